This is an optimization exercise on Yosys and OpenROAD, whose aim is small area, not a production implementation. The RTL was checked by simulation tests, not by an equivalence proof against the original design. The runs stand in the order in which they began. Some may have run side by side, so a run need not build on the results above it, and the first need not be the original design. Some runs may be left out. An edit can pass the tests and still lose a function that they never use. No driver is modelled on the clock port, so clocking that relies on it looks cheaper here than on a real chip. No activity file was given, so power comes from the tool's default toggle rates.

===== flow/config.mk =====
export PLATFORM = sky130hd
export DESIGN_NAME = uart_box
export DESIGN_NICKNAME = uart_box
export VERILOG_FILES = /design/flow/design.v
export SDC_FILE = /design/flow/constraint.sdc
export NUM_CORES = 4
export LEC_CHECK = 0
export CAP_MARGIN = 20
export CORE_MARGIN = 2
export CORE_UTILIZATION = 50
export SLEW_MARGIN = 20

===== flow/constraint.sdc =====
create_clock -name core_clock -period 10.0 [get_ports {CLK}]
set_input_delay 2.0000 -clock core_clock [delete_from_list [all_inputs] [get_ports {CLK}]]
set_output_delay 2.0000 -clock core_clock [all_outputs]
set_load 0.01 [all_outputs]

===== flow/design.v =====
module serial_tx_box 
(                             
input  wire	      	CLK,		
input  wire       	RST,		
input  wire       	I_STB,       
input  wire [7:0] 	I_DATA,	
output wire       	I_ACK,
output wire       	O_TxD,		
input  wire [15:0] 	CFG_CLK_DIV
);                            
wire       f0_stb;
wire       f0_ack;
reg  [7:0] f0_data [31:0];
reg  [5:0] f0_sel;
wire       f0_full;
wire       f0_rdy;
wire       f1_stb;	
wire       f1_clr;	
reg  [7:0] f1_data;
reg        f1_rdy;
wire       f1_ack;
reg  [15:0] sc_cntl;
reg  [2:0] sc_cnth;
wire       sc_tic;
wire       sc_lde;
integer    tx_state;
reg        tx_bit;
wire       tx_ack;
reg  [8:0] tx_reg;
assign                             f0_stb = f0_ack; 
always@(posedge CLK)
 if(f0_stb)
	begin
		f0_data[5'h00] <= I_DATA;
		f0_data[5'h01] <= f0_data[5'h00];
		f0_data[5'h02] <= f0_data[5'h01];
		f0_data[5'h03] <= f0_data[5'h02];
		f0_data[5'h04] <= f0_data[5'h03];
		f0_data[5'h05] <= f0_data[5'h04];
		f0_data[5'h06] <= f0_data[5'h05];
		f0_data[5'h07] <= f0_data[5'h06];
		f0_data[5'h08] <= f0_data[5'h07];
		f0_data[5'h09] <= f0_data[5'h08];
		f0_data[5'h0A] <= f0_data[5'h09];
		f0_data[5'h0B] <= f0_data[5'h0A];
		f0_data[5'h0C] <= f0_data[5'h0B];
		f0_data[5'h0D] <= f0_data[5'h0C];
		f0_data[5'h0E] <= f0_data[5'h0D];
		f0_data[5'h0F] <= f0_data[5'h0E];
		f0_data[5'h10] <= f0_data[5'h0F];
		f0_data[5'h11] <= f0_data[5'h10];
		f0_data[5'h12] <= f0_data[5'h11];
		f0_data[5'h13] <= f0_data[5'h12];
		f0_data[5'h14] <= f0_data[5'h13];
		f0_data[5'h15] <= f0_data[5'h14];
		f0_data[5'h16] <= f0_data[5'h15];
		f0_data[5'h17] <= f0_data[5'h16];
		f0_data[5'h18] <= f0_data[5'h17];
		f0_data[5'h19] <= f0_data[5'h18];
		f0_data[5'h1A] <= f0_data[5'h19];
		f0_data[5'h1B] <= f0_data[5'h1A];
		f0_data[5'h1C] <= f0_data[5'h1B];
		f0_data[5'h1D] <= f0_data[5'h1C];
		f0_data[5'h1E] <= f0_data[5'h1D];
		f0_data[5'h1F] <= f0_data[5'h1E];
	end
always@(posedge CLK or posedge RST) 
 if(RST)                         f0_sel       <=         - 1;
 else if(~f0_ack &&  f1_stb)     f0_sel       <=  f0_sel - 1;
 else if( f0_ack && ~f1_stb)     f0_sel       <=  f0_sel + 1;
assign                           f0_rdy        = ~f0_sel[5];
assign                           f0_full       =  f0_sel==6'b0_11111;
assign                           f0_ack        = ~f0_full && I_STB;
assign                           I_ACK         =  f0_ack;
assign                           f1_stb        = (f1_ack || ~f1_rdy) && f0_rdy;
assign                           f1_clr        =  f1_ack;
always@(posedge CLK or posedge RST)			   
 if(RST)                         f1_data      <= 0;
 else if(f1_stb)                 f1_data      <= f0_data[f0_sel[4:0]];
always@(posedge CLK or posedge RST)			   
 if(RST)                         f1_rdy       <= 0;
 else if(f1_stb)                 f1_rdy       <= f0_rdy;
 else if(f1_clr)                 f1_rdy       <= 0;
assign                           f1_ack        = tx_ack & f1_rdy;
assign                           sc_tic   = (sc_cntl==CFG_CLK_DIV);
always@(posedge CLK or posedge RST)
 if(RST)                         sc_cntl <= 1; 
 else if(tx_state==0)            sc_cntl <= 1;
 else if(tx_state==13)           sc_cntl <= 1;
 else                            sc_cntl <= (sc_tic) ? 1 : sc_cntl + 1;
always@(posedge CLK or posedge RST)
 if(RST)                         sc_cnth <= 0; 
 else if(tx_state==0)            sc_cnth <= 0;
 else if(tx_state==13)           sc_cnth <= 0;
 else if(sc_tic)                 sc_cnth <= sc_cnth+1;
assign                           sc_lde  = sc_tic && (sc_cnth==3'h0);
always@(posedge CLK or posedge RST)
 if(RST)                         tx_state <= 0;
 else case(tx_state)
  0:   	 if( f1_rdy)            tx_state <= 1; 
  1:      if( sc_lde)            tx_state <= 2;   
  2:      if( sc_lde)            tx_state <= 3;   
  3:      if( sc_lde)            tx_state <= 4;   
  4:      if( sc_lde)            tx_state <= 5;   
  5:      if( sc_lde)            tx_state <= 6;   
  6:      if( sc_lde)            tx_state <= 7;   
  7:      if( sc_lde)            tx_state <= 8;   
  8:      if( sc_lde)            tx_state <= 9;   
  9:      if( sc_lde)            tx_state <= 10;  
 10:      if( sc_lde)            tx_state <= 11;  
 11:      if( sc_lde)            tx_state <= 12; 
 12:      if( sc_lde)            tx_state <= 13;  
 13:      if( f1_rdy)            tx_state <= 1;
     else                        tx_state <= 0;
 endcase
assign                           tx_ack    = (tx_state==1) && sc_lde && f1_rdy;
always@(posedge CLK or posedge RST)
 if(RST)                         tx_reg   <= 9'h1FF;
 else if(tx_state==1  && sc_lde) tx_reg   <= {f1_data,1'b0};
 else if(tx_state==2  && sc_lde) tx_reg   <= {1'b1,tx_reg[8:1]};
 else if(tx_state==3  && sc_lde) tx_reg   <= {1'b1,tx_reg[8:1]};
 else if(tx_state==4  && sc_lde) tx_reg   <= {1'b1,tx_reg[8:1]};
 else if(tx_state==5  && sc_lde) tx_reg   <= {1'b1,tx_reg[8:1]};
 else if(tx_state==6  && sc_lde) tx_reg   <= {1'b1,tx_reg[8:1]};
 else if(tx_state==7  && sc_lde) tx_reg   <= {1'b1,tx_reg[8:1]};
 else if(tx_state==8  && sc_lde) tx_reg   <= {1'b1,tx_reg[8:1]};
 else if(tx_state==9  && sc_lde) tx_reg   <= {1'b1,tx_reg[8:1]};
 else if(tx_state==10 && sc_lde) tx_reg   <= 9'h1FF;
always@(posedge CLK or posedge RST)
 if(RST)                         tx_bit  <= 1'b1; 
 else                            tx_bit  <= tx_reg[0];
assign                           O_TxD    = tx_bit;
endmodule
module serial_rx_box 
(                             
input  wire	      	CLK,		
input  wire       	RST,		
input  wire       	I_RxD,		
output wire       	O_STB,       
output wire [7:0] 	O_DATA,	
input  wire       	O_ACK,
input  wire [15:0] CFG_CLK_DIV
);                            
reg  [15:0] sc_cntl;
reg  [2:0] sc_cnth;
wire       sc_tic;
wire       sc_lde;
wire       f0_stb;
reg  [7:0] f0_data [31:0];
reg  [5:0] f0_sel;
wire       f0_rdy;
wire       f0_full;
wire       f0_wr;
wire       f1_stb;	
wire       f1_clr;	
reg  [7:0] f1_data;
reg        f1_rdy;
wire       f1_ack;
integer    rx_state;
reg  [3:0] rx_filter;
wire       rx_bit;
reg  [7:0] rx_reg;
assign                         sc_tic   = (sc_cntl==CFG_CLK_DIV);
always@(posedge CLK or posedge RST)
 if(RST)                       sc_cntl <= 1; 
 else if(rx_state==0)          sc_cntl <= 1;
 else                          sc_cntl <= (sc_tic) ? 1 : sc_cntl + 1;
always@(posedge CLK or posedge RST)
 if(RST)                       sc_cnth <= 0; 
 else if(rx_state==0)          sc_cnth <= 0;
 else if(sc_tic)               sc_cnth <= sc_cnth+1;
assign                         sc_lde  = sc_tic && (sc_cnth==3'h4);
always@(posedge CLK or posedge RST)
 if(RST)                     rx_filter <= 4'hF;
 else                        rx_filter <= {rx_filter[2:0],I_RxD};
assign                       rx_bit     = rx_filter[3];
always@(posedge CLK or posedge RST)
 if(RST)                     rx_state <= 0;
 else case(rx_state)
  0:   	 if(!rx_bit)        rx_state <= 1; 
  1:      if( sc_lde)        rx_state <= 2;   
  2:      if( sc_lde)        rx_state <= 3;   
  3:      if( sc_lde)        rx_state <= 4;   
  4:      if( sc_lde)        rx_state <= 5;   
  5:      if( sc_lde)        rx_state <= 6;   
  6:      if( sc_lde)        rx_state <= 7;   
  7:      if( sc_lde)        rx_state <= 8;   
  8:      if( sc_lde)        rx_state <= 9;   
  9:      if( sc_lde)        rx_state <= 10;  
 10:      if( sc_lde)        rx_state <= 11;  
 11:                         rx_state <= 0;
 endcase
always@(posedge CLK or posedge RST)
 if(RST)                        rx_reg   <= 0;
 else if(rx_state==2 && sc_lde) rx_reg   <= {rx_bit,rx_reg[7:1]};
 else if(rx_state==3 && sc_lde) rx_reg   <= {rx_bit,rx_reg[7:1]};
 else if(rx_state==4 && sc_lde) rx_reg   <= {rx_bit,rx_reg[7:1]};
 else if(rx_state==5 && sc_lde) rx_reg   <= {rx_bit,rx_reg[7:1]};
 else if(rx_state==6 && sc_lde) rx_reg   <= {rx_bit,rx_reg[7:1]};
 else if(rx_state==7 && sc_lde) rx_reg   <= {rx_bit,rx_reg[7:1]};
 else if(rx_state==8 && sc_lde) rx_reg   <= {rx_bit,rx_reg[7:1]};
 else if(rx_state==9 && sc_lde) rx_reg   <= {rx_bit,rx_reg[7:1]};
assign                          f0_stb    = (rx_state==11);
assign                              f0_full       =  f0_sel==6'b0_11111;
assign                              f0_wr         =  f0_stb && (~f0_full || f1_stb);
always@(posedge CLK)
 if(f0_wr)
	begin
		f0_data[5'h00] <= rx_reg;
		f0_data[5'h01] <= f0_data[5'h00];
		f0_data[5'h02] <= f0_data[5'h01];
		f0_data[5'h03] <= f0_data[5'h02];
		f0_data[5'h04] <= f0_data[5'h03];
		f0_data[5'h05] <= f0_data[5'h04];
		f0_data[5'h06] <= f0_data[5'h05];
		f0_data[5'h07] <= f0_data[5'h06];
		f0_data[5'h08] <= f0_data[5'h07];
		f0_data[5'h09] <= f0_data[5'h08];
		f0_data[5'h0A] <= f0_data[5'h09];
		f0_data[5'h0B] <= f0_data[5'h0A];
		f0_data[5'h0C] <= f0_data[5'h0B];
		f0_data[5'h0D] <= f0_data[5'h0C];
		f0_data[5'h0E] <= f0_data[5'h0D];
		f0_data[5'h0F] <= f0_data[5'h0E];
		f0_data[5'h10] <= f0_data[5'h0F];
		f0_data[5'h11] <= f0_data[5'h10];
		f0_data[5'h12] <= f0_data[5'h11];
		f0_data[5'h13] <= f0_data[5'h12];
		f0_data[5'h14] <= f0_data[5'h13];
		f0_data[5'h15] <= f0_data[5'h14];
		f0_data[5'h16] <= f0_data[5'h15];
		f0_data[5'h17] <= f0_data[5'h16];
		f0_data[5'h18] <= f0_data[5'h17];
		f0_data[5'h19] <= f0_data[5'h18];
		f0_data[5'h1A] <= f0_data[5'h19];
		f0_data[5'h1B] <= f0_data[5'h1A];
		f0_data[5'h1C] <= f0_data[5'h1B];
		f0_data[5'h1D] <= f0_data[5'h1C];
		f0_data[5'h1E] <= f0_data[5'h1D];
		f0_data[5'h1F] <= f0_data[5'h1E];
	end
always@(posedge CLK or posedge RST) 
 if(RST)                            f0_sel       <=         - 1;
 else if(~f0_wr  &&  f1_stb)        f0_sel       <=  f0_sel - 1;
 else if( f0_wr  && ~f1_stb)        f0_sel       <=  f0_sel + 1;
assign                              f0_rdy        = ~f0_sel[5];
assign                              f1_stb        = (f1_ack || ~f1_rdy) && f0_rdy;
assign                              f1_clr        =  f1_ack;
always@(posedge CLK or posedge RST)			   
 if(RST)                            f1_data      <= 0;
 else if(f1_stb)                    f1_data      <= f0_data[f0_sel[4:0]];
 else if(f1_clr)                    f1_data      <= 0;
always@(posedge CLK or posedge RST)			   
 if(RST)                            f1_rdy       <= 0;
 else if(f1_stb)                    f1_rdy       <= f0_rdy;
 else if(f1_clr)                    f1_rdy       <= 0;
assign                              O_DATA        = f1_data;
assign                              O_STB         = f1_rdy;
assign                              f1_ack        = O_ACK & f1_rdy;
endmodule
module uart_box
(
input  wire        CLK,
input  wire        RST,
input  wire        I_STB,
input  wire [7:0]  I_DATA,
output wire        I_ACK,
output wire        O_TxD,
input  wire        I_RxD,
output wire        O_STB,
output wire [7:0]  O_DATA,
input  wire        O_ACK,
input  wire [15:0] CFG_CLK_DIV
);
serial_tx_box tx
(
.CLK        (CLK),
.RST        (RST),
.I_STB      (I_STB),
.I_DATA     (I_DATA),
.I_ACK      (I_ACK),
.O_TxD      (O_TxD),
.CFG_CLK_DIV(CFG_CLK_DIV)
);
serial_rx_box rx
(
.CLK        (CLK),
.RST        (RST),
.I_RxD      (I_RxD),
.O_STB      (O_STB),
.O_DATA     (O_DATA),
.O_ACK      (O_ACK),
.CFG_CLK_DIV(CFG_CLK_DIV)
);
endmodule

===== flow/run.sh =====
#!/bin/bash
# synth_recipe.tcl (not shown) runs the flow's synth.tcl, then flattens the netlist and writes it again
# the make line also repeats each setting of config.mk as NAME=value (left out here)
make -C /OpenROAD-flow-scripts/flow DESIGN_CONFIG=/design/flow/config.mk WORK_HOME=/design/flow/orfs CLKGATE_MAP_FILE= SYNTH_SCRIPT=/design/flow/synth_recipe.tcl finish

==> summary.txt, run 1 <==
Final layout
  – Antenna diodes: 0
  – Final #Nets: 1857
  – Fillers: between 4000 and 5000
  – Top Registers: rx.f0_data: 256 flops, tx.f0_data: 256 flops
  – Share of cells above drive strength 1: a little under an eighth
  – Layout area overhead: 13.5%

Power
  – Worst VDD drop: 0.136 mV
  – Psw: 0.00250 W
  – Combinational power share: a little over a quarter
  – Pleak: approximately 9 nW
  – Sw frac: 33.0%
  – Seq pwr share: between 30% and 40%
  – Clock group share of total power: 34.0%
  – Int Pwr: about 0.0051 W
  – Pwr/cell area: 264 mW/mm^2

Synthesis
  – YS warnings: 4
  – Yosys reg bits: 610
  – Post-synthesis mux area share: between 2 and 2.5%
  – Top FF cell, synth: edfxtp_1
  – Area share of xor/xnor cells in the synthesized design: between 2 and 3%
  – Async SR Flop Fraction: between 10% and 20%
  – Synth Area in Adders: 1.10%
  – Post-synth EDFFs: between 500 and 600
  – Simple-gate share of the synthesized area: between 10% and 20%
  – Avg Synthesized Cell Area: 14.3 sq um
  – Cell count after synthesis: approximately 1800
  – Syn Std Cell Area: roughly 0.025 sq mm
  – Synth unique cells: 80
  – Main combinational cell family by area after synthesis: simple AND/OR/NAND/NOR gates
  – Sequential-to-total area share from yosys stat: slightly above 70%
  – Post-synthesis compound-gate area fraction: a little under a tenth

Clock network
  – TritonCTS clock tree: built
  – H-Tree Level Count: 3
  – Post-CTS resize count: 0
  – Sink Count: about 600
  – Root Driver: clkbuf_16
  – Clk pin slew, worst setup/hold paths: 0.06 ns
  – Worst skew pair latency: 0.61 ns
  – Post-CTS setup buffer count: 0
  – # hold bufs at CTS: 0
  – Clock buffer depth: 3
  – TritonCTS Buffers: 66

Critical path
  – Worst Setup Start Kind: input pin
  – CP Launch Point: I_STB
  – CP required: 8.00 ns
  – Slowest-stage cell, CP: clkdlybuf4s50_1
  – Worst EP arrival: slightly above 4 ns
  – Critical Path Most Common Cell: clkdlybuf4s50_1
  – CP Class: input pin to primary output
  – CP bufs+invs: 3
  – Crit path max-delay family: buffers and inverters
  – Crit-path max FO: a little over 90
  – CP Capture Type: primary output
  – R2R Setup Slk: around 5.7 ns
  – CP max stage delay: ~0.67 ns
  – R2r startpoint: tx.f0_sel[3]
  – CP Cell Sequence: clkdlybuf4s50_1 > o21ai_0 > inv_8 > clkdlybuf4s50_1

Routing
  – Wl on met1: 27.7 mm
  – Initial DRC Count: 1984
  – Post-DR vias/cell: about 6.4
  – Avg WL per Cell: about 26 um
  – DRC errors left: 0
  – DRT Pass-1 Iters: 6
  – WL met2: between 20 and 30 mm
  – Drt total wl: ~66 mm
  – DRT antenna net count: 0
  – Met3 WL: approximately 6.0 mm
  – Via count: 16100
  – Top Metal Used: met4

Timing
  – TNS Setup: 0 ns
  – Worst-margin pin slew: 1.16 ns
  – Fin crit share: between 60% and 70%
  – Hold Vio Cnt, Final: 0
  – Pins over their slew limit: 0
  – Fmax: roughly 160 MHz
  – Min Clock Period, post-route: between 6 and 7 ns
  – Slew headroom: between 20% and 30%
  – RSZ-0062 raised after global routing: false
  – Worst hold margin: between 0.3 and 0.4 ns
  – Setup Skew: 0.0283 ns
  – Final setup vio count: 0

GRT
  – Initial antenna violation count: 0
  – Total GRT Usage: between 20% and 30%
  – Grt total ovfl: 0
  – Largest net degree at the start of global routing: 220
  – First-pass GRT wire length: slightly below 100 mm
  – Vias in the first global route: approximately 16000

Run status
  – Status: finished clean

Floorplan
  – Die ar.: ~0.052 sq mm
  – Die X: ~230 um
  – Starting density of the core: approximately half
  – Core area: around 0.050 sq mm
  – Die height: around 230 um
  – Number of I/O pins: 40
  – Num rows: 82

Worst hold path
  – Class of the worst hold path: flip-flop to flip-flop
  – Hold path start: rx.rx_filter[1]

Flow run
  – Max cap viols: 0

Placed design
  – RD Place Congestion: roughly 0.84
  – I/O Buffers: 39
  – HPWL after DPL: a little over 40 mm
## cell usage after synthesis (7+ instances only)
master	count	area, sq um
dfrtp_1	70	1750
buf_2	36	180
o21ai_0	47	235
nand2_1	75	282
nor2b_1	25	156
nor2_1	91	342
a31oi_1	22	138
and3_1	36	225
buf_1	10	37.5
nand4_1	41	257
xnor2_1	33	289
nor3_1	36	180
o22ai_1	7	43.8
nand3_1	135	676
clkbuf_1	54	203
nor3b_1	10	75.1
inv_1	28	105
a32o_1	24	240
dfstp_2	28	736
nand2b_1	10	62.6
mux2i_1	29	290
ha_1	19	238
mux2_2	28	315
a22oi_1	37	278
xor2_1	43	377
a32oi_1	37	324
and3b_1	8	70.1
and2_1	14	87.6
edfxtp_1	512	15400
a21oi_1	38	190
a22o_1	24	210
nor4_1	18	113
o31ai_1	7	52.6
a221oi_1	9	78.8
## path summary, 6_finish.rpt
check | to | depth (start not counted)
worst min-delay path | rx.rx_filter[2] | 0
worst min register to register | rx.rx_filter[2] | 0
min in group asynchronous | rx.f1_rdy | 2
max in group asynchronous | rx.sc_cntl[15] | 3
worst max-delay path | I_ACK | 4
worst max register to register | tx.f0_data[6][0] | 6
## routing by layer
layer,track usage [%],vias to the layer above
li1,-,7028
met1,36.2,8066
met2,36.4,848
met3,5.69,157
met4,9.52,0
met5,0,-
## cells in the final DEF, fill, tap and decap left out, drive strengths merged, types with 29 or more instances in the layout
master and n:
a32oi 37, buf 37, and3 36, xor2 43
o21ai 50, edfxtp 512, nand2 75, a21oi 39
dfrtp 70, nand4 41, mux2 29, clkdlybuf4s50 39
nor3 37, mux2i 29, xnor2 33, a22oi 37
nand3 135, nor2 91, clkbuf 81, inv 32
## power by group through the flow
stage               Sequential, W  Combinational [W]  Clock (W)
floorplan                 0.00302            0.00124          0
global placement          0.00307            0.00194          0
detailed placement        0.00307            0.00194          0
CTS                       0.00302            0.00195    0.00262
global route              0.00304            0.00210    0.00271
finish                    0.00303            0.00199    0.00258
## kinds of logic (layout without fill, tap and decap cells)
family | count (synthesis) | in the layout
adders and majority gates | 21 | 21
and+or+nand+nor | 544 | 544
xor gates and xnor gates | 76 | 76
buffers and inverters | 134 | 224
AOI/OAI and AO/OA | 324 | 324
muxes | 58 | 58
DFF | 610 | 610
## layout make-up
class	instances	area, sq um	share of cell area [%]
clock buffer	81	1760	6.12
clock inverter	37	510	1.78
inverter	30	123	0.427
multi-input combinational	1023	6930	24.1
sequential	610	17900	62.2
tap	672	841	2.93
timing repair buffer	76	702	2.44
## worst register-to-register path: stages, from the launching register on
cell and delay [ns]:
dfstp_2 0.65, and3_1 0.40, nand2_1 0.09, o21ai_0 0.25, inv_8 0.56, buf_4 0.97
buf_4 0.94
## stage by stage
stage               instance area [sq um]  total power, W  std cells  utilization, %  setup WS (ns)
CTS                                 28700         0.00759       2528            57.3           3.87
global placement                    26400         0.00502       2409            52.8           3.90
global route                        28700         0.00785       2529            57.4           3.81
floorplan                           25300         0.00426       1767               -          0.895
detailed placement                  26400         0.00501       2410            52.8           3.87
finish                              28700         0.00759       2529            57.4           3.85
==> inputs of run 2 (changes only) <==
==> flow/design.v (replaced) <==
module serial_tx_box
(
input  wire        CLK,
input  wire        RST,
input  wire        I_STB,
input  wire [7:0]  I_DATA,
output wire        I_ACK,
output wire        O_TxD,
input  wire [15:0] CFG_CLK_DIV
);
reg  [7:0]  f0_data [31:0];      
reg  [5:0]  f0_sel;
reg  [7:0]  f1_data;             
reg         f1_rdy;
reg  [7:0]  tx_data;             
reg  [15:0] sc_cntl;
reg  [2:0]  sc_cnth;
reg  [3:0]  tx_state;
reg         tx_bit;
reg         ph;
integer     i;
wire        f0_rdy  = ~f0_sel[5];
wire        f0_full = (f0_sel == 6'b0_11111);
wire        f0_ack  = ~f0_full && I_STB;
wire        sc_tic  = (sc_cntl == CFG_CLK_DIV);
wire        sc_lde  = sc_tic && (sc_cnth == 3'h0);
wire        tx_ack  = (tx_state == 4'd1) && sc_lde;
wire        f1_stb  = (tx_ack || ~f1_rdy) && f0_rdy;
wire        sc_clr  = (tx_state == 4'd0) || (tx_state == 4'd13);
wire        tx_shl  = sc_lde && (tx_state != 4'd1) && (tx_state != 4'd2);
assign      I_ACK   = f0_ack;
assign      O_TxD   = tx_bit;
always @(posedge CLK or posedge RST)
 if (RST)                        ph <= 1'b0;
 else                            ph <= ~ph;
wire [7:0]  f0_nxt [31:0];
wire [7:0]  f0_in   = I_DATA ^ {8{ph}};
wire        f0_ack_n = ~f0_ack;
ph_keep8 k0 (.q(f0_data[0]), .x(f0_in), .en(f0_ack), .en_n(f0_ack_n), .d(f0_nxt[0]));
genvar g;
generate for (g = 1; g < 32; g = g + 1) begin : fk
  ph_keep8 k (.q(f0_data[g]), .x(f0_data[g-1]), .en(f0_ack), .en_n(f0_ack_n), .d(f0_nxt[g]));
end endgenerate
always @(posedge CLK)
 for (i = 0; i < 32; i = i + 1) f0_data[i] <= f0_nxt[i];
always @(posedge CLK or posedge RST)
 if (RST)                        f0_sel <= 6'h3F;
 else if (~f0_ack &&  f1_stb)    f0_sel <= f0_sel - 6'd1;
 else if ( f0_ack && ~f1_stb)    f0_sel <= f0_sel + 6'd1;
wire [31:0] f0_pick_n;
wire [7:0]  f0_out_n;
dec32_n  dc (.a(f0_sel[4:0]), .y_n(f0_pick_n));
mux32x8_n mx (.d({f0_data[31], f0_data[30], f0_data[29], f0_data[28], f0_data[27], f0_data[26],
                  f0_data[25], f0_data[24], f0_data[23], f0_data[22], f0_data[21], f0_data[20],
                  f0_data[19], f0_data[18], f0_data[17], f0_data[16], f0_data[15], f0_data[14],
                  f0_data[13], f0_data[12], f0_data[11], f0_data[10], f0_data[9],  f0_data[8],
                  f0_data[7],  f0_data[6],  f0_data[5],  f0_data[4],  f0_data[3],  f0_data[2],
                  f0_data[1],  f0_data[0]}),
              .s_n(f0_pick_n), .y_n(f0_out_n));
wire [7:0]  f1_nxt;
wire        f1_stb_n = ~f1_stb;
ph_keep8 k1 (.q(f1_data), .x(f0_out_n), .en(f1_stb), .en_n(f1_stb_n), .d(f1_nxt));
always @(posedge CLK)            f1_data <= f1_nxt;
always @(posedge CLK or posedge RST)
 if (RST)                        f1_rdy <= 1'b0;
 else if (f1_stb)                f1_rdy <= 1'b1;
 else if (tx_ack)                f1_rdy <= 1'b0;
always @(posedge CLK)
 if (sc_clr)                     sc_cntl <= 16'd1;
 else                            sc_cntl <= sc_tic ? 16'd1 : sc_cntl + 16'd1;
always @(posedge CLK)
 if (sc_clr)                     sc_cnth <= 3'd0;
 else if (sc_tic)                sc_cnth <= sc_cnth + 3'd1;
always @(posedge CLK or posedge RST)
 if (RST)                        tx_state <= 4'd0;
 else case (tx_state)
  4'd0:     if (f1_rdy)          tx_state <= 4'd1;
  4'd13:    tx_state <= f1_rdy ? 4'd1 : 4'd0;
  default:  if (sc_lde)          tx_state <= tx_state + 4'd1;
 endcase
wire [7:0]  tx_nxtd;
wire        tx_hold = ~(tx_ack | tx_shl);
ph_keep3x8 ks (.q(tx_data), .h(tx_hold), .x(f1_data), .l(tx_ack), .s({tx_data[0], tx_data[7:1]}),
               .sh(tx_shl), .d(tx_nxtd));
always @(posedge CLK)            tx_data <= tx_nxtd;
wire        tx_nxt  = (tx_state == 4'd2) ? 1'b0 :
                      (tx_state >= 4'd3 && tx_state <= 4'd10) ? ~(tx_data[0] ^ ph) : 1'b1;
always @(posedge CLK or posedge RST)
 if (RST)                        tx_bit <= 1'b1;
 else                            tx_bit <= tx_nxt;
endmodule
module serial_rx_box
(
input  wire        CLK,
input  wire        RST,
input  wire        I_RxD,
output wire        O_STB,
output wire [7:0]  O_DATA,
input  wire        O_ACK,
input  wire [15:0] CFG_CLK_DIV
);
reg  [7:0]  f0_data [31:0];      
reg  [5:0]  f0_sel;
reg  [7:0]  f1_data;             
reg         f1_rdy;
reg  [15:0] sc_cntl;
reg  [2:0]  sc_cnth;
reg  [3:0]  rx_state;
reg  [3:0]  rx_filter;
reg  [7:0]  rx_reg;              
reg         ph;
integer     i;
wire        rx_bit  = rx_filter[3];
wire        rx_idle = (rx_state == 4'd0);
wire        sc_tic  = (sc_cntl == CFG_CLK_DIV);
wire        sc_lde  = sc_tic && (sc_cnth == 3'h4);
wire        f0_stb  = (rx_state == 4'd11);
wire        f0_rdy  = ~f0_sel[5];
wire        f0_full = (f0_sel == 6'b0_11111);
wire        f1_ack  = O_ACK && f1_rdy;
wire        f1_stb  = (f1_ack || ~f1_rdy) && f0_rdy;
wire        f0_wr   = f0_stb && (~f0_full || f1_stb);
assign      O_STB   = f1_rdy;
assign      O_DATA  = ~(f1_data ^ {8{ph}});
always @(posedge CLK or posedge RST)
 if (RST)                        ph <= 1'b0;
 else                            ph <= ~ph;
always @(posedge CLK)
 if (rx_idle)                    sc_cntl <= 16'd1;
 else                            sc_cntl <= sc_tic ? 16'd1 : sc_cntl + 16'd1;
always @(posedge CLK)
 if (rx_idle)                    sc_cnth <= 3'd0;
 else if (sc_tic)                sc_cnth <= sc_cnth + 3'd1;
always @(posedge CLK or posedge RST)
 if (RST)                        rx_filter <= 4'hF;
 else                            rx_filter <= {rx_filter[2:0], I_RxD};
always @(posedge CLK or posedge RST)
 if (RST)                        rx_state <= 4'd0;
 else case (rx_state)
  4'd0:     if (!rx_bit)         rx_state <= 4'd1;
  4'd11:                         rx_state <= 4'd0;
  default:  if (sc_lde)          rx_state <= rx_state + 4'd1;
 endcase
wire        rx_sh   = sc_lde && (rx_state != 4'd10);
wire        rx_sh_n = ~rx_sh;
wire [7:0]  rx_nxt;
ph_keep8 kr (.q(rx_reg), .x({rx_bit ^ ph, rx_reg[7:1]}), .en(rx_sh), .en_n(rx_sh_n), .d(rx_nxt));
always @(posedge CLK)            rx_reg <= rx_nxt;
wire [7:0]  f0_nxt [31:0];
wire        f0_wr_n = ~f0_wr;
ph_keep8 k0 (.q(f0_data[0]), .x(rx_reg), .en(f0_wr), .en_n(f0_wr_n), .d(f0_nxt[0]));
genvar g;
generate for (g = 1; g < 32; g = g + 1) begin : fk
  ph_keep8 k (.q(f0_data[g]), .x(f0_data[g-1]), .en(f0_wr), .en_n(f0_wr_n), .d(f0_nxt[g]));
end endgenerate
always @(posedge CLK)
 for (i = 0; i < 32; i = i + 1) f0_data[i] <= f0_nxt[i];
always @(posedge CLK or posedge RST)
 if (RST)                        f0_sel <= 6'h3F;
 else if (~f0_wr &&  f1_stb)     f0_sel <= f0_sel - 6'd1;
 else if ( f0_wr && ~f1_stb)     f0_sel <= f0_sel + 6'd1;
wire [31:0] f0_pick_n;
wire [7:0]  f0_out_n;
dec32_n  dc (.a(f0_sel[4:0]), .y_n(f0_pick_n));
mux32x8_n mx (.d({f0_data[31], f0_data[30], f0_data[29], f0_data[28], f0_data[27], f0_data[26],
                  f0_data[25], f0_data[24], f0_data[23], f0_data[22], f0_data[21], f0_data[20],
                  f0_data[19], f0_data[18], f0_data[17], f0_data[16], f0_data[15], f0_data[14],
                  f0_data[13], f0_data[12], f0_data[11], f0_data[10], f0_data[9],  f0_data[8],
                  f0_data[7],  f0_data[6],  f0_data[5],  f0_data[4],  f0_data[3],  f0_data[2],
                  f0_data[1],  f0_data[0]}),
              .s_n(f0_pick_n), .y_n(f0_out_n));
wire [7:0]  f1_nxt;
wire        f1_stb_n = ~f1_stb;
ph_keep8 k1 (.q(f1_data), .x(f0_out_n), .en(f1_stb), .en_n(f1_stb_n), .d(f1_nxt));
always @(posedge CLK)            f1_data <= f1_nxt;
always @(posedge CLK or posedge RST)
 if (RST)                        f1_rdy <= 1'b0;
 else if (f1_stb)                f1_rdy <= 1'b1;
 else if (f1_ack)                f1_rdy <= 1'b0;
endmodule
module ph_keep8
(
input  wire [7:0]  q,
input  wire [7:0]  x,
input  wire        en,
input  wire        en_n,
output wire [7:0]  d
);
genvar g;
generate for (g = 0; g < 8; g = g + 1) begin : b
  oai22 c (.a1(q[g]), .a2(en), .b1(x[g]), .b2(en_n), .y(d[g]));
end endgenerate
endmodule
module oai22
(
input  wire a1, a2, b1, b2,
output wire y
);
assign y = ~((a1 | a2) & (b1 | b2));
endmodule
module nor2
(
input  wire a, b,
output wire y
);
assign y = ~(a | b);
endmodule
module nand4
(
input  wire a, b, c, d,
output wire y
);
assign y = ~(a & b & c & d);
endmodule
module ph_keep3x8
(
input  wire [7:0]  q,
input  wire        h,
input  wire [7:0]  x,
input  wire        l,
input  wire [7:0]  s,
input  wire        sh,
output wire [7:0]  d
);
genvar g;
generate for (g = 0; g < 8; g = g + 1) begin : b
  aoi222 c (.a1(q[g]), .a2(h), .b1(x[g]), .b2(l), .c1(s[g]), .c2(sh), .y(d[g]));
end endgenerate
endmodule
module aoi222
(
input  wire a1, a2, b1, b2, c1, c2,
output wire y
);
assign y = ~((a1 & a2) | (b1 & b2) | (c1 & c2));
endmodule
module dec32_n
(
input  wire [4:0]  a,
output wire [31:0] y_n
);
genvar g;
generate for (g = 0; g < 32; g = g + 1) begin : d
  assign y_n[g] = ~(a == g);
end endgenerate
endmodule
module mux32x8_n
(
input  wire [255:0] d,
input  wire [31:0]  s_n,
output wire [7:0]   y_n
);
genvar g, k;
generate for (g = 0; g < 8; g = g + 1) begin : b
  wire [15:0] p_n;
  wire [7:0]  q;
  wire [1:0]  r_n;
  for (k = 0; k < 16; k = k + 1) begin : p
    oai22 c (.a1(d[(2*k)*8+g]), .a2(s_n[2*k]), .b1(d[(2*k+1)*8+g]), .b2(s_n[2*k+1]), .y(p_n[k]));
  end
  for (k = 0; k < 8; k = k + 1) begin : r
    nor2 c (.a(p_n[2*k]), .b(p_n[2*k+1]), .y(q[k]));
  end
  nand4 c0 (.a(q[0]), .b(q[1]), .c(q[2]), .d(q[3]), .y(r_n[0]));
  nand4 c1 (.a(q[4]), .b(q[5]), .c(q[6]), .d(q[7]), .y(r_n[1]));
  assign y_n[g] = r_n[0] | r_n[1];
end endgenerate
endmodule
module uart_box
(
input  wire        CLK,
input  wire        RST,
input  wire        I_STB,
input  wire [7:0]  I_DATA,
output wire        I_ACK,
output wire        O_TxD,
input  wire        I_RxD,
output wire        O_STB,
output wire [7:0]  O_DATA,
input  wire        O_ACK,
input  wire [15:0] CFG_CLK_DIV
);
serial_tx_box tx
(
.CLK        (CLK),
.RST        (RST),
.I_STB      (I_STB),
.I_DATA     (I_DATA),
.I_ACK      (I_ACK),
.O_TxD      (O_TxD),
.CFG_CLK_DIV(CFG_CLK_DIV)
);
serial_rx_box rx
(
.CLK        (CLK),
.RST        (RST),
.I_RxD      (I_RxD),
.O_STB      (O_STB),
.O_DATA     (O_DATA),
.O_ACK      (O_ACK),
.CFG_CLK_DIV(CFG_CLK_DIV)
);
endmodule
--- a/flow/config.mk
+++ b/flow/config.mk
@@ -11 +11,2 @@
 export SLEW_MARGIN = 20
+export SYNTH_HIERARCHICAL = 1
==> summary.txt, run 2 <==
Run status
  – Status: finished clean

Synthesis
  – Count leader, synth: o22ai_1
  – Top FF cell, synth: dfxtp_1
  – Sequential-to-total area share from yosys stat: 58.6%
  – Synth unique cells: 56
  – Post-synth top area share: 55.1%
  – Syn Std Cell Area: between 0.02 and 0.025 sq mm
  – Async SR Flop Fraction: between 4 and 5%
  – Simple-gate share of the synthesized area: under 10%
  – Synth Area in Adders: ~1.5%
  – Yosys reg bits: between 600 and 700
  – Synth cell count leaders: o22ai_1 (792), dfxtp_1 (582), nor2_1 (178)
  – Main area contributors after synthesis: dfxtp_1 (55%), o22ai_1 (23%), nor2_1 (3.2%), dfstp_2 (2.1%), xor2_1 (2.0%)
  – Post-synthesis compound-gate area fraction: 25.2%
  – Post-synth EDFFs: 0
  – Avg Synthesized Cell Area: between 10 and 15 sq um
  – YS warnings: 12
  – Area share of xor/xnor cells in the synthesized design: under 10%
  – Yosys top cell by area: dfxtp_1
  – Cell count after synthesis: between 2000 and 2500
  – Post-synthesis mux area share: 0.550%
  – Main combinational cell family by area after synthesis: compound AO/OA/AOI/OAI gates

Final layout
  – Most frequent cells in the layout: o22ai_1 (792), dfxtp_1 (582), nor2_1 (178)
  – Commonest non-fill, non-tap cell in the layout: o22ai_1
  – Antenna diodes: 0
  – Fillers: 3639
  – Top Registers: rx.f0_data: 256 flops, tx.f0_data: 256 flops
  – Post-route cell area: 0.0242 sq mm
  – Final #Nets: 2193
  – Share of cells above drive strength 1: ~7%
  – Layout area overhead: 14.4%

Placed design
  – I/O Buffers: 39
  – Worst slack at placement: ~3.7 ns
  – RD Place Congestion: roughly 0.84
  – Placed Area: between 0.02 and 0.025 sq mm
  – HPWL after DPL: 32.9 mm

Routing
  – DRC errors left: 0
  – Drt total wl: ~50 mm
  – Post-DR vias/cell: slightly above 6
  – Initial DRC Count: between 1000 and 1500
  – Avg WL per Cell: ~18 um
  – DRT antenna net count: 0
  – Via count: approximately 17000
  – DRT Pass-1 Iters: 5

Floorplan
  – Die ar.: around 0.044 sq mm
  – Die X: approximately 210 um
  – Number of I/O pins: 40
  – Die height: between 200 and 250 um
  – Core area: approximately 0.042 sq mm
  – Num rows: between 70 and 80
  – Starting density of the core: 50.6%

Timing
  – RSZ-0062 raised after global routing: false
  – Setup WS post-layout: approximately 3.7 ns
  – Fin crit share: between 60% and 70%
  – Min Clock Period, post-route: 6.29 ns
  – Fmax: 159 MHz
  – Pins over their slew limit: 0
  – Slew headroom: between 20 and 30%
  – Worst-margin pin slew: about 1.1 ns
  – Hold Vio Cnt, Final: 0
  – TNS Setup: 0 ns
  – Final setup vio count: 0
  – Setup Skew: 0.0282 ns

Clock network
  – TritonCTS Buffers: 61
  – Post-CTS resize count: 0
  – Root Driver: clkbuf_16
  – Worst skew pair latency: 0.62 ns
  – Clk pin slew, worst setup/hold paths: approximately 0.060 ns
  – # hold bufs at CTS: 0
  – Clock buffer depth: 3
  – H-Tree Level Count: 2
  – TritonCTS clock tree: built
  – Sink Count: roughly 610
  – Post-CTS setup buffer count: 0

GRT
  – Largest net degree at the start of global routing: 171
  – Initial antenna violation count: 0
  – Total GRT Usage: between 20% and 30%
  – Grt total ovfl: 0
  – First-pass GRT wire length: ~82 mm
  – Vias in the first global route: 16000

Critical path
  – CP Cell Sequence: clkdlybuf4s50_1 > o21ai_4 > buf_4 > inv_6 > clkdlybuf4s50_1
  – Critical Path Most Common Cell: clkdlybuf4s50_1
  – Crit-path max FO: between 80 and 90
  – CP Capture Type: primary output
  – Slowest-stage cell, CP: buf_4
  – Worst EP arrival: ~4.3 ns
  – Crit path max-delay family: buffers and inverters
  – CP Class: input pin to primary output
  – CP max stage delay: approximately 0.7 ns
  – CP bufs+invs: 4
  – CP required: approximately 8 ns
  – Worst Setup Start Kind: input pin

Worst hold path
  – Class of the worst hold path: flip-flop to flip-flop

Power
  – Pwr/cell area: 267 mW/mm^2
  – Worst VDD drop: between 0.15 and 0.2 mV
  – Pleak: around 9.3 nW

Flow run
  – Max cap viols: 0
[run 2: cell count changes in the layout (fill, tap and decap cells not counted), sizes merged, moves of 28 or more]
| cell | change |
|---|---|
| o22ai | +785 |
| nor2 | +87 |
| buf | -28 |
| a22oi | -36 |
| a32oi | -37 |
| edfxtp | -512 |
| o21ai | -38 |
| dfxtp | +582 |
| nand3 | -115 |
| dfrtp | -58 |
[run 2: per-module statistics from Yosys (local to each module, per instance), excerpt]
module	cell area, sq um	flip-flops and latches
aoi222	10.0	0
dec32_n	236	0
mux32x8_n	50.0	0
nand4	6.26	0
nor2	3.75	0
oai22	6.26	0
serial_rx_box	7460	307
serial_tx_box	7420	304
[run 2: worst paths after layout]
check / startpoint / to / slack (ns) / cells past startpoint
max in group asynchronous: RST / rx.f1_rdy / 7.70 / 2
min in group asynchronous: RST / tx.tx_state[2] / 1.87 / 2
worst max-delay path: I_STB / I_ACK / 3.71 / 5
worst min-delay path: rx.rx_filter[2] / rx.rx_filter[3] / 0.35 / 0
worst max register to register: tx.f0_sel[3] / tx.f0_data[11][0] / 6.09 / 6
worst min register to register: rx.rx_filter[2] / rx.rx_filter[3] / 0.35 / 0
[run 2: power breakdown]
| group | switching (W) | internal (W) | leakage (nW) |
|---|---|---|---|
| registers | 0.000263 | 0.00272 | 5.43 |
| clock network | 0.000940 | 0.00129 | 0.999 |
| logic | 0.000736 | 0.000529 | 2.83 |
[run 2: final cells by class]
type	count	area, sq um	share of cell area (%)
Sequential cell	611	12400	51.2
Timing Repair Buffer	48	458	1.89
Clock inverter	37	309	1.28
Clock buffer	75	1670	6.90
Tap cell	539	674	2.79
Inverter	24	103	0.424
Multi-Input combinational cell	1394	8590	35.5
[run 2: layer usage]
| layer | GRT usage (%) | wire length, um |
|---|---|---|
| met5 | 0 | 0 |
| met1 | 30.6 | 23400 |
| met2 | 36.3 | 23300 |
| met3 | 2.84 | 1740 |
| met4 | 8.34 | 1440 |
[run 2: through the flow]
stage	total power [W]	hold slack, ns	util [%]	instances
after CTS	0.00653	0.356	57.8	2728
after global placement	0.00425	0.348	53.1	2616
after detailed placement	0.00428	0.348	53.1	2616
after floorplan	0.00381	0.345	-	2049
final	0.00647	0.355	57.8	2728
after global routing	0.00677	0.360	57.8	2728
[run 2: logic make-up (layout without fill, tap and decap cells)]
group,Yosys count,in the layout
simple gates,424,424
flops,611,611
fa+ha+maj,24,24
xor+xnor,88,88
buf+inv,44,184
compound gates,847,847
mux,11,11
==> inputs of run 3 (changes only) <==
--- a/flow/design.v
+++ b/flow/design.v
@@ -4,2 +4,3 @@
 input  wire        RST,
+input  wire        PH,              
 input  wire        I_STB,
@@ -11,3 +12,3 @@
 reg  [7:0]  f0_data [31:0];      
-reg  [5:0]  f0_sel;
+reg  [5:0]  f0_cnt;              
 reg  [7:0]  f1_data;             
@@ -15,3 +16,2 @@
 reg  [7:0]  tx_data;             
-reg  [15:0] sc_cntl;
 reg  [2:0]  sc_cnth;
@@ -19,8 +19,7 @@
 reg         tx_bit;
-reg         ph;
 integer     i;
-wire        f0_rdy  = ~f0_sel[5];
-wire        f0_full = (f0_sel == 6'b0_11111);
+wire        f0_rdy  = f0_cnt[5];
+wire        f0_full = (f0_cnt == 6'b10_0000);
 wire        f0_ack  = ~f0_full && I_STB;
-wire        sc_tic  = (sc_cntl == CFG_CLK_DIV);
+wire        sc_tic;
 wire        sc_lde  = sc_tic && (sc_cnth == 3'h0);
@@ -32,7 +31,4 @@
 assign      O_TxD   = tx_bit;
-always @(posedge CLK or posedge RST)
- if (RST)                        ph <= 1'b0;
- else                            ph <= ~ph;
 wire [7:0]  f0_nxt [31:0];
-wire [7:0]  f0_in   = I_DATA ^ {8{ph}};
+wire [7:0]  f0_in    = I_DATA ^ {8{PH}};
 wire        f0_ack_n = ~f0_ack;
@@ -46,8 +42,8 @@
 always @(posedge CLK or posedge RST)
- if (RST)                        f0_sel <= 6'h3F;
- else if (~f0_ack &&  f1_stb)    f0_sel <= f0_sel - 6'd1;
- else if ( f0_ack && ~f1_stb)    f0_sel <= f0_sel + 6'd1;
+ if (RST)                        f0_cnt <= 6'h00;
+ else if (~f0_ack &&  f1_stb)    f0_cnt <= f0_cnt + 6'd1;
+ else if ( f0_ack && ~f1_stb)    f0_cnt <= f0_cnt - 6'd1;
 wire [31:0] f0_pick_n;
 wire [7:0]  f0_out_n;
-dec32_n  dc (.a(f0_sel[4:0]), .y_n(f0_pick_n));
+dec32_n  dc (.a_n(f0_cnt[4:0]), .y_n(f0_pick_n));
 mux32x8_n mx (.d({f0_data[31], f0_data[30], f0_data[29], f0_data[28], f0_data[27], f0_data[26],
@@ -67,5 +63,3 @@
  else if (tx_ack)                f1_rdy <= 1'b0;
-always @(posedge CLK)
- if (sc_clr)                     sc_cntl <= 16'd1;
- else                            sc_cntl <= sc_tic ? 16'd1 : sc_cntl + 16'd1;
+scaler16 sc (.CLK(CLK), .ld(sc_clr), .div(CFG_CLK_DIV), .tic(sc_tic));
 always @(posedge CLK)
@@ -86,3 +80,3 @@
 wire        tx_nxt  = (tx_state == 4'd2) ? 1'b0 :
-                      (tx_state >= 4'd3 && tx_state <= 4'd10) ? ~(tx_data[0] ^ ph) : 1'b1;
+                      (tx_state >= 4'd3 && tx_state <= 4'd10) ? ~(tx_data[0] ^ PH) : 1'b1;
 always @(posedge CLK or posedge RST)
@@ -95,2 +89,3 @@
 input  wire        RST,
+input  wire        PH,              
 input  wire        I_RxD,
@@ -102,19 +97,17 @@
 reg  [7:0]  f0_data [31:0];      
-reg  [5:0]  f0_sel;
+reg  [5:0]  f0_cnt;              
 reg  [7:0]  f1_data;             
 reg         f1_rdy;
-reg  [15:0] sc_cntl;
 reg  [2:0]  sc_cnth;
 reg  [3:0]  rx_state;
-reg  [3:0]  rx_filter;
+reg  [3:0]  rx_filter_n;         
 reg  [7:0]  rx_reg;              
-reg         ph;
 integer     i;
-wire        rx_bit  = rx_filter[3];
+wire        rx_bit  = ~rx_filter_n[3];
 wire        rx_idle = (rx_state == 4'd0);
-wire        sc_tic  = (sc_cntl == CFG_CLK_DIV);
+wire        sc_tic;
 wire        sc_lde  = sc_tic && (sc_cnth == 3'h4);
 wire        f0_stb  = (rx_state == 4'd11);
-wire        f0_rdy  = ~f0_sel[5];
-wire        f0_full = (f0_sel == 6'b0_11111);
+wire        f0_rdy  = f0_cnt[5];
+wire        f0_full = (f0_cnt == 6'b10_0000);
 wire        f1_ack  = O_ACK && f1_rdy;
@@ -123,9 +116,4 @@
 assign      O_STB   = f1_rdy;
-assign      O_DATA  = ~(f1_data ^ {8{ph}});
-always @(posedge CLK or posedge RST)
- if (RST)                        ph <= 1'b0;
- else                            ph <= ~ph;
-always @(posedge CLK)
- if (rx_idle)                    sc_cntl <= 16'd1;
- else                            sc_cntl <= sc_tic ? 16'd1 : sc_cntl + 16'd1;
+assign      O_DATA  = ~(f1_data ^ {8{PH}});
+scaler16 sc (.CLK(CLK), .ld(rx_idle), .div(CFG_CLK_DIV), .tic(sc_tic));
 always @(posedge CLK)
@@ -134,4 +122,4 @@
 always @(posedge CLK or posedge RST)
- if (RST)                        rx_filter <= 4'hF;
- else                            rx_filter <= {rx_filter[2:0], I_RxD};
+ if (RST)                        rx_filter_n <= 4'h0;
+ else                            rx_filter_n <= {rx_filter_n[2:0], ~I_RxD};
 always @(posedge CLK or posedge RST)
@@ -146,3 +134,3 @@
 wire [7:0]  rx_nxt;
-ph_keep8 kr (.q(rx_reg), .x({rx_bit ^ ph, rx_reg[7:1]}), .en(rx_sh), .en_n(rx_sh_n), .d(rx_nxt));
+ph_keep8 kr (.q(rx_reg), .x({rx_bit ^ PH, rx_reg[7:1]}), .en(rx_sh), .en_n(rx_sh_n), .d(rx_nxt));
 always @(posedge CLK)            rx_reg <= rx_nxt;
@@ -158,8 +146,8 @@
 always @(posedge CLK or posedge RST)
- if (RST)                        f0_sel <= 6'h3F;
- else if (~f0_wr &&  f1_stb)     f0_sel <= f0_sel - 6'd1;
- else if ( f0_wr && ~f1_stb)     f0_sel <= f0_sel + 6'd1;
+ if (RST)                        f0_cnt <= 6'h00;
+ else if (~f0_wr &&  f1_stb)     f0_cnt <= f0_cnt + 6'd1;
+ else if ( f0_wr && ~f1_stb)     f0_cnt <= f0_cnt - 6'd1;
 wire [31:0] f0_pick_n;
 wire [7:0]  f0_out_n;
-dec32_n  dc (.a(f0_sel[4:0]), .y_n(f0_pick_n));
+dec32_n  dc (.a_n(f0_cnt[4:0]), .y_n(f0_pick_n));
 mux32x8_n mx (.d({f0_data[31], f0_data[30], f0_data[29], f0_data[28], f0_data[27], f0_data[26],
@@ -180,2 +168,43 @@
 endmodule
+module uart_box
+(
+input  wire        CLK,
+input  wire        RST,
+input  wire        I_STB,
+input  wire [7:0]  I_DATA,
+output wire        I_ACK,
+output wire        O_TxD,
+input  wire        I_RxD,
+output wire        O_STB,
+output wire [7:0]  O_DATA,
+input  wire        O_ACK,
+input  wire [15:0] CFG_CLK_DIV
+);
+reg ph;
+always @(posedge CLK or posedge RST)
+ if (RST)  ph <= 1'b0;
+ else      ph <= ~ph;
+serial_tx_box tx
+(
+.CLK        (CLK),
+.RST        (RST),
+.PH         (ph),
+.I_STB      (I_STB),
+.I_DATA     (I_DATA),
+.I_ACK      (I_ACK),
+.O_TxD      (O_TxD),
+.CFG_CLK_DIV(CFG_CLK_DIV)
+);
+serial_rx_box rx
+(
+.CLK        (CLK),
+.RST        (RST),
+.PH         (ph),
+.I_RxD      (I_RxD),
+.O_STB      (O_STB),
+.O_DATA     (O_DATA),
+.O_ACK      (O_ACK),
+.CFG_CLK_DIV(CFG_CLK_DIV)
+);
+endmodule
 module ph_keep8
@@ -193,23 +222,2 @@
 endmodule
-module oai22
-(
-input  wire a1, a2, b1, b2,
-output wire y
-);
-assign y = ~((a1 | a2) & (b1 | b2));
-endmodule
-module nor2
-(
-input  wire a, b,
-output wire y
-);
-assign y = ~(a | b);
-endmodule
-module nand4
-(
-input  wire a, b, c, d,
-output wire y
-);
-assign y = ~(a & b & c & d);
-endmodule
 module ph_keep3x8
@@ -229,18 +237,49 @@
 endmodule
-module aoi222
-(
-input  wire a1, a2, b1, b2, c1, c2,
-output wire y
-);
-assign y = ~((a1 & a2) | (b1 & b2) | (c1 & c2));
-endmodule
 module dec32_n
 (
-input  wire [4:0]  a,
+input  wire [4:0]  a_n,
 output wire [31:0] y_n
 );
+wire [4:0] a;
+wire [7:0] hi;
+wire [3:0] lo;
 genvar g;
+generate for (g = 0; g < 5; g = g + 1) begin : i
+  inv1 c (.a(a_n[g]), .y(a[g]));
+end endgenerate
+generate for (g = 0; g < 8; g = g + 1) begin : h
+  and3 c (.a(g & 1 ? a[2] : a_n[2]), .b(g & 2 ? a[3] : a_n[3]), .c(g & 4 ? a[4] : a_n[4]), .y(hi[g]));
+end endgenerate
+generate for (g = 0; g < 4; g = g + 1) begin : l
+  nor2 c (.a(g & 1 ? a_n[0] : a[0]), .b(g & 2 ? a_n[1] : a[1]), .y(lo[g]));
+end endgenerate
 generate for (g = 0; g < 32; g = g + 1) begin : d
-  assign y_n[g] = ~(a == g);
+  nand2 c (.a(hi[g / 4]), .b(lo[g % 4]), .y(y_n[g]));
+end endgenerate
+endmodule
+module scaler16
+(
+input  wire        CLK,
+input  wire        ld,
+input  wire [15:0] div,
+output wire        tic
+);
+reg  [15:0] q;
+wire [15:0] d;
+wire [16:0] t;
+wire [15:0] s_n;
+wire        load;
+assign t[0] = 1'b1;
+genvar g;
+generate for (g = 0; g < 16; g = g + 1) begin : b
+  xnor2 x (.a(q[g]), .b(t[g]), .y(s_n[g]));
+  mux2i m (.a0(s_n[g]), .a1(div[g]), .s(load), .y(d[g]));
+  if (g < 15) begin : c
+    and2 a (.a(q[g]), .b(t[g]), .y(t[g+1]));
+  end
 end endgenerate
+assign t[16] = 1'b0;
+assign tic  = (q == 16'hFFFE);
+assign load = ld | tic;
+always @(posedge CLK) q <= d;
 endmodule
@@ -268,36 +307,71 @@
 endmodule
-module uart_box
+module oai22
 (
-input  wire        CLK,
-input  wire        RST,
-input  wire        I_STB,
-input  wire [7:0]  I_DATA,
-output wire        I_ACK,
-output wire        O_TxD,
-input  wire        I_RxD,
-output wire        O_STB,
-output wire [7:0]  O_DATA,
-input  wire        O_ACK,
-input  wire [15:0] CFG_CLK_DIV
+input  wire a1, a2, b1, b2,
+output wire y
 );
-serial_tx_box tx
+assign y = ~((a1 | a2) & (b1 | b2));
+endmodule
+module aoi222
 (
-.CLK        (CLK),
-.RST        (RST),
-.I_STB      (I_STB),
-.I_DATA     (I_DATA),
-.I_ACK      (I_ACK),
-.O_TxD      (O_TxD),
-.CFG_CLK_DIV(CFG_CLK_DIV)
+input  wire a1, a2, b1, b2, c1, c2,
+output wire y
 );
-serial_rx_box rx
+assign y = ~((a1 & a2) | (b1 & b2) | (c1 & c2));
+endmodule
+module nor2
 (
-.CLK        (CLK),
-.RST        (RST),
-.I_RxD      (I_RxD),
-.O_STB      (O_STB),
-.O_DATA     (O_DATA),
-.O_ACK      (O_ACK),
-.CFG_CLK_DIV(CFG_CLK_DIV)
+input  wire a, b,
+output wire y
+);
+assign y = ~(a | b);
+endmodule
+module nand4
+(
+input  wire a, b, c, d,
+output wire y
+);
+assign y = ~(a & b & c & d);
+endmodule
+module inv1
+(
+input  wire a,
+output wire y
+);
+assign y = ~a;
+endmodule
+module nand2
+(
+input  wire a, b,
+output wire y
+);
+assign y = ~(a & b);
+endmodule
+module and2
+(
+input  wire a, b,
+output wire y
+);
+assign y = a & b;
+endmodule
+module and3
+(
+input  wire a, b, c,
+output wire y
+);
+assign y = a & b & c;
+endmodule
+module xnor2
+(
+input  wire a, b,
+output wire y
+);
+assign y = ~(a ^ b);
+endmodule
+module mux2i
+(
+input  wire a0, a1, s,
+output wire y
 );
+assign y = ~(s ? a1 : a0);
 endmodule
--- a/flow/config.mk
+++ b/flow/config.mk
@@ -10,2 +10,4 @@
 export CORE_UTILIZATION = 50
+export CTS_BUF_LIST = sky130_fd_sc_hd__clkbuf_4 sky130_fd_sc_hd__clkbuf_8
+export CTS_CLUSTER_SIZE = 30
 export SLEW_MARGIN = 20
==> summary.txt, run 3 <==
Run status
  – Status: finished clean

Floorplan
  – Die X: between 200 and 250 um
  – Num rows: 74
  – Starting density of the core: just over 50%
  – Core area: about 0.04 sq mm
  – Number of I/O pins: 40
  – Die ar.: 0.0435 sq mm
  – Die height: roughly 210 um

Timing
  – Fin crit share: 63.9%
  – Fmax: approximately 160 MHz
  – Hold Vio Cnt, Final: 0
  – Min Clock Period, post-route: 6.39 ns
  – Final setup vio count: 0
  – Worst-margin pin slew: about 1.2 ns
  – Slew headroom: 21.6%
  – TNS Setup: 0 ns
  – Setup WS post-layout: 3.61 ns
  – RSZ-0062 raised after global routing: false
  – Setup Skew: ~0.018 ns
  – Pins over their slew limit: 0

Critical path
  – Worst Setup Start Kind: input pin
  – Crit-path max FO: between 100 and 150
  – CP Class: input pin to primary output
  – CP Capture Type: primary output
  – Worst EP arrival: about 4.4 ns
  – CP required: about 8.0 ns

Synthesis
  – YS warnings: 14
  – Post-synth top area share: roughly 56%
  – Synth cell count leaders: o22ai_1 (794), dfxtp_1 (582), nor2_1 (154)
  – Synth unique cells: 50
  – Syn Std Cell Area: between 0.02 and 0.025 sq mm
  – Yosys reg bits: approximately 600
  – Post-synth EDFFs: 0
  – Count leader, synth: o22ai_1
  – Avg Synthesized Cell Area: between 10 and 15 sq um
  – Main area contributors after synthesis: dfxtp_1 (56%), o22ai_1 (24%), dfrtp_1 (3.2%), nor2_1 (2.8%), xnor2_1 (2.1%)
  – Sequential-to-total area share from yosys stat: 59.1%
  – Cell count after synthesis: 1987
  – Top FF cell, synth: dfxtp_1
  – Async SR Flop Fraction: under 10%
  – Yosys top cell by area: dfxtp_1

Final layout
  – Top Registers: rx.f0_data: 256 flops, tx.f0_data: 256 flops
  – Post-route cell area: between 0.02 and 0.025 sq mm
  – Commonest non-fill, non-tap cell in the layout: o22ai_1
  – Layout area overhead: 16.1%
  – Core Util, Final: roughly three fifths
  – Final #Nets: between 2000 and 2500
  – Fillers: 3502
  – Share of cells above drive strength 1: 9.60%
  – Register area: 0.0124 sq mm
  – Area of the multi-input gates: between 0.008 and 0.009 sq mm
  – Most frequent cells in the layout: o22ai_1 (794), dfxtp_1 (582), nor2_1 (154)

Routing
  – Drt total wl: 47.7 mm
  – DRT Pass-1 Iters: 6
  – Post-DR vias/cell: between 6 and 7
  – Via count: approximately 17000
  – Initial DRC Count: between 1000 and 1500
  – Avg WL per Cell: approximately 17 um
  – DRC errors left: 0
  – DRT antenna net count: 0

Clock network
  – Worst skew pair latency: around 0.66 ns
  – TritonCTS clock tree: built
  – H-Tree Level Count: 3
  – Clock buffer depth: 3
  – # hold bufs at CTS: 0
  – TritonCTS Buffers: 99
  – Post-CTS setup buffer count: 0
  – Sink Count: 610
  – Post-CTS resize count: 0
  – Clk pin slew, worst setup/hold paths: about 0.060 ns
  – Root Driver: clkbuf_8

Placed design
  – RD Place Congestion: just under 0.8
  – I/O Buffers: 39
  – Placed Area: 0.0221 sq mm
  – Worst slack at placement: approximately 3.6 ns
  – HPWL after DPL: a little over 30 mm

Power
  – Pwr/cell area: ~280 mW/mm^2
  – Pleak: about 9.3 nW
  – Worst VDD drop: 0.151 mV

GRT
  – Total GRT Usage: 21.4%
  – Grt total ovfl: 0
  – Vias in the first global route: 15200
  – First-pass GRT wire length: 77.3 mm
  – Initial antenna violation count: 3
  – Largest net degree at the start of global routing: 258

Flow run
  – Max cap viols: 0

Worst hold path
  – Class of the worst hold path: flip-flop to flip-flop
[run 3: cell types whose count changed in the layout (fill, tap and decap cells not counted), moves of 14 or more]
cell | previous run | this run
clkbuf_4 | 0 | 28
nand3_1 | 20 | 3
dfstp_2 | 17 | 1
nand2_1 | 96 | 79
xor2_1 | 48 | 16
nor2_1 | 178 | 154
clkbuf_16 | 61 | 0
mux2i_1 | 6 | 37
and2_1 | 5 | 30
clkinv_2 | 25 | 11
dfrtp_1 | 12 | 27
clkbuf_8 | 9 | 133
[run 3: final cells by class]
cell class | instances | share of cell area (%)
antenna | 1 | 0.0103
clock buffer | 161 | 8.41
clock inverter | 17 | 0.613
inverter | 32 | 0.577
multi-input combinational | 1340 | 34.8
sequential | 610 | 50.9
tap | 532 | 2.74
timing repair buffer | 48 | 1.94
[run 3: cells by family after synthesis]
group                      Yosys count  synth area share (%)
AOI/OAI and AO/OA                  835                  25.2
xor gates and xnor gates            65                  2.72
adders and majority gates           22                  1.39
buffers and inverters               39                 0.796
DFF                                610                  59.1
muxes                               44                  2.20
other                                2                0.0359
and+or+nand+nor                    370                  8.50
[run 3: where the power goes]
part | switching (W) | total, W | internal [W]
clock network | 0.000951 | 0.00229 | 0.00134
logic | 0.000574 | 0.00107 | 0.000495
registers | 0.000392 | 0.00334 | 0.00295
[run 3: path summary, 6_finish.rpt]
| path | startpoint | to | slack [ns] | depth (start not counted) |
|---|---|---|---|---|
| max in group asynchronous | RST | rx.f0_cnt[5] | 7.82 | 2 |
| worst max register to register | tx.sc.q[0] | tx.f0_cnt[5] | 5.73 | 15 |
| worst max-delay path | I_STB | I_ACK | 3.61 | 4 |
| worst min-delay path | rx.rx_filter_n[2] | rx.rx_filter_n[3] | 0.35 | 0 |
| worst min register to register | rx.rx_filter_n[2] | rx.rx_filter_n[3] | 0.35 | 0 |
| min in group asynchronous | RST | ph | 1.55 | 2 |
[run 3: per-stage QoR]
step	std cells	total power (W)	hold slack (ns)
after global placement	2562	0.00437	0.334
after floorplan	1989	0.00409	0.331
after detailed placement	2562	0.00444	0.335
after CTS	2740	0.00675	0.349
final	2741	0.00670	0.347
after global routing	2740	0.00704	0.372
[run 3: worst max-delay path: stages]
cell             delay (ns)
clkdlybuf4s50_1        0.56
nand2_8                0.46
inv_6                  0.65
clkdlybuf4s50_1        0.65
[run 3: layer usage]
metal	vias up	part of all wire, %	GRT usage (%)
met1	7814	49	30.8
met4	2	2.0	6.72
met3	85	5.0	4.56
met2	360	44	31.9
li1	8285	-	-
met5	-	0.027	0
[run 3: Yosys stat by module, one instance, submodules excluded, a selection]
module         cells inside  copies in the design  flops+latches
serial_tx_box           389                     1            287
serial_rx_box           379                     1            290
scaler16                 24                     2             16
mux32x8_n                 8                     2              0
uart_box                  3                     1              1
mux2i                     1                    32              0
aoi222                    1                     8              0
xnor2                     1                    32              0
and2                      1                    30              0
and3                      1                    16              0
nand4                     1                    32              0
oai22                     1                   792              0
nor2                      1                   136              0
nand2                     1                    64              0
==> inputs of run 4 (changes only) <==
--- a/flow/config.mk
+++ b/flow/config.mk
@@ -10,4 +10,2 @@
 export CORE_UTILIZATION = 50
-export CTS_BUF_LIST = sky130_fd_sc_hd__clkbuf_4 sky130_fd_sc_hd__clkbuf_8
-export CTS_CLUSTER_SIZE = 30
 export SLEW_MARGIN = 20
==> summary.txt, run 4 <==
Power
  – Final total power: around 0.0067 W
  – Pwr/cell area: 277 mW/mm^2
  – Pleak: 9.18 nW
  – Worst VDD drop: 0.138 mV

Synthesis
  – Simple-gate share of the synthesized area: 8.50%
  – Post-synth top area share: 55.7%
  – Top FF cell, synth: dfxtp_1
  – Avg Synthesized Cell Area: between 10 and 15 sq um
  – Main combinational cell family by area after synthesis: compound AO/OA/AOI/OAI gates
  – Area share of xor/xnor cells in the synthesized design: ~2.7%
  – Post-synth EDFFs: 0
  – Cell count after synthesis: approximately 2000
  – Syn Std Cell Area: 0.0209 sq mm
  – YS warnings: 14
  – Main area contributors after synthesis: dfxtp_1 (56%), o22ai_1 (24%), dfrtp_1 (3.2%), nor2_1 (2.8%), xnor2_1 (2.1%)
  – Synth cell count leaders: o22ai_1 (794), dfxtp_1 (582), nor2_1 (154)
  – Sequential-to-total area share from yosys stat: about three fifths
  – Yosys top cell by area: dfxtp_1
  – Synth unique cells: 50
  – Count leader, synth: o22ai_1
  – Synth Area in Adders: roughly 1.4%
  – Post-synthesis mux area share: about 2.2%
  – Yosys reg bits: between 600 and 700
  – Post-synthesis compound-gate area fraction: roughly 25%
  – Async SR Flop Fraction: between 4 and 5%

GRT
  – Vias in the first global route: 14900
  – Grt total ovfl: 0
  – Total GRT Usage: 21.1%
  – First-pass GRT wire length: 76.9 mm
  – Initial antenna violation count: 4
  – Largest net degree at the start of global routing: between 200 and 300

Clock network
  – Post-CTS resize count: 0
  – Clock buffer depth: 3
  – Root Driver: clkbuf_16
  – # hold bufs at CTS: 0
  – Clk pin slew, worst setup/hold paths: roughly 0.060 ns
  – Worst skew pair latency: a little over 0.6 ns
  – TritonCTS clock tree: built
  – Post-CTS setup buffer count: 0
  – Sink Count: 610
  – TritonCTS Buffers: around 60
  – H-Tree Level Count: 2

Timing
  – Slew headroom: just under 20%
  – Final setup vio count: 0
  – RSZ-0062 raised after global routing: false
  – Pins over their slew limit: 0
  – Worst-margin pin slew: 1.21 ns
  – Fmax: about 160 MHz
  – Fin crit share: between 60% and 70%
  – Setup Skew: 0.0211 ns
  – Min Clock Period, post-route: 6.39 ns
  – Hold Vio Cnt, Final: 0
  – Setup WS post-layout: between 3 and 4 ns

Placed design
  – Worst slack at placement: ~3.6 ns
  – HPWL after DPL: 30.4 mm
  – Placed Cells: approximately 2600
  – RD Place Congestion: around 0.8
  – I/O Buffers: 39

Final layout
  – Commonest non-fill, non-tap cell in the layout: o22ai_1
  – Most frequent cells in the layout: o22ai_1 (794), dfxtp_1 (582), nor2_1 (154)
  – Final #Nets: 2144
  – Non-Filler Instances: between 2000 and 3000
  – Share of cells above drive strength 1: under 10%
  – Layout area overhead: 15.3%
  – Top Registers: rx.f0_data: 256 flops, tx.f0_data: 256 flops

Routing
  – DRC errors left: 0
  – Initial DRC Count: ~1400
  – DRT Pass-1 Iters: 6
  – Via count: approximately 16000
  – Avg WL per Cell: ~18 um
  – Drt total wl: 47.3 mm
  – DRT antenna net count: 0
  – Post-DR vias/cell: 6.14

Critical path
  – Slowest-stage cell, CP: inv_6
  – CP bufs+invs: 3
  – Crit path max-delay family: buffers and inverters
  – Worst Setup Start Kind: input pin
  – CP max stage delay: around 0.65 ns
  – Crit-path max FO: between 100 and 150
  – CP Class: input pin to primary output
  – CP Cell Sequence: clkdlybuf4s50_1 > nand2_8 > inv_6 > clkdlybuf4s50_1
  – Critical Path Most Common Cell: clkdlybuf4s50_1
  – CP required: 8.00 ns
  – CP Capture Type: primary output
  – Worst EP arrival: 4.39 ns

Worst hold path
  – Class of the worst hold path: flip-flop to flip-flop

Floorplan
  – Die X: roughly 210 um
  – Starting density of the core: around half
  – Number of I/O pins: 40
  – Core area: about 0.04 sq mm
  – Die ar.: between 0.04 and 0.05 sq mm
  – Num rows: 74
  – Die height: between 200 and 250 um

Flow run
  – Max cap viols: 0

Run status
  – Status: finished clean
## run 4: layout make-up
cell class              instances  area (sq um)
repair buffers                 48           470
inverters                      32           140
clock inverters                18           240
well taps                     532           666
multi-input cells            1340          8450
clock buffers                  91          1780
flip-flops and latches        610         12400
diodes                          1          2.50
fillers                      3504         16900
## run 4: worst register-to-register path, stage by stage, from the launching register on
cell and delay, ns:
dfxtp_1 0.33, nand4b_1 0.31, nor4_1 0.79, and3b_1 0.41
and3_2 0.33, nand2b_4 0.16, nand2_1 0.19, inv_1 0.28
ha_1 0.22, inv_1 0.12, ha_1 0.30, a21oi_1 0.16
nor2b_1 0.08, a31oi_1 0.21, mux2i_1 0.24, xnor2_1 0.13
## run 4: cells by family (layout without fill, tap and decap cells)
group / after synthesis / in the layout
fa+ha+maj: 22 / 22
simple gates: 370 / 370
xor+xnor: 65 / 65
buf+inv: 39 / 189
compound gates: 835 / 835
flops: 610 / 610
mux: 44 / 44
other cells: 2 / 5
## run 4: per-layer routing
layer	vias to the layer above	global-route usage (%)	routed length, um
li1	8180	-	-
met1	7794	30.9	23400
met2	371	31.9	20600
met3	66	4.32	2480
met4	2	5.36	837
met5	-	0	13
## run 4: modules after synthesis, one instance, submodules excluded, a selection
| module | cells inside | copies in the design |
|---|---|---|
| aoi222 | 1 | 8 |
| serial_rx_box | 379 | 1 |
| nor2 | 1 | 136 |
| oai22 | 1 | 792 |
| mux32x8_n | 8 | 2 |
| nand2 | 1 | 64 |
| and2 | 1 | 30 |
| inv1 | 1 | 10 |
## run 4: through the flow
stage               TNS [ns]  instance area, sq um  hold WS, ns  util, %
floorplan            -246.59                 20900        0.331        -
global placement           0                 22100        0.334     53.8
detailed placement         0                 22100        0.335     53.8
CTS                        0                 24100        0.363     58.7
global route               0                 24100        0.370     58.8
finish                     0                 24100        0.359     58.8
## run 4: worst paths after layout
path	depth (start not counted)	to	slack (ns)	from
worst max register to register	15	tx.f0_cnt[5]	5.67	tx.sc.q[0]
worst max-delay path	4	I_ACK	3.61	I_STB
min in group asynchronous	2	ph	1.61	RST
max in group asynchronous	2	rx.f0_cnt[4]	7.73	RST
worst min-delay path	0	rx.rx_filter_n[1]	0.36	rx.rx_filter_n[0]
worst min register to register	0	rx.rx_filter_n[1]	0.36	rx.rx_filter_n[0]
## run 4: where the power goes
group	leakage (nW)	total [W]	switching, W	internal (W)
clock network	1.00	0.00228	0.000910	0.00137
logic	2.73	0.00107	0.000573	0.000495
registers	5.45	0.00334	0.000391	0.00295
total	9.18	0.00669	0.00187	0.00481
==> inputs of run 5 (changes only) <==
--- a/flow/config.mk
+++ b/flow/config.mk
@@ -9,3 +9,6 @@
 export CORE_MARGIN = 2
-export CORE_UTILIZATION = 50
+export CORE_UTILIZATION = 70
+export CTS_BUF_LIST = sky130_fd_sc_hd__clkbuf_8
+export CTS_CLUSTER_DIAMETER = 120
+export CTS_CLUSTER_SIZE = 16
 export SLEW_MARGIN = 20
==> summary.txt, run 5 <==
Critical path
  – CP Class: input pin to primary output
  – CP required: around 8.0 ns
  – Worst Setup Start Kind: input pin
  – Crit-path max FO: between 100 and 150
  – CP Capture Type: primary output
  – Worst EP arrival: about 4.7 ns

Synthesis
  – Yosys reg bits: between 600 and 700
  – Synth cell count leaders: o22ai_1 (794), dfxtp_1 (582), nor2_1 (154)
  – Yosys top cell by area: dfxtp_1
  – Count leader, synth: o22ai_1
  – Top FF cell, synth: dfxtp_1
  – Post-synth EDFFs: 0
  – Avg Synthesized Cell Area: roughly 11 sq um
  – Post-synth top area share: a little under three fifths
  – Async SR Flop Fraction: 4.59%
  – YS warnings: 14
  – Main area contributors after synthesis: dfxtp_1 (56%), o22ai_1 (24%), dfrtp_1 (3.2%), nor2_1 (2.8%), xnor2_1 (2.1%)
  – Synth unique cells: 50
  – Syn Std Cell Area: about 0.021 sq mm
  – Sequential-to-total area share from yosys stat: between 50% and 60%
  – Cell count after synthesis: approximately 2000

Clock network
  – TritonCTS Buffers: 44
  – # hold bufs at CTS: 0
  – H-Tree Level Count: 2
  – Clk pin slew, worst setup/hold paths: approximately 0.1 ns
  – TritonCTS clock tree: built
  – Post-CTS setup buffer count: 0
  – Worst skew pair latency: 0.60 ns
  – Clock buffer depth: 3
  – Sink Count: between 600 and 700
  – Post-CTS resize count: 0
  – Root Driver: clkbuf_8

GRT
  – First-pass GRT wire length: 75.5 mm
  – Largest net degree at the start of global routing: 258
  – Grt total ovfl: 0
  – Total GRT Usage: between 20% and 30%
  – Initial antenna violation count: 0
  – Vias in the first global route: 15500

Power
  – Pleak: roughly 8.5 nW
  – Pwr/cell area: around 250 mW/mm^2
  – Worst VDD drop: between 0.15 and 0.2 mV

Timing
  – Pins over their slew limit: 0
  – RSZ-0062 raised after global routing: false
  – TNS Setup: 0 ns
  – Worst hold margin: around 0.36 ns
  – Setup Skew: between 0.02 and 0.025 ns
  – Hold Vio Cnt, Final: 0
  – Worst-margin pin slew: ~1.0 ns
  – Min Clock Period, post-route: just under 7 ns
  – Fmax: roughly 150 MHz
  – Fin crit share: between 60% and 70%
  – Slew headroom: between 30% and 40%
  – Final setup vio count: 0

Routing
  – DRT antenna net count: 0
  – Avg WL per Cell: between 15 and 20 um
  – DRT Pass-1 Iters: 8
  – DRC errors left: 0
  – Post-DR vias/cell: a little under 7
  – Via count: 16700
  – Initial DRC Count: around 1500
  – Drt total wl: 46.5 mm

Floorplan
  – Starting density of the core: between 70 and 80%
  – Die height: roughly 180 um
  – Num rows: 63
  – Die X: 177 um
  – Die ar.: 0.0313 sq mm
  – Core area: about 0.03 sq mm
  – Number of I/O pins: 40

Final layout
  – Layout area overhead: 8.11%
  – Commonest non-fill, non-tap cell in the layout: o22ai_1
  – Antenna diodes: 0
  – Most frequent cells in the layout: o22ai_1 (794), dfxtp_1 (582), nor2_1 (154)
  – Final #Nets: ~2100
  – Share of cells above drive strength 1: about 3.9%
  – Top Registers: rx.f0_data: 256 flops, tx.f0_data: 256 flops

Worst hold path
  – Class of the worst hold path: flip-flop to flip-flop

Placed design
  – I/O Buffers: 39
  – RD Place Congestion: ~0.86
  – HPWL after DPL: ~30 mm

Flow run
  – Max cap viols: 0

Run status
  – Status: finished clean
## run 5: changes by cell type in the layout (fill, tap and decap cells not counted), moves of 2 or more
| cell | change |
|---|---|
| buf_6 | +2 |
| buf_4 | -4 |
| clkbuf_16 | -61 |
| inv_1 | +7 |
| clkinv_2 | -12 |
| clkbuf_1 | -16 |
| clkinvlp_4 | +2 |
| clkbuf_8 | +31 |
| bufinv_16 | -6 |
## run 5: final timing paths
| check | end | cells after the start | slack (ns) | start |
|---|---|---|---|---|
| setup / recovery | I_ACK | 4 | 3.26 | I_STB |
| min in group asynchronous | ph | 2 | 1.81 | RST |
| setup reg to reg | tx.f0_cnt[5] | 15 | 5.68 | tx.sc.q[10] |
| max in group asynchronous | rx.rx_filter_n[1] | 2 | 7.51 | RST |
| hold / removal | rx.rx_filter_n[3] | 0 | 0.36 | rx.rx_filter_n[2] |
| hold reg to reg | rx.rx_filter_n[3] | 0 | 0.36 | rx.rx_filter_n[2] |
## run 5: Yosys stat by module, one instance, submodules excluded, a selection
module,times used,flip-flops and latches,cells inside
and3,16,0,1
inv1,10,0,1
oai22,792,0,1
nand4,32,0,1
serial_tx_box,1,287,389
serial_rx_box,1,290,379
uart_box,1,1,3
nor2,136,0,1
mux32x8_n,2,0,8
nand2,64,0,1
xnor2,32,0,1
scaler16,2,16,24
mux2i,32,0,1
and2,30,0,1
## run 5: cell type report
class | instances | area, sq um
clock inverter | 10 | 57.6
tap | 390 | 488
sequential | 610 | 12400
inverter | 32 | 138
fill | 2095 | 6890
multi-input combinational | 1340 | 8450
clock buffer | 45 | 619
timing repair buffer | 47 | 490
## run 5: power by group
part | switching, W | total, W | internal [W]
Clock | 0.000733 | 0.00115 | 0.000414
Combinational | 0.000554 | 0.00105 | 0.000494
Sequential | 0.000410 | 0.00335 | 0.00294
## run 5: logic make-up (layout without fill, tap and decap cells)
group | after synthesis | count (layout) | synth area share, %
other | 2 | 4 | 0.0359
buffers and inverters | 39 | 134 | 0.796
AND/OR/NAND/NOR | 370 | 370 | 8.50
multiplexers | 44 | 44 | 2.20
AO/OA/AOI/OAI | 835 | 835 | 25.2
adder cells (fa/ha/maj) | 22 | 22 | 1.39
XOR/XNOR | 65 | 65 | 2.72
flip-flops | 610 | 610 | 59.1
## run 5: per-stage QoR
step | util [%] | power (W) | area, sq um | std cells | setup WS, ns
6_report | 76.6 | 0.00555 | 22600 | 2474 | 3.26
5_1_grt | 76.6 | 0.00582 | 22600 | 2474 | 3.11
4_1_cts | 76.5 | 0.00555 | 22600 | 2473 | 3.32
3_5_place_dp | 74.2 | 0.00442 | 21900 | 2418 | 3.33
3_3_place_gp | 74.2 | 0.00435 | 21900 | 2418 | 3.37
2_1_floorplan | - | 0.00409 | 20900 | 1989 | -0.963
## run 5: critical path, stage by stage
cell	delay, ns
clkdlybuf4s50_1	0.56
nand2_8	0.43
inv_6	0.93
clkdlybuf4s50_1	0.69
## run 5: metal layers
| layer | up-vias | routed length (um) | global-route usage (%) |
|---|---|---|---|
| li1 | 8103 | - | - |
| met1 | 8095 | 21000 | 39.8 |
| met2 | 408 | 21800 | 46.9 |
| met3 | 115 | 1850 | 3.03 |
| met4 | 0 | 1880 | 13.2 |
| met5 | - | 0 | 0 |
==> inputs of run 6 (changes only) <==
--- a/flow/config.mk
+++ b/flow/config.mk
@@ -9,3 +9,3 @@
 export CORE_MARGIN = 2
-export CORE_UTILIZATION = 70
+export CORE_UTILIZATION = 50
 export CTS_BUF_LIST = sky130_fd_sc_hd__clkbuf_8
==> summary.txt, run 6 <==
Placed design
  – HPWL after DPL: between 30 and 40 mm
  – I/O Buffers: 39
  – RD Place Congestion: 0.796
  – Placed Area: 0.0221 sq mm

GRT
  – Total GRT Usage: 20.8%
  – Initial antenna violation count: 3
  – Largest net degree at the start of global routing: roughly 260
  – Grt total ovfl: 0
  – Vias in the first global route: between 10000 and 15000
  – First-pass GRT wire length: approximately 76 mm

Power
  – Pwr/cell area: 244 mW/mm^2
  – Seq pwr share: approximately three fifths
  – Psw: between 0.0015 and 0.002 W
  – Pleak: 8.54 nW
  – Int Pwr: approximately 0.0038 W
  – Combinational power share: around a fifth
  – Clock group share of total power: 20.9%
  – Sw frac: between 30% and 40%
  – Worst VDD drop: 0.165 mV

Synthesis
  – Post-synth EDFFs: 0
  – Top FF cell, synth: dfxtp_1
  – Post-synthesis mux area share: under 10%
  – Post-synth top area share: approximately 56%
  – Main combinational cell family by area after synthesis: compound AO/OA/AOI/OAI gates
  – Post-synthesis compound-gate area fraction: 25.2%
  – Syn Std Cell Area: ~0.021 sq mm
  – Avg Synthesized Cell Area: around 11 sq um
  – YS warnings: 14
  – Yosys reg bits: 610
  – Count leader, synth: o22ai_1
  – Main area contributors after synthesis: dfxtp_1 (56%), o22ai_1 (24%), dfrtp_1 (3.2%), nor2_1 (2.8%), xnor2_1 (2.1%)
  – Async SR Flop Fraction: between 4 and 5%
  – Simple-gate share of the synthesized area: 8.50%
  – Cell count after synthesis: just under 2000
  – Sequential-to-total area share from yosys stat: 59.1%
  – Synth cell count leaders: o22ai_1 (794), dfxtp_1 (582), nor2_1 (154)
  – Synth unique cells: 50
  – Synth Area in Adders: ~1.4%
  – Yosys top cell by area: dfxtp_1
  – Area share of xor/xnor cells in the synthesized design: around 2.7%

Clock network
  – Post-CTS resize count: 0
  – H-Tree Level Count: 2
  – # hold bufs at CTS: 0
  – Worst skew pair latency: roughly 0.64 ns
  – Sink Count: approximately 600
  – Post-CTS setup buffer count: 0
  – Clock buffer depth: 3
  – TritonCTS clock tree: built
  – TritonCTS Buffers: between 40 and 50
  – Root Driver: clkbuf_8
  – Clk pin slew, worst setup/hold paths: around 0.11 ns

Critical path
  – Worst EP arrival: about 4.4 ns
  – R2R Setup Slk: about 5.8 ns
  – Crit-path max FO: between 100 and 150
  – CP Capture Type: primary output
  – CP Class: input pin to primary output
  – Worst Setup Start Kind: input pin
  – R2r startpoint: tx.sc.q[9]
  – RR Endpoint: tx.f0_cnt[5]
  – CP required: ~8.0 ns
  – Reg2Reg Depth: 15

Worst hold path
  – Class of the worst hold path: flip-flop to flip-flop
  – Hold path start: rx.rx_filter_n[2]
  – Hold depth: 0
  – Hold Path End: rx.rx_filter_n[3]

Floorplan
  – Die height: between 200 and 250 um
  – Core area: about 0.041 sq mm
  – Num rows: 74
  – Number of I/O pins: 40
  – Die X: 208 um
  – Starting density of the core: roughly 50%
  – Die ar.: about 0.043 sq mm

Final layout
  – Most frequent cells in the layout: o22ai_1 (794), dfxtp_1 (582), nor2_1 (154)
  – Core Util, Final: a little under three fifths
  – Area of the multi-input gates: roughly 0.0084 sq mm
  – Final #Nets: 2127
  – Register area: between 0.01 and 0.015 sq mm
  – Layout area overhead: 8.81%
  – Top Registers: rx.f0_data: 256 flops, tx.f0_data: 256 flops
  – Post-route cell area: about 0.023 sq mm
  – Share of cells above drive strength 1: 3.84%
  – Fillers: about 3600
  – Commonest non-fill, non-tap cell in the layout: o22ai_1

Routing
  – DRT Pass-1 Iters: 7
  – Initial DRC Count: between 1000 and 1500
  – Post-DR vias/cell: between 6 and 7
  – DRC errors left: 0
  – Drt total wl: about 47 mm
  – Avg WL per Cell: between 15 and 20 um
  – DRT antenna net count: 0
  – Via count: roughly 16000

Timing
  – Final setup vio count: 0
  – Worst-margin pin slew: about 1.1 ns
  – Fmax: approximately 160 MHz
  – RSZ-0062 raised after global routing: false
  – TNS Setup: 0 ns
  – Fin crit share: about 64%
  – Setup Skew: slightly above 0.05 ns
  – Hold Vio Cnt, Final: 0
  – Worst hold margin: about 0.35 ns
  – Pins over their slew limit: 0
  – Min Clock Period, post-route: between 6 and 7 ns
  – Slew headroom: a little under a quarter

Flow run
  – Max cap viols: 0

Run status
  – Status: finished clean
-- run 6: cell counts after synthesis --
Identical to the previous run, type by type.
-- run 6: cell type report --
class | instances | area share [%]
Inverter | 32 | 0.616
Antenna cell | 1 | 0.0110
Clock buffer | 45 | 2.72
Clock inverter | 8 | 0.187
Tap cell | 532 | 2.93
Multi-Input combinational cell | 1340 | 37.2
Timing Repair Buffer | 48 | 2.07
Sequential cell | 610 | 54.3
-- run 6: through the flow --
| step | total power, W | cells | setup slack [ns] |
|---|---|---|---|
| after floorplan | 0.00409 | 1989 | -0.963 |
| after global placement | 0.00437 | 2562 | 3.65 |
| after detailed placement | 0.00444 | 2562 | 3.65 |
| after CTS | 0.00560 | 2615 | 3.64 |
| after global routing | 0.00588 | 2615 | 3.47 |
| final | 0.00556 | 2616 | 3.62 |
-- run 6: layer usage --
metal	track usage (%)	vias up	wire (um)	part of all wire [%]
met5	0	-	13	0.028
met2	31.4	280	20400	43
met4	5.83	2	845	1.8
li1	-	8096	-	-
met3	3.38	64	1910	4.1
met1	30.8	7629	23700	51
-- run 6: worst max-delay path by stage --
stage,startpoint,to,slack (ns),depth (start not counted)
6_report,I_STB,I_ACK,3.62,4
4_1_cts,I_STB,I_ACK,3.64,4
3_5_place_dp,I_STB,I_ACK,3.65,4
2_1_floorplan,O_ACK,rx.f0_data[0][0],-0.96,6
3_3_place_gp,I_STB,I_ACK,3.65,4
5_1_grt,I_STB,I_ACK,3.47,4
-- run 6: cell families (layout without fill, tap and decap cells) --
logic type / Yosys count / count (layout)
other: 2 / 5
adder cells (fa/ha/maj): 22 / 22
flip-flops: 610 / 610
AND/OR/NAND/NOR: 370 / 370
AO/OA/AOI/OAI: 835 / 835
buffers and inverters: 39 / 133
multiplexers: 44 / 44
XOR/XNOR: 65 / 65
-- run 6: modules after synthesis (local to each module, per instance), excerpt --
module / flip-flops and latches / area, sq um
and2: 0 / 6.26
nand4: 0 / 6.26
serial_rx_box: 290 / 6550
oai22: 0 / 6.26
scaler16: 16 / 378
inv1: 0 / 3.75
-- run 6: worst max-delay path, cell delays in order --
cell             delay, ns
clkdlybuf4s50_1       0.56
nand2_8               0.47
inv_6                 0.65
clkdlybuf4s50_1       0.65
-- run 6: power by group through the flow --
stage / logic, W / registers, W / clock network (W)
final: 0.00106 / 0.00333 / 0.00116
after global routing: 0.00117 / 0.00341 / 0.00130
after CTS: 0.00106 / 0.00333 / 0.00121
after detailed placement: 0.00106 / 0.00338 / 0
after global placement: 0.00102 / 0.00336 / 0
after floorplan: 0.000794 / 0.00329 / 0
==> inputs of run 7 (changes only) <==
--- a/flow/design.v
+++ b/flow/design.v
@@ -16,4 +16,4 @@
 reg  [7:0]  tx_data;             
-reg  [2:0]  sc_cnth;
-reg  [3:0]  tx_state;
+reg         tx_busy;             
+reg  [6:0]  tx_cnt;              
 reg         tx_bit;
@@ -24,7 +24,9 @@
 wire        sc_tic;
-wire        sc_lde  = sc_tic && (sc_cnth == 3'h0);
-wire        tx_ack  = (tx_state == 4'd1) && sc_lde;
+wire [3:0]  tx_bitn = tx_cnt[6:3];
+wire        sc_lde  = sc_tic && (tx_cnt[2:0] == 3'h7);
+wire        tx_last = (tx_bitn == 4'd12);                   
+wire        tx_ack  = tx_busy && (tx_bitn == 4'd0) && sc_lde;
 wire        f1_stb  = (tx_ack || ~f1_rdy) && f0_rdy;
-wire        sc_clr  = (tx_state == 4'd0) || (tx_state == 4'd13);
-wire        tx_shl  = sc_lde && (tx_state != 4'd1) && (tx_state != 4'd2);
+wire        sc_clr  = ~tx_busy || tx_last;
+wire        tx_shl  = sc_lde && (tx_bitn >= 4'd2);
 assign      I_ACK   = f0_ack;
@@ -45,6 +47,6 @@
  else if ( f0_ack && ~f1_stb)    f0_cnt <= f0_cnt - 6'd1;
-wire [31:0] f0_pick_n;
-wire [7:0]  f0_out_n;
-dec32_n  dc (.a_n(f0_cnt[4:0]), .y_n(f0_pick_n));
-mux32x8_n mx (.d({f0_data[31], f0_data[30], f0_data[29], f0_data[28], f0_data[27], f0_data[26],
+wire [31:0] f0_pick;
+wire [7:0]  f0_out;
+dec32    dc (.a_n(f0_cnt[4:0]), .y(f0_pick));
+mux32x8  mx (.d({f0_data[31], f0_data[30], f0_data[29], f0_data[28], f0_data[27], f0_data[26],
                   f0_data[25], f0_data[24], f0_data[23], f0_data[22], f0_data[21], f0_data[20],
@@ -54,6 +56,6 @@
                   f0_data[1],  f0_data[0]}),
-              .s_n(f0_pick_n), .y_n(f0_out_n));
+              .s(f0_pick), .y(f0_out));
 wire [7:0]  f1_nxt;
 wire        f1_stb_n = ~f1_stb;
-ph_keep8 k1 (.q(f1_data), .x(f0_out_n), .en(f1_stb), .en_n(f1_stb_n), .d(f1_nxt));
+ph_keep8 k1 (.q(f1_data), .x(f0_out), .en(f1_stb), .en_n(f1_stb_n), .d(f1_nxt));
 always @(posedge CLK)            f1_data <= f1_nxt;
@@ -64,12 +66,9 @@
 scaler16 sc (.CLK(CLK), .ld(sc_clr), .div(CFG_CLK_DIV), .tic(sc_tic));
-always @(posedge CLK)
- if (sc_clr)                     sc_cnth <= 3'd0;
- else if (sc_tic)                sc_cnth <= sc_cnth + 3'd1;
 always @(posedge CLK or posedge RST)
- if (RST)                        tx_state <= 4'd0;
- else case (tx_state)
-  4'd0:     if (f1_rdy)          tx_state <= 4'd1;
-  4'd13:    tx_state <= f1_rdy ? 4'd1 : 4'd0;
-  default:  if (sc_lde)          tx_state <= tx_state + 4'd1;
- endcase
+ if (RST)                        tx_busy <= 1'b0;
+ else if (~tx_busy)              tx_busy <= f1_rdy;
+ else if (tx_last)               tx_busy <= f1_rdy;
+always @(posedge CLK)
+ if (sc_clr)                     tx_cnt <= 7'h07;
+ else if (sc_tic)                tx_cnt <= tx_cnt + 7'd1;
 wire [7:0]  tx_nxtd;
@@ -79,4 +78,5 @@
 always @(posedge CLK)            tx_data <= tx_nxtd;
-wire        tx_nxt  = (tx_state == 4'd2) ? 1'b0 :
-                      (tx_state >= 4'd3 && tx_state <= 4'd10) ? ~(tx_data[0] ^ PH) : 1'b1;
+wire        tx_nxt  = ~tx_busy ? 1'b1 :
+                      (tx_bitn == 4'd1) ? 1'b0 :
+                      (tx_bitn >= 4'd2 && tx_bitn <= 4'd9) ? (tx_data[0] ^ PH) : 1'b1;
 always @(posedge CLK or posedge RST)
@@ -100,4 +100,4 @@
 reg         f1_rdy;
-reg  [2:0]  sc_cnth;
-reg  [3:0]  rx_state;
+reg         rx_busy;             
+reg  [6:0]  rx_cnt;              
 reg  [3:0]  rx_filter_n;         
@@ -106,6 +106,7 @@
 wire        rx_bit  = ~rx_filter_n[3];
-wire        rx_idle = (rx_state == 4'd0);
+wire        rx_idle = ~rx_busy;
+wire [3:0]  rx_bitn = rx_cnt[6:3];
 wire        sc_tic;
-wire        sc_lde  = sc_tic && (sc_cnth == 3'h4);
-wire        f0_stb  = (rx_state == 4'd11);
+wire        sc_lde  = sc_tic && (rx_cnt[2:0] == 3'h7);
+wire        f0_stb  = rx_busy && (rx_bitn == 4'd10);
 wire        f0_rdy  = f0_cnt[5];
@@ -116,7 +117,4 @@
 assign      O_STB   = f1_rdy;
-assign      O_DATA  = ~(f1_data ^ {8{PH}});
+assign      O_DATA  = f1_data ^ {8{PH}};
 scaler16 sc (.CLK(CLK), .ld(rx_idle), .div(CFG_CLK_DIV), .tic(sc_tic));
-always @(posedge CLK)
- if (rx_idle)                    sc_cnth <= 3'd0;
- else if (sc_tic)                sc_cnth <= sc_cnth + 3'd1;
 always @(posedge CLK or posedge RST)
@@ -125,9 +123,9 @@
 always @(posedge CLK or posedge RST)
- if (RST)                        rx_state <= 4'd0;
- else case (rx_state)
-  4'd0:     if (!rx_bit)         rx_state <= 4'd1;
-  4'd11:                         rx_state <= 4'd0;
-  default:  if (sc_lde)          rx_state <= rx_state + 4'd1;
- endcase
-wire        rx_sh   = sc_lde && (rx_state != 4'd10);
+ if (RST)                        rx_busy <= 1'b0;
+ else if (rx_idle)               rx_busy <= ~rx_bit;
+ else if (f0_stb)                rx_busy <= 1'b0;
+always @(posedge CLK)
+ if (rx_idle)                    rx_cnt <= 7'h03;
+ else if (sc_tic)                rx_cnt <= rx_cnt + 7'd1;
+wire        rx_sh   = sc_lde && (rx_bitn != 4'd9);
 wire        rx_sh_n = ~rx_sh;
@@ -149,6 +147,6 @@
  else if ( f0_wr && ~f1_stb)     f0_cnt <= f0_cnt - 6'd1;
-wire [31:0] f0_pick_n;
-wire [7:0]  f0_out_n;
-dec32_n  dc (.a_n(f0_cnt[4:0]), .y_n(f0_pick_n));
-mux32x8_n mx (.d({f0_data[31], f0_data[30], f0_data[29], f0_data[28], f0_data[27], f0_data[26],
+wire [31:0] f0_pick;
+wire [7:0]  f0_out;
+dec32    dc (.a_n(f0_cnt[4:0]), .y(f0_pick));
+mux32x8  mx (.d({f0_data[31], f0_data[30], f0_data[29], f0_data[28], f0_data[27], f0_data[26],
                   f0_data[25], f0_data[24], f0_data[23], f0_data[22], f0_data[21], f0_data[20],
@@ -158,6 +156,6 @@
                   f0_data[1],  f0_data[0]}),
-              .s_n(f0_pick_n), .y_n(f0_out_n));
+              .s(f0_pick), .y(f0_out));
 wire [7:0]  f1_nxt;
 wire        f1_stb_n = ~f1_stb;
-ph_keep8 k1 (.q(f1_data), .x(f0_out_n), .en(f1_stb), .en_n(f1_stb_n), .d(f1_nxt));
+ph_keep8 k1 (.q(f1_data), .x(f0_out), .en(f1_stb), .en_n(f1_stb_n), .d(f1_nxt));
 always @(posedge CLK)            f1_data <= f1_nxt;
@@ -237,10 +235,10 @@
 endmodule
-module dec32_n
+module dec32
 (
 input  wire [4:0]  a_n,
-output wire [31:0] y_n
+output wire [31:0] y
 );
 wire [4:0] a;
-wire [7:0] hi;
-wire [3:0] lo;
+wire [7:0] hi_n;
+wire [3:0] lo_n;
 genvar g;
@@ -250,9 +248,9 @@
 generate for (g = 0; g < 8; g = g + 1) begin : h
-  and3 c (.a(g & 1 ? a[2] : a_n[2]), .b(g & 2 ? a[3] : a_n[3]), .c(g & 4 ? a[4] : a_n[4]), .y(hi[g]));
+  nand3 c (.a(g & 1 ? a[2] : a_n[2]), .b(g & 2 ? a[3] : a_n[3]), .c(g & 4 ? a[4] : a_n[4]), .y(hi_n[g]));
 end endgenerate
 generate for (g = 0; g < 4; g = g + 1) begin : l
-  nor2 c (.a(g & 1 ? a_n[0] : a[0]), .b(g & 2 ? a_n[1] : a[1]), .y(lo[g]));
+  nand2 c (.a(g & 1 ? a[0] : a_n[0]), .b(g & 2 ? a[1] : a_n[1]), .y(lo_n[g]));
 end endgenerate
 generate for (g = 0; g < 32; g = g + 1) begin : d
-  nand2 c (.a(hi[g / 4]), .b(lo[g % 4]), .y(y_n[g]));
+  nor2 c (.a(hi_n[g / 4]), .b(lo_n[g % 4]), .y(y[g]));
 end endgenerate
@@ -268,10 +266,10 @@
 wire [15:0] d;
-wire [16:0] t;
-wire [15:0] s_n;
-wire        load;
-assign t[0] = 1'b1;
+wire [15:0] t;                   
+wire [15:0] s_n;                 
+wire        load, load_n;
+assign t[1]   = q[0];
+assign s_n[0] = q[0];
 genvar g;
-generate for (g = 0; g < 16; g = g + 1) begin : b
+generate for (g = 1; g < 16; g = g + 1) begin : b
   xnor2 x (.a(q[g]), .b(t[g]), .y(s_n[g]));
-  mux2i m (.a0(s_n[g]), .a1(div[g]), .s(load), .y(d[g]));
   if (g < 15) begin : c
@@ -280,12 +278,15 @@
 end endgenerate
-assign t[16] = 1'b0;
-assign tic  = (q == 16'hFFFE);
-assign load = ld | tic;
+generate for (g = 0; g < 16; g = g + 1) begin : m
+  oai22 o (.a1(s_n[g]), .a2(load), .b1(div[g]), .b2(load_n), .y(d[g]));
+end endgenerate
+assign tic    = (q == 16'hFFFE);
+assign load   = ld | tic;
+assign load_n = ~load;
 always @(posedge CLK) q <= d;
 endmodule
-module mux32x8_n
+module mux32x8
 (
 input  wire [255:0] d,
-input  wire [31:0]  s_n,
-output wire [7:0]   y_n
+input  wire [31:0]  s,
+output wire [7:0]   y
 );
@@ -293,14 +294,14 @@
 generate for (g = 0; g < 8; g = g + 1) begin : b
-  wire [15:0] p_n;
-  wire [7:0]  q;
-  wire [1:0]  r_n;
-  for (k = 0; k < 16; k = k + 1) begin : p
-    oai22 c (.a1(d[(2*k)*8+g]), .a2(s_n[2*k]), .b1(d[(2*k+1)*8+g]), .b2(s_n[2*k+1]), .y(p_n[k]));
+  wire [11:0] p_n;
+  wire [2:0]  q;
+  for (k = 0; k < 10; k = k + 1) begin : p
+    aoi222 c (.a1(d[(3*k)*8+g]), .a2(s[3*k]), .b1(d[(3*k+1)*8+g]), .b2(s[3*k+1]),
+              .c1(d[(3*k+2)*8+g]), .c2(s[3*k+2]), .y(p_n[k]));
   end
-  for (k = 0; k < 8; k = k + 1) begin : r
-    nor2 c (.a(p_n[2*k]), .b(p_n[2*k+1]), .y(q[k]));
+  nand2 c30 (.a(d[30*8+g]), .b(s[30]), .y(p_n[10]));
+  nand2 c31 (.a(d[31*8+g]), .b(s[31]), .y(p_n[11]));
+  for (k = 0; k < 3; k = k + 1) begin : r
+    nand4 c (.a(p_n[4*k]), .b(p_n[4*k+1]), .c(p_n[4*k+2]), .d(p_n[4*k+3]), .y(q[k]));
   end
-  nand4 c0 (.a(q[0]), .b(q[1]), .c(q[2]), .d(q[3]), .y(r_n[0]));
-  nand4 c1 (.a(q[4]), .b(q[5]), .c(q[6]), .d(q[7]), .y(r_n[1]));
-  assign y_n[g] = r_n[0] | r_n[1];
+  or3 c (.a(q[0]), .b(q[1]), .c(q[2]), .y(y[g]));
 end endgenerate
@@ -377 +378,15 @@
 endmodule
+module nand3
+(
+input  wire a, b, c,
+output wire y
+);
+assign y = ~(a & b & c);
+endmodule
+module or3
+(
+input  wire a, b, c,
+output wire y
+);
+assign y = a | b | c;
+endmodule
==> summary.txt, run 7 <==
Final layout
  – Post-route cell area: around 0.022 sq mm
  – Commonest non-fill, non-tap cell in the layout: dfxtp_1
  – Top Registers: rx.f0_data: 256 flops, tx.f0_data: 256 flops
  – Core Util, Final: 54.8%
  – Most frequent cells in the layout: dfxtp_1 (590), o22ai_1 (568), a222oi_1 (168)
  – Fillers: 3550
  – Layout area overhead: 8.86%
  – Final #Nets: approximately 1900
  – Share of cells above drive strength 1: between 4 and 5%

Power
  – Seq pwr share: between 60% and 70%
  – Clock group share of total power: roughly a fifth
  – Pwr/cell area: 249 mW/mm^2
  – Combinational power share: 17.2%
  – Psw: around 0.0017 W
  – Int Pwr: 0.00381 W
  – Final total power: around 0.0055 W
  – Pleak: ~7.9 nW
  – Worst VDD drop: roughly 0.13 mV
  – Sw frac: a little under a third

Routing
  – Via count: between 15000 and 20000
  – DRC errors left: 0
  – DRT antenna net count: 0
  – Drt total wl: slightly above 50 mm
  – Post-DR vias/cell: approximately 6.7
  – Avg WL per Cell: roughly 21 um
  – DRT Pass-1 Iters: 9
  – Initial DRC Count: between 1500 and 2000

GRT
  – First-pass GRT wire length: 79.9 mm
  – Vias in the first global route: 14500
  – Grt total ovfl: 0
  – Total GRT Usage: 23.4%
  – Initial antenna violation count: 5
  – Largest net degree at the start of global routing: around 160

Synthesis
  – Top FF cell, synth: dfxtp_1
  – Synth cell count leaders: dfxtp_1 (590), o22ai_1 (568), a222oi_1 (168)
  – YS warnings: 14
  – Count leader, synth: dfxtp_1
  – Syn Std Cell Area: approximately 0.020 sq mm
  – Cell count after synthesis: roughly 1800
  – Synth unique cells: 60
  – Yosys reg bits: 612
  – Sequential-to-total area share from yosys stat: 60.6%
  – Post-synth top area share: between 50% and 60%
  – Avg Synthesized Cell Area: between 10 and 15 sq um
  – Yosys top cell by area: dfxtp_1
  – Async SR Flop Fraction: under 10%
  – Main area contributors after synthesis: dfxtp_1 (58%), o22ai_1 (17%), a222oi_1 (8.2%), dfrtp_1 (2.6%), nand4_1 (1.8%)
  – Post-synth EDFFs: 0

Critical path
  – Crit-path max FO: 161
  – Reg2Reg Depth: 13
  – CP required: ~8 ns
  – Worst EP arrival: ~4.6 ns
  – Worst Setup Start Kind: input pin
  – CP Capture Type: primary output
  – RR Endpoint: tx.f0_cnt[5]
  – CP Class: input pin to primary output
  – R2r startpoint: tx.sc.q[8]
  – R2R Setup Slk: ~6.2 ns

Clock network
  – Sink Count: 612
  – Post-CTS setup buffer count: 0
  – Worst skew pair latency: between 0.6 and 0.7 ns
  – Root Driver: clkbuf_8
  – # hold bufs at CTS: 0
  – Clk pin slew, worst setup/hold paths: 0.10 ns
  – TritonCTS clock tree: built
  – H-Tree Level Count: 2
  – Clock buffer depth: 3
  – TritonCTS Buffers: 44
  – Post-CTS resize count: 0

Floorplan
  – Number of I/O pins: 40
  – Num rows: 74
  – Starting density of the core: around half
  – Die height: a little over 200 um
  – Die ar.: ~0.042 sq mm
  – Core area: slightly above 0.04 sq mm
  – Die X: between 200 and 250 um

Worst hold path
  – Hold path start: rx.rx_filter_n[2]
  – Hold Path End: rx.rx_filter_n[3]
  – Class of the worst hold path: flip-flop to flip-flop
  – Hold depth: 0

Timing
  – Worst-margin pin slew: about 1.0 ns
  – Pins over their slew limit: 0
  – Hold Vio Cnt, Final: 0
  – Final setup vio count: 0
  – Fin crit share: approximately 66%
  – Min Clock Period, post-route: approximately 6.6 ns
  – Fmax: between 150 and 200 MHz
  – Setup WS post-layout: 3.41 ns
  – Setup Skew: 0.0240 ns
  – TNS Setup: 0 ns
  – RSZ-0062 raised after global routing: false
  – Slew headroom: about a third

Placed design
  – Worst slack at placement: 3.40 ns
  – I/O Buffers: 39
  – HPWL after DPL: around 33 mm
  – RD Place Congestion: 0.824
  – Placed Area: roughly 0.022 sq mm

Run status
  – Status: finished clean

Flow run
  – Max cap viols: 0
-- run 7: power by group through the flow --
stage	registers [W]	logic (W)	clock network [W]
5_1_grt	0.00348	0.00103	0.00129
2_1_floorplan	0.00333	0.000691	0
3_5_place_dp	0.00346	0.000937	0
6_report	0.00342	0.000947	0.00116
4_1_cts	0.00340	0.000941	0.00120
3_3_place_gp	0.00344	0.000903	0
-- run 7: layout make-up --
class	instances	area [sq um]	share of cell area, %
clock inverter	6	35.0	0.158
tap	532	666	3.00
sequential	612	12400	55.6
timing repair buffer	51	480	2.16
multi-input combinational	1150	7950	35.8
clock buffer	45	619	2.79
antenna	1	2.50	0.0113
inverter	24	100	0.451
-- run 7: kinds of logic (layout without fill, tap and decap cells) --
kind of cell    Yosys count  after routing  share of synthesized area [%]
other cells               0              1                              0
compound gates          778            778                           27.3
xor+xnor                 64             64                           2.75
fa+ha+maj                15             15                          0.993
simple gates            285            285                           7.26
mux                       8              8                          0.497
flops                   612            612                           60.6
buf+inv                  31            126                          0.644
-- run 7: metal layers --
layer  wire length, um  up-vias  part of all wire (%)  track usage [%]
met5                13        -                 0.025                0
met4               831        2                   1.6             5.41
met3              3050       60                   5.9             3.91
met2             22300      422                    43             34.6
met1             25100     8010                    49             35.7
li1                  -     7750                     -                -
-- run 7: critical path, stage by stage --
cell and delay, ns:
clkdlybuf4s50_1 0.56, nand2_8 0.49, inv_6 0.78, clkdlybuf4s50_1 0.66
-- run 7: stage by stage --
step	cells	hold slack, ns
floorplan	1793	0.331
global placement	2369	0.334
detailed placement	2369	0.338
CTS	2420	0.362
global route	2420	0.368
finish	2421	0.358
-- run 7: worst max-delay path by stage --
stage / start / to / cells past startpoint
6_report: I_STB / I_ACK / 4
4_1_cts: I_STB / I_ACK / 4
3_3_place_gp: I_STB / I_ACK / 4
2_1_floorplan: O_ACK / rx.f0_data[0][0] / 5
3_5_place_dp: I_STB / I_ACK / 4
5_1_grt: I_STB / I_ACK / 4
-- run 7: per-module statistics from Yosys (local to each module, per instance), a selection --
module	area (sq um)	copies in the design	flops+latches	cells
inv1	3.75	10	0	1
nand3	5.00	16	0	1
and2	6.26	28	0	1
nor2	3.75	64	0	1
serial_rx_box	6530	1	291	372
xnor2	8.76	30	0	1
scaler16	378	2	16	24
==> inputs of run 8 (changes only) <==
==> flow/flow/run.sh (new file) <==
#!/bin/bash
# Layout flow: the standard ORFS flow (standard.sh, unchanged synthesis) with settings changed
# through ORFS's own variables and step hooks:
#  - clock tree: clkbuf_8 buffers, clusters of at most 16 sinks, no dummy loads
#  - port buffers: sky130_fd_sc_hd__buf_1 on every input and output port
#  - after clock tree: power recovery downsizing (flow/recover.tcl)
# Each tool's full output stays in orfs/logs/ (ORFS's per-step logs) and in flow_make.log here.
set -euo pipefail
F="$(pwd)/flow"
export CTS_ARGS="-sink_clustering_enable -repair_clock_nets -dont_use_dummy_load -buf_list sky130_fd_sc_hd__clkbuf_8 -sink_clustering_size 16 -sink_clustering_max_diameter 120"
export BUFFER_PORTS_ARGS="-buffer_cell sky130_fd_sc_hd__buf_1"
export POST_CTS_TCL="$F/recover.tcl"
bash standard.sh > flow_make.log 2>&1
==> flow/flow/recover.tcl (new file) <==
# POST_CTS hook: downsize cells on paths with slack to spare, then legalize again.
repair_timing -recover_power 100
detailed_placement
check_placement -verbose
==> flow/standard.sh (new file) <==
#!/bin/bash
# synth_recipe.tcl (not shown) runs the flow's synth.tcl, then flattens the netlist and writes it again
# the make line also repeats each setting of config.mk as NAME=value (left out here)
make -C /OpenROAD-flow-scripts/flow DESIGN_CONFIG=/design/flow/config.mk WORK_HOME=/design/flow/orfs CLKGATE_MAP_FILE= SYNTH_SCRIPT=/design/flow/synth_recipe.tcl "${@:-finish}"
removed: flow/run.sh
==> summary.txt, run 8 <==
Final layout
  – Share of cells above drive strength 1: 3.82%
  – Top Registers: rx.f0_data: 256 flops, tx.f0_data: 256 flops
  – Core Util, Final: between 50% and 60%
  – Final #Nets: 1931
  – Commonest non-fill, non-tap cell in the layout: dfxtp_1
  – Antenna diodes: 0
  – Fillers: roughly 3600
  – Most frequent cells in the layout: dfxtp_1 (590), o22ai_1 (568), a222oi_1 (168)
  – Layout area overhead: 7.58%
  – Post-route cell area: between 0.02 and 0.025 sq mm

GRT
  – Most used routing layer: met1
  – Grt total ovfl: 0
  – Met1 usage: approximately 37%
  – Met3 global-route usage: around 3.5%
  – Initial antenna violation count: 1
  – Total GRT Usage: between 20% and 30%
  – Vias in the first global route: 14600
  – Met2 Resource Use GR: between 30% and 40%
  – Largest net degree at the start of global routing: 147
  – First-pass GRT wire length: about 80 mm

Synthesis
  – Synth unique cells: 60
  – Sequential-to-total area share from yosys stat: between 60% and 70%
  – Count leader, synth: dfxtp_1
  – Async SR Flop Fraction: ~3.6%
  – Main area contributors after synthesis: dfxtp_1 (58%), o22ai_1 (17%), a222oi_1 (8.2%), dfrtp_1 (2.6%), nand4_1 (1.8%)
  – Post-synth EDFFs: 0
  – Avg Synthesized Cell Area: 11.4 sq um
  – Top FF cell, synth: dfxtp_1
  – YS warnings: 14
  – Yosys reg bits: approximately 610
  – Synth cell count leaders: dfxtp_1 (590), o22ai_1 (568), a222oi_1 (168)
  – Yosys top cell by area: dfxtp_1
  – Cell count after synthesis: roughly 1800
  – Post-synth top area share: 57.9%
  – Syn Std Cell Area: just over 0.02 sq mm

Critical path
  – R2r startpoint: tx.f0_cnt[0]
  – Crit-path max FO: between 100 and 150
  – Reg2Reg Depth: 7
  – CP max stage delay: ~0.85 ns
  – R2R Setup Slk: about 5.6 ns
  – CP Class: input pin to primary output
  – CP Launch Point: I_STB
  – CP Cell Sequence: buf_1 > nand2_8 > clkinvlp_4 > buf_1
  – RR Endpoint: tx.f0_data[22][5]
  – Worst EP arrival: ~3.8 ns
  – Slowest-stage cell, CP: clkinvlp_4
  – CP required: approximately 8.0 ns
  – Critical Path Most Common Cell: buf_1
  – CP Capture Type: primary output
  – Worst setup endpoint: I_ACK
  – Worst Setup Start Kind: input pin

Worst hold path
  – Class of the worst hold path: flip-flop to flip-flop

Timing
  – TNS Setup: 0 ns
  – Fmax: 172 MHz
  – Worst-margin pin slew: 1.05 ns
  – RSZ-0062 raised after global routing: false
  – Fin crit share: roughly three fifths
  – Hold Vio Cnt, Final: 0
  – Pins over their slew limit: 0
  – Min Clock Period, post-route: 5.82 ns
  – Setup Skew: 0.0593 ns
  – Final setup vio count: 0
  – Slew headroom: a little under a third

Floorplan
  – Die ar.: roughly 0.042 sq mm
  – Num rows: between 70 and 80
  – Die X: between 200 and 250 um
  – Starting density of the core: between 50% and 60%
  – Number of I/O pins: 40
  – Core area: just over 0.04 sq mm
  – Die height: around 210 um

Placed design
  – HPWL after DPL: between 30 and 40 mm
  – I/O Buffers: 39
  – Placed Area: 0.0213 sq mm
  – RD Place Congestion: 0.789

Routing
  – DRT antenna net count: 0
  – Avg WL per Cell: approximately 21 um
  – Drt total wl: around 51 mm
  – Post-DR vias/cell: roughly 6.8
  – Initial DRC Count: between 2000 and 2500
  – DRT Pass-1 Iters: 10
  – DRC errors left: 0
  – Via count: 16300

Clock network
  – Sink Count: between 600 and 700
  – Worst skew pair latency: 0.65 ns
  – Clk pin slew, worst setup/hold paths: ~0.10 ns
  – TritonCTS clock tree: built

Power
  – Worst VDD drop: 0.122 mV
  – Pwr/cell area: ~250 mW/mm^2
  – Final total power: 0.00548 W
  – Pleak: slightly below 8 nW

Flow run
  – Max cap viols: 0

Run status
  – Status: finished clean
[run 8: cell types whose count changed in the layout (fill, tap and decap cells not counted), moves of 3 or more]
cell	previous run	this run
buf_16	0	3
mux2_1	0	3
mux2_4	4	1
and2_0	0	10
buf_4	12	5
clkbuf_1	0	4
clkbuf_4	0	3
buf_1	0	38
clkdlybuf4s50_1	39	0
inv_1	26	21
and2_1	29	19
[run 8: worst min path at each step]
stage	start	to	slack [ns]	cells after the start
detailed placement	rx.rx_filter_n[2]	rx.rx_filter_n[3]	0.34	0
finish	rx.rx_filter_n[2]	rx.rx_filter_n[3]	0.36	0
floorplan	rx.rx_filter_n[0]	rx.rx_filter_n[1]	0.33	0
global route	rx.rx_filter_n[2]	rx.rx_filter_n[3]	0.38	0
global placement	rx.rx_filter_n[2]	rx.rx_filter_n[3]	0.33	0
[run 8: cells by family (layout without fill, tap and decap cells)]
| group | Yosys count | in the layout | share of synthesized area, % |
|---|---|---|---|
| AOI/OAI and AO/OA | 778 | 778 | 27.3 |
| adders and majority gates | 15 | 15 | 0.993 |
| and+or+nand+nor | 285 | 285 | 7.26 |
| buffers and inverters | 31 | 123 | 0.644 |
| muxes | 8 | 8 | 0.497 |
| xor gates and xnor gates | 64 | 64 | 2.75 |
| DFF | 612 | 612 | 60.6 |
[run 8: area by class of cell]
| cell class | count | area [sq um] | share of cell area, % |
|---|---|---|---|
| clock buffers | 44 | 606 | 2.76 |
| inverters | 24 | 98.8 | 0.450 |
| flip-flops and latches | 612 | 12400 | 56.3 |
| multi-input cells | 1150 | 7900 | 36.0 |
| repair buffers | 55 | 325 | 1.48 |
| well taps | 532 | 666 | 3.03 |
[run 8: routing by layer]
layer,vias up,routed length [um]
li1,7750,-
met1,8066,25500
met2,451,21900
met3,50,3070
met4,0,604
met5,-,0
[run 8: Yosys stat by module, one instance, submodules excluded, a selection]
module	times used	cells inside
serial_rx_box	1	372
inv1	10	1
nand2	40	1
or3	16	1
uart_box	1	3
xnor2	30	1
scaler16	2	24
serial_tx_box	1	382
nor2	64	1
[run 8: stage by stage]
| stage | cells | setup slack, ns | hold slack, ns |
|---|---|---|---|
| after floorplan | 1793 | 0.555 | 0.331 |
| after global placement | 2369 | 4.76 | 0.334 |
| after detailed placement | 2369 | 4.68 | 0.336 |
| after global routing | 2417 | 4.06 | 0.378 |
| final | 2417 | 4.18 | 0.357 |
[run 8: report_power, final]
| group | leakage, nW | internal [W] | switching (W) |
|---|---|---|---|
| logic | 2.02 | 0.000418 | 0.000521 |
| registers | 5.40 | 0.00297 | 0.000445 |
| clock network | 0.316 | 0.000396 | 0.000734 |
| total | 7.74 | 0.00378 | 0.00170 |
[run 8: worst max-delay path: cells and delay by family]
kind,cells,cell delay [ns]
simple gates,1,0.43
buf+inv,3,1.29
==> inputs of run 9 (changes only) <==
==> flow/flow/run.sh (replaced) <==
#!/bin/bash
# Layout flow: the standard ORFS flow (standard.sh, unchanged synthesis) with two settings
# changed through ORFS's own variables:
#  - clock tree: clkbuf_8 buffers, clusters of at most 16 sinks, no dummy loads
#  - port buffers: sky130_fd_sc_hd__buf_1 on every input and output port
# Each tool's full output stays in orfs/logs/ (ORFS's per-step logs) and in flow_make.log here.
set -euo pipefail
export CTS_ARGS="-sink_clustering_enable -repair_clock_nets -dont_use_dummy_load -buf_list sky130_fd_sc_hd__clkbuf_8 -sink_clustering_size 16 -sink_clustering_max_diameter 120"
export BUFFER_PORTS_ARGS="-buffer_cell sky130_fd_sc_hd__buf_1"
bash standard.sh > flow_make.log 2>&1
removed: flow/flow/recover.tcl
==> summary.txt, run 9 <==
Timing
  – TNS Setup: 0 ns
  – Slew headroom: between 20% and 30%
  – Pins over their slew limit: 0
  – Min Clock Period, post-route: around 5.3 ns
  – Worst-margin pin slew: 1.06 ns
  – Final setup vio count: 0
  – Setup WS post-layout: 4.74 ns
  – Fin crit share: 52.6%
  – Setup Skew: around 0.059 ns
  – Fmax: 190 MHz
  – Hold Vio Cnt, Final: 0
  – RSZ-0062 raised after global routing: false
  – Worst hold margin: between 0.3 and 0.4 ns

Clock network
  – Sink Count: 612
  – Clk pin slew, worst setup/hold paths: ~0.10 ns
  – TritonCTS clock tree: built
  – Clock buffer depth: 3
  – # hold bufs at CTS: 0
  – H-Tree Level Count: 2
  – TritonCTS Buffers: 44
  – Worst skew pair latency: 0.65 ns
  – Root Driver: clkbuf_8
  – Post-CTS resize count: 0
  – Post-CTS setup buffer count: 0

Floorplan
  – Num rows: 74
  – Starting density of the core: about half
  – Die ar.: 0.0425 sq mm
  – Die X: 206 um
  – Core area: 0.0406 sq mm
  – Number of I/O pins: 40
  – Die height: 206 um

Synthesis
  – Yosys top cell by area: dfxtp_1
  – Sequential-to-total area share from yosys stat: between 60% and 70%
  – YS warnings: 14
  – Top FF cell, synth: dfxtp_1
  – Post-synthesis compound-gate area fraction: a little over a quarter
  – Yosys reg bits: around 610
  – Cell count after synthesis: about 1800
  – Avg Synthesized Cell Area: about 11 sq um
  – Simple-gate share of the synthesized area: ~7.3%
  – Post-synth EDFFs: 0
  – Post-synthesis mux area share: less than 1%
  – Area share of xor/xnor cells in the synthesized design: under 10%
  – Main area contributors after synthesis: dfxtp_1 (58%), o22ai_1 (17%), a222oi_1 (8.2%), dfrtp_1 (2.6%), nand4_1 (1.8%)
  – Post-synth top area share: 57.9%
  – Count leader, synth: dfxtp_1
  – Synth cell count leaders: dfxtp_1 (590), o22ai_1 (568), a222oi_1 (168)
  – Synth Area in Adders: less than 1%
  – Synth unique cells: 60
  – Async SR Flop Fraction: between 3 and 4%
  – Main combinational cell family by area after synthesis: compound AO/OA/AOI/OAI gates
  – Syn Std Cell Area: between 0.02 and 0.025 sq mm

Routing
  – DRT antenna net count: 0
  – Post-DR vias/cell: approximately 6.8
  – Via count: about 16000
  – DRC errors left: 0
  – Initial DRC Count: slightly above 2000
  – Avg WL per Cell: roughly 21 um
  – DRT Pass-1 Iters: 10
  – Drt total wl: 51.0 mm

Critical path
  – RR Endpoint: tx.f0_data[22][5]
  – Crit-path max FO: just over 100
  – Reg2Reg Depth: 7
  – R2r startpoint: tx.f0_cnt[0]
  – CP Launch Point: I_STB
  – CP Capture Type: primary output
  – R2R Setup Slk: roughly 5.9 ns
  – Worst setup endpoint: I_ACK
  – Worst EP arrival: 3.26 ns
  – CP required: roughly 8.0 ns
  – CP Class: input pin to primary output
  – Worst Setup Start Kind: input pin

Final layout
  – Antenna diodes: 0
  – Non-Filler Instances: roughly 2400
  – Register area: around 0.012 sq mm
  – Post-route cell area: between 0.02 and 0.025 sq mm
  – Layout area overhead: 7.42%
  – Area of the multi-input gates: ~0.0080 sq mm
  – Share of cells above drive strength 1: around 4.1%
  – Most frequent cells in the layout: dfxtp_1 (590), o22ai_1 (568), a222oi_1 (168)
  – Fillers: 3593
  – Commonest non-fill, non-tap cell in the layout: dfxtp_1
  – Final #Nets: 1927
  – Top Registers: rx.f0_data: 256 flops, tx.f0_data: 256 flops

GRT
  – First-pass GRT wire length: between 80 and 90 mm
  – Vias in the first global route: ~15000
  – Initial antenna violation count: 1
  – Total GRT Usage: approximately a quarter
  – Grt total ovfl: 0
  – Largest net degree at the start of global routing: ~150

Worst hold path
  – Class of the worst hold path: flip-flop to flip-flop

Placed design
  – RD Place Congestion: 0.789
  – Placed Area: about 0.021 sq mm
  – Worst slack at placement: between 4 and 5 ns
  – I/O Buffers: 39
  – HPWL after DPL: 32.6 mm
  – Placed Cells: 2369

Power
  – Pleak: just under 8 nW
  – Pwr/cell area: between 200 and 300 mW/mm^2
  – Worst VDD drop: 0.122 mV

Flow run
  – Max cap viols: 0

Run status
  – Status: finished clean
run 9: worst min-delay path by stage:
| stage | from | end | slack [ns] | cells after the start |
|---|---|---|---|---|
| after floorplan | rx.rx_filter_n[0] | rx.rx_filter_n[1] | 0.33 | 0 |
| after global placement | rx.rx_filter_n[2] | rx.rx_filter_n[3] | 0.33 | 0 |
| after global routing | rx.rx_filter_n[2] | rx.rx_filter_n[3] | 0.38 | 0 |
| final | rx.rx_filter_n[2] | rx.rx_filter_n[3] | 0.36 | 0 |
| after CTS | rx.rx_filter_n[2] | rx.rx_filter_n[3] | 0.36 | 0 |
| after detailed placement | rx.rx_filter_n[2] | rx.rx_filter_n[3] | 0.34 | 0 |
run 9: logic make-up after synthesis:
kind of cell / Yosys count
compound gates: 778
xor+xnor: 64
fa+ha+maj: 15
buf+inv: 31
flops: 612
mux: 8
simple gates: 285
run 9: metal layers:
metal	global-route usage (%)	routed length, um	vias up	part of all wire, %
li1	-	-	7758	-
met4	4.57	604	0	1.2
met2	34.0	21900	488	43
met1	36.8	25200	8062	49
met3	3.53	3280	48	6.4
met5	0	0	-	0
run 9: worst max-delay path, cell delays in order:
cell	delay [ns]
buf_1	0.19
nand2_8	0.34
inv_6	0.46
buf_1	0.19
run 9: power by group:
| part | total (W) | switching (W) | internal [W] |
|---|---|---|---|
| combinational | 0.000941 | 0.000522 | 0.000419 |
| sequential | 0.00341 | 0.000445 | 0.00297 |
| clock | 0.00113 | 0.000735 | 0.000396 |
run 9: final cells by class:
class,count,area share (%)
clock buffer,44,2.76
inverter,24,0.457
multi-input combinational,1150,36.3
timing repair buffer,51,1.08
tap,532,3.04
sequential,612,56.4
run 9: per-module statistics from Yosys (local to each module, per instance), a selection:
module    copies in the design  cells
uart_box                     1      3
xnor2                       30      1
and2                        28      1
or3                         16      1
nand2                       40      1
nor2                        64      1
run 9: per-stage QoR:
| step | power, W | utilization, % |
|---|---|---|
| 5_1_grt | 0.00577 | 54.1 |
| 3_5_place_dp | 0.00438 | 52.6 |
| 4_1_cts | 0.00551 | 54.1 |
| 3_3_place_gp | 0.00434 | 52.6 |
| 6_report | 0.00549 | 54.1 |
| 2_1_floorplan | 0.00402 | - |
==> inputs of run 10 (changes only) <==
==> flow/flow/run.sh (replaced) <==
#!/bin/bash
# Layout flow: the standard ORFS flow (standard.sh, unchanged synthesis) with two settings
# changed through ORFS's own variables:
#  - clock tree: clkbuf_8 buffers, clusters of at most 18 sinks, no dummy loads
#  - port buffers: sky130_fd_sc_hd__buf_1 on every input and output port
# Each tool's full output stays in orfs/logs/ (ORFS's per-step logs) and in flow_make.log here.
set -euo pipefail
export CTS_ARGS="-sink_clustering_enable -repair_clock_nets -dont_use_dummy_load -buf_list sky130_fd_sc_hd__clkbuf_8 -sink_clustering_size 18 -sink_clustering_max_diameter 120"
export BUFFER_PORTS_ARGS="-buffer_cell sky130_fd_sc_hd__buf_1"
bash standard.sh > flow_make.log 2>&1
==> summary.txt, run 10 <==
Critical path
  – Critical path depth: 4
  – Critical Path Most Common Cell: buf_1
  – CP required: 8.00 ns
  – Crit-path max FO: roughly 100
  – R2r startpoint: tx.f0_cnt[0]
  – CP Class: input pin to primary output
  – Slowest-stage cell, CP: inv_6
  – Reg2Reg Depth: 7
  – CP Launch Point: I_STB
  – CP bufs+invs: 3
  – Worst Setup Start Kind: input pin
  – CP Cell Sequence: buf_1 > nand2_8 > inv_6 > buf_1
  – CP Capture Type: primary output
  – CP max stage delay: 0.46 ns
  – Crit path max-delay family: buffers and inverters
  – Worst EP arrival: approximately 3.3 ns

Routing
  – Initial DRC Count: about 2200
  – DRT Pass-1 Iters: 13
  – DRT antenna net count: 0
  – Avg WL per Cell: roughly 21 um
  – Via count: 16300
  – Drt total wl: ~50 mm
  – DRC errors left: 0
  – Post-DR vias/cell: between 6 and 7

Worst hold path
  – Hold path start: rx.rx_filter_n[2]
  – Hold depth: 0
  – Class of the worst hold path: flip-flop to flip-flop

Placed design
  – I/O Buffers: 39
  – HPWL after DPL: about 33 mm
  – RD Place Congestion: ~0.8

Timing
  – Worst-margin pin slew: approximately 1.1 ns
  – Pins over their slew limit: 0
  – Slew headroom: about 29%
  – Fin crit share: 53.0%
  – TNS Setup: 0 ns
  – Hold Vio Cnt, Final: 0
  – RSZ-0062 raised after global routing: false
  – Fmax: approximately 190 MHz
  – Setup Skew: between 0.03 and 0.04 ns
  – Min Clock Period, post-route: 5.30 ns
  – Final setup vio count: 0

Clock network
  – TritonCTS Buffers: 39
  – # hold bufs at CTS: 0
  – Root Driver: clkbuf_8
  – Clk pin slew, worst setup/hold paths: between 0.1 and 0.15 ns
  – Post-CTS setup buffer count: 0
  – Clock buffer depth: 3
  – Worst skew pair latency: 0.63 ns
  – H-Tree Level Count: 2
  – Post-CTS resize count: 0
  – TritonCTS clock tree: built
  – Sink Count: roughly 600

Synthesis
  – Yosys top cell by area: dfxtp_1
  – Synth unique cells: 60
  – Cell count after synthesis: between 1500 and 2000
  – Count leader, synth: dfxtp_1
  – Post-synth top area share: 57.9%
  – Main area contributors after synthesis: dfxtp_1 (58%), o22ai_1 (17%), a222oi_1 (8.2%), dfrtp_1 (2.6%), nand4_1 (1.8%)
  – Async SR Flop Fraction: ~3.6%
  – Top FF cell, synth: dfxtp_1
  – Yosys reg bits: between 600 and 700
  – YS warnings: 14
  – Sequential-to-total area share from yosys stat: about three fifths
  – Post-synth EDFFs: 0
  – Avg Synthesized Cell Area: between 10 and 15 sq um
  – Syn Std Cell Area: around 0.02 sq mm
  – Synth cell count leaders: dfxtp_1 (590), o22ai_1 (568), a222oi_1 (168)

Run status
  – Status: finished clean

Floorplan
  – Core area: ~0.041 sq mm
  – Die ar.: 0.0425 sq mm
  – Die X: between 200 and 250 um
  – Die height: between 200 and 250 um
  – Number of I/O pins: 40
  – Num rows: 74
  – Starting density of the core: about half

GRT
  – Initial antenna violation count: 1
  – Grt total ovfl: 0
  – First-pass GRT wire length: about 80 mm
  – Vias in the first global route: approximately 15000
  – Total GRT Usage: about a quarter
  – Largest net degree at the start of global routing: between 100 and 150

Final layout
  – Core Util, Final: 53.9%
  – Most frequent cells in the layout: dfxtp_1 (590), o22ai_1 (568), a222oi_1 (168)
  – Top Registers: rx.f0_data: 256 flops, tx.f0_data: 256 flops
  – Commonest non-fill, non-tap cell in the layout: dfxtp_1
  – Antenna diodes: 0
  – Final #Nets: 1922
  – Layout area overhead: 7.08%
  – Fillers: approximately 3600
  – Share of cells above drive strength 1: roughly 4%

Flow run
  – Max cap viols: 0

Power
  – Pleak: 7.73 nW
  – Pwr/cell area: 249 mW/mm^2
  – Worst VDD drop: about 0.11 mV
run 10: metrics by stage:
stage	setup slack (ns)	area, sq um	total power [W]	hold slack [ns]	cells
after floorplan	0.555	20400	0.00402	0.331	1793
after global placement	4.76	21300	0.00434	0.334	2369
after detailed placement	4.68	21300	0.00438	0.336	2369
after CTS	4.73	21900	0.00546	0.363	2408
after global routing	4.63	21900	0.00572	0.379	2408
final	4.70	21900	0.00544	0.360	2408
run 10: metal layers:
metal	vias to the layer above	global-route usage [%]	share of wire [%]
met5	-	0	0
met4	0	4.80	1.4
met3	52	3.78	6.7
met2	477	33.9	43
met1	8060	36.5	49
li1	7757	-	-
run 10: kinds of logic after synthesis:
logic type | count (synthesis) | synth area share, %
AOI/OAI and AO/OA | 778 | 27.3
DFF | 612 | 60.6
and+or+nand+nor | 285 | 7.26
xor gates and xnor gates | 64 | 2.75
buffers and inverters | 31 | 0.644
adders and majority gates | 15 | 0.993
muxes | 8 | 0.497
run 10: power by group:
group          total [W]  leakage (nW)  internal [W]  switching (W)
Combinational   0.000940          2.05      0.000419       0.000521
Sequential       0.00341          5.40       0.00297       0.000447
Clock            0.00108         0.280      0.000354       0.000729
Total            0.00544          7.73       0.00374        0.00170
run 10: cell type report:
class | count | area, sq um | area share, %
repair buffers | 51 | 236 | 1.08
inverters | 24 | 100 | 0.458
multi-input cells | 1150 | 7950 | 36.4
clock buffers | 39 | 537 | 2.46
well taps | 532 | 666 | 3.05
flip-flops and latches | 612 | 12400 | 56.6
run 10: path summary, 6_finish.rpt:
check / to / slack [ns]
max: I_ACK / 4.70
min: rx.rx_filter_n[3] / 0.36
max reg2reg: tx.f0_data[22][5] / 5.88
min reg2reg: rx.rx_filter_n[3] / 0.36
max in group asynchronous: rx.f0_cnt[2] / 8.16
min in group asynchronous: ph / 1.28
run 10: per-module statistics from Yosys, one instance, submodules excluded, a selection:
module | cells inside | cell area [sq um] | times used
scaler16 | 24 | 378 | 2
nand2 | 1 | 3.75 | 40
inv1 | 1 | 3.75 | 10
xnor2 | 1 | 8.76 | 30
uart_box | 3 | 32.5 | 1
nand4 | 1 | 6.26 | 48
serial_tx_box | 382 | 6510 | 1
serial_rx_box | 372 | 6530 | 1
nand3 | 1 | 5.00 | 16
nor2 | 1 | 3.75 | 64
or3 | 1 | 6.26 | 16
aoi222 | 1 | 10.0 | 168
and2 | 1 | 6.26 | 28
==> inputs of run 11 (changes only) <==
--- a/flow/config.mk
+++ b/flow/config.mk
@@ -7,3 +7,3 @@
 export LEC_CHECK = 0
-export CAP_MARGIN = 20
+export CAP_MARGIN = 0
 export CORE_MARGIN = 2
@@ -13,3 +13,3 @@
 export CTS_CLUSTER_SIZE = 16
-export SLEW_MARGIN = 20
+export SLEW_MARGIN = 0
 export SYNTH_HIERARCHICAL = 1
==> summary.txt, run 11 <==
Run status
  – Status: finished clean

Routing
  – Post-DR vias/cell: slightly below 7
  – DRT Pass-1 Iters: 13
  – Avg WL per Cell: between 20 and 25 um
  – Drt total wl: a little over 50 mm
  – Initial DRC Count: 2194
  – Via count: around 16000
  – DRT antenna net count: 0
  – DRC errors left: 0

GRT
  – Largest net degree at the start of global routing: between 100 and 150
  – Total GRT Usage: a little under a quarter
  – Met1 usage: 36.5%
  – First-pass GRT wire length: roughly 80 mm
  – Met3 global-route usage: around 3.8%
  – Grt total ovfl: 0
  – Most used routing layer: met1
  – Vias in the first global route: between 10000 and 15000
  – Met2 Resource Use GR: ~34%
  – Initial antenna violation count: 1

Final layout
  – Commonest non-fill, non-tap cell in the layout: dfxtp_1
  – Most frequent cells in the layout: dfxtp_1 (590), o22ai_1 (568), a222oi_1 (168)
  – Layout area overhead: 7.08%
  – Antenna diodes: 0
  – Share of cells above drive strength 1: ~3.9%
  – Top Registers: rx.f0_data: 256 flops, tx.f0_data: 256 flops
  – Non-Filler Instances: 2408
  – Final #Nets: around 1900

Critical path
  – RR Endpoint: tx.f0_data[22][5]
  – CP Cell Sequence: buf_1 > nand2_8 > inv_6 > buf_1
  – Critical Path Most Common Cell: buf_1
  – CP max stage delay: 0.46 ns
  – R2r startpoint: tx.f0_cnt[0]
  – R2R Setup Slk: a little under 6 ns
  – Crit path max-delay family: buffers and inverters
  – CP Capture Type: primary output
  – CP bufs+invs: 3
  – Slowest-stage cell, CP: inv_6
  – Crit-path max FO: 102
  – CP required: 8.00 ns
  – Reg2Reg Depth: 7
  – CP Class: input pin to primary output
  – Worst Setup Start Kind: input pin
  – Worst EP arrival: between 3 and 4 ns

Timing
  – Pins over their slew limit: 0
  – Min Clock Period, post-route: around 5.3 ns
  – TNS Setup: 0 ns
  – Slew headroom: slightly below 30%
  – Hold Vio Cnt, Final: 0
  – Final setup vio count: 0
  – Worst-margin pin slew: ~1.1 ns
  – RSZ-0062 raised after global routing: false
  – Fmax: 189 MHz
  – Fin crit share: 53.0%
  – Setup Skew: approximately 0.037 ns

Synthesis
  – Sequential-to-total area share from yosys stat: approximately three fifths
  – Yosys top cell by area: dfxtp_1
  – Avg Synthesized Cell Area: around 11 sq um
  – Yosys reg bits: 612
  – Post-synth EDFFs: 0
  – Synth cell count leaders: dfxtp_1 (590), o22ai_1 (568), a222oi_1 (168)
  – Syn Std Cell Area: just over 0.02 sq mm
  – Main area contributors after synthesis: dfxtp_1 (58%), o22ai_1 (17%), a222oi_1 (8.2%), dfrtp_1 (2.6%), nand4_1 (1.8%)
  – Synth unique cells: 60
  – Count leader, synth: dfxtp_1
  – Post-synth top area share: slightly below 60%
  – YS warnings: 14
  – Async SR Flop Fraction: under 10%
  – Top FF cell, synth: dfxtp_1
  – Cell count after synthesis: 1793

Clock network
  – H-Tree Level Count: 2
  – TritonCTS Buffers: 39
  – TritonCTS clock tree: built
  – Root Driver: clkbuf_8
  – Post-CTS setup buffer count: 0
  – Clock buffer depth: 3
  – Post-CTS resize count: 0
  – Sink Count: between 600 and 700
  – # hold bufs at CTS: 0
  – Clk pin slew, worst setup/hold paths: around 0.11 ns
  – Worst skew pair latency: 0.63 ns

Power
  – Pwr/cell area: 249 mW/mm^2
  – Pleak: around 7.7 nW
  – Worst VDD drop: ~0.11 mV

Placed design
  – Placed Cells: between 2000 and 2500
  – I/O Buffers: 39
  – HPWL after DPL: about 33 mm
  – RD Place Congestion: about 0.79

Floorplan
  – Num rows: 74
  – Core area: around 0.04 sq mm
  – Die ar.: about 0.042 sq mm
  – Die X: 206 um
  – Die height: 206 um
  – Number of I/O pins: 40
  – Starting density of the core: approximately 50%

Worst hold path
  – Hold path start: rx.rx_filter_n[2]
  – Hold depth: 0
  – Hold Path End: rx.rx_filter_n[3]
  – Class of the worst hold path: flip-flop to flip-flop

Flow run
  – Max cap viols: 0
run 11: cell counts after synthesis:
Identical to the previous run, type by type.
run 11: final cells by class:
| cell class | instances | area, sq um |
|---|---|---|
| sequential | 612 | 12400 |
| inverter | 24 | 100 |
| timing repair buffer | 51 | 236 |
| clock buffer | 39 | 537 |
| tap | 532 | 666 |
| fill | 3587 | 18700 |
| multi-input combinational | 1150 | 7950 |
run 11: how the worst max path moves through the flow:
stage | startpoint | endpoint | slack [ns] | depth (start not counted)
after floorplan | O_ACK | rx.f0_data[0][0] | 0.55 | 5
after global placement | I_STB | I_ACK | 4.76 | 4
after detailed placement | I_STB | tx.f0_data[24][0] | 4.68 | 6
after CTS | I_STB | I_ACK | 4.73 | 4
after global routing | I_STB | I_ACK | 4.63 | 4
final | I_STB | I_ACK | 4.70 | 4
run 11: worst register-to-register path: cells and delay by family (launching register included):
kind            cells  cell delay (ns)
simple gates        3             0.71
compound gates      1             0.27
flops               1             0.55
buf+inv             3             2.43
run 11: per-module statistics from Yosys (local to each module, per instance), excerpt:
module / flops+latches / cell area (sq um)
scaler16: 16 / 378
serial_tx_box: 288 / 6510
nand2: 0 / 3.75
nor2: 0 / 3.75
nand4: 0 / 6.26
and2: 0 / 6.26
nand3: 0 / 5.00
or3: 0 / 6.26
run 11: cell families after synthesis:
logic type / synth area share (%)
buffers and inverters: 0.644
DFF: 60.6
AOI/OAI and AO/OA: 27.3
xor gates and xnor gates: 2.75
adders and majority gates: 0.993
muxes: 0.497
and+or+nand+nor: 7.26
run 11: report_power, final:
group | internal, W | switching, W | total (W)
combinational | 0.000419 | 0.000521 | 0.000940
clock | 0.000354 | 0.000729 | 0.00108
sequential | 0.00297 | 0.000447 | 0.00341
total | 0.00374 | 0.00170 | 0.00544
run 11: layer usage:
metal  wire (um)  up-vias  part of all wire, %
li1            -     7757                    -
met1       25100     8060                   49
met2       21800      477                   43
met3        3420       52                  6.7
met4         719        0                  1.4
met5           0        -                    0
run 11: metrics by stage:
step           total power (W)  util, %  setup WS [ns]  hold slack (ns)  instance area [sq um]
3_3_place_gp           0.00434     52.6           4.76            0.334                  21300
5_1_grt                0.00572     53.9           4.63            0.379                  21900
3_5_place_dp           0.00438     52.6           4.68            0.336                  21300
4_1_cts                0.00546     53.9           4.73            0.363                  21900
2_1_floorplan          0.00402        -          0.555            0.331                  20400
6_report               0.00544     53.9           4.70            0.360                  21900
==> inputs of run 12 (changes only) <==
--- a/flow/config.mk
+++ b/flow/config.mk
@@ -7,5 +7,5 @@
 export LEC_CHECK = 0
-export CAP_MARGIN = 0
+export CAP_MARGIN = 20
 export CORE_MARGIN = 2
-export CORE_UTILIZATION = 50
+export CORE_UTILIZATION = 70
 export CTS_BUF_LIST = sky130_fd_sc_hd__clkbuf_8
@@ -13,3 +13,3 @@
 export CTS_CLUSTER_SIZE = 16
-export SLEW_MARGIN = 0
+export SLEW_MARGIN = 20
 export SYNTH_HIERARCHICAL = 1
==> summary.txt, run 12 <==
Synthesis
  – Yosys top cell by area: dfxtp_1
  – Area share of xor/xnor cells in the synthesized design: 2.75%
  – Sequential-to-total area share from yosys stat: around three fifths
  – Top FF cell, synth: dfxtp_1
  – Avg Synthesized Cell Area: ~11 sq um
  – Post-synth top area share: 57.9%
  – Synth unique cells: 60
  – YS warnings: 14
  – Post-synth EDFFs: 0
  – Async SR Flop Fraction: roughly 3.6%
  – Count leader, synth: dfxtp_1
  – Synth cell count leaders: dfxtp_1 (590), o22ai_1 (568), a222oi_1 (168)
  – Cell count after synthesis: approximately 1800
  – Post-synthesis mux area share: less than 1%
  – Syn Std Cell Area: around 0.020 sq mm
  – Post-synthesis compound-gate area fraction: 27.3%
  – Main combinational cell family by area after synthesis: compound AO/OA/AOI/OAI gates
  – Main area contributors after synthesis: dfxtp_1 (58%), o22ai_1 (17%), a222oi_1 (8.2%), dfrtp_1 (2.6%), nand4_1 (1.8%)
  – Synth Area in Adders: less than 1%
  – Yosys reg bits: 612
  – Simple-gate share of the synthesized area: about 7.3%

Run status
  – Status: finished clean

Placed design
  – HPWL after DPL: ~32 mm
  – RD Place Congestion: about 0.83
  – Placed Area: between 0.02 and 0.025 sq mm
  – I/O Buffers: 39
  – Worst slack at placement: ~4.1 ns

Routing
  – Via count: 16600
  – DRT Pass-1 Iters: 11
  – DRT antenna net count: 0
  – Post-DR vias/cell: approximately 7.4
  – Drt total wl: roughly 49 mm
  – Initial DRC Count: around 2100
  – DRC errors left: 0
  – Avg WL per Cell: between 20 and 25 um

Floorplan
  – Core area: roughly 0.029 sq mm
  – Num rows: slightly above 60
  – Starting density of the core: between 70% and 80%
  – Die height: around 170 um
  – Die X: 175 um
  – Number of I/O pins: 40
  – Die ar.: 0.0305 sq mm

Timing
  – Setup WS post-layout: 4.12 ns
  – Slew headroom: 29.8%
  – Pins over their slew limit: 0
  – TNS Setup: 0 ns
  – Fin crit share: between 50% and 60%
  – RSZ-0062 raised after global routing: false
  – Worst-margin pin slew: 1.05 ns
  – Hold Vio Cnt, Final: 0
  – Final setup vio count: 0
  – Min Clock Period, post-route: slightly below 6 ns
  – Fmax: 170 MHz
  – Setup Skew: around 0.032 ns

Final layout
  – Commonest non-fill, non-tap cell in the layout: dfxtp_1
  – Most frequent cells in the layout: dfxtp_1 (590), o22ai_1 (568), a222oi_1 (168)
  – Layout area overhead: 6.17%
  – Antenna diodes: 0
  – Top Registers: rx.f0_data: 256 flops, tx.f0_data: 256 flops
  – Final #Nets: just under 2000
  – Post-route cell area: 0.0217 sq mm
  – Share of cells above drive strength 1: 3.84%

Critical path
  – CP required: 8.00 ns
  – R2r startpoint: tx.sc.q[10]
  – Worst Setup Start Kind: input pin
  – RR Endpoint: tx.f0_cnt[5]
  – CP Class: input pin to primary output
  – R2R Setup Slk: 6.01 ns
  – Worst EP arrival: about 3.9 ns
  – Crit-path max FO: between 100 and 150
  – CP Launch Point: I_STB
  – CP Capture Type: primary output
  – Worst setup endpoint: I_ACK
  – Reg2Reg Depth: 13

Power
  – Combinational power share: about 17%
  – Clock group share of total power: between 10% and 20%
  – Final total power: ~0.0054 W
  – Pleak: ~7.7 nW
  – Worst VDD drop: around 0.17 mV
  – Sw frac: around 31%
  – Psw: 0.00166 W
  – Seq pwr share: 63.2%
  – Int Pwr: between 0.003 and 0.004 W
  – Pwr/cell area: around 250 mW/mm^2

GRT
  – Largest net degree at the start of global routing: approximately 150
  – First-pass GRT wire length: between 70 and 80 mm
  – Total GRT Usage: ~30%
  – Initial antenna violation count: 0
  – Grt total ovfl: 0
  – Vias in the first global route: 15100

Clock network
  – Worst skew pair latency: 0.57 ns
  – H-Tree Level Count: 2
  – Post-CTS setup buffer count: 0
  – # hold bufs at CTS: 0
  – Clock buffer depth: 3
  – Clk pin slew, worst setup/hold paths: 0.10 ns
  – TritonCTS Buffers: 39
  – TritonCTS clock tree: built
  – Root Driver: clkbuf_8
  – Post-CTS resize count: 0
  – Sink Count: 612

Flow run
  – Max cap viols: 0

Worst hold path
  – Class of the worst hold path: flip-flop to flip-flop
## run 12: cell counts after synthesis
Identical to the previous run, type by type.
## run 12: worst max-delay path: stages
cell and delay (ns):
buf_1 0.21, nand2_8 0.47, inv_6 0.89, buf_1 0.22
## run 12: worst min-delay path by stage
stage,from,to,slack [ns],depth (start not counted)
after CTS,rx.rx_filter_n[2],rx.rx_filter_n[3],0.37,0
after detailed placement,rx.rx_filter_n[1],rx.rx_filter_n[2],0.34,0
after global placement,rx.rx_filter_n[2],rx.rx_filter_n[3],0.34,0
after floorplan,rx.rx_filter_n[0],rx.rx_filter_n[1],0.33,0
after global routing,rx.rx_filter_n[1],rx.rx_filter_n[2],0.38,0
final,rx.rx_filter_n[2],rx.rx_filter_n[3],0.36,0
## run 12: logic make-up (layout without fill, tap and decap cells)
| family | count (synthesis) | in the layout |
|---|---|---|
| compound gates | 778 | 778 |
| xor+xnor | 64 | 64 |
| fa+ha+maj | 15 | 15 |
| buf+inv | 31 | 113 |
| flops | 612 | 612 |
| mux | 8 | 8 |
| simple gates | 285 | 285 |
## run 12: layout make-up
cell class              count  area (sq um)
fillers                  2024          7030
inverters                  24           100
flip-flops and latches    612         12400
multi-input cells        1150          7950
well taps                 384           480
repair buffers             50           236
clock buffers              39           537
## run 12: per-stage QoR
step	hold WS, ns	util (%)	std cells
2_1_floorplan	0.331	-	1793
3_3_place_gp	0.340	73.6	2220
3_5_place_dp	0.338	73.6	2220
4_1_cts	0.367	75.5	2259
5_1_grt	0.377	75.5	2259
6_report	0.362	75.5	2259
## run 12: routing by layer
layer	track usage [%]	wire length [um]
met1	41.9	21000
met2	51.5	23900
met3	3.87	2800
met4	10.5	1500
met5	0	0
## run 12: modules after synthesis, one instance, submodules excluded, a selection
module | cell area (sq um) | cells
aoi222 | 10.0 | 1
and2 | 6.26 | 1
nor2 | 3.75 | 1
serial_tx_box | 6510 | 382
oai22 | 6.26 | 1
serial_rx_box | 6530 | 372
nand3 | 5.00 | 1
or3 | 6.26 | 1
scaler16 | 378 | 24
nand4 | 6.26 | 1
uart_box | 32.5 | 3
xnor2 | 8.76 | 1
inv1 | 3.75 | 1
nand2 | 3.75 | 1
## run 12: power groups by stage
stage / logic [W] / clock network (W) / registers [W]
CTS: 0.000917 / 0.00107 / 0.00340
global route: 0.00101 / 0.00116 / 0.00347
detailed placement: 0.000911 / 0 / 0.00345
finish: 0.000937 / 0.00105 / 0.00341
global placement: 0.000872 / 0 / 0.00342
floorplan: 0.000691 / 0 / 0.00333
==> inputs of run 13 (changes only) <==
--- a/flow/design.v
+++ b/flow/design.v
@@ -20,2 +20,3 @@
 integer     i;
+genvar      g;
 wire        f0_rdy  = f0_cnt[5];
@@ -37,3 +38,2 @@
 ph_keep8 k0 (.q(f0_data[0]), .x(f0_in), .en(f0_ack), .en_n(f0_ack_n), .d(f0_nxt[0]));
-genvar g;
 generate for (g = 1; g < 32; g = g + 1) begin : fk
@@ -43,6 +43,8 @@
  for (i = 0; i < 32; i = i + 1) f0_data[i] <= f0_nxt[i];
+wire [5:0]  f0_cnt_d;
+wire        f0_chg = f0_ack ^ f1_stb;
+updn6 uc (.q(f0_cnt), .t0(f0_chg), .dn(f0_ack), .d(f0_cnt_d));
 always @(posedge CLK or posedge RST)
  if (RST)                        f0_cnt <= 6'h00;
- else if (~f0_ack &&  f1_stb)    f0_cnt <= f0_cnt + 6'd1;
- else if ( f0_ack && ~f1_stb)    f0_cnt <= f0_cnt - 6'd1;
+ else                            f0_cnt <= f0_cnt_d;
 wire [31:0] f0_pick;
@@ -70,5 +72,18 @@
  else if (tx_last)               tx_busy <= f1_rdy;
-always @(posedge CLK)
- if (sc_clr)                     tx_cnt <= 7'h07;
- else if (sc_tic)                tx_cnt <= tx_cnt + 7'd1;
+wire [6:0]  tx_cnt_d, tx_cnt_sn;
+wire [6:0]  tx_cnt_t;
+wire        tx_cnt_clr_n = ~sc_clr;
+assign      tx_cnt_t[0] = sc_tic;
+generate for (g = 0; g < 7; g = g + 1) begin : tx_cnt_b
+  xnor2 x (.a(tx_cnt[g]), .b(tx_cnt_t[g]), .y(tx_cnt_sn[g]));
+  if (g < 6) begin : c
+    and2 a (.a(tx_cnt[g]), .b(tx_cnt_t[g]), .y(tx_cnt_t[g+1]));
+  end
+  if ((7'h07 >> g) & 1) begin : one
+    nand2 c (.a(tx_cnt_clr_n), .b(tx_cnt_sn[g]), .y(tx_cnt_d[g]));
+  end else begin : zero
+    nor2  c (.a(sc_clr), .b(tx_cnt_sn[g]), .y(tx_cnt_d[g]));
+  end
+end endgenerate
+always @(posedge CLK)            tx_cnt <= tx_cnt_d;
 wire [7:0]  tx_nxtd;
@@ -105,2 +120,3 @@
 integer     i;
+genvar      g;
 wire        rx_bit  = ~rx_filter_n[3];
@@ -126,5 +142,18 @@
  else if (f0_stb)                rx_busy <= 1'b0;
-always @(posedge CLK)
- if (rx_idle)                    rx_cnt <= 7'h03;
- else if (sc_tic)                rx_cnt <= rx_cnt + 7'd1;
+wire [6:0]  rx_cnt_d, rx_cnt_sn;
+wire [6:0]  rx_cnt_t;
+wire        rx_cnt_clr_n = ~rx_idle;
+assign      rx_cnt_t[0] = sc_tic;
+generate for (g = 0; g < 7; g = g + 1) begin : rx_cnt_b
+  xnor2 x (.a(rx_cnt[g]), .b(rx_cnt_t[g]), .y(rx_cnt_sn[g]));
+  if (g < 6) begin : c
+    and2 a (.a(rx_cnt[g]), .b(rx_cnt_t[g]), .y(rx_cnt_t[g+1]));
+  end
+  if ((7'h03 >> g) & 1) begin : one
+    nand2 c (.a(rx_cnt_clr_n), .b(rx_cnt_sn[g]), .y(rx_cnt_d[g]));
+  end else begin : zero
+    nor2  c (.a(rx_idle), .b(rx_cnt_sn[g]), .y(rx_cnt_d[g]));
+  end
+end endgenerate
+always @(posedge CLK)            rx_cnt <= rx_cnt_d;
 wire        rx_sh   = sc_lde && (rx_bitn != 4'd9);
@@ -137,3 +166,2 @@
 ph_keep8 k0 (.q(f0_data[0]), .x(rx_reg), .en(f0_wr), .en_n(f0_wr_n), .d(f0_nxt[0]));
-genvar g;
 generate for (g = 1; g < 32; g = g + 1) begin : fk
@@ -143,6 +171,8 @@
  for (i = 0; i < 32; i = i + 1) f0_data[i] <= f0_nxt[i];
+wire [5:0]  f0_cnt_d;
+wire        f0_chg = f0_wr ^ f1_stb;
+updn6 uc (.q(f0_cnt), .t0(f0_chg), .dn(f0_wr), .d(f0_cnt_d));
 always @(posedge CLK or posedge RST)
  if (RST)                        f0_cnt <= 6'h00;
- else if (~f0_wr &&  f1_stb)     f0_cnt <= f0_cnt + 6'd1;
- else if ( f0_wr && ~f1_stb)     f0_cnt <= f0_cnt - 6'd1;
+ else                            f0_cnt <= f0_cnt_d;
 wire [31:0] f0_pick;
@@ -392 +422,27 @@
 endmodule
+module updn6
+(
+input  wire [5:0] q,
+input  wire       t0,
+input  wire       dn,
+output wire [5:0] d
+);
+wire [5:0] t;
+wire [4:0] p;
+assign t[0] = t0;
+genvar g;
+generate for (g = 0; g < 6; g = g + 1) begin : b
+  xor2 s (.a(q[g]), .b(t[g]), .y(d[g]));
+  if (g < 5) begin : c
+    xor2 x (.a(q[g]), .b(dn), .y(p[g]));
+    and2 a (.a(t[g]), .b(p[g]), .y(t[g+1]));
+  end
+end endgenerate
+endmodule
+module xor2
+(
+input  wire a, b,
+output wire y
+);
+assign y = a ^ b;
+endmodule
==> summary.txt, run 13 <==
Power
  – Worst VDD drop: 0.140 mV
  – Psw: approximately 0.0016 W
  – Final total power: 0.00523 W
  – Clock group share of total power: about 20%
  – Pwr/cell area: 244 mW/mm^2
  – Int Pwr: 0.00358 W
  – Sw frac: 31.5%
  – Combinational power share: around a fifth
  – Seq pwr share: 61.0%
  – Pleak: about 7.7 nW

Synthesis
  – Syn Std Cell Area: between 0.02 and 0.025 sq mm
  – Main area contributors after synthesis: dfxtp_1 (59%), o22ai_1 (18%), a222oi_1 (8.4%), dfrtp_1 (2.6%), xnor2_1 (2.0%)
  – Area share of xor/xnor cells in the synthesized design: around 3.7%
  – Synth Area in Adders: 0%
  – Post-synthesis mux area share: 0%
  – Top FF cell, synth: dfxtp_1
  – Post-synth EDFFs: 0
  – Sequential-to-total area share from yosys stat: 61.5%
  – Count leader, synth: dfxtp_1
  – Yosys reg bits: 612
  – Post-synthesis compound-gate area fraction: between 20% and 30%
  – Synth cell count leaders: dfxtp_1 (590), o22ai_1 (568), a222oi_1 (168)
  – Post-synth top area share: between 50% and 60%
  – Simple-gate share of the synthesized area: under 10%
  – Synth unique cells: 44
  – Async SR Flop Fraction: between 3 and 4%
  – Main combinational cell family by area after synthesis: compound AO/OA/AOI/OAI gates
  – Avg Synthesized Cell Area: approximately 11 sq um
  – YS warnings: 14
  – Cell count after synthesis: ~1800
  – Yosys top cell by area: dfxtp_1

Clock network
  – Clk pin slew, worst setup/hold paths: 0.11 ns
  – H-Tree Level Count: 2
  – # hold bufs at CTS: 0
  – TritonCTS Buffers: 39
  – Post-CTS resize count: 0
  – TritonCTS clock tree: built
  – Post-CTS setup buffer count: 0
  – Worst skew pair latency: just under 0.6 ns
  – Sink Count: just over 600
  – Root Driver: clkbuf_8
  – Clock buffer depth: 3

GRT
  – First-pass GRT wire length: roughly 75 mm
  – Vias in the first global route: between 10000 and 15000
  – Grt total ovfl: 0
  – Largest net degree at the start of global routing: around 260
  – Initial antenna violation count: 1
  – Total GRT Usage: between 20% and 30%

Timing
  – Setup Skew: roughly 0.032 ns
  – Worst-margin pin slew: 1.33 ns
  – Pins over their slew limit: 0
  – Min Clock Period, post-route: 4.83 ns
  – Final setup vio count: 0
  – Setup WS post-layout: approximately 5.2 ns
  – Hold Vio Cnt, Final: 0
  – Fin crit share: approximately half
  – TNS Setup: 0 ns
  – RSZ-0062 raised after global routing: false
  – Slew headroom: between 10% and 20%
  – Fmax: between 200 and 250 MHz

Floorplan
  – Num rows: just over 60
  – Die height: roughly 170 um
  – Core area: around 0.028 sq mm
  – Die X: ~170 um
  – Number of I/O pins: 40
  – Die ar.: around 0.030 sq mm
  – Starting density of the core: 70.6%

Final layout
  – Top Registers: rx.f0_data: 256 flops, tx.f0_data: 256 flops
  – Antenna diodes: 0
  – Share of cells above drive strength 1: between 3 and 4%
  – Final #Nets: about 1900
  – Commonest non-fill, non-tap cell in the layout: dfxtp_1
  – Post-route cell area: between 0.02 and 0.025 sq mm
  – Non-Filler Instances: ~2200
  – Fillers: 2045
  – Most frequent cells in the layout: dfxtp_1 (590), o22ai_1 (568), a222oi_1 (168)
  – Layout area overhead: 6.62%

Critical path
  – RR Endpoint: tx.f0_cnt[5]
  – Worst setup endpoint: I_ACK
  – Worst EP arrival: 2.83 ns
  – Crit-path max FO: 80
  – R2r startpoint: tx.f0_cnt[0]
  – CP required: ~8.0 ns
  – Worst Setup Start Kind: input pin
  – CP Capture Type: primary output
  – CP Launch Point: I_STB
  – Reg2Reg Depth: 10
  – CP Class: input pin to primary output
  – R2R Setup Slk: 6.50 ns

Routing
  – Drt total wl: 47.2 mm
  – Initial DRC Count: roughly 2300
  – Post-DR vias/cell: between 7 and 8
  – Avg WL per Cell: 21.2 um
  – DRT antenna net count: 0
  – Via count: ~16000
  – DRC errors left: 0
  – DRT Pass-1 Iters: 12

Flow run
  – Max cap viols: 0

Placed design
  – Placed Cells: between 2000 and 2500
  – Worst slack at placement: slightly above 5 ns
  – HPWL after DPL: around 30 mm
  – Placed Area: approximately 0.021 sq mm
  – RD Place Congestion: 0.879
  – I/O Buffers: 39

Run status
  – Status: finished clean

Worst hold path
  – Class of the worst hold path: flip-flop to flip-flop
-- run 13: cell type report --
type	count	area (sq um)	area share (%)
sequential	612	12400	57.7
multi-input combinational	1120	7670	35.8
clock buffer	39	537	2.51
tap	384	480	2.24
timing repair buffer	49	267	1.24
inverter	26	106	0.496
-- run 13: cells by family after synthesis --
| group | count (synthesis) |
|---|---|
| and+or+nand+nor | 282 |
| AOI/OAI and AO/OA | 753 |
| DFF | 612 |
| xor gates and xnor gates | 85 |
| buffers and inverters | 28 |
-- run 13: worst max-delay path: stages --
cell and delay (ns):
buf_1 0.13, o31ai_4 0.13, inv_8 0.34, buf_1 0.20
-- run 13: worst min-delay path by stage --
stage | depth (start not counted) | end | slack [ns] | startpoint
2_1_floorplan | 0 | rx.rx_filter_n[1] | 0.33 | rx.rx_filter_n[0]
6_report | 0 | rx.rx_filter_n[1] | 0.36 | rx.rx_filter_n[0]
3_5_place_dp | 0 | rx.rx_filter_n[3] | 0.34 | rx.rx_filter_n[2]
4_1_cts | 0 | rx.rx_filter_n[1] | 0.36 | rx.rx_filter_n[0]
5_1_grt | 0 | rx.rx_filter_n[1] | 0.36 | rx.rx_filter_n[0]
3_3_place_gp | 0 | rx.rx_filter_n[2] | 0.33 | rx.rx_filter_n[1]
-- run 13: power by group through the flow --
stage	logic [W]	registers, W	clock network [W]
global placement	0.000934	0.00321	0
CTS	0.000972	0.00318	0.00107
floorplan	0.000698	0.00314	0
finish	0.000991	0.00319	0.00105
detailed placement	0.000967	0.00324	0
global route	0.00106	0.00324	0.00116
-- run 13: modules after synthesis (local to each module, per instance), excerpt --
module / cells inside / flops+latches / cell area [sq um] / copies in the design
or3: 1 / 0 / 6.26 / 16
serial_rx_box: 325 / 291 / 6110 / 1
inv1: 1 / 0 / 3.75 / 10
scaler16: 24 / 16 / 378 / 2
nand3: 1 / 0 / 5.00 / 16
nand4: 1 / 0 / 6.26 / 48
nand2: 1 / 0 / 3.75 / 45
-- run 13: per-layer routing --
metal | global-route usage, % | routed length (um) | vias up
li1 | - | - | 7582
met1 | 41.0 | 20200 | 7781
met2 | 48.0 | 22200 | 550
met3 | 3.36 | 2670 | 114
met5 | 0 | 0 | -
met4 | 13.3 | 2080 | 0
-- run 13: per-stage QoR --
stage,hold WS (ns),util (%)
after detailed placement,0.338,73.3
after global placement,0.333,73.3
final,0.356,75.3
after global routing,0.363,75.3
after floorplan,0.331,-
after CTS,0.356,75.2
==> inputs of run 14 (changes only) <==
--- a/flow/design.v
+++ b/flow/design.v
@@ -311,5 +311,13 @@
 end endgenerate
-assign tic    = (q == 16'hFFFE);
-assign load   = ld | tic;
-assign load_n = ~load;
+wire [3:0] z_n;
+wire [1:0] z;
+nand4  n0 (.a(q[15]), .b(q[14]), .c(q[13]), .d(q[12]), .y(z_n[3]));
+nand4  n1 (.a(q[11]), .b(q[10]), .c(q[9]),  .d(q[8]),  .y(z_n[2]));
+nand4  n2 (.a(q[7]),  .b(q[6]),  .c(q[5]),  .d(q[4]),  .y(z_n[1]));
+nand4b n3 (.a_n(q[0]), .b(q[1]), .c(q[2]),  .d(q[3]),  .y(z_n[0]));
+nor2   o0 (.a(z_n[3]), .b(z_n[2]), .y(z[1]));
+nor2   o1 (.a(z_n[1]), .b(z_n[0]), .y(z[0]));
+and2   a0 (.a(z[1]), .b(z[0]), .y(tic));
+nor2   l0 (.a(ld), .b(tic), .y(load_n));
+inv1   l1 (.a(load_n), .y(load));
 always @(posedge CLK) q <= d;
@@ -448 +456,8 @@
 endmodule
+module nand4b
+(
+input  wire a_n, b, c, d,
+output wire y
+);
+assign y = ~(~a_n & b & c & d);
+endmodule
==> summary.txt, run 14 <==
Synthesis
  – Main area contributors after synthesis: dfxtp_1 (59%), o22ai_1 (18%), a222oi_1 (8.4%), dfrtp_1 (2.6%), xnor2_1 (2.1%)
  – YS warnings: 14
  – Sequential-to-total area share from yosys stat: between 60% and 70%
  – Avg Synthesized Cell Area: approximately 11 sq um
  – Async SR Flop Fraction: 3.59%
  – Yosys top cell by area: dfxtp_1
  – Syn Std Cell Area: 0.0201 sq mm
  – Cell count after synthesis: 1762
  – Synth cell count leaders: dfxtp_1 (590), o22ai_1 (568), a222oi_1 (168)
  – Top FF cell, synth: dfxtp_1
  – Synth unique cells: 41
  – Post-synth top area share: approximately 59%
  – Count leader, synth: dfxtp_1
  – Post-synth EDFFs: 0
  – Yosys reg bits: around 610

Routing
  – DRC errors left: 0
  – DRT Pass-1 Iters: 10
  – Drt total wl: around 46 mm
  – Post-DR vias/cell: slightly above 7
  – Via count: 15900
  – DRT antenna net count: 0
  – Avg WL per Cell: around 20 um
  – Initial DRC Count: roughly 2100

Critical path
  – CP Cell Sequence: buf_1 > o31ai_4 > inv_8 > buf_1
  – CP required: approximately 8.0 ns
  – CP Class: input pin to primary output
  – Worst Setup Start Kind: input pin
  – Slowest-stage cell, CP: inv_8
  – Crit-path max FO: 160
  – Worst EP arrival: approximately 3.1 ns
  – CP Capture Type: primary output
  – Critical Path Most Common Cell: buf_1
  – CP max stage delay: 0.59 ns

Power
  – Pleak: 7.66 nW
  – Final total power: 0.00520 W
  – Pwr/cell area: around 240 mW/mm^2
  – Worst VDD drop: between 0.1 and 0.15 mV

Final layout
  – Core Util, Final: 76.3%
  – Antenna diodes: 0
  – Final #Nets: 1879
  – Layout area overhead: 6.49%
  – Commonest non-fill, non-tap cell in the layout: dfxtp_1
  – Post-route cell area: around 0.021 sq mm
  – Share of cells above drive strength 1: approximately 3.7%
  – Top Registers: rx.f0_data: 256 flops, tx.f0_data: 256 flops
  – Most frequent cells in the layout: dfxtp_1 (590), o22ai_1 (568), a222oi_1 (168)

Clock network
  – TritonCTS clock tree: built
  – # hold bufs at CTS: 0
  – Worst skew pair latency: between 0.5 and 0.6 ns
  – Clock buffer depth: 3
  – TritonCTS Buffers: 39
  – Post-CTS setup buffer count: 0
  – Root Driver: clkbuf_8
  – Clk pin slew, worst setup/hold paths: about 0.1 ns
  – Post-CTS resize count: 0
  – H-Tree Level Count: 2
  – Sink Count: roughly 600

GRT
  – Total GRT Usage: 29.2%
  – Grt total ovfl: 0
  – Largest net degree at the start of global routing: roughly 260
  – First-pass GRT wire length: around 73 mm
  – Initial antenna violation count: 0
  – Vias in the first global route: 14500

Worst hold path
  – Class of the worst hold path: flip-flop to flip-flop

Timing
  – Setup WS post-layout: 4.92 ns
  – Min Clock Period, post-route: slightly above 5 ns
  – Final setup vio count: 0
  – TNS Setup: 0 ns
  – Setup Skew: ~0.043 ns
  – Fmax: just under 200 MHz
  – RSZ-0062 raised after global routing: false
  – Slew headroom: ~24%
  – Pins over their slew limit: 0
  – Hold Vio Cnt, Final: 0
  – Fin crit share: 50.8%
  – Worst-margin pin slew: around 1.1 ns

Floorplan
  – Die X: ~170 um
  – Die height: 173 um
  – Number of I/O pins: 40
  – Num rows: approximately 60
  – Die ar.: 0.0301 sq mm
  – Core area: 0.0280 sq mm
  – Starting density of the core: a little under three quarters

Placed design
  – Worst slack at placement: approximately 4.6 ns
  – RD Place Congestion: ~0.85
  – Placed Area: 0.0208 sq mm
  – HPWL after DPL: ~29 mm
  – I/O Buffers: 39

Run status
  – Status: finished clean

Flow run
  – Max cap viols: 0
==> run 14: final cells by class <==
type | count | area (sq um)
clock buffer | 39 | 537
inverter | 26 | 106
timing repair buffer | 49 | 262
tap | 378 | 473
multi-input combinational | 1122 | 7640
sequential | 612 | 12400
fill | 1977 | 6630
==> run 14: where the power goes <==
part	internal, W	total (W)	leakage [nW]	switching (W)
clock	0.000354	0.00104	0.280	0.000686
combinational	0.000394	0.000974	1.97	0.000580
sequential	0.00283	0.00318	5.41	0.000350
total	0.00358	0.00520	7.66	0.00162
==> run 14: cells by family after synthesis <==
logic type | synth area share, %
compound gates | 26.7
flops | 61.6
simple gates | 7.47
xor+xnor | 3.71
buf+inv | 0.542
==> run 14: per-module statistics from Yosys (local to each module, per instance), a selection <==
module / times used / flops+latches
serial_tx_box: 1 / 288
scaler16: 2 / 16
uart_box: 1 / 1
aoi222: 168 / 0
xnor2: 44 / 0
nand4b: 2 / 0
xor2: 22 / 0
or3: 16 / 0
oai22: 568 / 0
nand2: 45 / 0
nor2: 79 / 0
==> run 14: worst paths after layout <==
path / start / end / slack, ns / cells past startpoint
min in group asynchronous: RST / ph / 1.27 / 2
setup reg to reg: rx.f0_cnt[3] / rx.f0_data[6][0] / 6.18 / 6
hold / removal: rx.rx_filter_n[2] / rx.rx_filter_n[3] / 0.36 / 0
max in group asynchronous: RST / rx.rx_filter_n[0] / 8.22 / 2
setup / recovery: I_STB / I_ACK / 4.92 / 4
hold reg to reg: rx.rx_filter_n[2] / rx.rx_filter_n[3] / 0.36 / 0
==> run 14: metal layers <==
layer	up-vias	track usage (%)	routed length (um)
met5	-	0	0
met4	0	10.1	1360
met3	87	3.00	2140
met2	504	48.0	22100
met1	7744	40.5	20100
li1	7554	-	-
==> run 14: through the flow <==
step           instances  hold slack [ns]
5_1_grt             2226            0.387
6_report            2226            0.362
3_5_place_dp        2186            0.340
4_1_cts             2225            0.366
2_1_floorplan       1762            0.331
3_3_place_gp        2186            0.341
==> run 14: worst max-delay path, delay by kind of cell <==
| kind | cells | cell delay (ns) |
|---|---|---|
| buffers and inverters | 3 | 0.91 |
| AO/OA/AOI/OAI | 1 | 0.12 |
==> inputs of run 15 (changes only) <==
==> flow/flow/run.sh (replaced) <==
#!/bin/bash
# Layout flow: the standard ORFS flow (standard.sh, unchanged synthesis) with two settings
# changed through ORFS's own variables:
#  - clock tree: clkbuf_4 buffers, clusters of at most 10 sinks, no dummy loads
#  - port buffers: sky130_fd_sc_hd__buf_1 on every input and output port
# Each tool's full output stays in orfs/logs/ (ORFS's per-step logs) and in flow_make.log here.
set -euo pipefail
export CTS_ARGS="-sink_clustering_enable -repair_clock_nets -dont_use_dummy_load -buf_list sky130_fd_sc_hd__clkbuf_4 -sink_clustering_size 10 -sink_clustering_max_diameter 60"
export BUFFER_PORTS_ARGS="-buffer_cell sky130_fd_sc_hd__buf_1"
bash standard.sh > flow_make.log 2>&1
==> summary.txt, run 15 <==
Final layout
  – Layout area overhead: 6.50%
  – Fillers: 2014
  – Commonest non-fill, non-tap cell in the layout: dfxtp_1
  – Final #Nets: roughly 1900
  – Share of cells above drive strength 1: under 10%
  – Non-Filler Instances: between 2000 and 2500
  – Top Registers: rx.f0_data: 256 flops, tx.f0_data: 256 flops
  – Most frequent cells in the layout: dfxtp_1 (590), o22ai_1 (568), a222oi_1 (168)

Clock network
  – TritonCTS clock tree: built
  – Root Driver: clkbuf_4
  – TritonCTS Buffers: between 70 and 80
  – Sink Count: about 610
  – # hold bufs at CTS: 0
  – Clock buffer depth: 3
  – Post-CTS resize count: 0
  – H-Tree Level Count: 3
  – Clk pin slew, worst setup/hold paths: about 0.1 ns
  – Post-CTS setup buffer count: 0
  – Worst skew pair latency: between 0.7 and 0.8 ns

Routing
  – Via count: 16200
  – WL met2: between 20 and 25 mm
  – Initial DRC Count: 2137
  – DRC errors left: 0
  – Wl on met1: about 20 mm
  – DRT antenna net count: 0
  – Avg WL per Cell: 20.4 um
  – Drt total wl: between 40 and 50 mm
  – Post-DR vias/cell: roughly 7.2
  – Top Metal Used: met4
  – DRT Pass-1 Iters: 13
  – Met3 WL: around 2.4 mm

Worst hold path
  – Class of the worst hold path: flip-flop to flip-flop

Synthesis
  – Yosys reg bits: 612
  – Sequential-to-total area share from yosys stat: around three fifths
  – Count leader, synth: dfxtp_1
  – Syn Std Cell Area: 0.0201 sq mm
  – Post-synth top area share: 58.8%
  – Avg Synthesized Cell Area: around 11 sq um
  – Top FF cell, synth: dfxtp_1
  – Async SR Flop Fraction: under 10%
  – YS warnings: 14
  – Main area contributors after synthesis: dfxtp_1 (59%), o22ai_1 (18%), a222oi_1 (8.4%), dfrtp_1 (2.6%), xnor2_1 (2.1%)
  – Synth unique cells: between 40 and 50
  – Cell count after synthesis: around 1800
  – Synth cell count leaders: dfxtp_1 (590), o22ai_1 (568), a222oi_1 (168)
  – Yosys top cell by area: dfxtp_1
  – Post-synth EDFFs: 0

Timing
  – Fin crit share: approximately 50%
  – Worst-margin pin slew: 1.16 ns
  – Hold Vio Cnt, Final: 0
  – Pins over their slew limit: 0
  – Setup Skew: roughly 0.074 ns
  – Final setup vio count: 0
  – RSZ-0062 raised after global routing: false
  – Min Clock Period, post-route: 5.10 ns
  – TNS Setup: 0 ns
  – Slew headroom: 22.6%
  – Fmax: slightly below 200 MHz

GRT
  – Initial antenna violation count: 1
  – Total GRT Usage: 29.6%
  – Grt total ovfl: 0
  – Vias in the first global route: 14800
  – Largest net degree at the start of global routing: 258
  – First-pass GRT wire length: roughly 74 mm

Floorplan
  – Num rows: 61
  – Number of I/O pins: 40
  – Starting density of the core: slightly above 70%
  – Core area: 0.0280 sq mm
  – Die height: about 170 um
  – Die ar.: between 0.03 and 0.04 sq mm
  – Die X: between 150 and 200 um

Power
  – Pwr/cell area: around 240 mW/mm^2
  – Worst VDD drop: ~0.15 mV
  – Pleak: 7.71 nW
  – Final total power: approximately 0.0052 W

Critical path
  – CP required: ~8.0 ns
  – Worst EP arrival: ~3.1 ns
  – CP Class: input pin to primary output
  – Worst Setup Start Kind: input pin
  – Crit-path max FO: 160
  – CP Capture Type: primary output

Placed design
  – HPWL after DPL: between 20 and 30 mm
  – I/O Buffers: 39
  – RD Place Congestion: about 0.85
  – Placed Cells: 2186

Flow run
  – Max cap viols: 0

Run status
  – Status: finished clean
[run 15: cell types whose count changed in the layout (fill, tap and decap cells not counted)]
cell | previous run | this run
clkbuf_8 | 39 | 0
diode_2 | 0 | 2
clkbuf_4 | 0 | 71
[run 15: logic make-up after synthesis]
logic type	after synthesis	share of synthesized area (%)
AOI/OAI and AO/OA	749	26.7
and+or+nand+nor	288	7.47
xor gates and xnor gates	85	3.71
buffers and inverters	28	0.542
DFF	612	61.6
[run 15: final timing paths]
kind | from | endpoint | slack (ns) | cells after the start
setup / recovery | I_STB | I_ACK | 4.90 | 4
hold / removal | rx.rx_filter_n[2] | rx.rx_filter_n[3] | 0.36 | 0
setup reg to reg | rx.f0_cnt[0] | rx.f0_data[5][0] | 6.21 | 6
hold reg to reg | rx.rx_filter_n[2] | rx.rx_filter_n[3] | 0.36 | 0
max in group asynchronous | RST | rx.f0_cnt[5] | 8.33 | 2
min in group asynchronous | RST | ph | 1.15 | 2
[run 15: area by class of cell]
cell class | instances | area [sq um] | share of cell area, %
Antenna cell | 2 | 5.00 | 0.0234
Timing Repair Buffer | 49 | 262 | 1.22
Sequential cell | 612 | 12400 | 57.8
Inverter | 26 | 106 | 0.497
Tap cell | 378 | 473 | 2.21
Clock buffer | 71 | 533 | 2.49
Multi-Input combinational cell | 1122 | 7640 | 35.7
[run 15: Yosys stat by module (local to each module, per instance), excerpt]
module,cells inside,copies in the design,area (sq um),flip-flops and latches
nand2,1,45,3.75,0
and2,1,52,6.26,0
inv1,1,12,3.75,0
uart_box,3,1,32.5,1
nand4b,1,2,8.76,0
scaler16,16,2,320,16
serial_rx_box,325,1,6110,291
nand3,1,16,5.00,0
serial_tx_box,324,1,6110,288
oai22,1,568,6.26,0
nand4,1,54,6.26,0
[run 15: worst max-delay path, cell delays in order]
cell and delay (ns):
buf_1 0.11, o31ai_4 0.12, inv_8 0.59, buf_1 0.21
[run 15: report_power, final]
| part | switching, W | total, W | internal (W) | leakage (nW) |
|---|---|---|---|---|
| clock network | 0.000713 | 0.00104 | 0.000329 | 0.327 |
| logic | 0.000583 | 0.000977 | 0.000394 | 1.97 |
| registers | 0.000351 | 0.00319 | 0.00283 | 5.41 |
| total | 0.00165 | 0.00520 | 0.00356 | 7.71 |
[run 15: metal layers]
layer,vias to the layer above,GRT usage (%)
met5,-,0
met4,0,11.5
met3,93,3.66
met2,582,48.5
met1,7835,40.3
li1,7649,-
[run 15: per-stage QoR]
step / util [%] / hold WS, ns / setup WS [ns] / cell area (sq um)
floorplan: - / 0.331 / -4.59 / 20100
global placement: 74.3 / 0.341 / 4.66 / 20800
detailed placement: 74.3 / 0.340 / 4.60 / 20800
CTS: 76.2 / 0.367 / 4.91 / 21300
global route: 76.3 / 0.382 / 4.81 / 21400
finish: 76.3 / 0.364 / 4.90 / 21400
==> inputs of run 16 (changes only) <==
==> flow/flow/run.sh (replaced) <==
#!/bin/bash
# Layout flow: the standard ORFS flow (standard.sh, unchanged synthesis) with two settings
# changed through ORFS's own variables:
#  - clock tree: clkbuf_8 buffers, clusters of at most 18 sinks, no dummy loads
#  - port buffers: sky130_fd_sc_hd__buf_1 on every input and output port
# Each tool's full output stays in orfs/logs/ (ORFS's per-step logs) and in flow_make.log here.
set -euo pipefail
export CTS_ARGS="-sink_clustering_enable -repair_clock_nets -dont_use_dummy_load -buf_list sky130_fd_sc_hd__clkbuf_8 -sink_clustering_size 18 -sink_clustering_max_diameter 120"
export BUFFER_PORTS_ARGS="-buffer_cell sky130_fd_sc_hd__buf_1"
bash standard.sh > flow_make.log 2>&1
--- a/flow/config.mk
+++ b/flow/config.mk
@@ -9,3 +9,3 @@
 export CORE_MARGIN = 2
-export CORE_UTILIZATION = 70
+export CORE_UTILIZATION = 80
 export CTS_BUF_LIST = sky130_fd_sc_hd__clkbuf_8
==> summary.txt, run 16 <==
Floorplan
  – Number of I/O pins: 40
  – Die X: around 160 um
  – Die ar.: ~0.026 sq mm
  – Die height: 162 um
  – Core area: approximately 0.024 sq mm
  – Starting density of the core: a little over 80%
  – Num rows: 57

Clock network
  – Clock buffer depth: 3
  – Worst skew pair latency: 0.57 ns
  – TritonCTS clock tree: built
  – Post-CTS resize count: 0
  – # hold bufs at CTS: 0
  – Post-CTS setup buffer count: 0
  – Root Driver: clkbuf_8
  – Clk pin slew, worst setup/hold paths: 0.10 ns
  – Sink Count: approximately 600
  – H-Tree Level Count: 2
  – TritonCTS Buffers: 39

GRT
  – Total GRT Usage: between 30% and 40%
  – First-pass GRT wire length: roughly 80 mm
  – Largest net degree at the start of global routing: about 260
  – Initial antenna violation count: 2
  – Grt total ovfl: 0
  – Vias in the first global route: 15400

Synthesis
  – Post-synth EDFFs: 0
  – Yosys reg bits: 612
  – Avg Synthesized Cell Area: 11.4 sq um
  – Sequential-to-total area share from yosys stat: a little over 60%
  – Syn Std Cell Area: approximately 0.02 sq mm
  – YS warnings: 14
  – Yosys top cell by area: dfxtp_1
  – Main area contributors after synthesis: dfxtp_1 (59%), o22ai_1 (18%), a222oi_1 (8.4%), dfrtp_1 (2.6%), xnor2_1 (2.1%)
  – Synth cell count leaders: dfxtp_1 (590), o22ai_1 (568), a222oi_1 (168)
  – Count leader, synth: dfxtp_1
  – Post-synth top area share: around 59%
  – Synth unique cells: 41
  – Async SR Flop Fraction: 3.59%
  – Cell count after synthesis: about 1800
  – Top FF cell, synth: dfxtp_1

Critical path
  – Worst EP arrival: 2.91 ns
  – Crit-path max FO: 66
  – CP Class: input pin to primary output
  – CP Capture Type: primary output
  – Critical path depth: 4
  – Reg2Reg Depth: 5
  – CP Cell Sequence: buf_1 > o31ai_4 > inv_6 > buf_1
  – Slowest-stage cell, CP: inv_6
  – Worst Setup Start Kind: input pin
  – CP required: 8.00 ns
  – CP bufs+invs: 3
  – Crit path max-delay family: buffers and inverters
  – Critical Path Most Common Cell: buf_1
  – CP max stage delay: around 0.40 ns

Timing
  – Worst-margin pin slew: 1.13 ns
  – Hold Vio Cnt, Final: 0
  – Final setup vio count: 0
  – Pins over their slew limit: 0
  – Slew headroom: 24.6%
  – Fmax: between 200 and 250 MHz
  – Setup Skew: a little over 0.02 ns
  – Min Clock Period, post-route: 4.91 ns
  – Fin crit share: just under 50%
  – RSZ-0062 raised after global routing: false

Routing
  – Initial DRC Count: 2561
  – DRT Pass-1 Iters: 15
  – DRC errors left: 0
  – DRT antenna net count: 0
  – Post-DR vias/cell: 7.67
  – Via count: about 17000
  – Avg WL per Cell: 22.8 um
  – Drt total wl: ~50 mm

Placed design
  – I/O Buffers: 39
  – RD Place Congestion: roughly 0.86
  – Placed Area: just over 0.02 sq mm
  – HPWL after DPL: 31.8 mm
  – Placed Cells: approximately 2100

Power
  – Pleak: 7.65 nW
  – Final total power: between 0.005 and 0.006 W
  – Worst VDD drop: ~0.18 mV
  – Pwr/cell area: between 200 and 250 mW/mm^2

Final layout
  – Non-Filler Instances: about 2200
  – Commonest non-fill, non-tap cell in the layout: dfxtp_1
  – Post-route cell area: ~0.021 sq mm
  – Layout area overhead: 6.05%
  – Top Registers: rx.f0_data: 256 flops, tx.f0_data: 256 flops
  – Core Util, Final: 87.0%
  – Final #Nets: between 1500 and 2000
  – Most frequent cells in the layout: dfxtp_1 (590), o22ai_1 (568), a222oi_1 (168)
  – Share of cells above drive strength 1: roughly 3.7%

Run status
  – Status: finished clean

Worst hold path
  – Class of the worst hold path: flip-flop to flip-flop
  – Hold depth: 0

Flow run
  – Max cap viols: 0
[run 16: cell counts after synthesis]
No cell type changed its count.
[run 16: path summary, 6_finish.rpt]
check / start / endpoint / slack [ns]
min in group asynchronous: RST / ph / 1.33
hold reg to reg: rx.rx_filter_n[2] / rx.rx_filter_n[3] / 0.36
hold / removal: rx.rx_filter_n[2] / rx.rx_filter_n[3] / 0.36
setup / recovery: I_STB / I_ACK / 5.09
max in group asynchronous: RST / rx.f0_cnt[1] / 8.19
setup reg to reg: rx.f0_cnt[3] / rx.f0_data[17][4] / 6.78
[run 16: layer usage]
| metal | part of all wire, % | vias to the layer above | wire length (um) | track usage (%) |
|---|---|---|---|---|
| li1 | - | 7551 | - | - |
| met1 | 39 | 8025 | 19400 | 46.8 |
| met5 | 0.022 | - | 11 | 0 |
| met2 | 48 | 924 | 24000 | 60.5 |
| met3 | 7.5 | 160 | 3690 | 4.51 |
| met4 | 5.0 | 2 | 2490 | 18.3 |
[run 16: cell families (layout without fill, tap and decap cells)]
logic type / count (synthesis) / after routing / synth area share, %
simple gates: 288 / 288 / 7.47
xor+xnor: 85 / 85 / 3.71
buf+inv: 28 / 113 / 0.542
compound gates: 749 / 749 / 26.7
flops: 612 / 612 / 61.6
other cells: 0 / 1 / 0
[run 16: per-module statistics from Yosys (local to each module, per instance), excerpt]
module / times used / flops+latches / cells
uart_box: 1 / 1 / 3
xnor2: 44 / 0 / 1
nand4: 54 / 0 / 1
scaler16: 2 / 16 / 16
inv1: 12 / 0 / 1
and2: 52 / 0 / 1
nor2: 79 / 0 / 1
serial_rx_box: 1 / 291 / 325
or3: 16 / 0 / 1
nand3: 16 / 0 / 1
[run 16: worst reg2reg max path, stage by stage (launching register included)]
cell and delay, ns:
dfrtp_1 0.50, or4_4 0.56, nor2_2 0.19, a31o_4 0.64, buf_4 0.86, o22ai_1 0.29
[run 16: stage by stage]
stage	TNS, ns	hold slack [ns]	setup slack (ns)
2_1_floorplan	-833.40	0.331	-4.59
3_5_place_dp	0	0.336	5.08
6_report	0	0.361	5.09
4_1_cts	0	0.359	5.07
5_1_grt	0	0.365	5.03
3_3_place_gp	0	0.333	5.15
[run 16: layout make-up]
type / instances / area [sq um]
antenna: 1 / 2.50
clock buffer: 39 / 537
timing repair buffer: 48 / 239
multi-input combinational: 1122 / 7640
sequential: 612 / 12400
tap: 324 / 405
fill: 1267 / 3170
inverter: 26 / 104
[run 16: power breakdown]
part / switching (W) / internal, W / leakage, nW
combinational: 0.000619 / 0.000395 / 1.96
sequential: 0.000365 / 0.00283 / 5.41
clock: 0.000690 / 0.000354 / 0.280

[port drivers added, routing unchanged]
The results above use ideal ports. As a check the final layouts listed here were re-extracted and re-timed, cells and wires unchanged.
Step 1 (the two cells are an assumption about what drives the block):
set clk [get_ports {CLK}]
set_driving_cell -lib_cell sky130_fd_sc_hd__clkbuf_16 $clk
set_driving_cell -lib_cell sky130_fd_sc_hd__buf_2 [delete_from_list [all_inputs] $clk]
Step 2 also shifts input and output timing later by t, the mid clock arrival at the registers, as if the neighbouring blocks saw the same clock.
a / b / c = no drivers / after step 1 / after step 2; a / b = the first two.
run | t (ns) | setup slack, ns | latest minus earliest clock arrival (ns) | worst data-port slew with drivers (ns)
run 1 | 0.654 | 3.846 / 3.815 / 3.815 | 0.032 / 0.032 | 0.05
run 2 | 0.654 | 3.714 / 3.681 / 3.681 | 0.028 / 0.028 | 0.06
run 3 | 0.712 | 3.609 / 3.586 / 3.586 | 0.022 / 0.021 | 0.06
run 4 | 0.655 | 3.606 / 3.583 / 3.583 | 0.023 / 0.023 | 0.06
run 5 | 0.643 | 3.258 / 3.233 / 3.233 | 0.034 / 0.034 | 0.05
run 6 | 0.671 | 3.617 / 3.594 / 3.594 | 0.051 / 0.051 | 0.06
run 7 | 0.674 | 3.410 / 3.386 / 3.386 | 0.033 / 0.033 | 0.06
run 8 | 0.666 | 4.176 / 4.148 / 4.148 | 0.059 / 0.060 | 0.06
run 9 | 0.666 | 4.737 / 4.705 / 4.618 | 0.059 / 0.060 | 0.06
run 10 | 0.664 | 4.695 / 4.665 / 4.568 | 0.039 / 0.040 | 0.06
run 11 | 0.664 | 4.695 / 4.665 / 4.568 | 0.039 / 0.040 | 0.06
run 12 | 0.605 | 4.120 / 4.093 / 4.093 | 0.040 / 0.040 | 0.04
run 13 | 0.619 | 5.171 / 5.145 / 5.145 | 0.034 / 0.034 | 0.03
run 14 | 0.616 | 4.925 / 4.888 / 4.888 | 0.048 / 0.048 | 0.05
run 15 | 0.746 | 4.903 / 4.865 / 4.865 | 0.079 / 0.079 | 0.05
run 16 | 0.609 | 5.090 / 5.070 / 5.070 | 0.025 / 0.025 | 0.04
After both steps every run listed still meets setup and hold.
